This is an optimization exercise on Yosys and OpenROAD, whose aim is small area, a short achievable clock period and few clock cycles per item, not a production implementation.
At most, simulation tests tie the RTL to the original design; equivalence was not proved.
The runs stand in the order in which they began. Some may have run side by side, so a run need not build on the results above it, and the first need not be the original design.
Some runs may be left out. An edit can pass the tests and still lose a function that they never use.
No functional check of the RTL was part of runs 1 and 6 to 12.
In runs 15 to 22 the design's own scripts or RTL, not TritonCTS, make the clock network.
The clock input has no modelled driver; a real chip could not lean on it and would need a root buffer or a full tree.

`design/flow/run.sh`:
```
#!/bin/bash
# synth_recipe.tcl (not shown) runs the flow's synth.tcl, then flattens the netlist and writes it again
# the make line also repeats each setting of config.mk as NAME=value (left out here)
make -C /OpenROAD-flow-scripts/flow DESIGN_CONFIG=/design/flow/config.mk WORK_HOME=/design/flow/orfs CLKGATE_MAP_FILE= SYNTH_SCRIPT=/design/flow/synth_recipe.tcl finish
```
`design/flow/design.v`:
```
module eb15_ctrl #(
    parameter S0 = 5'b1_0_10_0,
    parameter S1 = 5'b1_1_01_0,
    parameter S2 = 5'b0_1_00_0,
    parameter S3 = 5'b1_1_10_1,
    parameter S4 = 5'b0_1_00_1
) (
    input  s_valid,
    output s_ready,
    output m_valid,
    input  m_ready,
    output en0, en1, sel,
    input  clk, reset_n
);
reg [4:0] state, state_nxt;
always @(posedge clk or negedge reset_n)
    if (~reset_n) state <= S0;
    else          state <= state_nxt;
always @*
    casez({state, s_valid, m_ready})
        {S0, 2'b1?} : state_nxt = S1;
        {S1, 2'b01} : state_nxt = S0;
        {S1, 2'b10} : state_nxt = S2;
        {S1, 2'b11} : state_nxt = S3;
        {S2, 2'b?1} : state_nxt = S3;
        {S3, 2'b01} : state_nxt = S0;
        {S3, 2'b10} : state_nxt = S4;
        {S3, 2'b11} : state_nxt = S1;
        {S4, 2'b?1} : state_nxt = S1;
        default       state_nxt = state;
    endcase
assign s_ready = state[4];
assign m_valid = state[3];
assign en0     = state[2] & s_valid;
assign en1     = state[1] & s_valid;
assign sel     = state[0];
endmodule
`default_nettype none
module elbuf_ctrl (
    input   wire           clk,
    input   wire           reset_n,
    input   wire           s0_valid,
    output  wire           s0_ready,
    output  wire           m0_valid,
    input   wire           m0_ready,
    output  wire           en0_0,
    output  wire           en0_1,
    output  wire           sel0
);
wire             req0, ack0, ack0_0, req0_0;
assign req0 = s0_valid;
assign s0_ready = ack0;
wire ack0m, req0m;
eb15_ctrl u_eb15_ctrl(
	.s_valid (req0 ),
    .s_ready (ack0 ),
    .m_valid (req0m ),
    .m_ready (ack0m ),
    .en0     (en0_0 ),
    .en1     (en0_1 ),
    .sel     (sel0  ),
    .clk     (clk   ),
    .reset_n (reset_n )
);
assign req0_0 = req0m;
assign ack0m = ack0_0;
assign m0_valid = req0_0;
assign ack0_0 = m0_ready;
endmodule  
`default_nettype wire
module elbuf (
    input              clk,
    input              reset_n,
    input       [32:0] s0_data,
    input              s0_valid,
    output             s0_ready,
    output      [32:0] m0_data,
    output             m0_valid,
    input              m0_ready
);
wire      [32:0] dat0, dat0_nxt;
assign dat0_nxt = s0_data; 
assign m0_data = dat0; 
wire en0_0, en0_1, sel0;
reg [32:0] dat0_r0, dat0_r1;
always @(posedge clk) if (en0_0) dat0_r0 <= dat0_nxt;
always @(posedge clk) if (en0_1) dat0_r1 <= dat0_nxt;
assign dat0 = sel0 ? dat0_r1 : dat0_r0;
elbuf_ctrl u_elbuf_ctrl(
	.clk      (clk      ),
    .reset_n  (reset_n  ),
    .s0_valid (s0_valid ),
    .s0_ready (s0_ready ),
    .m0_valid (m0_valid ),
    .m0_ready (m0_ready ),
    .en0_0    (en0_0    ),
    .en0_1    (en0_1    ),
    .sel0     (sel0     )
);
endmodule
`timescale 1 ns / 1 ps
`default_nettype none
module arbiter
(
	input  wire          axis_aclk,
	input  wire          axis_aresetn,
	input  wire [31 : 0] s0a_axis_tdata,
	input  wire  		 s0a_axis_tvalid,
	output wire  		 s0a_axis_tready,
	input  wire  		 s0a_axis_tlast,
	input  wire [31 : 0] s0b_axis_tdata,
	input  wire          s0b_axis_tvalid,
	output wire          s0b_axis_tready,
	input  wire          s0b_axis_tlast,
	output wire [31 : 0] m0k_axis_tdata,
	output wire          m0k_axis_tvalid,
	input wire           m0k_axis_tready,
	output wire          m0k_axis_tlast,
    output wire          m0k_axis_a,
    output wire          m0k_axis_b
);
reg arb;
wire [31:0] dat0, dat1;
wire dat0_last, dat1_last;
wire ack0, req0;
wire ack1, req1;
wire s_ready;
elbuf u_elbuf0(
	.clk      (axis_aclk       ),
    .reset_n  (axis_aresetn    ),
    .s0_data  ({s0a_axis_tlast, s0a_axis_tdata}),
    .s0_valid (s0a_axis_tvalid ),
    .s0_ready (s0a_axis_tready ),
    .m0_data ({dat0_last, dat0}),
    .m0_valid (req0),
    .m0_ready (ack0)
);
elbuf u_elbuf1(
	.clk      (axis_aclk       ),
    .reset_n  (axis_aresetn    ),
    .s0_data  ({s0b_axis_tlast, s0b_axis_tdata}),
    .s0_valid (s0b_axis_tvalid ),
    .s0_ready (s0b_axis_tready ),
    .m0_data ({dat1_last, dat1}),
    .m0_valid (req1),
    .m0_ready (ack1)
);
wire [31:0] dat0_nxt;
wire dat0_nlast, dat0_nreq;
assign dat0_nxt = (arb) ? dat1 : dat0;
assign dat0_nlast = (arb) ? dat1_last: dat0_last;
assign dat0_nreq = (arb) ? req1 : req0;
assign {ack1, ack0} = (arb) ? {s_ready, 1'b0} : {1'b0, s_ready};
wire m_valid, en0_0, en0_1, sel0;
eb15_ctrl u_eb15_ctrl(
    .s_valid (dat0_nreq      ),
    .s_ready (s_ready        ),
    .m_valid (m_valid        ),
    .m_ready (m0k_axis_tready),
    .en0     (en0_0          ),
    .en1     (en0_1          ),
    .sel     (sel0           ),
    .clk     (axis_aclk      ),
    .reset_n (axis_aresetn   )
);
wire take = dat0_nreq & s_ready;
reg  lock;
always @(posedge axis_aclk or negedge axis_aresetn)
    if (~axis_aresetn) lock <= 1'b0;
    else if (take) lock <= ~dat0_nlast;
always @(posedge axis_aclk or negedge axis_aresetn)
    if (~axis_aresetn) arb <= 1'b0;
    else if (take ? dat0_nlast : (~lock & ~dat0_nreq)) arb <= ~arb;
reg [33:0] dat0_r0, dat0_r1;
wire [33:0] dat0_r;
always @(posedge axis_aclk) if (en0_0) dat0_r0 <= {arb, dat0_nlast, dat0_nxt};
always @(posedge axis_aclk) if (en0_1) dat0_r1 <= {arb, dat0_nlast, dat0_nxt};
assign dat0_r = sel0 ? dat0_r1 : dat0_r0;
assign m0k_axis_tvalid = m_valid;
assign m0k_axis_tdata = dat0_r[31:0];
assign m0k_axis_tlast = dat0_r[32];
assign m0k_axis_a = ~dat0_r[33];
assign m0k_axis_b = dat0_r[33];
endmodule
`default_nettype wire
```
`design/flow/config.mk`:
```
export PLATFORM = sky130hd
export DESIGN_NAME = arbiter
export DESIGN_NICKNAME = arbiter
export VERILOG_FILES = /design/flow/design.v
export SDC_FILE = /design/flow/constraint.sdc
export NUM_CORES = 4
export LEC_CHECK = 0
export CAP_MARGIN = 20
export CORE_MARGIN = 2
export CORE_UTILIZATION = 40
export SLEW_MARGIN = 20
```
`design/flow/constraint.sdc`:
```
create_clock -name core_clock -period 4.0 [get_ports {axis_aclk}]
set_input_delay 0.8000 -clock core_clock [delete_from_list [all_inputs] [get_ports {axis_aclk}]]
set_output_delay 0.8000 -clock core_clock [all_outputs]
set_load 0.01 [all_outputs]
```
==> results of run 1 <==
critical path: cells and delay by family, from the launching register on:
family / cells / cell delay (ns)
muxes: 1 / 0.44
buffers and inverters: 1 / 0.48
DFF: 1 / 1.00
cell families after synthesis:
family / count (synthesis) / synth area share (%)
mux: 73 / 9.01
simple gates: 98 / 6.80
compound gates: 94 / 7.37
flops: 217 / 74.5
xor+xnor: 3 / 0.304
buf+inv: 34 / 2.05
metal layers:
| metal | wire, µm | vias to the layer above | track usage, % |
|---|---|---|---|
| li1 | - | 2243 | - |
| met1 | 6730 | 2369 | 17.1 |
| met2 | 9000 | 130 | 28.1 |
| met3 | 1080 | 28 | 3.73 |
| met4 | 316 | 0 | 4.86 |
| met5 | 0 | - | 0 |
per-stage QoR:
stage | cells | instance area, µm² | hold WS [ns]
4_1_cts | 916 | 10600 | 0.519
6_report | 916 | 10600 | 0.508
3_5_place_dp | 874 | 9940 | 0.485
2_1_floorplan | 519 | 8650 | 0.450
3_3_place_gp | 874 | 9940 | 0.465
5_1_grt | 916 | 10600 | 0.559
sequential cells by signal, indices dropped and copies added (netlist names), 33 cells and up:
signal,flops
dat0_r1,34
u_elbuf1.dat0_r0,33
dat0_r0,34
u_elbuf1.dat0_r1,33
u_elbuf0.dat0_r0,33
u_elbuf0.dat0_r1,33
synth_stat cells (9+ instances only):
master / n
edfxtp_1: 200
mux2i_1: 37
mux2_2: 35
a21oi_1: 34
nor2b_1: 34
a211oi_1: 32
nand2_1: 16
dfrtp_1: 11
buf_2: 10
clkbuf_1: 9
nor2_1: 9
how the worst min path moves through the flow:
stage,from,to,cells after the start
after floorplan,lock$_DFFE_PN0P_,lock$_DFFE_PN0P_,2
after global placement,lock$_DFFE_PN0P_,lock$_DFFE_PN0P_,2
after detailed placement,lock$_DFFE_PN0P_,lock$_DFFE_PN0P_,2
after CTS,lock$_DFFE_PN0P_,lock$_DFFE_PN0P_,2
after global routing,lock$_DFFE_PN0P_,lock$_DFFE_PN0P_,2
final,lock$_DFFE_PN0P_,lock$_DFFE_PN0P_,2
cell type report:
cell class	count	area, µm²	area share [%]
flip-flops and latches	217	6440	60.8
repair buffers	111	1100	10.4
clock buffers	28	594	5.61
well taps	275	344	3.25
clock inverters	14	61.3	0.579
inverters	3	11.3	0.106
multi-input cells	268	2040	19.2
==> impl_metrics.csv, run 1 <==
group,metric,value,unit
outcome,status,"complete, no violations",
detailed_routing,drc,0,
worst_setup_path,crit_chain,"mux2_2 > clkdlybuf4s50_1",
clock_tree,root_buffer,"clkbuf_16",
clock_tree,clockBufferDepth,3,
synthesis,synth_warnings,3,
placement,post-dp-hpwl,10.7,mm
clock_tree,numCtsBuffers,23,
synthesis,synth_edf_count,200,
sta,hold_viol_final,0,
detailed_routing,drtPass1Iterations,4,
detailed_routing,wirelength,17.1,mm
worst_setup_path,worst_setup_path_start_kind,"register",
synthesis,synth_ff_type,"edfxtp_1",
detailed_routing,via_count,4770,
worst_setup_path,cp.required,3.20,ns
clock_tree,cts_sinks,217,
synthesis,synthDistinctLibCells,54,
worst_setup_path,endpoint_kind,"output port",
synthesis,synth.yosys.seq_area_share,74.5,%
die,start_util,41.0,%
cells_and_area,fin_util,50.2,%
die,ioPinCount,109,
global_routing,gr-total-overflow,0,
worst_setup_path,critical_path.max_stage_delay,1.00,ns
synthesis,async_flop_share,7.83,%
synthesis,syn_inst,519,
sta,slew_headroom,33.1,%
worst_setup_path,reg2reg_slack,1.65,ns
worst_setup_path,cp_data_arrival_time,2.43,ns
sta,worst_pin_slew,1.00,ns
die,rows,53,
clock_tree,post_cts_hold_buffer_count,0,
cells_and_area,final_common_cell,"edfxtp_1",
placement,place_ws,1.25,ns
clock_tree,cts_tree,"done",
synthesis,netlist_top_cells_area,"edfxtp_1, mux2_2, mux2i_1, dfrtp_1, a211oi_1",
synthesis,synth_area,8650,µm²
die,die_y,151,µm
synthesis,syn-mean-instance-area,16.7,µm²
global_routing,first_global_vias,5048,
sta,skew,0.00614,ns
cells_and_area,n_fill_cell,1789,
sta,grt_setup_unrepaired,"false",
worst_setup_path,path_class,"register to output port",
global_routing,antenna_found_initial,0,
global_routing,grt_max_degree,47,
sta,setup_viol,0,
flow_run,cap_viol_max_count,0,
sta,min_period,3.23,ns
synthesis,yosys.area.top_type_share,69.5,%
detailed_routing,drt-initial-drc-count,361,
clock_tree,post_cts_buffers,0,
detailed_routing,wl_per_cell,18.7,µm
synthesis,yosys_register_bits,217,
synthesis,post-synth-top-area-cell,"edfxtp_1",
clock_tree,cts_resized,0,
worst_setup_path,reg2reg_from,"arb$_DFFE_PN0P_",
detailed_routing,via_per_inst,5.21,
sta,drv_slew,0,
worst_setup_path,crit_start,"u_eb15_ctrl.state[0]$_DFFE_PN0P_",
sta,fin_crit_sh,80.8,%
cells_and_area,antennaDiodeCount,0,
cells_and_area,drive_gt1_share,14.2,%
worst_setup_path,critical_path.max_fanout,41,
clock_tree,clk_latency,0.50,ns
die,die_w,151,µm
cells_and_area,layout_common_cells,"edfxtp_1, clkdlybuf4s50_1, mux2i_1",
worst_setup_path,critPathSlowestCell,"dfrtp_2",
sta,timing.final.ws_setup,0.768,ns
clock_tree,h-tree-depth,1,
placement,gp_routability_congestion,0.799,
cells_and_area,areaGrowthSynthToFinish,22.5,%
sta,fin_setup_tns,0,ns
die,core,21100,µm²
worst_setup_path,reg2regPathDepth,2,
min_path,hp-class,"register to register",
worst_setup_path,reg2reg_to,"dat0_r1[14]$_DFFE_PP_",
cells_and_area,finalNetCount,695,
global_routing,grt_usage,15.2,%
sta,fmax,309,MHz
global_routing,grt_pass1_wl,26.5,mm
detailed_routing,ant_nets,0,
worst_setup_path,cp-endpoint,"m0k_axis_tdata[31]",
die,dieArea,22800,µm²
placement,port_buffers,108,
clock_tree,clkTransAtPathRegs,0.06,ns
synthesis,syn_nets,590,
Power of run 1 is not shown: the default activity estimate is doubtful for this run.
==> run 2, diff against run 1 <==
==> design/flow/design.v (replaced) <==
`timescale 1 ns / 1 ps
`default_nettype none
module arbiter
(
	input  wire          axis_aclk,
	input  wire          axis_aresetn,
	input  wire [31 : 0] s0a_axis_tdata,
	input  wire  		 s0a_axis_tvalid,
	output wire  		 s0a_axis_tready,
	input  wire  		 s0a_axis_tlast,
	input  wire [31 : 0] s0b_axis_tdata,
	input  wire          s0b_axis_tvalid,
	output wire          s0b_axis_tready,
	input  wire          s0b_axis_tlast,
	output wire [31 : 0] m0k_axis_tdata,
	output wire          m0k_axis_tvalid,
	input wire           m0k_axis_tready,
	output wire          m0k_axis_tlast,
    output wire          m0k_axis_a,
    output wire          m0k_axis_b
);
reg arb;
reg lock;
wire sel_valid = arb ? s0b_axis_tvalid : s0a_axis_tvalid;
wire sel_last  = arb ? s0b_axis_tlast  : s0a_axis_tlast;
wire oth_valid = arb ? s0a_axis_tvalid : s0b_axis_tvalid;
wire take      = sel_valid & m0k_axis_tready;
always @(posedge axis_aclk or negedge axis_aresetn)
    if (~axis_aresetn) lock <= 1'b0;
    else if (take) lock <= ~sel_last;
always @(posedge axis_aclk or negedge axis_aresetn)
    if (~axis_aresetn) arb <= 1'b0;
    else if (take ? (sel_last & oth_valid) : (~lock & ~sel_valid)) arb <= ~arb;
assign m0k_axis_tvalid = sel_valid;
assign m0k_axis_tdata  = arb ? s0b_axis_tdata : s0a_axis_tdata;
assign m0k_axis_tlast  = sel_last;
assign m0k_axis_a      = ~arb;
assign m0k_axis_b      = arb;
assign s0a_axis_tready = m0k_axis_tready & ~arb;
assign s0b_axis_tready = m0k_axis_tready & arb;
endmodule
`default_nettype wire
==> run 2 against run 1 <==
Against the previous run: synthesized cell count is 90% lower; synthesized area is 94% lower; the flow now stops in global placement (3_3_place_gp).
==> impl_metrics.csv, run 2 <==
group,metric,value,unit
outcome,status,"stopped before the end",
outcome,failing_step,"global placement (3_3_place_gp)",
outcome,firstError,"[ERROR GPL-0301] Utilization 138.537 % exceeds 100%.",
synthesis,async_flop_share,100,%
synthesis,syn_inst,51,
synthesis,post-synth-top-area-cell,"mux2_1",
synthesis,synth.yosys.seq_area_share,9.20,%
synthesis,synth_edf_count,0,
die,rows,13,
synthesis,synth_area,544,µm²
synthesis,yosys_register_bits,2,
synthesis,yosysMostFrequentCell,"mux2_1",
synthesis,syn_nets,122,
die,start_util,42.4,%
die,ioPinCount,109,
synthesis,syn-mean-instance-area,10.7,µm²
synthesis,yosys.area.top_type_share,51.7,%
synthesis,ys_top_cells_by_count,"mux2_1, mux2_2, buf_6",
synthesis,netlist_top_cells_area,"mux2_1, mux2_2, dfrtp_1, buf_6, mux2_4",
placement,port_buffers,108,
synthesis,synthDistinctLibCells,16,
die,die_y,40.9,µm
die,die_w,40.9,µm
synthesis,synth_ff_type,"dfrtp_1",
synthesis,synth_warnings,1,
[run 2: cell count changes after synthesis, sizes merged, moves of 8 or more]
| cell | change |
|---|---|
| a211oi | -33 |
| a21oi | -34 |
| buf | -16 |
| clkbuf | -11 |
| dfrtp | -9 |
| edfxtp | -200 |
| mux2i | -36 |
| nand2 | -15 |
| nor2 | -8 |
| nor2b | -33 |
[run 2: kinds of logic after synthesis]
group / after synthesis / share of synthesized area (%)
and+or+nand+nor: 5 / 4.60
buffers and inverters: 6 / 8.97
muxes: 35 / 73.6
DFF: 2 / 9.20
AOI/OAI and AO/OA: 3 / 3.68
Testbench counts for the RTL of run 2, summed over its fixed seeds: cycles 32,092, items 24,069.
==> run 3, diff against run 2 <==
==> design/flow/design.v (replaced) <==
`timescale 1 ns / 1 ps
`default_nettype none
module arbiter
(
	input  wire          axis_aclk,
	input  wire          axis_aresetn,
	input  wire [31 : 0] s0a_axis_tdata,
	input  wire  		 s0a_axis_tvalid,
	output wire  		 s0a_axis_tready,
	input  wire  		 s0a_axis_tlast,
	input  wire [31 : 0] s0b_axis_tdata,
	input  wire          s0b_axis_tvalid,
	output wire          s0b_axis_tready,
	input  wire          s0b_axis_tlast,
	output wire [31 : 0] m0k_axis_tdata,
	output wire          m0k_axis_tvalid,
	input wire           m0k_axis_tready,
	output wire          m0k_axis_tlast,
    output wire          m0k_axis_a,
    output wire          m0k_axis_b
);
reg ga, gb;
reg lock;
wire sel_valid = gb ? s0b_axis_tvalid : s0a_axis_tvalid;
wire sel_last  = gb ? s0b_axis_tlast  : s0a_axis_tlast;
wire oth_valid = gb ? s0a_axis_tvalid : s0b_axis_tvalid;
wire take      = sel_valid & m0k_axis_tready;
wire flip = take ? (sel_last & oth_valid) : (~lock & ~sel_valid);
always @(posedge axis_aclk or negedge axis_aresetn)
    if (~axis_aresetn) lock <= 1'b0;
    else if (take) lock <= ~sel_last;
always @(posedge axis_aclk or negedge axis_aresetn)
    if (~axis_aresetn) ga <= 1'b1;
    else if (flip) ga <= ~ga;
always @(posedge axis_aclk or negedge axis_aresetn)
    if (~axis_aresetn) gb <= 1'b0;
    else if (flip) gb <= ~gb;
assign m0k_axis_tvalid = sel_valid;
assign m0k_axis_tdata  = ({32{ga}} & s0a_axis_tdata) | ({32{gb}} & s0b_axis_tdata);
assign m0k_axis_tlast  = (ga & s0a_axis_tlast) | (gb & s0b_axis_tlast);
assign m0k_axis_a      = ga;
assign m0k_axis_b      = gb;
assign s0a_axis_tready = m0k_axis_tready & ~gb;
assign s0b_axis_tready = m0k_axis_tready & gb;
endmodule
`default_nettype wire
==> design/flow/flow/run.sh (new file) <==
#!/bin/bash
set -euo pipefail
bash standard.sh BUFFER_PORTS_ARGS="-buffer_cell sky130_fd_sc_hd__buf_1" finish > standard.log 2>&1
==> design/flow/standard.sh (new file) <==
#!/bin/bash
# synth_recipe.tcl (not shown) runs the flow's synth.tcl, then flattens the netlist and writes it again
# the make line also repeats each setting of config.mk as NAME=value (left out here)
make -C /OpenROAD-flow-scripts/flow DESIGN_CONFIG=/design/flow/config.mk WORK_HOME=/design/flow/orfs CLKGATE_MAP_FILE= SYNTH_SCRIPT=/design/flow/synth_recipe.tcl "${@:-finish}"
--- a/design/flow/config.mk
+++ b/design/flow/config.mk
@@ -7,5 +7,6 @@
 export LEC_CHECK = 0
 export CAP_MARGIN = 20
 export CORE_MARGIN = 2
-export CORE_UTILIZATION = 40
+export CORE_UTILIZATION = 20
+export SETUP_SLACK_MARGIN = 2.0
 export SLEW_MARGIN = 20
removed: design/flow/run.sh
==> run 3 against run 2 <==
Against the previous run: synthesized cell count increased by 5.9%; now clean on timing, DRC and antenna; synthesized area decreased by 9.2%.
==> impl_metrics.csv, run 3 <==
group,metric,value,unit
detailed_routing,via_count,952,
detailed_routing,ant_nets,0,
detailed_routing,drt-initial-drc-count,7,
synthesis,synth_warnings,1,
synthesis,synth_ff_type,"dfrtp_1",
die,ioPinCount,109,
cells_and_area,reg.largest.list,"ga: 1 flops, gb: 1 flops, lock: 1 flops",
sta,min_period,2.10,ns
placement,port_buffers,108,
worst_setup_path,endpoint_kind,"output port",
cells_and_area,drive_gt1_share,36.0,%
sta,timing.final.ws_setup,1.90,ns
placement,post-place-cells,184,
worst_setup_path,path_class,"input pin to output port",
die,core,2410,µm²
detailed_routing,wirelength,2.75,mm
sta,skew,0.00398,ns
worst_setup_path,reg2reg_slack,2.49,ns
synthesis,syn_inst,54,
synthesis,synth.yosys.seq_area_share,15.4,%
global_routing,grt_usage,15.6,%
clock_tree,clkTransAtPathRegs,0.04,ns
flow_run,cap_viol_max_count,0,
synthesis,ys_top_cells_by_count,"a22o_1, buf_2, dfrtp_1, xor2_1",
worst_setup_path,worst_setup_path_start_kind,"input pin",
detailed_routing,routed.top_layer,"met3",
sta,hold_viol_final,0,
synthesis,post-synth-top-area-cell,"a22o_1",
synthesis,syn_nets,125,
detailed_routing,met2_length,1.43,mm
synthesis,yosysMostFrequentCell,"a22o_1",
worst_setup_path,reg2reg_to,"lock$_DFFE_PN0P_",
cells_and_area,finalNetCount,244,
placement,gp_routability_congestion,0.612,
global_routing,gr-total-overflow,0,
synthesis,yosys_register_bits,3,
die,die_w,53.7,µm
clock_tree,cts_tree,"done",
cells_and_area,areaGrowthSynthToFinish,135,%
sta,hold_ws,0.372,ns
worst_setup_path,reg2regPathDepth,4,
cells_and_area,antennaDiodeCount,0,
detailed_routing,via_per_inst,4.71,
detailed_routing,wl_met3,283,µm
cells_and_area,final_common_cell,"buf_1",
detailed_routing,wl_per_cell,13.6,µm
clock_tree,h-tree-depth,1,
sta,drv_slew,0,
sta,worst_pin_slew,0.241,ns
clock_tree,clockBufferDepth,2,
detailed_routing,drc,0,
synthesis,yosys.area.top_type_share,58.5,%
synthesis,synth_area,494,µm²
global_routing,grt_max_degree,20,
worst_setup_path,reg2reg_from,"gb$_DFFE_PN0P_",
detailed_routing,drtPass1Iterations,4,
min_path,hp-class,"input pin to async pin",
detailed_routing,wl_met1,1.03,mm
synthesis,netlist_top_cells_area,"a22o_1, dfrtp_1, buf_2, dfstp_2, xor2_1",
sta,fin_setup_tns,0,ns
global_routing,first_global_vias,772,
clock_tree,root_buffer,"clkbuf_4",
synthesis,synthDistinctLibCells,15,
synthesis,async_flop_share,100,%
die,start_util,20.5,%
die,rows,18,
sta,grt_setup_unrepaired,"true",
global_routing,antenna_found_initial,0,
cells_and_area,layout_common_cells,"buf_1, buf_2, a22o_1",
die,die_y,53.7,µm
placement,post-dp-hpwl,1.93,mm
placement,place_ws,1.55,ns
cells_and_area,fin_cells,202,
worst_setup_path,critical_path.max_fanout,2,
sta,fin_crit_sh,52.4,%
worst_setup_path,cp.required,3.20,ns
clock_tree,post_cts_hold_buffer_count,0,
clock_tree,clk_latency,0.23,ns
global_routing,grt_pass1_wl,3.28,mm
sta,setup_viol,0,
worst_setup_path,cp_data_arrival_time,1.30,ns
clock_tree,numCtsBuffers,3,
outcome,status,"complete, no violations",
die,dieArea,2880,µm²
synthesis,synth_edf_count,0,
synthesis,syn-mean-instance-area,9.15,µm²
clock_tree,cts_sinks,3,
sta,fmax,477,MHz
sta,slew_headroom,83.5,%
[run 3: worst max-delay path by stage]
stage	startpoint	end	slack [ns]	cells past startpoint
after detailed placement	gb$_DFFE_PN0P_	m0k_axis_tvalid	1.55	2
after floorplan	ga$_DFFE_PN1P_	m0k_axis_tdata[11]	2.02	3
after CTS	ga$_DFFE_PN1P_	m0k_axis_tlast	1.90	3
after global routing	ga$_DFFE_PN1P_	m0k_axis_tdata[7]	1.86	3
after global placement	gb$_DFFE_PN0P_	m0k_axis_tvalid	1.64	2
final	s0a_axis_tvalid	m0k_axis_tvalid	1.90	3
[run 3: cell type report]
class                      instances  area, µm²
clock buffer                       4       26.3
fill                             267       1250
multi-input combinational         43        379
sequential                         3       83.8
tap                               30       37.5
timing repair buffer             122        636
[run 3: cells by family after synthesis]
kind of cell | synth area share (%)
AO/OA/AOI/OAI | 61.0
flip-flops | 15.4
buffers and inverters | 8.35
XOR/XNOR | 3.54
multiplexers | 7.34
AND/OR/NAND/NOR | 4.30
[run 3: what timing repair did]
action / in CTS / in global routing
setup endpoints to repair: 40 / 37
setup buffers: 8 / 4
gates cloned: 0 / 2
gates resized for setup: 43 / 11
[run 3: per-stage QoR]
step,utilization (%),area [µm²]
2_1_floorplan,-,494
3_3_place_gp,37.2,896
3_5_place_dp,37.2,896
4_1_cts,44.0,1060
5_1_grt,48.2,1160
6_report,48.2,1160
[run 3: worst max-delay path, cell delays in order]
cell	delay [ns]
buf_6	0.09
mux2_4	0.27
buf_6	0.13
[run 3: metal layers]
| layer | GRT usage, % | vias to the layer above |
|---|---|---|
| li1 | - | 462 |
| met1 | 16.3 | 433 |
| met2 | 31.7 | 57 |
| met3 | 3.06 | 0 |
| met4 | 2.56 | 0 |
| met5 | 0 | - |
Testbench counts for the RTL of run 3, summed over its fixed seeds: cycles 32,092, items 24,069.
Power of run 3 is not shown: the default activity estimate is doubtful for this run.
==> run 4, diff against run 3 <==
--- a/design/flow/config.mk
+++ b/design/flow/config.mk
@@ -8,5 +8,5 @@
 export CAP_MARGIN = 20
 export CORE_MARGIN = 2
 export CORE_UTILIZATION = 20
-export SETUP_SLACK_MARGIN = 2.0
+export SETUP_SLACK_MARGIN = 1.7
 export SLEW_MARGIN = 20
==> run 4 against run 3 <==
Against the previous run: critical path depth down 1; global-route usage fell by 2.2 points; first-iteration DRC count increased by 43%; fmax fell by 6.5%; die area unchanged.
==> impl_metrics.csv, run 4 <==
group,metric,value,unit
die,start_util,20.5,%
worst_setup_path,endpoint_kind,"output port",
synthesis,synth_top_family_by_area,"compound AO/OA/AOI/OAI gates",
clock_tree,root_buffer,"clkbuf_4",
cells_and_area,reg.largest.list,"ga: 1 flops, gb: 1 flops, lock: 1 flops",
detailed_routing,drc,0,
synthesis,synth.yosys.seq_area_share,15.4,%
detailed_routing,wirelength,2.32,mm
cells_and_area,layout_common_cells,"buf_1, a22o_1, clkbuf_4",
global_routing,met3_usage,3.06,%
worst_setup_path,cp.required,3.20,ns
worst_setup_path,critical_path.max_fanout,35,
sta,setup_viol,0,
sta,fin_setup_tns,0,ns
die,ioPinCount,109,
sta,drv_slew,0,
die,rows,18,
synthesis,synthAdderAreaFrac,0,%
clock_tree,clockBufferDepth,2,
global_routing,antenna_found_initial,0,
synthesis,syn_nets,125,
clock_tree,cts_tree,"done",
sta,skew,0.00521,ns
sta,min_period,2.24,ns
worst_setup_path,reg2regPathDepth,3,
placement,port_buffers,108,
placement,post-dp-hpwl,1.93,mm
worst_setup_path,crit_start,"ga$_DFFE_PN1P_",
clock_tree,clkTransAtPathRegs,0.04,ns
synthesis,netlist_top_cells_area,"a22o_1, dfrtp_1, buf_2, dfstp_2, xor2_1",
global_routing,first_global_vias,712,
outcome,status,"complete, no violations",
global_routing,grt_max_degree,40,
detailed_routing,wl_per_cell,12.3,µm
worst_setup_path,path_class,"register to output port",
sta,hold_viol_final,0,
cells_and_area,final_design_area_no_fill,930,µm²
global_routing,grtUsageMet2,26.4,%
synthesis,synth_edf_count,0,
synthesis,yosysMostFrequentCell,"a22o_1",
flow_run,cap_viol_max_count,0,
synthesis,syn_inst,54,
worst_setup_path,reg2reg_slack,2.45,ns
worst_setup_path,reg2reg_from,"gb$_DFFE_PN0P_",
sta,grt_setup_unrepaired,"true",
worst_setup_path,cp_data_arrival_time,1.44,ns
die,die_w,53.7,µm
cells_and_area,final_common_cell,"buf_1",
global_routing,gr-total-overflow,0,
die,dieArea,2880,µm²
synthesis,ys_top_cells_by_count,"a22o_1, buf_2, dfrtp_1, xor2_1",
clock_tree,numCtsBuffers,3,
sta,slew_headroom,73.1,%
clock_tree,post_cts_hold_buffer_count,0,
clock_tree,cts_sinks,3,
global_routing,grt_usage,13.4,%
placement,placed_area,896,µm²
synthesis,synth_area,494,µm²
sta,fmax,446,MHz
synthesis,syn-mean-instance-area,9.15,µm²
synthesis,synth-xor-area-share,3.54,%
global_routing,top_usage_layer,"met2",
worst_setup_path,worst_setup_path_start_kind,"register",
global_routing,use_met1,14.3,%
worst_setup_path,reg2reg_to,"lock$_DFFE_PN0P_",
sta,fin_crit_sh,56.0,%
cells_and_area,fin_cells,188,
cells_and_area,drive_gt1_share,5.06,%
synthesis,yosys_register_bits,3,
placement,post-place-cells,184,
die,core,2410,µm²
cells_and_area,antennaDiodeCount,0,
cells_and_area,areaGrowthSynthToFinish,88.1,%
clock_tree,h-tree-depth,1,
die,die_y,53.7,µm
synthesis,synthDistinctLibCells,15,
synthesis,synth-compound-area-share,61.0,%
synthesis,synth_ff_type,"dfrtp_1",
synthesis,yosys.area.top_type_share,58.5,%
clock_tree,clk_latency,0.23,ns
placement,gp_routability_congestion,0.612,
global_routing,grt_pass1_wl,2.88,mm
detailed_routing,drtPass1Iterations,4,
detailed_routing,via_per_inst,4.74,
synthesis,synth_warnings,1,
synthesis,post-synth-top-area-cell,"a22o_1",
detailed_routing,drt-initial-drc-count,10,
detailed_routing,via_count,892,
synthesis,yosys.area_share.simple,4.30,%
synthesis,synth.area.mux_share,7.34,%
clock_tree,post_cts_buffers,0,
cells_and_area,finalNetCount,230,
sta,worst_pin_slew,0.403,ns
detailed_routing,ant_nets,0,
synthesis,async_flop_share,100,%
min_path,hp-class,"input pin to async pin",
==> run 4: cell counts after synthesis <==
Identical to the previous run, type by type.
==> run 4: final cells by class <==
cell class                 instances  area [µm²]
multi-input combinational         43         377
sequential                         3        83.8
fill                             280        1480
timing repair buffer             108         405
tap                               30        37.5
clock buffer                       4        26.3
==> run 4: per-layer routing <==
metal | part of all wire [%] | vias up | wire [µm]
met5 | 0 | - | 0
met4 | 0 | 0 | 0
met3 | 11 | 0 | 266
met2 | 50 | 57 | 1160
met1 | 38 | 402 | 891
li1 | - | 433 | -
==> run 4: worst max-delay path by stage <==
stage | cells after the start | endpoint
final | 2 | m0k_axis_tdata[30]
after global placement | 2 | m0k_axis_tvalid
after floorplan | 3 | m0k_axis_tdata[11]
after detailed placement | 2 | m0k_axis_tvalid
after CTS | 2 | m0k_axis_tvalid
after global routing | 2 | m0k_axis_tdata[30]
==> run 4: repair_timing <==
| item | 4_1_cts | 5_1_grt |
|---|---|---|
| resized for setup | 2 | 1 |
| endpoints found under the setup margin | 37 | 22 |
| gates cloned | 0 | 0 |
| hold endpoints to repair | 0 | 0 |
==> run 4: critical path, stage by stage, from the launching register on <==
cell     delay, ns
dfstp_4       0.81
a22o_1        0.20
buf_1         0.19
==> run 4: cell families after synthesis <==
| logic type | after synthesis |
|---|---|
| simple gates | 4 |
| xor+xnor | 2 |
| buf+inv | 8 |
| compound gates | 34 |
| flops | 3 |
| mux | 3 |
==> run 4: metrics by stage <==
step / hold slack [ns] / setup slack [ns] / util (%)
floorplan: 0.500 / 2.02 / -
global placement: 0.519 / 1.64 / 37.2
detailed placement: 0.522 / 1.55 / 37.2
CTS: 0.359 / 1.66 / 38.5
global route: 0.364 / 1.69 / 38.6
finish: 0.363 / 1.76 / 38.6
Power of run 4 is not shown: the default activity estimate is doubtful for this run.
==> run 5, diff against run 4 <==
--- a/design/flow/config.mk
+++ b/design/flow/config.mk
@@ -6,7 +6,7 @@
 export NUM_CORES = 4
 export LEC_CHECK = 0
 export CAP_MARGIN = 20
-export CORE_MARGIN = 2
-export CORE_UTILIZATION = 20
+export CORE_AREA = 2.3 2.72 67.62 65.28
+export DIE_AREA = 0 0 70 68
 export SETUP_SLACK_MARGIN = 1.7
 export SLEW_MARGIN = 20
==> run 5 against run 4 <==
Against the previous run: utilization down 15 points; worst setup slack better by 0.018 ns; die area increased by 65%; synthesized area is the same; fmax is 0.81% higher; clock-buffer cell count is the same; synthesized cell count did not move; sequential share of layout area fell by 0.47 points; worst hold slack gained 0.038 ns; final cell count is 11% higher.
==> impl_metrics.csv, run 5 <==
group,metric,value,unit
outcome,status,"complete, no violations",
detailed_routing,wl_per_cell,12.1,µm
die,dieArea,4760,µm²
worst_setup_path,cp_num_buf_inv,1,
cells_and_area,finalNetCount,231,
sta,slew_headroom,78.7,%
detailed_routing,via_per_inst,4.33,
worst_setup_path,cp_top_family,"flip-flops",
worst_setup_path,path_class,"register to output port",
global_routing,first_global_vias,807,
clock_tree,post_cts_buffers,0,
synthesis,async_flop_share,100,%
worst_setup_path,cp.required,3.20,ns
synthesis,syn_inst,54,
detailed_routing,drc,0,
cells_and_area,final_design_area_no_fill,981,µm²
worst_setup_path,worst_setup_path_start_kind,"register",
synthesis,ys_top_cells_by_count,"a22o_1, buf_2, dfrtp_1, xor2_1",
die,start_util,12.1,%
synthesis,netlist_top_cells_area,"a22o_1, dfrtp_1, buf_2, dfstp_2, xor2_1",
synthesis,synth_ff_type,"dfrtp_1",
placement,post-dp-hpwl,2.11,mm
sta,min_period,2.22,ns
clock_tree,root_buffer,"clkbuf_8",
synthesis,synthDistinctLibCells,15,
cells_and_area,fin_util,24.0,%
detailed_routing,drt-initial-drc-count,12,
die,die_y,68,µm
die,die_w,70,µm
global_routing,grt_pass1_wl,3.42,mm
clock_tree,clockBufferDepth,2,
synthesis,synth_warnings,1,
die,ioPinCount,109,
placement,gp_routability_congestion,0.624,
global_routing,gr-total-overflow,0,
global_routing,antenna_found_initial,0,
cells_and_area,layout_common_cells,"buf_1, a22o_1, clkbuf_8",
sta,grt_setup_unrepaired,"true",
sta,hold_viol_final,0,
sta,skew,0.00252,ns
worst_setup_path,critical_path.max_stage_delay,0.82,ns
cells_and_area,areaGrowthSynthToFinish,98.5,%
synthesis,synth.yosys.seq_area_share,15.4,%
die,core,4090,µm²
cells_and_area,drive_gt1_share,5.66,%
worst_setup_path,critical_path.max_fanout,35,
worst_setup_path,reg2reg_slack,2.57,ns
synthesis,synth_area,494,µm²
worst_setup_path,critPathSlowestCell,"dfstp_4",
clock_tree,clk_latency,0.21,ns
flow_run,cap_viol_max_count,0,
detailed_routing,ant_nets,0,
global_routing,grt_usage,9.15,%
sta,fmax,450,MHz
min_path,hp-class,"input pin to async pin",
global_routing,grt_max_degree,36,
worst_setup_path,cp_data_arrival_time,1.42,ns
synthesis,yosys_register_bits,3,
placement,place_ws,1.74,ns
synthesis,post-synth-top-area-cell,"a22o_1",
synthesis,syn-mean-instance-area,9.15,µm²
detailed_routing,via_count,904,
sta,worst_pin_slew,0.320,ns
sta,drv_slew,0,
sta,setup_viol,0,
sta,timing.final.ws_setup,1.78,ns
synthesis,yosys.area.top_type_share,58.5,%
sta,fin_crit_sh,55.6,%
detailed_routing,wirelength,2.53,mm
placement,port_buffers,108,
clock_tree,cts_sinks,3,
clock_tree,numCtsBuffers,3,
clock_tree,cts_tree,"done",
synthesis,yosysMostFrequentCell,"a22o_1",
worst_setup_path,crit_chain,"a22o_1 > buf_1",
synthesis,synth_edf_count,0,
detailed_routing,drtPass1Iterations,4,
clock_tree,h-tree-depth,1,
clock_tree,post_cts_hold_buffer_count,0,
sta,fin_setup_tns,0,ns
clock_tree,clkTransAtPathRegs,0.03,ns
placement,placed_area,928,µm²
cells_and_area,reg.largest.list,"ga: 1 flops, gb: 1 flops, lock: 1 flops",
cells_and_area,antennaDiodeCount,0,
worst_setup_path,endpoint_kind,"output port",
synthesis,syn_nets,125,
cells_and_area,n_fill_cell,471,
die,rows,23,
cells_and_area,final_common_cell,"buf_1",
-- run 5: layer usage --
metal | wire [µm] | share of wire [%] | up-vias | global-route usage (%)
met3 | 243 | 9.6 | 0 | 2.50
met1 | 974 | 38 | 411 | 10.1
li1 | - | - | 436 | -
met4 | 0 | 0 | 0 | 2.88
met5 | 0 | 0 | - | 0
met2 | 1320 | 52 | 57 | 17.3
-- run 5: final timing paths --
path,end,start,cells after the start
max in group asynchronous,ga$_DFFE_PN1P_,axis_aresetn,1
max reg2reg,lock$_DFFE_PN0P_,gb$_DFFE_PN0P_,3
min,lock$_DFFE_PN0P_,axis_aresetn,1
max,m0k_axis_tdata[24],ga$_DFFE_PN1P_,2
min in group core_clock,lock$_DFFE_PN0P_,lock$_DFFE_PN0P_,1
min reg2reg,lock$_DFFE_PN0P_,lock$_DFFE_PN0P_,1
-- run 5: cell families (layout without fill, tap and decap cells) --
kind of cell / after synthesis / after routing / share of synthesized area [%]
XOR/XNOR: 2 / 2 / 3.54
multiplexers: 3 / 3 / 7.34
AND/OR/NAND/NOR: 4 / 4 / 4.30
AO/OA/AOI/OAI: 34 / 34 / 61.0
buffers and inverters: 8 / 113 / 8.35
flip-flops: 3 / 3 / 15.4
-- run 5: repair_timing --
item,CTS,global route
resized for setup,2,1
hold endpoints to repair,0,0
setup endpoints to repair,35,15
-- run 5: layout make-up --
cell class | instances | area (µm²) | share of cell area (%)
timing repair buffer | 109 | 413 | 42.1
multi-input combinational | 43 | 377 | 38.4
sequential | 3 | 83.8 | 8.55
tap | 50 | 62.6 | 6.38
clock buffer | 4 | 45.0 | 4.59
-- run 5: metrics by stage --
| step | hold WS, ns | cells |
|---|---|---|
| floorplan | 0.500 | 54 |
| global placement | 0.521 | 205 |
| detailed placement | 0.514 | 205 |
| CTS | 0.399 | 209 |
| global route | 0.408 | 209 |
| finish | 0.401 | 209 |
Power of run 5 is not shown: the default activity estimate is doubtful for this run.
==> run 6, diff against run 5 <==
--- a/design/flow/design.v
+++ b/design/flow/design.v
@@ -35,7 +35,7 @@
 always @(posedge axis_aclk or negedge axis_aresetn)
     if (~axis_aresetn) gb <= 1'b0;
     else if (flip) gb <= ~gb;
-assign m0k_axis_tvalid = sel_valid;
+assign m0k_axis_tvalid = (ga & s0a_axis_tvalid) | (gb & s0b_axis_tvalid);
 assign m0k_axis_tdata  = ({32{ga}} & s0a_axis_tdata) | ({32{gb}} & s0b_axis_tdata);
 assign m0k_axis_tlast  = (ga & s0a_axis_tlast) | (gb & s0b_axis_tlast);
 assign m0k_axis_a      = ga;
--- a/design/flow/config.mk
+++ b/design/flow/config.mk
@@ -7,6 +7,9 @@
 export LEC_CHECK = 0
 export CAP_MARGIN = 20
 export CORE_AREA = 2.3 2.72 67.62 65.28
+export CTS_BUF_LIST = sky130_fd_sc_hd__clkbuf_2 sky130_fd_sc_hd__clkbuf_4
+export CTS_CLUSTER_DIAMETER = 100
+export CTS_CLUSTER_SIZE = 30
 export DIE_AREA = 0 0 70 68
-export SETUP_SLACK_MARGIN = 1.7
+export SETUP_SLACK_MARGIN = 1.9
 export SLEW_MARGIN = 20
==> run 6 against run 5 <==
Against the previous run: still clean on timing, DRC and antenna; synthesized area increased by 1.8%; final cell count up 5.3%; first-iteration DRC count rose by 33%; fmax up 5.0%; wire length is 9.2% higher; flip-flop and latch count unchanged; die area unchanged; via count grew 7.7%; worst hold slack got worse by 0.041 ns; critical endpoint is now m0k_axis_tdata[20]; largest cell class unchanged.
==> impl_metrics.csv, run 6 <==
group,metric,value,unit
synthesis,synth_warnings,1,
global_routing,met3_usage,1.91,%
cells_and_area,n_fill_cell,467,
clock_tree,numCtsBuffers,3,
die,rows,23,
global_routing,grt_pass1_wl,4.01,mm
clock_tree,clk_latency,0.23,ns
placement,port_buffers,108,
global_routing,grt_usage,10.7,%
sta,grt_setup_unrepaired,"true",
outcome,status,"complete, no violations",
synthesis,yosys.area_share.simple,4.98,%
synthesis,synth_ff_type,"dfrtp_1",
synthesis,synth_area,503,µm²
worst_setup_path,worst_setup_path_start_kind,"register",
min_path,hp-class,"input pin to async pin",
worst_setup_path,endpoint_kind,"output port",
die,dieArea,4760,µm²
worst_setup_path,crit_chain,"buf_12 > a22o_1 > buf_1",
sta,worst_pin_slew,0.352,ns
clock_tree,clockBufferDepth,2,
cells_and_area,final_common_cell,"buf_1",
global_routing,grtUsageMet2,21.3,%
synthesis,yosysMostFrequentCell,"a22o_1",
cells_and_area,antennaDiodeCount,0,
placement,post-dp-hpwl,2.02,mm
die,ioPinCount,109,
worst_setup_path,critical_path.max_fanout,18,
synthesis,synthDistinctLibCells,16,
detailed_routing,drc,0,
synthesis,synth-xor-area-share,1.74,%
clock_tree,clkTransAtPathRegs,0.04,ns
die,core,4090,µm²
sta,hold_viol_final,0,
die,die_w,70,µm
cells_and_area,layout_common_cells,"buf_1, a22o_1, buf_2",
cells_and_area,reg.largest.list,"ga: 1 flops, gb: 1 flops, lock: 1 flops",
sta,setup_viol,0,
sta,slew_headroom,75.9,%
synthesis,synth.yosys.seq_area_share,15.2,%
synthesis,syn_inst,58,
global_routing,first_global_vias,894,
detailed_routing,wl_per_cell,12.6,µm
detailed_routing,via_count,974,
cells_and_area,multiInputGateArea,390,µm²
synthesis,syn-mean-instance-area,8.67,µm²
worst_setup_path,critPathSlowestCell,"dfstp_4",
sta,fin_crit_sh,52.9,%
cells_and_area,drive_gt1_share,25.9,%
detailed_routing,wirelength,2.77,mm
synthesis,ys_top_cells_by_count,"a22o_1, buf_2, clkbuf_1",
synthesis,netlist_top_cells_area,"a22o_1, dfrtp_1, dfstp_2, buf_2, mux2_1",
flow_run,cap_viol_max_count,0,
sta,min_period,2.12,ns
cells_and_area,regArea,83.8,µm²
sta,skew,0.000125,ns
synthesis,synth.area.mux_share,6.47,%
synthesis,synth-compound-area-share,64.4,%
sta,drv_slew,0,
global_routing,antenna_found_initial,0,
synthesis,synthAdderAreaFrac,0,%
cells_and_area,areaGrowthSynthToFinish,118,%
synthesis,async_flop_share,100,%
sta,fmax,472,MHz
synthesis,synth_edf_count,0,
worst_setup_path,cp_top_family,"flip-flops",
detailed_routing,via_per_inst,4.43,
die,start_util,12.3,%
global_routing,use_met1,11.7,%
synthesis,syn_nets,129,
global_routing,gr-total-overflow,0,
synthesis,yosys_register_bits,3,
global_routing,top_usage_layer,"met2",
sta,fin_setup_tns,0,ns
worst_setup_path,cp_num_buf_inv,2,
clock_tree,h-tree-depth,1,
detailed_routing,drt-initial-drc-count,16,
placement,gp_routability_congestion,0.695,
worst_setup_path,critical_path.max_stage_delay,0.64,ns
detailed_routing,ant_nets,0,
clock_tree,cts_tree,"done",
die,die_y,68,µm
detailed_routing,drtPass1Iterations,4,
clock_tree,root_buffer,"clkbuf_4",
clock_tree,cts_sinks,3,
synthesis,post-synth-top-area-cell,"a22o_1",
worst_setup_path,cp_data_arrival_time,1.32,ns
worst_setup_path,path_class,"register to output port",
worst_setup_path,cp.required,3.20,ns
global_routing,grt_max_degree,23,
synthesis,synth_top_family_by_area,"compound AO/OA/AOI/OAI gates",
cells_and_area,finalNetCount,242,
synthesis,yosys.area.top_type_share,59.2,%
## run 6: worst paths after layout
check,startpoint,endpoint,slack (ns),cells past startpoint
worst max-delay path,ga$_DFFE_PN1P_,m0k_axis_tdata[20],1.88,3
worst min-delay path,axis_aresetn,gb$_DFFE_PN0P_,0.36,1
worst max register to register,gb$_DFFE_PN0P_,lock$_DFFE_PN0P_,2.47,4
worst min register to register,lock$_DFFE_PN0P_,lock$_DFFE_PN0P_,0.57,1
max in group asynchronous,axis_aresetn,ga$_DFFE_PN1P_,3.42,1
min in group core_clock,lock$_DFFE_PN0P_,lock$_DFFE_PN0P_,0.57,1
## run 6: area by class of cell
| type | count | share of cell area [%] |
|---|---|---|
| sequential | 3 | 7.63 |
| timing repair buffer | 116 | 48.4 |
| clock buffer | 4 | 2.73 |
| multi-input combinational | 47 | 35.5 |
| tap | 50 | 5.69 |
## run 6: kinds of logic after synthesis
group	after synthesis
buf+inv	8
xor+xnor	1
flops	3
compound gates	38
mux	3
simple gates	5
## run 6: stage by stage
step           cells  hold slack, ns  util [%]  worst slack [ns]  cell area (µm²)
3_3_place_gp     209           0.534      23.1              1.83              942
4_1_cts          219           0.354      26.5              1.86             1080
5_1_grt          220           0.366      26.9              1.83             1100
6_report         220           0.360      26.9              1.88             1100
2_1_floorplan     58           0.504         -              1.99              503
3_5_place_dp     209           0.548      23.1              1.75              942
## run 6: metal layers
| metal | share of wire [%] | vias to the layer above |
|---|---|---|
| met5 | 0 | - |
| met4 | 0.54 | 0 |
| met3 | 7.8 | 2 |
| met2 | 53 | 52 |
| met1 | 39 | 450 |
| li1 | - | 470 |
## run 6: timing repair
item | 4_1_cts | 5_1_grt
endpoints found under the setup margin | 37 | 34
hold buffers | 0 | 0
setup buffers | 6 | 1
resized for setup | 30 | 5
Power of run 6 is not shown: the default activity estimate is doubtful for this run.
==> run 7, diff against run 6 <==
--- a/design/flow/config.mk
+++ b/design/flow/config.mk
@@ -7,9 +7,8 @@
 export LEC_CHECK = 0
 export CAP_MARGIN = 20
 export CORE_AREA = 2.3 2.72 67.62 65.28
-export CTS_BUF_LIST = sky130_fd_sc_hd__clkbuf_2 sky130_fd_sc_hd__clkbuf_4
 export CTS_CLUSTER_DIAMETER = 100
 export CTS_CLUSTER_SIZE = 30
 export DIE_AREA = 0 0 70 68
-export SETUP_SLACK_MARGIN = 1.9
+export SETUP_SLACK_MARGIN = 1.8
 export SLEW_MARGIN = 20
==> run 7 against run 6 <==
Against the previous run: flip-flop and latch count is the same; highest routed layer is now met3; fmax shrank 0.38%; utilization is 1.3 points lower; wire length down 2.6%; cell area is 4.8% lower; via count is 2.2% lower; register-to-register slack worse by 0.04 ns; sequential share of layout area is 0.38 points higher; final cell count decreased by 1.8%; largest cell class unchanged; die area unchanged; critical path depth is the same.
==> impl_metrics.csv, run 7 <==
group,metric,value,unit
synthesis,synthDistinctLibCells,16,
cells_and_area,areaGrowthSynthToFinish,108,%
worst_setup_path,critical_path.max_fanout,22,
worst_setup_path,reg2reg_to,"gb$_DFFE_PN0P_",
cells_and_area,final_common_cell,"buf_1",
worst_setup_path,cp.required,3.20,ns
sta,hold_viol_final,0,
sta,setup_viol,0,
sta,timing.final.ws_setup,1.87,ns
synthesis,syn-mean-instance-area,8.67,µm²
sta,worst_pin_slew,0.359,ns
global_routing,first_global_vias,869,
synthesis,netlist_top_cells_area,"a22o_1, dfrtp_1, dfstp_2, buf_2, mux2_1",
placement,port_buffers,108,
cells_and_area,layout_common_cells,"buf_1, a22o_1, clkbuf_8",
clock_tree,numCtsBuffers,3,
synthesis,async_flop_share,100,%
synthesis,synth_area,503,µm²
cells_and_area,antennaDiodeCount,0,
synthesis,yosys.area.top_type_share,59.2,%
global_routing,grt_max_degree,23,
synthesis,synth_ff_type,"dfrtp_1",
sta,fmax,470,MHz
synthesis,synth_warnings,1,
die,core,4090,µm²
detailed_routing,drtPass1Iterations,4,
worst_setup_path,reg2reg_from,"gb$_DFFE_PN0P_",
global_routing,grt_usage,10.2,%
sta,hold_ws,0.385,ns
worst_setup_path,cp_data_arrival_time,1.33,ns
clock_tree,clockBufferDepth,2,
clock_tree,clkTransAtPathRegs,0.03,ns
worst_setup_path,reg2reg_slack,2.43,ns
placement,place_ws,1.75,ns
worst_setup_path,worst_setup_path_start_kind,"register",
clock_tree,h-tree-depth,1,
sta,fin_setup_tns,0,ns
detailed_routing,wl_per_cell,12.5,µm
sta,grt_setup_unrepaired,"false",
clock_tree,cts_tree,"done",
clock_tree,post_cts_hold_buffer_count,0,
synthesis,yosysMostFrequentCell,"a22o_1",
global_routing,grt_pass1_wl,3.88,mm
global_routing,antenna_found_initial,0,
worst_setup_path,reg2regPathDepth,4,
clock_tree,clk_latency,0.21,ns
detailed_routing,ant_nets,0,
die,ioPinCount,109,
die,die_y,68,µm
detailed_routing,via_count,953,
detailed_routing,drc,0,
cells_and_area,n_fill_cell,461,
flow_run,cap_viol_max_count,0,
die,rows,23,
sta,min_period,2.13,ns
cells_and_area,drive_gt1_share,5.42,%
synthesis,post-synth-top-area-cell,"a22o_1",
clock_tree,root_buffer,"clkbuf_8",
worst_setup_path,path_class,"register to output port",
die,die_w,70,µm
global_routing,gr-total-overflow,0,
synthesis,ys_top_cells_by_count,"a22o_1, buf_2, clkbuf_1",
synthesis,synth.yosys.seq_area_share,15.2,%
min_path,hp-class,"input pin to async pin",
die,start_util,12.3,%
clock_tree,cts_sinks,3,
synthesis,yosys_register_bits,3,
synthesis,synth_edf_count,0,
detailed_routing,drt-initial-drc-count,12,
cells_and_area,finalNetCount,238,
synthesis,syn_nets,129,
sta,drv_slew,0,
sta,skew,0.00208,ns
worst_setup_path,endpoint_kind,"output port",
die,dieArea,4760,µm²
sta,fin_crit_sh,53.1,%
worst_setup_path,crit_start,"gb$_DFFE_PN0P_",
detailed_routing,via_per_inst,4.41,
synthesis,syn_inst,58,
sta,slew_headroom,75.4,%
cells_and_area,reg.largest.list,"ga: 1 flops, gb: 1 flops, lock: 1 flops",
detailed_routing,wirelength,2.70,mm
placement,gp_routability_congestion,0.695,
worst_setup_path,cp-endpoint,"m0k_axis_tlast",
outcome,status,"complete, no violations",
placement,post-dp-hpwl,2.02,mm
run 7: cell counts after synthesis:
No cell type changed its count.
run 7: logic make-up (layout without fill, tap and decap cells):
family / Yosys count / in the layout / share of synthesized area [%]
xor gates and xnor gates: 1 / 1 / 1.74
muxes: 3 / 3 / 6.47
and+or+nand+nor: 5 / 5 / 4.97
DFF: 3 / 3 / 15.2
buffers and inverters: 8 / 116 / 7.21
AOI/OAI and AO/OA: 38 / 38 / 64.4
run 7: what timing repair did:
item | CTS | global route
setup endpoints to repair | 36 | 23
resized for setup | 3 | 2
buffers inserted | 3 | 0
run 7: stage by stage:
stage                     cell area [µm²]  util [%]  instances
after floorplan                       503         -         58
after global placement                942      23.1        209
after detailed placement              942      23.1        209
after CTS                            1040      25.4        216
after global routing                 1050      25.6        216
final                                1050      25.6        216
run 7: final cells by class:
cell class	count	area, µm²	share of cell area, %
timing repair buffer	112	464	44.4
tap	50	62.6	5.98
multi-input combinational	47	390	37.3
clock buffer	4	45.0	4.31
sequential	3	83.8	8.01
run 7: per-layer routing:
metal	GRT usage [%]	part of all wire [%]
met3	1.91	8.1
met1	11.8	40
met2	19.8	52
met4	2.16	0
met5	0	0
run 7: how the worst min path moves through the flow:
stage                                start  cells after the start  slack [ns]          endpoint
final                         axis_aresetn                      1        0.38    gb$_DFFE_PN0P_
after global routing          axis_aresetn                      1        0.40    gb$_DFFE_PN0P_
after CTS                     axis_aresetn                      1        0.38    gb$_DFFE_PN0P_
after detailed placement  lock$_DFFE_PN0P_                      1        0.55  lock$_DFFE_PN0P_
after global placement    lock$_DFFE_PN0P_                      1        0.53  lock$_DFFE_PN0P_
after floorplan               axis_aresetn                      0        0.50    gb$_DFFE_PN0P_
run 7: critical path, stage by stage, from the launching register on:
cell and delay (ns):
dfrtp_4 0.57, buf_6 0.20, a22o_1 0.20, buf_1 0.13
Power of run 7 is not shown: the default activity estimate is doubtful for this run.
==> run 8, diff against run 7 <==
==> design/flow/flow/run.sh (replaced) <==
#!/bin/bash
set -euo pipefail
bash standard.sh \
  BUFFER_PORTS_ARGS="-buffer_cell sky130_fd_sc_hd__buf_1" \
  CTS_ARGS="-buf_list sky130_fd_sc_hd__clkbuf_2 -root_buf sky130_fd_sc_hd__clkbuf_2 -dont_use_dummy_load -repair_clock_nets" \
  finish > standard.log 2>&1
--- a/design/flow/config.mk
+++ b/design/flow/config.mk
@@ -7,8 +7,6 @@
 export LEC_CHECK = 0
 export CAP_MARGIN = 20
 export CORE_AREA = 2.3 2.72 67.62 65.28
-export CTS_CLUSTER_DIAMETER = 100
-export CTS_CLUSTER_SIZE = 30
 export DIE_AREA = 0 0 70 68
 export SETUP_SLACK_MARGIN = 1.8
 export SLEW_MARGIN = 20
==> run 8 against run 7 <==
Against the previous run: non-clock buffer count unchanged; utilization down 0.73 points; still clean on timing, DRC and antenna; cell area down 2.9%; critical endpoint unchanged; first-iteration DRC count unchanged; wire length down 0.15%; worst setup slack better by 0.026 ns.
==> impl_metrics.csv, run 8 <==
group,metric,value,unit
cells_and_area,n_fill_cell,464,
cells_and_area,final_common_cell,"buf_1",
die,ioPinCount,109,
synthesis,synth_warnings,1,
outcome,status,"complete, no violations",
detailed_routing,drc,0,
worst_setup_path,reg2reg_from,"gb$_DFFE_PN0P_",
cells_and_area,reg.largest.list,"ga: 1 flops, gb: 1 flops, lock: 1 flops",
die,core,4090,µm²
worst_setup_path,path_class,"register to output port",
synthesis,async_flop_share,100,%
synthesis,ys_top_cells_by_count,"a22o_1, buf_2, clkbuf_1",
placement,post-dp-hpwl,2.02,mm
worst_setup_path,crit_chain,"buf_6 > a22o_1 > buf_1",
clock_tree,h-tree-depth,1,
detailed_routing,drt-initial-drc-count,12,
synthesis,netlist_top_cells_area,"a22o_1, dfrtp_1, dfstp_2, buf_2, mux2_1",
sta,slew_headroom,75.5,%
synthesis,synth-compound-area-share,64.4,%
worst_setup_path,cp_top_family,"flip-flops",
worst_setup_path,endpoint_kind,"output port",
sta,fin_setup_tns,0,ns
placement,port_buffers,108,
global_routing,grt_max_degree,23,
detailed_routing,ant_nets,0,
detailed_routing,via_count,961,
die,die_w,70,µm
synthesis,synth_edf_count,0,
clock_tree,root_buffer,"clkbuf_2",
synthesis,syn-mean-instance-area,8.67,µm²
worst_setup_path,critPathSlowestCell,"dfrtp_4",
synthesis,post-synth-top-area-cell,"a22o_1",
global_routing,antenna_found_initial,0,
cells_and_area,areaGrowthSynthToFinish,102,%
synthesis,synth.area.mux_share,6.47,%
clock_tree,clk_latency,0.20,ns
die,die_y,68,µm
synthesis,synth_top_family_by_area,"compound AO/OA/AOI/OAI gates",
synthesis,syn_inst,58,
placement,gp_routability_congestion,0.695,
worst_setup_path,critical_path.max_fanout,22,
sta,hold_ws,0.396,ns
global_routing,grt_usage,10.2,%
cells_and_area,finalNetCount,238,
cells_and_area,layout_common_cells,"buf_1, a22o_1, clkbuf_2",
synthesis,synth.yosys.seq_area_share,15.2,%
worst_setup_path,reg2reg_slack,2.44,ns
detailed_routing,via_per_inst,4.47,
min_path,hp-class,"input pin to async pin",
sta,skew,0.0108,ns
clock_tree,numCtsBuffers,3,
worst_setup_path,worst_setup_path_start_kind,"register",
die,rows,23,
global_routing,first_global_vias,864,
cells_and_area,antennaDiodeCount,0,
sta,setup_viol,0,
cells_and_area,drive_gt1_share,5.45,%
synthesis,yosys.area.top_type_share,59.2,%
detailed_routing,drtPass1Iterations,2,
worst_setup_path,cp.required,3.20,ns
worst_setup_path,crit_start,"gb$_DFFE_PN0P_",
synthesis,synth_ff_type,"dfrtp_1",
worst_setup_path,critical_path.max_stage_delay,0.57,ns
clock_tree,post_cts_hold_buffer_count,0,
synthesis,synthDistinctLibCells,16,
die,dieArea,4760,µm²
flow_run,cap_viol_max_count,0,
sta,fin_crit_sh,52.5,%
synthesis,synth-xor-area-share,1.74,%
sta,fmax,476,MHz
sta,min_period,2.10,ns
sta,hold_viol_final,0,
synthesis,yosysMostFrequentCell,"a22o_1",
synthesis,synthAdderAreaFrac,0,%
clock_tree,clockBufferDepth,2,
synthesis,synth_area,503,µm²
synthesis,syn_nets,129,
worst_setup_path,cp_data_arrival_time,1.30,ns
clock_tree,cts_sinks,3,
synthesis,yosys.area_share.simple,4.98,%
die,start_util,12.3,%
sta,worst_pin_slew,0.357,ns
synthesis,yosys_register_bits,3,
sta,grt_setup_unrepaired,"false",
global_routing,gr-total-overflow,0,
clock_tree,cts_tree,"done",
sta,drv_slew,0,
clock_tree,clkTransAtPathRegs,0.04,ns
detailed_routing,wirelength,2.69,mm
worst_setup_path,cp_num_buf_inv,2,
global_routing,grt_pass1_wl,3.86,mm
detailed_routing,wl_per_cell,12.5,µm
==> run 8: cell counts after synthesis <==
Identical to the previous run, type by type.
==> run 8: final timing paths <==
path	endpoint	depth (start not counted)
max	m0k_axis_tlast	3
min	lock$_DFFE_PN0P_	1
max reg2reg	gb$_DFFE_PN0P_	4
min reg2reg	lock$_DFFE_PN0P_	1
max in group asynchronous	ga$_DFFE_PN1P_	1
min in group core_clock	lock$_DFFE_PN0P_	1
==> run 8: cells by family after synthesis <==
| logic type | Yosys count |
|---|---|
| buffers and inverters | 8 |
| AO/OA/AOI/OAI | 38 |
| XOR/XNOR | 1 |
| flip-flops | 3 |
| multiplexers | 3 |
| AND/OR/NAND/NOR | 5 |
==> run 8: repair_timing <==
| item | 4_1_cts | 5_1_grt |
|---|---|---|
| buffers inserted | 3 | 0 |
| gates resized for setup | 3 | 2 |
| setup endpoints to repair | 36 | 26 |
==> run 8: routing by layer <==
layer	up-vias	routed length [µm]	GRT usage, %
met4	0	0	2.16
met2	52	1400	19.6
met3	0	216	1.91
met1	447	1070	11.8
li1	462	-	-
met5	-	0	0
==> run 8: area by class of cell <==
class                           count  area, µm²  area share, %
Multi-Input combinational cell     47        390           38.4
Sequential cell                     3       83.8           8.25
Tap cell                           50       62.6           6.16
Clock buffer                        3       15.0           1.48
Timing Repair Buffer              112        464           45.7
==> run 8: through the flow <==
step,cell area [µm²],setup slack (ns),std cells,utilization [%]
4_1_cts,1010,1.81,215,24.6
3_3_place_gp,942,1.83,209,23.1
5_1_grt,1020,1.81,215,24.9
6_report,1020,1.90,215,24.9
3_5_place_dp,942,1.75,209,23.1
2_1_floorplan,503,1.99,58,-
==> run 8: worst register-to-register path, delay by kind of cell (launching register included) <==
kind            cells  cell delay (ns)
mux                 1             0.39
compound gates      2             0.28
flops               1             0.54
buf+inv             1             0.23
Power of run 8 is not shown: the default activity estimate is doubtful for this run.
==> run 9, diff against run 8 <==
==> design/flow/flow/run.sh (replaced) <==
#!/bin/bash
set -euo pipefail
bash standard.sh \
  BUFFER_PORTS_ARGS="-buffer_cell sky130_fd_sc_hd__buf_1" \
  CTS_ARGS="-buf_list sky130_fd_sc_hd__clkbuf_4 -root_buf sky130_fd_sc_hd__clkbuf_4 -dont_use_dummy_load -repair_clock_nets" \
  finish > standard.log 2>&1
==> run 9 against run 8 <==
Against the previous run: worst setup slack lost 0.033 ns; clock skew decreased by 0.0029 ns; wire length down 0.26%; register-to-register slack about the same; global-route usage did not move; critical path type unchanged; final cell count did not move; clock-buffer cell count stayed put; first-iteration DRC count is the same; flip-flop and latch count stayed put; worst hold slack worse by 0.032 ns; critical endpoint unchanged.
==> impl_metrics.csv, run 9 <==
group,metric,value,unit
worst_setup_path,reg2reg_from,"gb$_DFFE_PN0P_",
synthesis,synth_warnings,1,
worst_setup_path,cp_data_arrival_time,1.33,ns
synthesis,post-synth-top-area-cell,"a22o_1",
global_routing,grt_max_degree,23,
worst_setup_path,critical_path.max_fanout,22,
sta,fin_crit_sh,53.3,%
worst_setup_path,reg2reg_slack,2.44,ns
detailed_routing,wirelength,2.68,mm
cells_and_area,antennaDiodeCount,0,
global_routing,grt_usage,10.2,%
detailed_routing,drt-initial-drc-count,12,
die,die_y,68,µm
global_routing,antenna_found_initial,0,
clock_tree,clk_latency,0.23,ns
clock_tree,cts_sinks,3,
detailed_routing,drc,0,
detailed_routing,wl_per_cell,12.5,µm
clock_tree,numCtsBuffers,3,
synthesis,netlist_top_cells_area,"a22o_1, dfrtp_1, dfstp_2, buf_2, mux2_1",
sta,hold_viol_final,0,
global_routing,gr-total-overflow,0,
global_routing,grt_pass1_wl,3.86,mm
cells_and_area,areaGrowthSynthToFinish,104,%
synthesis,synth_area,503,µm²
detailed_routing,via_per_inst,4.44,
sta,grt_setup_unrepaired,"false",
sta,worst_pin_slew,0.357,ns
clock_tree,clockBufferDepth,2,
die,die_w,70,µm
synthesis,yosys.area.top_type_share,59.2,%
placement,gp_routability_congestion,0.695,
cells_and_area,layout_common_cells,"buf_1, a22o_1, clkbuf_4, clkbuf_2",
outcome,status,"complete, no violations",
worst_setup_path,endpoint_kind,"output port",
sta,skew,0.00790,ns
sta,setup_viol,0,
cells_and_area,final_common_cell,"buf_1",
worst_setup_path,worst_setup_path_start_kind,"register",
clock_tree,clkTransAtPathRegs,0.04,ns
flow_run,cap_viol_max_count,0,
synthesis,async_flop_share,100,%
placement,post-dp-hpwl,2.02,mm
die,rows,23,
cells_and_area,n_fill_cell,464,
clock_tree,cts_tree,"done",
synthesis,syn-mean-instance-area,8.67,µm²
sta,slew_headroom,75.5,%
worst_setup_path,crit_chain,"buf_6 > a22o_1 > buf_1",
synthesis,ys_top_cells_by_count,"a22o_1, buf_2, clkbuf_1",
worst_setup_path,reg2regPathDepth,4,
worst_setup_path,path_class,"register to output port",
die,start_util,12.3,%
detailed_routing,drtPass1Iterations,2,
synthesis,synth_ff_type,"dfrtp_1",
worst_setup_path,cp.required,3.20,ns
synthesis,synthDistinctLibCells,16,
clock_tree,post_cts_hold_buffer_count,0,
cells_and_area,reg.largest.list,"ga: 1 flops, gb: 1 flops, lock: 1 flops",
worst_setup_path,critPathSlowestCell,"dfrtp_4",
cells_and_area,finalNetCount,238,
global_routing,first_global_vias,864,
placement,port_buffers,108,
synthesis,syn_inst,58,
sta,drv_slew,0,
die,ioPinCount,109,
clock_tree,h-tree-depth,1,
sta,fmax,469,MHz
worst_setup_path,critical_path.max_stage_delay,0.57,ns
synthesis,syn_nets,129,
synthesis,yosysMostFrequentCell,"a22o_1",
synthesis,yosys_register_bits,3,
detailed_routing,ant_nets,0,
die,dieArea,4760,µm²
synthesis,synth_edf_count,0,
synthesis,synth.yosys.seq_area_share,15.2,%
sta,min_period,2.13,ns
clock_tree,root_buffer,"clkbuf_4",
detailed_routing,via_count,955,
die,core,4090,µm²
cells_and_area,drive_gt1_share,7.27,%
worst_setup_path,reg2reg_to,"gb$_DFFE_PN0P_",
min_path,hp-class,"input pin to async pin",
sta,fin_setup_tns,0,ns
-- run 9: cell counts after synthesis --
Identical to the previous run, type by type.
-- run 9: cells by family after synthesis --
kind of cell / synth area share [%]
AOI/OAI and AO/OA: 64.4
xor gates and xnor gates: 1.74
buffers and inverters: 7.21
DFF: 15.2
muxes: 6.47
and+or+nand+nor: 4.97
-- run 9: repair_timing --
item                       4_1_cts  5_1_grt
buffers inserted                 3        0
gates resized for setup          3        5
setup endpoints to repair       36       26
gates cloned                     0        0
-- run 9: worst max-delay path, delay by kind of cell, from the launching register on --
family | cells | cell delay (ns)
buf+inv | 2 | 0.33
flops | 1 | 0.57
compound gates | 1 | 0.20
-- run 9: area by class of cell --
cell class | count | area, µm² | area share [%]
Multi-Input combinational cell | 47 | 390 | 38.0
Tap cell | 50 | 62.6 | 6.09
Sequential cell | 3 | 83.8 | 8.16
Clock buffer | 3 | 22.5 | 2.19
Timing Repair Buffer | 112 | 468 | 45.6
-- run 9: stage by stage --
stage / setup slack [ns] / cells / instance area (µm²) / hold slack, ns / util (%)
after floorplan: 1.99 / 58 / 503 / 0.504 / -
after global placement: 1.83 / 209 / 942 / 0.534 / 23.1
after detailed placement: 1.75 / 209 / 942 / 0.548 / 23.1
after CTS: 1.79 / 215 / 1010 / 0.359 / 24.8
after global routing: 1.80 / 215 / 1030 / 0.370 / 25.1
final: 1.87 / 215 / 1030 / 0.364 / 25.1
-- run 9: worst max-delay path by stage --
stage                               from                  to  slack [ns]  cells after the start
after floorplan           ga$_DFFE_PN1P_  m0k_axis_tdata[21]        1.99                      3
after global placement    gb$_DFFE_PN0P_  m0k_axis_tdata[15]        1.83                      3
after detailed placement  gb$_DFFE_PN0P_   m0k_axis_tdata[0]        1.75                      3
after CTS                 gb$_DFFE_PN0P_   m0k_axis_tdata[0]        1.79                      3
after global routing      gb$_DFFE_PN0P_   m0k_axis_tdata[3]        1.80                      3
final                     gb$_DFFE_PN0P_      m0k_axis_tlast        1.87                      3
-- run 9: metal layers --
| metal | part of all wire (%) | GRT usage [%] |
|---|---|---|
| met1 | 39 | 11.8 |
| met2 | 52 | 19.6 |
| met3 | 8.3 | 1.91 |
| met4 | 0 | 2.16 |
| met5 | 0 | 0 |
Power of run 9 is not shown: the default activity estimate is doubtful for this run.
==> run 10, diff against run 9 <==
==> design/flow/flow/run.sh (replaced) <==
#!/bin/bash
set -euo pipefail
DU="sky130_fd_sc_hd__probe_p_8 sky130_fd_sc_hd__probec_p_8 sky130_fd_sc_hd__lpflow_bleeder_1 sky130_fd_sc_hd__lpflow_clkbufkapwr_1 sky130_fd_sc_hd__lpflow_clkbufkapwr_16 sky130_fd_sc_hd__lpflow_clkbufkapwr_2 sky130_fd_sc_hd__lpflow_clkbufkapwr_4 sky130_fd_sc_hd__lpflow_clkbufkapwr_8 sky130_fd_sc_hd__lpflow_clkinvkapwr_1 sky130_fd_sc_hd__lpflow_clkinvkapwr_16 sky130_fd_sc_hd__lpflow_clkinvkapwr_2 sky130_fd_sc_hd__lpflow_clkinvkapwr_4 sky130_fd_sc_hd__lpflow_clkinvkapwr_8 sky130_fd_sc_hd__lpflow_decapkapwr_12 sky130_fd_sc_hd__lpflow_decapkapwr_3 sky130_fd_sc_hd__lpflow_decapkapwr_4 sky130_fd_sc_hd__lpflow_decapkapwr_6 sky130_fd_sc_hd__lpflow_decapkapwr_8 sky130_fd_sc_hd__lpflow_inputiso0n_1 sky130_fd_sc_hd__lpflow_inputiso0p_1 sky130_fd_sc_hd__lpflow_inputiso1n_1 sky130_fd_sc_hd__lpflow_inputiso1p_1 sky130_fd_sc_hd__lpflow_inputisolatch_1 sky130_fd_sc_hd__lpflow_isobufsrc_1 sky130_fd_sc_hd__lpflow_isobufsrc_16 sky130_fd_sc_hd__lpflow_isobufsrc_2 sky130_fd_sc_hd__lpflow_isobufsrc_4 sky130_fd_sc_hd__lpflow_isobufsrc_8 sky130_fd_sc_hd__lpflow_isobufsrckapwr_16 sky130_fd_sc_hd__lpflow_lsbuf_lh_hl_isowell_tap_1 sky130_fd_sc_hd__lpflow_lsbuf_lh_hl_isowell_tap_2 sky130_fd_sc_hd__lpflow_lsbuf_lh_hl_isowell_tap_4 sky130_fd_sc_hd__lpflow_lsbuf_lh_isowell_4 sky130_fd_sc_hd__lpflow_lsbuf_lh_isowell_tap_1 sky130_fd_sc_hd__lpflow_lsbuf_lh_isowell_tap_2 sky130_fd_sc_hd__lpflow_lsbuf_lh_isowell_tap_4"
DU="$DU sky130_fd_sc_hd__buf_12 sky130_fd_sc_hd__buf_16 sky130_fd_sc_hd__clkbuf_8 sky130_fd_sc_hd__clkbuf_16"
DU="$DU sky130_fd_sc_hd__dfrtp_2 sky130_fd_sc_hd__dfrtp_4 sky130_fd_sc_hd__dfstp_2 sky130_fd_sc_hd__dfstp_4"
bash standard.sh \
  DONT_USE_CELLS="$DU" \
  BUFFER_PORTS_ARGS="-buffer_cell sky130_fd_sc_hd__buf_1" \
  CTS_ARGS="-buf_list sky130_fd_sc_hd__clkbuf_2 -root_buf sky130_fd_sc_hd__clkbuf_2 -dont_use_dummy_load -repair_clock_nets" \
  finish > standard.log 2>&1
--- a/design/flow/config.mk
+++ b/design/flow/config.mk
@@ -8,5 +8,5 @@
 export CAP_MARGIN = 20
 export CORE_AREA = 2.3 2.72 67.62 65.28
 export DIE_AREA = 0 0 70 68
-export SETUP_SLACK_MARGIN = 1.8
+export SETUP_SLACK_MARGIN = 1.9
 export SLEW_MARGIN = 20
==> run 10 against run 9 <==
Against the previous run: critical path type unchanged; die area did not move; highest routed layer unchanged; non-clock buffer count rose by 8; via count fell by 1.3%; global-route usage shrank 0.42 points; utilization rose by 1.1 points; synthesized area shrank 0.25%; register-to-register slack improved by 0.14 ns; critical path depth is 1 higher; cell area increased by 4.4%.
==> impl_metrics.csv, run 10 <==
group,metric,value,unit
synthesis,yosys.area_share.simple,4.99,%
synthesis,synth_ff_type,"dfrtp_1",
flow_run,cap_viol_max_count,0,
worst_setup_path,crit_start,"ga$_DFFE_PN1P_",
global_routing,first_global_vias,773,
die,die_w,70,µm
global_routing,grt_max_degree,23,
detailed_routing,via_per_inst,4.23,
synthesis,synth-xor-area-share,1.75,%
outcome,status,"complete, no violations",
cells_and_area,antennaDiodeCount,0,
synthesis,synth_edf_count,0,
placement,port_buffers,108,
synthesis,yosys.area.top_type_share,59.4,%
sta,skew,0.0153,ns
placement,post-dp-hpwl,1.89,mm
die,rows,23,
cells_and_area,areaGrowthSynthToFinish,114,%
detailed_routing,drt-initial-drc-count,18,
synthesis,async_flop_share,100,%
global_routing,antenna_found_initial,0,
die,die_y,68,µm
sta,setup_viol,0,
cells_and_area,final_common_cell,"buf_1",
cells_and_area,layout_common_cells,"buf_1, a22o_1, clkbuf_2",
clock_tree,clockBufferDepth,2,
cells_and_area,regArea,76.3,µm²
global_routing,grt_pass1_wl,3.70,mm
sta,timing.final.ws_setup,1.90,ns
detailed_routing,wl_per_cell,12.2,µm
placement,post-place-cells,209,
clock_tree,clk_latency,0.21,ns
synthesis,synth_warnings,1,
clock_tree,h-tree-depth,1,
sta,fin_setup_tns,0,ns
synthesis,ys_top_cells_by_count,"a22o_1, buf_2, clkbuf_1",
clock_tree,cts_tree,"done",
worst_setup_path,reg2reg_from,"gb$_DFFE_PN0P_",
worst_setup_path,endpoint_kind,"output port",
clock_tree,root_buffer,"clkbuf_2",
synthesis,synth_area,502,µm²
sta,hold_viol_final,0,
detailed_routing,via_count,943,
detailed_routing,drc,0,
sta,slew_headroom,75.0,%
die,core,4090,µm²
synthesis,netlist_top_cells_area,"a22o_1, dfrtp_1, dfstp_1, mux2_1, buf_2",
die,dieArea,4760,µm²
die,ioPinCount,109,
synthesis,synthDistinctLibCells,16,
global_routing,gr-total-overflow,0,
worst_setup_path,path_class,"register to output port",
global_routing,grt_usage,9.74,%
synthesis,synth-compound-area-share,64.6,%
detailed_routing,wirelength,2.72,mm
cells_and_area,fin_cells,223,
worst_setup_path,cp.required,3.20,ns
synthesis,syn_nets,129,
worst_setup_path,cp_data_arrival_time,1.30,ns
cells_and_area,multiInputGateArea,390,µm²
worst_setup_path,worst_setup_path_start_kind,"register",
synthesis,syn-mean-instance-area,8.65,µm²
detailed_routing,drtPass1Iterations,4,
detailed_routing,ant_nets,0,
synthesis,synth_top_family_by_area,"compound AO/OA/AOI/OAI gates",
cells_and_area,reg.largest.list,"ga: 1 flops, gb: 1 flops, lock: 1 flops",
cells_and_area,finalNetCount,246,
sta,grt_setup_unrepaired,"true",
sta,fmax,475,MHz
cells_and_area,n_fill_cell,463,
cells_and_area,fin_util,26.2,%
cells_and_area,drive_gt1_share,18.5,%
sta,fin_crit_sh,52.6,%
synthesis,yosys_register_bits,3,
synthesis,yosysMostFrequentCell,"a22o_1",
sta,worst_pin_slew,0.365,ns
synthesis,syn_inst,58,
clock_tree,post_cts_hold_buffer_count,0,
sta,drv_slew,0,
synthesis,post-synth-top-area-cell,"a22o_1",
clock_tree,cts_sinks,3,
worst_setup_path,critical_path.max_fanout,9,
synthesis,synthAdderAreaFrac,0,%
clock_tree,numCtsBuffers,3,
synthesis,synth.area.mux_share,6.48,%
min_path,hp-class,"input pin to async pin",
synthesis,synth.yosys.seq_area_share,15.2,%
clock_tree,clkTransAtPathRegs,0.05,ns
placement,place_ws,1.39,ns
sta,min_period,2.10,ns
die,start_util,12.3,%
placement,gp_routability_congestion,0.665,
==> run 10: per-layer routing <==
metal  vias to the layer above  global-route usage, %  wire, µm
li1                        477                      -         -
met1                       413                   12.2      1130
met2                        53                   17.5      1370
met3                         0                   1.91       221
met4                         0                   2.16         0
met5                         -                      0         0
==> run 10: timing repair <==
action / in CTS / in global routing
resized for setup: 1 / 29
buffers inserted: 6 / 5
endpoints found under the setup margin: 37 / 35
==> run 10: stage by stage <==
step / hold slack (ns) / cell area [µm²]
2_1_floorplan: 0.504 / 502
3_3_place_gp: 0.529 / 940
3_5_place_dp: 0.537 / 940
4_1_cts: 0.378 / 998
5_1_grt: 0.400 / 1070
6_report: 0.386 / 1070
==> run 10: critical path, cell delays in order, from the launching register on <==
cell and delay, ns:
dfstp_1 0.58, buf_8 0.13, buf_8 0.13, a22o_1 0.13, clkbuf_2 0.12
==> run 10: path summary, 6_finish.rpt <==
check                      depth (start not counted)  slack, ns                end
setup / recovery                                   4       1.90  m0k_axis_tdata[8]
hold / removal                                     1       0.39   lock$_DFFE_PN0P_
setup reg to reg                                   4       2.58     gb$_DFFE_PN0P_
hold reg to reg                                    1       0.55   lock$_DFFE_PN0P_
max in group asynchronous                          1       3.39     ga$_DFFE_PN1P_
min in group core_clock                            1       0.55   lock$_DFFE_PN0P_
==> run 10: final cells by class <==
class | instances | share of cell area, %
repair buffers | 120 | 49.2
multi-input cells | 47 | 36.4
flip-flops and latches | 3 | 7.12
well taps | 50 | 5.83
clock buffers | 3 | 1.40
==> run 10: cell families after synthesis <==
| family | count (synthesis) |
|---|---|
| buffers and inverters | 8 |
| and+or+nand+nor | 5 |
| muxes | 3 |
| AOI/OAI and AO/OA | 38 |
| xor gates and xnor gates | 1 |
| DFF | 3 |
Power of run 10 is not shown: the default activity estimate is doubtful for this run.
==> run 11, diff against run 10 <==
--- a/design/flow/config.mk
+++ b/design/flow/config.mk
@@ -8,5 +8,5 @@
 export CAP_MARGIN = 20
 export CORE_AREA = 2.3 2.72 67.62 65.28
 export DIE_AREA = 0 0 70 68
-export SETUP_SLACK_MARGIN = 1.9
+export SETUP_SLACK_MARGIN = 1.8
 export SLEW_MARGIN = 20
==> run 11 against run 10 <==
Against the previous run: critical path type unchanged; flip-flop and latch count stayed put; fmax up 1.3%; clock skew up 0.0015 ns; utilization down 1.8 points; synthesized area unchanged; global-route usage stayed put; via count shrank 1.7%; non-clock buffer count shrank 5; wire length down 4.4%; worst setup slack improved by 0.027 ns; worst hold slack barely moved; highest routed layer unchanged.
==> impl_metrics.csv, run 11 <==
group,metric,value,unit
outcome,status,"complete, no violations",
worst_setup_path,cp_top_family,"flip-flops",
clock_tree,cts_sinks,3,
cells_and_area,areaGrowthSynthToFinish,99.0,%
cells_and_area,reg.largest.list,"ga: 1 flops, gb: 1 flops, lock: 1 flops",
worst_setup_path,cp_num_cells,3,
synthesis,synthDistinctLibCells,16,
placement,gp_routability_congestion,0.665,
clock_tree,cts_tree,"done",
detailed_routing,drtPass1Iterations,4,
worst_setup_path,crit_start,"ga$_DFFE_PN1P_",
detailed_routing,ant_nets,0,
synthesis,yosys_register_bits,3,
synthesis,async_flop_share,100,%
worst_setup_path,reg2reg_from,"gb$_DFFE_PN0P_",
detailed_routing,drc,0,
sta,hold_viol_final,0,
global_routing,grt_max_degree,23,
cells_and_area,final_design_area_no_fill,998,µm²
sta,fin_setup_tns,0,ns
cells_and_area,finalNetCount,241,
die,ioPinCount,109,
die,dieArea,4760,µm²
worst_setup_path,cp_num_buf_inv,2,
sta,slew_headroom,76.0,%
synthesis,syn-mean-instance-area,8.65,µm²
synthesis,post-synth-top-area-cell,"a22o_1",
cells_and_area,drive_gt1_share,5.95,%
placement,post-place-cells,209,
synthesis,synth_edf_count,0,
flow_run,cap_viol_max_count,0,
placement,placed_area,940,µm²
die,core,4090,µm²
synthesis,yosys.area.top_type_share,59.4,%
sta,worst_pin_slew,0.350,ns
worst_setup_path,critPathSlowestCell,"dfstp_1",
sta,fmax,482,MHz
synthesis,syn_inst,58,
sta,fin_crit_sh,51.9,%
die,die_y,68,µm
worst_setup_path,path_class,"register to output port",
detailed_routing,via_count,927,
cells_and_area,final_common_cell,"buf_1",
sta,skew,0.0168,ns
synthesis,synth_area,502,µm²
clock_tree,root_buffer,"clkbuf_2",
cells_and_area,n_fill_cell,465,
clock_tree,clkTransAtPathRegs,0.05,ns
die,rows,23,
detailed_routing,wirelength,2.60,mm
detailed_routing,via_per_inst,4.25,
detailed_routing,wl_per_cell,11.9,µm
sta,min_period,2.08,ns
synthesis,syn_nets,129,
cells_and_area,antennaDiodeCount,0,
synthesis,ys_top_cells_by_count,"a22o_1, buf_2, clkbuf_1",
sta,drv_slew,0,
worst_setup_path,critical_path.max_stage_delay,0.54,ns
die,die_w,70,µm
synthesis,synth_warnings,1,
synthesis,synth_ff_type,"dfrtp_1",
cells_and_area,fin_cells,218,
global_routing,first_global_vias,773,
global_routing,grt_pass1_wl,3.70,mm
placement,post-dp-hpwl,1.89,mm
placement,port_buffers,108,
synthesis,yosysMostFrequentCell,"a22o_1",
global_routing,gr-total-overflow,0,
worst_setup_path,crit_chain,"buf_4 > a22o_1 > buf_1",
worst_setup_path,cp_data_arrival_time,1.28,ns
global_routing,antenna_found_initial,0,
min_path,hp-class,"input pin to async pin",
worst_setup_path,endpoint_kind,"output port",
clock_tree,clk_latency,0.21,ns
detailed_routing,drt-initial-drc-count,16,
worst_setup_path,worst_setup_path_start_kind,"register",
cells_and_area,layout_common_cells,"buf_1, a22o_1, clkbuf_2, buf_4, buf_2",
clock_tree,numCtsBuffers,3,
clock_tree,clockBufferDepth,2,
worst_setup_path,cp.required,3.20,ns
synthesis,synth.yosys.seq_area_share,15.2,%
sta,setup_viol,0,
worst_setup_path,critical_path.max_fanout,11,
clock_tree,h-tree-depth,1,
die,start_util,12.3,%
worst_setup_path,reg2regPathDepth,4,
sta,grt_setup_unrepaired,"false",
synthesis,netlist_top_cells_area,"a22o_1, dfrtp_1, dfstp_1, mux2_1, buf_2",
global_routing,grt_usage,9.74,%
-- run 11: cell counts after synthesis --
No cell type changed its count.
-- run 11: cells by family after synthesis --
| group | count (synthesis) | synth area share (%) |
|---|---|---|
| and+or+nand+nor | 5 | 4.99 |
| muxes | 3 | 6.48 |
| buffers and inverters | 8 | 6.98 |
| AOI/OAI and AO/OA | 38 | 64.6 |
| DFF | 3 | 15.2 |
| xor gates and xnor gates | 1 | 1.75 |
-- run 11: area by class of cell --
type	count	area [µm²]	area share, %
timing repair buffer	115	454	45.5
multi-input combinational	47	390	39.1
sequential	3	76.3	7.64
tap	50	62.6	6.27
clock buffer	3	15.0	1.50
-- run 11: path summary, 6_finish.rpt --
check,to,slack [ns]
max in group asynchronous,ga$_DFFE_PN1P_,3.39
worst min-delay path,lock$_DFFE_PN0P_,0.39
worst max register to register,gb$_DFFE_PN0P_,2.58
min in group core_clock,lock$_DFFE_PN0P_,0.55
worst max-delay path,m0k_axis_tdata[31],1.92
worst min register to register,lock$_DFFE_PN0P_,0.55
-- run 11: metal layers --
layer | GRT usage (%) | vias up | wire, µm
met5 | 0 | - | 0
met4 | 2.16 | 0 | 0
met3 | 1.91 | 0 | 207
met2 | 17.5 | 47 | 1310
met1 | 12.2 | 411 | 1080
li1 | - | 469 | -
-- run 11: through the flow --
stage          util, %  hold slack (ns)  setup WS, ns
6_report          24.4            0.387          1.92
5_1_grt           24.4            0.400          1.82
3_5_place_dp      23.0            0.537          1.39
3_3_place_gp      23.0            0.529          1.46
2_1_floorplan        -            0.504          1.96
4_1_cts           24.4            0.378          1.90
-- run 11: repair_timing --
action,4_1_cts,5_1_grt
setup buffers,6,0
hold buffers,0,0
resized for setup,1,0
setup endpoints to repair,36,0
Power of run 11 is not shown: the default activity estimate is doubtful for this run.
==> run 12, diff against run 11 <==
==> design/flow/design.v (replaced) <==
`timescale 1 ns / 1 ps
`default_nettype none
module arbiter
(
	input  wire          axis_aclk,
	input  wire          axis_aresetn,
	input  wire [31 : 0] s0a_axis_tdata,
	input  wire  		 s0a_axis_tvalid,
	output wire  		 s0a_axis_tready,
	input  wire  		 s0a_axis_tlast,
	input  wire [31 : 0] s0b_axis_tdata,
	input  wire          s0b_axis_tvalid,
	output wire          s0b_axis_tready,
	input  wire          s0b_axis_tlast,
	output wire [31 : 0] m0k_axis_tdata,
	output wire          m0k_axis_tvalid,
	input wire           m0k_axis_tready,
	output wire          m0k_axis_tlast,
    output wire          m0k_axis_a,
    output wire          m0k_axis_b
);
reg ga, gb;
reg lock;
wire sel_valid = (ga & s0a_axis_tvalid) | (gb & s0b_axis_tvalid);
wire sel_last  = (ga & s0a_axis_tlast)  | (gb & s0b_axis_tlast);
wire oth_valid = (gb & s0a_axis_tvalid) | (ga & s0b_axis_tvalid);
wire take      = sel_valid & m0k_axis_tready;
wire flip = oth_valid & (take ? sel_last : (~lock & ~sel_valid));
wire gb_nxt = gb ^ flip;
always @(posedge axis_aclk or negedge axis_aresetn)
    if (~axis_aresetn) lock <= 1'b0;
    else if (take) lock <= ~sel_last;
always @(posedge axis_aclk or negedge axis_aresetn)
    if (~axis_aresetn) gb <= 1'b0;
    else gb <= gb_nxt;
always @(posedge axis_aclk or negedge axis_aresetn)
    if (~axis_aresetn) ga <= 1'b1;
    else ga <= ~gb_nxt;
assign m0k_axis_tvalid = sel_valid;
assign m0k_axis_tdata  = ({32{ga}} & s0a_axis_tdata) | ({32{gb}} & s0b_axis_tdata);
assign m0k_axis_tlast  = sel_last;
assign m0k_axis_a      = ga;
assign m0k_axis_b      = gb;
assign s0a_axis_tready = m0k_axis_tready & ga;
assign s0b_axis_tready = m0k_axis_tready & gb;
endmodule
`default_nettype wire
==> design/flow/flow/run.sh (replaced) <==
#!/bin/bash
set -euo pipefail
R=orfs/results/sky130hd/arbiter/base

bash standard.sh synth > synth.log 2>&1

regs() { grep -oE 'sky130_fd_sc_hd__(df|ed|sdf|dl)[a-z]+_[0-9]+ +[^ (]+' "$1" | sed -E 's/_[0-9]+ +/ /' | sort; }
regs $R/1_2_yosys.v > regs_standard.txt
regs flow/netlist.v > regs_hand.txt
if [[ -s regs_standard.txt ]] && cmp -s regs_standard.txt regs_hand.txt; then
  echo "registers match: using flow/netlist.v" > netlist_choice.log
  cp $R/1_2_yosys.v $R/1_2_yosys_standard.v
  cp flow/netlist.v $R/1_2_yosys.v
  rm -f $R/1_synth.odb $R/1_synth.sdc
  bash standard.sh synth > synth_odb.log 2>&1
else
  echo "registers differ: keeping the standard netlist" > netlist_choice.log
fi

bash standard.sh \
  BUFFER_PORTS_ARGS="-buffer_cell sky130_fd_sc_hd__buf_1" \
  GPL_TIMING_DRIVEN=0 \
  CTS_ARGS="-buf_list sky130_fd_sc_hd__clkbuf_2 -root_buf sky130_fd_sc_hd__clkbuf_2 -dont_use_dummy_load -repair_clock_nets" \
  finish > standard.log 2>&1
==> design/flow/flow/netlist.v (new file) <==
/* hand-mapped netlist of arbiter, see gen/mknet.py */
module arbiter(axis_aclk, axis_aresetn, s0a_axis_tdata, s0a_axis_tvalid, s0a_axis_tready, s0a_axis_tlast, s0b_axis_tdata, s0b_axis_tvalid, s0b_axis_tready, s0b_axis_tlast, m0k_axis_tdata, m0k_axis_tvalid, m0k_axis_tready, m0k_axis_tlast, m0k_axis_a, m0k_axis_b);
  input axis_aclk;
  input axis_aresetn;
  input [31:0] s0a_axis_tdata;
  input s0a_axis_tvalid;
  output s0a_axis_tready;
  input s0a_axis_tlast;
  input [31:0] s0b_axis_tdata;
  input s0b_axis_tvalid;
  output s0b_axis_tready;
  input s0b_axis_tlast;
  output [31:0] m0k_axis_tdata;
  output m0k_axis_tvalid;
  input m0k_axis_tready;
  output m0k_axis_tlast;
  output m0k_axis_a;
  output m0k_axis_b;

  wire gax;
  wire gbx;
  wire ov;
  wire take;
  wire idle;
  wire xfree;
  wire flip;
  wire gb_nxt;
  wire ga_nxt;
  wire nlk;
  wire lock_nxt;
  wire lock;
  sky130_fd_sc_hd__buf_6 gbuf_a (.A(m0k_axis_a), .X(gax));
  sky130_fd_sc_hd__buf_6 gbuf_b (.A(m0k_axis_b), .X(gbx));
  sky130_fd_sc_hd__a22o_1 mx_d0 (.A1(gax), .A2(s0a_axis_tdata[0]), .B1(s0b_axis_tdata[0]), .B2(gbx), .X(m0k_axis_tdata[0]));
  sky130_fd_sc_hd__a22o_1 mx_d1 (.A1(gax), .A2(s0a_axis_tdata[1]), .B1(s0b_axis_tdata[1]), .B2(gbx), .X(m0k_axis_tdata[1]));
  sky130_fd_sc_hd__a22o_1 mx_d2 (.A1(gax), .A2(s0a_axis_tdata[2]), .B1(s0b_axis_tdata[2]), .B2(gbx), .X(m0k_axis_tdata[2]));
  sky130_fd_sc_hd__a22o_1 mx_d3 (.A1(gax), .A2(s0a_axis_tdata[3]), .B1(s0b_axis_tdata[3]), .B2(gbx), .X(m0k_axis_tdata[3]));
  sky130_fd_sc_hd__a22o_1 mx_d4 (.A1(gax), .A2(s0a_axis_tdata[4]), .B1(s0b_axis_tdata[4]), .B2(gbx), .X(m0k_axis_tdata[4]));
  sky130_fd_sc_hd__a22o_1 mx_d5 (.A1(gax), .A2(s0a_axis_tdata[5]), .B1(s0b_axis_tdata[5]), .B2(gbx), .X(m0k_axis_tdata[5]));
  sky130_fd_sc_hd__a22o_1 mx_d6 (.A1(gax), .A2(s0a_axis_tdata[6]), .B1(s0b_axis_tdata[6]), .B2(gbx), .X(m0k_axis_tdata[6]));
  sky130_fd_sc_hd__a22o_1 mx_d7 (.A1(gax), .A2(s0a_axis_tdata[7]), .B1(s0b_axis_tdata[7]), .B2(gbx), .X(m0k_axis_tdata[7]));
  sky130_fd_sc_hd__a22o_1 mx_d8 (.A1(gax), .A2(s0a_axis_tdata[8]), .B1(s0b_axis_tdata[8]), .B2(gbx), .X(m0k_axis_tdata[8]));
  sky130_fd_sc_hd__a22o_1 mx_d9 (.A1(gax), .A2(s0a_axis_tdata[9]), .B1(s0b_axis_tdata[9]), .B2(gbx), .X(m0k_axis_tdata[9]));
  sky130_fd_sc_hd__a22o_1 mx_d10 (.A1(gax), .A2(s0a_axis_tdata[10]), .B1(s0b_axis_tdata[10]), .B2(gbx), .X(m0k_axis_tdata[10]));
  sky130_fd_sc_hd__a22o_1 mx_d11 (.A1(gax), .A2(s0a_axis_tdata[11]), .B1(s0b_axis_tdata[11]), .B2(gbx), .X(m0k_axis_tdata[11]));
  sky130_fd_sc_hd__a22o_1 mx_d12 (.A1(gax), .A2(s0a_axis_tdata[12]), .B1(s0b_axis_tdata[12]), .B2(gbx), .X(m0k_axis_tdata[12]));
  sky130_fd_sc_hd__a22o_1 mx_d13 (.A1(gax), .A2(s0a_axis_tdata[13]), .B1(s0b_axis_tdata[13]), .B2(gbx), .X(m0k_axis_tdata[13]));
  sky130_fd_sc_hd__a22o_1 mx_d14 (.A1(gax), .A2(s0a_axis_tdata[14]), .B1(s0b_axis_tdata[14]), .B2(gbx), .X(m0k_axis_tdata[14]));
  sky130_fd_sc_hd__a22o_1 mx_d15 (.A1(gax), .A2(s0a_axis_tdata[15]), .B1(s0b_axis_tdata[15]), .B2(gbx), .X(m0k_axis_tdata[15]));
  sky130_fd_sc_hd__a22o_1 mx_d16 (.A1(gax), .A2(s0a_axis_tdata[16]), .B1(s0b_axis_tdata[16]), .B2(gbx), .X(m0k_axis_tdata[16]));
  sky130_fd_sc_hd__a22o_1 mx_d17 (.A1(gax), .A2(s0a_axis_tdata[17]), .B1(s0b_axis_tdata[17]), .B2(gbx), .X(m0k_axis_tdata[17]));
  sky130_fd_sc_hd__a22o_1 mx_d18 (.A1(gax), .A2(s0a_axis_tdata[18]), .B1(s0b_axis_tdata[18]), .B2(gbx), .X(m0k_axis_tdata[18]));
  sky130_fd_sc_hd__a22o_1 mx_d19 (.A1(gax), .A2(s0a_axis_tdata[19]), .B1(s0b_axis_tdata[19]), .B2(gbx), .X(m0k_axis_tdata[19]));
  sky130_fd_sc_hd__a22o_1 mx_d20 (.A1(gax), .A2(s0a_axis_tdata[20]), .B1(s0b_axis_tdata[20]), .B2(gbx), .X(m0k_axis_tdata[20]));
  sky130_fd_sc_hd__a22o_1 mx_d21 (.A1(gax), .A2(s0a_axis_tdata[21]), .B1(s0b_axis_tdata[21]), .B2(gbx), .X(m0k_axis_tdata[21]));
  sky130_fd_sc_hd__a22o_1 mx_d22 (.A1(gax), .A2(s0a_axis_tdata[22]), .B1(s0b_axis_tdata[22]), .B2(gbx), .X(m0k_axis_tdata[22]));
  sky130_fd_sc_hd__a22o_1 mx_d23 (.A1(gax), .A2(s0a_axis_tdata[23]), .B1(s0b_axis_tdata[23]), .B2(gbx), .X(m0k_axis_tdata[23]));
  sky130_fd_sc_hd__a22o_1 mx_d24 (.A1(gax), .A2(s0a_axis_tdata[24]), .B1(s0b_axis_tdata[24]), .B2(gbx), .X(m0k_axis_tdata[24]));
  sky130_fd_sc_hd__a22o_1 mx_d25 (.A1(gax), .A2(s0a_axis_tdata[25]), .B1(s0b_axis_tdata[25]), .B2(gbx), .X(m0k_axis_tdata[25]));
  sky130_fd_sc_hd__a22o_1 mx_d26 (.A1(gax), .A2(s0a_axis_tdata[26]), .B1(s0b_axis_tdata[26]), .B2(gbx), .X(m0k_axis_tdata[26]));
  sky130_fd_sc_hd__a22o_1 mx_d27 (.A1(gax), .A2(s0a_axis_tdata[27]), .B1(s0b_axis_tdata[27]), .B2(gbx), .X(m0k_axis_tdata[27]));
  sky130_fd_sc_hd__a22o_1 mx_d28 (.A1(gax), .A2(s0a_axis_tdata[28]), .B1(s0b_axis_tdata[28]), .B2(gbx), .X(m0k_axis_tdata[28]));
  sky130_fd_sc_hd__a22o_1 mx_d29 (.A1(gax), .A2(s0a_axis_tdata[29]), .B1(s0b_axis_tdata[29]), .B2(gbx), .X(m0k_axis_tdata[29]));
  sky130_fd_sc_hd__a22o_1 mx_d30 (.A1(gax), .A2(s0a_axis_tdata[30]), .B1(s0b_axis_tdata[30]), .B2(gbx), .X(m0k_axis_tdata[30]));
  sky130_fd_sc_hd__a22o_1 mx_d31 (.A1(gax), .A2(s0a_axis_tdata[31]), .B1(s0b_axis_tdata[31]), .B2(gbx), .X(m0k_axis_tdata[31]));
  sky130_fd_sc_hd__a22o_1 mx_v (.A1(gax), .A2(s0a_axis_tvalid), .B1(s0b_axis_tvalid), .B2(gbx), .X(m0k_axis_tvalid));
  sky130_fd_sc_hd__a22o_1 mx_l (.A1(gax), .A2(s0a_axis_tlast), .B1(s0b_axis_tlast), .B2(gbx), .X(m0k_axis_tlast));
  sky130_fd_sc_hd__a22o_1 mx_o (.A1(m0k_axis_a), .A2(s0b_axis_tvalid), .B1(s0a_axis_tvalid), .B2(m0k_axis_b), .X(ov));
  sky130_fd_sc_hd__and2_1 g_take (.A(m0k_axis_tvalid), .B(m0k_axis_tready), .X(take));
  sky130_fd_sc_hd__nor2_1 g_idle (.A(m0k_axis_tvalid), .B(lock), .Y(idle));
  sky130_fd_sc_hd__a21o_1 g_free (.A1(take), .A2(m0k_axis_tlast), .B1(idle), .X(xfree));
  sky130_fd_sc_hd__and2_1 g_flip (.A(ov), .B(xfree), .X(flip));
  sky130_fd_sc_hd__xor2_1 g_gbn (.A(m0k_axis_b), .B(flip), .X(gb_nxt));
  sky130_fd_sc_hd__inv_1 g_gan (.A(gb_nxt), .Y(ga_nxt));
  sky130_fd_sc_hd__nor2_1 g_nlk (.A(take), .B(lock), .Y(nlk));
  sky130_fd_sc_hd__a21oi_1 g_lock (.A1(take), .A2(m0k_axis_tlast), .B1(nlk), .Y(lock_nxt));
  sky130_fd_sc_hd__and2_1 g_rdya (.A(m0k_axis_tready), .B(m0k_axis_a), .X(s0a_axis_tready));
  sky130_fd_sc_hd__and2_1 g_rdyb (.A(m0k_axis_tready), .B(m0k_axis_b), .X(s0b_axis_tready));
  sky130_fd_sc_hd__dfstp_2 \ga$_DFF_PN1_  (.CLK(axis_aclk), .D(ga_nxt), .SET_B(axis_aresetn), .Q(m0k_axis_a));
  sky130_fd_sc_hd__dfrtp_1 \gb$_DFF_PN0_  (.CLK(axis_aclk), .D(gb_nxt), .RESET_B(axis_aresetn), .Q(m0k_axis_b));
  sky130_fd_sc_hd__dfrtp_1 \lock$_DFFE_PN0P_  (.CLK(axis_aclk), .D(lock_nxt), .RESET_B(axis_aresetn), .Q(lock));
endmodule
--- a/design/flow/config.mk
+++ b/design/flow/config.mk
@@ -8,5 +8,4 @@
 export CAP_MARGIN = 20
 export CORE_AREA = 2.3 2.72 67.62 65.28
 export DIE_AREA = 0 0 70 68
-export SETUP_SLACK_MARGIN = 1.8
 export SLEW_MARGIN = 20
==> run 12 against run 11 <==
Against the previous run: worst hold slack better by 0.0094 ns; fmax is 5.0% lower; worst setup slack worse by 0.11 ns; critical path type unchanged; highest routed layer unchanged.
==> impl_metrics.csv, run 12 <==
group,metric,value,unit
clock_tree,numCtsBuffers,3,
die,dieArea,4760,µm²
synthesis,syn_nets,121,
cells_and_area,areaGrowthSynthToFinish,104,%
detailed_routing,ant_nets,0,
clock_tree,root_buffer,"clkbuf_2",
detailed_routing,via_count,882,
global_routing,first_global_vias,736,
sta,skew,0.0177,ns
cells_and_area,fin_cells,211,
synthesis,synth_warnings,1,
synthesis,syn-mean-instance-area,9.26,µm²
clock_tree,post_cts_buffers,0,
sta,worst_pin_slew,0.249,ns
sta,drv_slew,0,
worst_setup_path,critical_path.max_stage_delay,0.56,ns
clock_tree,cts_sinks,3,
clock_tree,post_cts_hold_buffer_count,0,
worst_setup_path,worst_setup_path_start_kind,"register",
global_routing,grt_max_degree,35,
placement,port_buffers,108,
detailed_routing,drt-initial-drc-count,22,
sta,min_period,2.19,ns
sta,fmax,457,MHz
worst_setup_path,cp.required,3.20,ns
sta,hold_viol_final,0,
cells_and_area,reg.largest.list,"ga: 1 flops, gb: 1 flops, lock: 1 flops",
clock_tree,clk_latency,0.20,ns
detailed_routing,drtPass1Iterations,4,
clock_tree,clockBufferDepth,2,
sta,grt_setup_unrepaired,"false",
placement,post-place-cells,208,
worst_setup_path,critPathSlowestCell,"dfstp_2",
clock_tree,h-tree-depth,1,
global_routing,antenna_found_initial,0,
cells_and_area,antennaDiodeCount,0,
sta,fin_crit_sh,54.7,%
die,ioPinCount,109,
worst_setup_path,cp_data_arrival_time,1.39,ns
global_routing,gr-total-overflow,0,
detailed_routing,via_per_inst,4.18,
clock_tree,cts_resized,0,
die,start_util,11.3,%
worst_setup_path,endpoint_kind,"output port",
sta,fin_setup_tns,0,ns
worst_setup_path,crit_chain,"buf_6 > a22o_1 > buf_1",
cells_and_area,drive_gt1_share,3.73,%
die,core,4090,µm²
die,rows,23,
detailed_routing,wirelength,2.21,mm
global_routing,grt_pass1_wl,3.19,mm
die,die_y,68,µm
synthesis,syn_inst,50,
detailed_routing,drc,0,
worst_setup_path,critical_path.max_fanout,34,
clock_tree,clkTransAtPathRegs,0.05,ns
flow_run,cap_viol_max_count,0,
clock_tree,cts_tree,"done",
die,die_w,70,µm
cells_and_area,layout_common_cells,"buf_1, a22o_1, and2_1",
outcome,status,"complete, no violations",
sta,slew_headroom,83.4,%
sta,setup_viol,0,
placement,gp_routability_congestion,0.658,
detailed_routing,wl_per_cell,10.5,µm
cells_and_area,final_common_cell,"buf_1",
worst_setup_path,path_class,"register to output port",
cells_and_area,finalNetCount,234,
min_path,hp-class,"input pin to async pin",
placement,post-dp-hpwl,1.80,mm
synthesis,synth_area,463,µm²
global_routing,grt_usage,8.14,%
-- run 12: changes by cell type in the layout (fill, tap and decap cells not counted), moves of 2 or more --
cell and change:
and2_1 +3, buf_2 -3, buf_4 -3, mux2_1 -2, o22ai_1 -2
-- run 12: through the flow --
| stage | hold slack [ns] | setup slack, ns | area (µm²) | utilization (%) |
|---|---|---|---|---|
| 3_5_place_dp | 0.527 | 1.94 | 931 | 22.8 |
| 5_1_grt | 0.403 | 1.70 | 946 | 23.1 |
| 3_3_place_gp | 0.511 | 1.94 | 931 | 22.8 |
| 4_1_cts | 0.394 | 1.78 | 946 | 23.1 |
| 2_1_floorplan | 0.490 | 2.14 | 463 | - |
| 6_report | 0.396 | 1.81 | 946 | 23.1 |
-- run 12: final timing paths --
check                                 startpoint          endpoint  slack, ns  depth (start not counted)
worst min-delay path                axis_aresetn  lock$_DFFE_PN0P_       0.40                          1
worst max register to register      ga$_DFF_PN1_      ga$_DFF_PN1_       2.25                          7
worst max-delay path                ga$_DFF_PN1_    m0k_axis_tlast       1.81                          3
max in group asynchronous           axis_aresetn      ga$_DFF_PN1_       3.35                          1
min in group core_clock         lock$_DFFE_PN0P_  lock$_DFFE_PN0P_       0.55                          2
worst min register to register  lock$_DFFE_PN0P_  lock$_DFFE_PN0P_       0.55                          2
-- run 12: cell type report --
cell class,instances,area [µm²]
Tap cell,50,62.6
Buffer,2,22.5
Clock buffer,3,15.0
Sequential cell,3,76.3
Multi-Input combinational cell,44,360
Inverter,1,3.75
Timing Repair Buffer,108,405
Fill cell,469,3140
-- run 12: routing by layer --
layer  vias to the layer above  GRT usage, %  part of all wire, %
met5                         -             0                    0
met4                         0          1.44                    0
li1                        442             -                    -
met1                       379          9.95                   43
met2                        61          15.0                   46
met3                         0          1.77                   11
-- run 12: critical path: cells and delay by family (launching register included) --
kind | cells | cell delay, ns
AO/OA/AOI/OAI | 1 | 0.23
buffers and inverters | 2 | 0.41
flip-flops | 1 | 0.56
Power of run 12 is not shown: the default activity estimate is doubtful for this run.
==> run 13, diff against run 12 <==
--- a/design/flow/design.v
+++ b/design/flow/design.v
@@ -19,11 +19,11 @@
     output wire          m0k_axis_a,
     output wire          m0k_axis_b
 );
-reg ga, gb;
+reg gb;
 reg lock;
-wire sel_valid = (ga & s0a_axis_tvalid) | (gb & s0b_axis_tvalid);
-wire sel_last  = (ga & s0a_axis_tlast)  | (gb & s0b_axis_tlast);
-wire oth_valid = (gb & s0a_axis_tvalid) | (ga & s0b_axis_tvalid);
+wire sel_valid = gb ? s0b_axis_tvalid : s0a_axis_tvalid;
+wire sel_last  = gb ? s0b_axis_tlast  : s0a_axis_tlast;
+wire oth_valid = gb ? s0a_axis_tvalid : s0b_axis_tvalid;
 wire take      = sel_valid & m0k_axis_tready;
 wire flip = oth_valid & (take ? sel_last : (~lock & ~sel_valid));
 wire gb_nxt = gb ^ flip;
@@ -33,15 +33,12 @@
 always @(posedge axis_aclk or negedge axis_aresetn)
     if (~axis_aresetn) gb <= 1'b0;
     else gb <= gb_nxt;
-always @(posedge axis_aclk or negedge axis_aresetn)
-    if (~axis_aresetn) ga <= 1'b1;
-    else ga <= ~gb_nxt;
 assign m0k_axis_tvalid = sel_valid;
-assign m0k_axis_tdata  = ({32{ga}} & s0a_axis_tdata) | ({32{gb}} & s0b_axis_tdata);
+assign m0k_axis_tdata  = gb ? s0b_axis_tdata : s0a_axis_tdata;
 assign m0k_axis_tlast  = sel_last;
-assign m0k_axis_a      = ga;
+assign m0k_axis_a      = ~gb;
 assign m0k_axis_b      = gb;
-assign s0a_axis_tready = m0k_axis_tready & ga;
+assign s0a_axis_tready = m0k_axis_tready & ~gb;
 assign s0b_axis_tready = m0k_axis_tready & gb;
 endmodule
 `default_nettype wire
--- a/design/flow/flow/netlist.v
+++ b/design/flow/flow/netlist.v
@@ -17,6 +17,7 @@
   output m0k_axis_a;
   output m0k_axis_b;
 
+  wire gb;
   wire gax;
   wire gbx;
   wire ov;
@@ -25,12 +26,11 @@
   wire xfree;
   wire flip;
   wire gb_nxt;
-  wire ga_nxt;
   wire nlk;
   wire lock_nxt;
   wire lock;
-  sky130_fd_sc_hd__buf_6 gbuf_a (.A(m0k_axis_a), .X(gax));
-  sky130_fd_sc_hd__buf_6 gbuf_b (.A(m0k_axis_b), .X(gbx));
+  sky130_fd_sc_hd__inv_4 gbuf_a (.A(gb), .Y(gax));
+  sky130_fd_sc_hd__buf_6 gbuf_b (.A(gb), .X(gbx));
   sky130_fd_sc_hd__a22o_1 mx_d0 (.A1(gax), .A2(s0a_axis_tdata[0]), .B1(s0b_axis_tdata[0]), .B2(gbx), .X(m0k_axis_tdata[0]));
   sky130_fd_sc_hd__a22o_1 mx_d1 (.A1(gax), .A2(s0a_axis_tdata[1]), .B1(s0b_axis_tdata[1]), .B2(gbx), .X(m0k_axis_tdata[1]));
   sky130_fd_sc_hd__a22o_1 mx_d2 (.A1(gax), .A2(s0a_axis_tdata[2]), .B1(s0b_axis_tdata[2]), .B2(gbx), .X(m0k_axis_tdata[2]));
@@ -65,18 +65,18 @@
   sky130_fd_sc_hd__a22o_1 mx_d31 (.A1(gax), .A2(s0a_axis_tdata[31]), .B1(s0b_axis_tdata[31]), .B2(gbx), .X(m0k_axis_tdata[31]));
   sky130_fd_sc_hd__a22o_1 mx_v (.A1(gax), .A2(s0a_axis_tvalid), .B1(s0b_axis_tvalid), .B2(gbx), .X(m0k_axis_tvalid));
   sky130_fd_sc_hd__a22o_1 mx_l (.A1(gax), .A2(s0a_axis_tlast), .B1(s0b_axis_tlast), .B2(gbx), .X(m0k_axis_tlast));
-  sky130_fd_sc_hd__a22o_1 mx_o (.A1(m0k_axis_a), .A2(s0b_axis_tvalid), .B1(s0a_axis_tvalid), .B2(m0k_axis_b), .X(ov));
+  sky130_fd_sc_hd__a22o_1 mx_o (.A1(gax), .A2(s0b_axis_tvalid), .B1(s0a_axis_tvalid), .B2(gbx), .X(ov));
   sky130_fd_sc_hd__and2_1 g_take (.A(m0k_axis_tvalid), .B(m0k_axis_tready), .X(take));
   sky130_fd_sc_hd__nor2_1 g_idle (.A(m0k_axis_tvalid), .B(lock), .Y(idle));
   sky130_fd_sc_hd__a21o_1 g_free (.A1(take), .A2(m0k_axis_tlast), .B1(idle), .X(xfree));
   sky130_fd_sc_hd__and2_1 g_flip (.A(ov), .B(xfree), .X(flip));
-  sky130_fd_sc_hd__xor2_1 g_gbn (.A(m0k_axis_b), .B(flip), .X(gb_nxt));
-  sky130_fd_sc_hd__inv_1 g_gan (.A(gb_nxt), .Y(ga_nxt));
+  sky130_fd_sc_hd__xor2_1 g_gbn (.A(gb), .B(flip), .X(gb_nxt));
   sky130_fd_sc_hd__nor2_1 g_nlk (.A(take), .B(lock), .Y(nlk));
   sky130_fd_sc_hd__a21oi_1 g_lock (.A1(take), .A2(m0k_axis_tlast), .B1(nlk), .Y(lock_nxt));
-  sky130_fd_sc_hd__and2_1 g_rdya (.A(m0k_axis_tready), .B(m0k_axis_a), .X(s0a_axis_tready));
-  sky130_fd_sc_hd__and2_1 g_rdyb (.A(m0k_axis_tready), .B(m0k_axis_b), .X(s0b_axis_tready));
-  sky130_fd_sc_hd__dfstp_2 \ga$_DFF_PN1_  (.CLK(axis_aclk), .D(ga_nxt), .SET_B(axis_aresetn), .Q(m0k_axis_a));
-  sky130_fd_sc_hd__dfrtp_1 \gb$_DFF_PN0_  (.CLK(axis_aclk), .D(gb_nxt), .RESET_B(axis_aresetn), .Q(m0k_axis_b));
+  sky130_fd_sc_hd__and2_1 g_rdya (.A(m0k_axis_tready), .B(gax), .X(s0a_axis_tready));
+  sky130_fd_sc_hd__and2_1 g_rdyb (.A(m0k_axis_tready), .B(gbx), .X(s0b_axis_tready));
+  sky130_fd_sc_hd__dfrtp_1 \gb$_DFF_PN0_  (.CLK(axis_aclk), .D(gb_nxt), .RESET_B(axis_aresetn), .Q(gb));
   sky130_fd_sc_hd__dfrtp_1 \lock$_DFFE_PN0P_  (.CLK(axis_aclk), .D(lock_nxt), .RESET_B(axis_aresetn), .Q(lock));
+  assign m0k_axis_a = gax;
+  assign m0k_axis_b = gbx;
 endmodule
==> run 13 against run 12 <==
Against the previous run: sequential share of layout area decreased by 2.6 points; first-iteration DRC count decreased by 14%; register-to-register slack improved by 0.15 ns; synthesized area decreased by 7.6%; final cell count decreased by 0.95%; via count decreased by 0.57%.
==> impl_metrics.csv, run 13 <==
group,metric,value,unit
worst_setup_path,path_class,"register to output port",
sta,fin_setup_tns,0,ns
die,core,4090,µm²
detailed_routing,wirelength,2.19,mm
detailed_routing,ant_nets,0,
clock_tree,clk_latency,0.19,ns
cells_and_area,drive_gt1_share,3.14,%
synthesis,synth_warnings,1,
worst_setup_path,critical_path.max_fanout,37,
sta,setup_viol,0,
worst_setup_path,endpoint_kind,"output port",
detailed_routing,via_count,877,
clock_tree,clockBufferDepth,2,
worst_setup_path,cp.required,3.20,ns
detailed_routing,via_per_inst,4.20,
sta,min_period,2.10,ns
min_path,hp-class,"input pin to async pin",
sta,slew_headroom,77.2,%
global_routing,grt_pass1_wl,3.32,mm
cells_and_area,fin_cells,209,
clock_tree,cts_sinks,2,
clock_tree,h-tree-depth,1,
sta,worst_pin_slew,0.342,ns
clock_tree,cts_tree,"done",
clock_tree,clkTransAtPathRegs,0.03,ns
cells_and_area,reg.largest.list,"gb: 1 flops, lock: 1 flops",
clock_tree,root_buffer,"clkbuf_2",
detailed_routing,drt-initial-drc-count,19,
cells_and_area,layout_common_cells,"buf_1, a22o_1, and2_1",
clock_tree,post_cts_hold_buffer_count,0,
clock_tree,post_cts_buffers,0,
placement,post-place-cells,206,
flow_run,cap_viol_max_count,0,
sta,hold_viol_final,0,
sta,drv_slew,0,
sta,fin_crit_sh,52.6,%
synthesis,syn_nets,119,
die,rows,23,
cells_and_area,finalNetCount,232,
worst_setup_path,crit_chain,"inv_4 > a22o_1 > buf_1",
cells_and_area,antennaDiodeCount,0,
die,die_y,68,µm
global_routing,first_global_vias,795,
cells_and_area,fin_util,22.3,%
global_routing,antenna_found_initial,0,
placement,port_buffers,108,
worst_setup_path,critPathSlowestCell,"dfrtp_1",
worst_setup_path,cp_data_arrival_time,1.30,ns
cells_and_area,areaGrowthSynthToFinish,113,%
clock_tree,numCtsBuffers,3,
sta,fmax,475,MHz
global_routing,gr-total-overflow,0,
outcome,status,"complete, no violations",
synthesis,synth_area,428,µm²
die,start_util,10.5,%
placement,post-dp-hpwl,1.77,mm
synthesis,syn-mean-instance-area,8.91,µm²
sta,skew,0.00333,ns
detailed_routing,wl_per_cell,10.5,µm
clock_tree,cts_resized,0,
worst_setup_path,cp_top_family,"buffers and inverters",
cells_and_area,final_common_cell,"buf_1",
worst_setup_path,critical_path.max_stage_delay,0.42,ns
detailed_routing,drtPass1Iterations,4,
sta,timing.final.ws_setup,1.90,ns
synthesis,syn_inst,48,
sta,grt_setup_unrepaired,"false",
global_routing,grt_max_degree,38,
placement,place_ws,1.93,ns
worst_setup_path,worst_setup_path_start_kind,"register",
worst_setup_path,cp_num_buf_inv,2,
global_routing,grt_usage,8.60,%
die,ioPinCount,109,
detailed_routing,drc,0,
placement,gp_routability_congestion,0.685,
die,dieArea,4760,µm²
die,die_w,70,µm
==> run 13: cell count changes in the layout (fill, tap and decap cells not counted), sizes merged <==
cell / change
buf: -1
dfstp: -1
==> run 13: worst paths after layout <==
| kind | from | endpoint | slack [ns] | cells past startpoint |
|---|---|---|---|---|
| setup reg to reg | gb$_DFF_PN0_ | gb$_DFF_PN0_ | 2.40 | 6 |
| hold reg to reg | lock$_DFFE_PN0P_ | lock$_DFFE_PN0P_ | 0.53 | 2 |
| hold / removal | axis_aresetn | gb$_DFF_PN0_ | 0.39 | 1 |
| setup / recovery | gb$_DFF_PN0_ | m0k_axis_tlast | 1.90 | 3 |
| max in group asynchronous | axis_aresetn | lock$_DFFE_PN0P_ | 3.49 | 1 |
| min in group core_clock | lock$_DFFE_PN0P_ | lock$_DFFE_PN0P_ | 0.53 | 2 |
==> run 13: worst register-to-register path, delay by kind of cell (launching register included) <==
| family | cells | cell delay [ns] |
|---|---|---|
| buffers and inverters | 1 | 0.21 |
| flip-flops | 1 | 0.42 |
| XOR/XNOR | 1 | 0.14 |
| AO/OA/AOI/OAI | 2 | 0.40 |
| AND/OR/NAND/NOR | 2 | 0.31 |
==> run 13: layout make-up <==
cell class                      instances  area (µm²)
Multi-Input combinational cell         44         360
Inverter                                1        6.26
Timing Repair Buffer                  108         405
Tap cell                               50        62.6
Buffer                                  1        11.3
Clock buffer                            3        15.0
Fill cell                             464        3180
Sequential cell                         2        50.0
==> run 13: metal layers <==
layer	GRT usage, %	vias up	share of wire (%)
li1	-	438	-
met1	8.88	378	39
met2	16.8	61	49
met3	2.21	0	12
met4	3.61	0	0
met5	0	-	0
==> run 13: per-stage QoR <==
step	instance area (µm²)	hold slack (ns)
finish	911	0.386
global route	911	0.380
CTS	911	0.370
detailed placement	896	0.536
global placement	896	0.533
floorplan	428	0.490
Testbench counts for the RTL of run 13, summed over its fixed seeds: cycles 32,092, items 24,069.
Power of run 13 is not shown: the default activity estimate is doubtful for this run.
==> run 14, diff against run 13 <==
--- a/design/flow/flow/netlist.v
+++ b/design/flow/flow/netlist.v
@@ -29,7 +29,7 @@
   wire nlk;
   wire lock_nxt;
   wire lock;
-  sky130_fd_sc_hd__inv_4 gbuf_a (.A(gb), .Y(gax));
+  sky130_fd_sc_hd__inv_6 gbuf_a (.A(gb), .Y(gax));
   sky130_fd_sc_hd__buf_6 gbuf_b (.A(gb), .X(gbx));
   sky130_fd_sc_hd__a22o_1 mx_d0 (.A1(gax), .A2(s0a_axis_tdata[0]), .B1(s0b_axis_tdata[0]), .B2(gbx), .X(m0k_axis_tdata[0]));
   sky130_fd_sc_hd__a22o_1 mx_d1 (.A1(gax), .A2(s0a_axis_tdata[1]), .B1(s0b_axis_tdata[1]), .B2(gbx), .X(m0k_axis_tdata[1]));
@@ -75,7 +75,7 @@
   sky130_fd_sc_hd__a21oi_1 g_lock (.A1(take), .A2(m0k_axis_tlast), .B1(nlk), .Y(lock_nxt));
   sky130_fd_sc_hd__and2_1 g_rdya (.A(m0k_axis_tready), .B(gax), .X(s0a_axis_tready));
   sky130_fd_sc_hd__and2_1 g_rdyb (.A(m0k_axis_tready), .B(gbx), .X(s0b_axis_tready));
-  sky130_fd_sc_hd__dfrtp_1 \gb$_DFF_PN0_  (.CLK(axis_aclk), .D(gb_nxt), .RESET_B(axis_aresetn), .Q(gb));
+  sky130_fd_sc_hd__dfrtp_2 \gb$_DFF_PN0_  (.CLK(axis_aclk), .D(gb_nxt), .RESET_B(axis_aresetn), .Q(gb));
   sky130_fd_sc_hd__dfrtp_1 \lock$_DFFE_PN0P_  (.CLK(axis_aclk), .D(lock_nxt), .RESET_B(axis_aresetn), .Q(lock));
   assign m0k_axis_a = gax;
   assign m0k_axis_b = gbx;
==> run 14 against run 13 <==
Against the previous run: wire length rose by 6.2%; clock skew down 0.0023 ns; worst hold slack worse by 0.0018 ns; first-iteration DRC count unchanged; fmax is 1.8% higher; still clean; register-to-register slack worse by 0.02 ns; global-route usage is 0.25 points lower; synthesized area increased by 0.88%; largest cell class unchanged; worst setup slack better by 0.036 ns; sequential share of layout area grew 0.11 points; critical path depth stayed put.
==> impl_metrics.csv, run 14 <==
group,metric,value,unit
placement,port_buffers,108,
detailed_routing,ant_nets,0,
placement,placed_area,900,µm²
detailed_routing,wl_per_cell,11.1,µm
sta,hold_viol_final,0,
synthesis,synth_area,432,µm²
cells_and_area,drive_gt1_share,3.77,%
clock_tree,post_cts_hold_buffer_count,0,
clock_tree,cts_resized,0,
die,start_util,10.6,%
worst_setup_path,crit_chain,"buf_1 > a22o_1 > buf_1",
global_routing,gr-total-overflow,0,
sta,skew,0.000980,ns
detailed_routing,drc,0,
sta,fmax,484,MHz
placement,gp_routability_congestion,0.716,
worst_setup_path,cp_num_buf_inv,2,
detailed_routing,via_per_inst,4.11,
worst_setup_path,critical_path.max_stage_delay,0.25,ns
sta,setup_viol,0,
worst_setup_path,endpoint_kind,"output port",
cells_and_area,areaGrowthSynthToFinish,112,%
detailed_routing,drt-initial-drc-count,19,
sta,slew_headroom,82.2,%
flow_run,cap_viol_max_count,0,
synthesis,syn_nets,119,
worst_setup_path,path_class,"input pin to output port",
clock_tree,numCtsBuffers,3,
die,dieArea,4760,µm²
detailed_routing,wirelength,2.32,mm
synthesis,synth_warnings,1,
detailed_routing,drtPass1Iterations,4,
worst_setup_path,critical_path.max_fanout,3,
worst_setup_path,reg2regPathDepth,6,
synthesis,syn_inst,48,
global_routing,grt_max_degree,38,
clock_tree,clockBufferDepth,2,
cells_and_area,reg.largest.list,"gb: 1 flops, lock: 1 flops",
placement,post-dp-hpwl,1.84,mm
worst_setup_path,worst_setup_path_start_kind,"input pin",
global_routing,grt_pass1_wl,3.11,mm
die,ioPinCount,109,
outcome,status,"complete, no violations",
clock_tree,cts_sinks,2,
worst_setup_path,cp_num_cells,3,
global_routing,antenna_found_initial,0,
global_routing,first_global_vias,712,
min_path,hp-class,"input pin to async pin",
cells_and_area,antennaDiodeCount,0,
cells_and_area,layout_common_cells,"buf_1, a22o_1, and2_1",
worst_setup_path,crit_top_cell,"buf_1",
clock_tree,cts_tree,"done",
detailed_routing,via_count,860,
clock_tree,h-tree-depth,1,
sta,worst_pin_slew,0.268,ns
die,rows,23,
sta,fin_crit_sh,51.7,%
synthesis,syn-mean-instance-area,8.99,µm²
clock_tree,post_cts_buffers,0,
worst_setup_path,critPathSlowestCell,"a22o_1",
die,core,4090,µm²
clock_tree,clk_latency,0.19,ns
sta,fin_setup_tns,0,ns
cells_and_area,finalNetCount,232,
cells_and_area,final_common_cell,"buf_1",
global_routing,grt_usage,8.35,%
sta,drv_slew,0,
clock_tree,clkTransAtPathRegs,0.03,ns
worst_setup_path,cp_data_arrival_time,1.27,ns
die,die_w,70,µm
sta,grt_setup_unrepaired,"false",
sta,min_period,2.07,ns
die,die_y,68,µm
cells_and_area,final_design_area_no_fill,915,µm²
clock_tree,root_buffer,"clkbuf_2",
worst_setup_path,cp.required,3.20,ns
worst_setup_path,cp_top_family,"compound AO/OA/AOI/OAI gates",
-- run 14: worst paths after layout --
check	start	to	slack, ns
worst max-delay path	s0a_axis_tvalid	m0k_axis_tvalid	1.93
worst min-delay path	axis_aresetn	lock$_DFFE_PN0P_	0.38
worst max register to register	gb$_DFF_PN0_	gb$_DFF_PN0_	2.38
worst min register to register	lock$_DFFE_PN0P_	lock$_DFFE_PN0P_	0.53
max in group asynchronous	axis_aresetn	gb$_DFF_PN0_	3.48
min in group core_clock	lock$_DFFE_PN0P_	lock$_DFFE_PN0P_	0.53
-- run 14: through the flow --
step	util, %	worst slack [ns]	std cells	hold slack (ns)
2_1_floorplan	-	2.14	48	0.490
3_3_place_gp	22.0	1.93	206	0.535
3_5_place_dp	22.0	1.94	206	0.525
4_1_cts	22.4	1.92	209	0.368
5_1_grt	22.4	1.85	209	0.373
6_report	22.4	1.93	209	0.384
-- run 14: worst register-to-register path, cell delays in order, from the launching register on --
cell     delay (ns)
dfrtp_2        0.44
buf_6          0.21
a22o_1         0.25
and2_1         0.17
a21o_1         0.15
and2_1         0.15
xor2_1         0.14
-- run 14: cell type report --
class | instances | area (µm²)
plain buffers | 1 | 11.3
clock buffers | 3 | 15.0
fillers | 465 | 3170
inverters | 1 | 8.76
multi-input cells | 44 | 360
flip-flops and latches | 2 | 51.3
well taps | 50 | 62.6
repair buffers | 108 | 405
-- run 14: layer usage --
layer  up-vias  track usage (%)  share of wire (%)
met1       356             9.24                 43
li1        439                -                  -
met4         0             3.61                  0
met3         0             1.47                9.3
met5         -                0                  0
met2        65             16.0                 47
Power of run 14 is not shown: the default activity estimate is doubtful for this run.
==> run 15, diff against run 14 <==
--- a/design/flow/flow/run.sh
+++ b/design/flow/flow/run.sh
@@ -1,6 +1,7 @@
 #!/bin/bash
 set -euo pipefail
 R=orfs/results/sky130hd/arbiter/base
+VARS=(BUFFER_PORTS_ARGS="-buffer_cell sky130_fd_sc_hd__buf_1" GPL_TIMING_DRIVEN=0)
 
 bash standard.sh synth > synth.log 2>&1
 
@@ -17,8 +18,12 @@
   echo "registers differ: keeping the standard netlist" > netlist_choice.log
 fi
 
-bash standard.sh \
-  BUFFER_PORTS_ARGS="-buffer_cell sky130_fd_sc_hd__buf_1" \
-  GPL_TIMING_DRIVEN=0 \
-  CTS_ARGS="-buf_list sky130_fd_sc_hd__clkbuf_2 -root_buf sky130_fd_sc_hd__clkbuf_2 -dont_use_dummy_load -repair_clock_nets" \
-  finish > standard.log 2>&1
+bash standard.sh "${VARS[@]}" place > place.log 2>&1
+
+# clock: one buffer instead of ORFS's CTS step
+RESULTS=$R CLOCK_BUFFER=sky130_fd_sc_hd__clkbuf_1 \
+  openroad -no_init -exit flow/clock_buffer.tcl > clock_buffer.log 2>&1
+cp $R/4_1_cts.odb $R/4_cts.odb
+{ cat $R/3_place.sdc; echo "set_propagated_clock [get_clocks {core_clock}]"; } > $R/4_cts.sdc
+
+bash standard.sh "${VARS[@]}" finish > standard.log 2>&1
==> design/flow/flow/clock_buffer.tcl (new file) <==
# Clock "tree" for this two-register design: one clock buffer, placed at the
# registers' centroid, drives every register clock pin. It replaces ORFS's
# CTS step (4_1_cts), which for two sinks builds a root buffer and two leaf
# buffers. Reads 3_place.odb and writes 4_1_cts.odb.
set results $::env(RESULTS)
read_db $results/3_place.odb
read_liberty $::env(FLOW_HOME)/platforms/sky130hd/lib/sky130_fd_sc_hd__tt_025C_1v80.lib
read_sdc $results/3_place.sdc

set blk [ord::get_db_block]
set clk [$blk findNet axis_aclk]
set master [[ord::get_db] findMaster $::env(CLOCK_BUFFER)]
set sinks [$clk getITerms]
set n [llength $sinks]
if {$n == 0 || $n > 8} { error "unexpected clock sink count $n" }
set xs 0; set ys 0
foreach it $sinks {
  set loc [[$it getInst] getLocation]
  set xs [expr {$xs + [lindex $loc 0]}]; set ys [expr {$ys + [lindex $loc 1]}]
}
set buf [odb::dbInst_create $blk $master clkbuf_regs]
set net [odb::dbNet_create $blk clknet_regs]
$net setSigType CLOCK
foreach it $sinks { $it disconnect; $it connect $net }
[$buf findITerm A] connect $clk
[$buf findITerm X] connect $net
$buf setLocation [expr {$xs / $n}] [expr {$ys / $n}]
$buf setPlacementStatus PLACED
puts "inserted $::env(CLOCK_BUFFER) clkbuf_regs for $n clock pins"

detailed_placement
check_placement -verbose
set_propagated_clock [all_clocks]
estimate_parasitics -placement
report_clock_latency
report_checks -path_delay max -digits 3
report_worst_slack -max
report_worst_slack -min
write_db $results/4_1_cts.odb
==> run 15 against run 14 <==
Against the previous run: worst hold slack better by 0.10 ns; synthesized area stayed put; first-iteration DRC count is 26% lower; clock skew is 0.00095 ns lower; wire length down 2.8%; critical path depth did not move; global-route usage fell by 0.82 points; cell area fell by 1.2%; flip-flop and latch count did not move; worst setup slack hardly changed.
==> impl_metrics.csv, run 15 <==
group,metric,value,unit
outcome,status,"complete, no violations",
worst_setup_path,reg2regPathDepth,6,
cells_and_area,drive_gt1_share,1.91,%
synthesis,synth_warnings,1,
cells_and_area,layout_common_cells,"buf_1, a22o_1, and2_1",
worst_setup_path,reg2reg_from,"gb$_DFF_PN0_",
cells_and_area,finalNetCount,230,
sta,skew,0.0000286,ns
global_routing,grt_max_degree,38,
global_routing,antenna_found_initial,0,
min_path,hp-class,"input pin to async pin",
die,start_util,10.6,%
detailed_routing,via_per_inst,4.13,
worst_setup_path,reg2reg_to,"gb$_DFF_PN0_",
die,core,4090,µm²
cells_and_area,antennaDiodeCount,0,
sta,hold_viol_final,0,
worst_setup_path,endpoint_kind,"output port",
global_routing,grt_usage,7.53,%
clock_tree,clkTransAtPathRegs,0.07,ns
worst_setup_path,path_class,"input pin to output port",
worst_setup_path,cp-endpoint,"m0k_axis_tvalid",
placement,port_buffers,108,
cells_and_area,n_fill_cell,465,
placement,gp_routability_congestion,0.716,
sta,fmax,484,MHz
cells_and_area,reg.largest.list,"gb: 1 flops, lock: 1 flops",
die,die_w,70,µm
synthesis,syn-mean-instance-area,8.99,µm²
sta,slew_headroom,82.2,%
die,ioPinCount,109,
detailed_routing,wl_per_cell,10.9,µm
sta,min_period,2.07,ns
cells_and_area,areaGrowthSynthToFinish,109,%
detailed_routing,drt-initial-drc-count,14,
synthesis,syn_inst,48,
sta,fin_crit_sh,51.7,%
worst_setup_path,reg2reg_slack,2.37,ns
die,dieArea,4760,µm²
placement,post-dp-hpwl,1.84,mm
clock_tree,clk_latency,0.08,ns
detailed_routing,drc,0,
worst_setup_path,cp_data_arrival_time,1.27,ns
sta,drv_slew,0,
detailed_routing,ant_nets,0,
sta,worst_pin_slew,0.267,ns
worst_setup_path,critical_path.max_fanout,3,
die,die_y,68,µm
flow_run,cap_viol_max_count,0,
die,rows,23,
worst_setup_path,worst_setup_path_start_kind,"input pin",
global_routing,gr-total-overflow,0,
detailed_routing,drtPass1Iterations,4,
global_routing,grt_pass1_wl,2.98,mm
global_routing,first_global_vias,675,
cells_and_area,final_common_cell,"buf_1",
sta,hold_ws,0.485,ns
worst_setup_path,cp.required,3.20,ns
synthesis,syn_nets,119,
sta,setup_viol,0,
sta,grt_setup_unrepaired,"false",
sta,fin_setup_tns,0,ns
synthesis,synth_area,432,µm²
detailed_routing,via_count,854,
detailed_routing,wirelength,2.26,mm
worst_setup_path,crit_start,"s0a_axis_tvalid",
[run 15: worst max-delay path: stages]
cell and delay (ns):
buf_1 0.08, a22o_1 0.25, buf_1 0.13
[run 15: how the worst min path moves through the flow]
stage / from / to / slack (ns) / cells past startpoint
6_report: axis_aresetn / lock$_DFFE_PN0P_ / 0.49 / 1
5_1_grt: axis_aresetn / lock$_DFFE_PN0P_ / 0.49 / 1
3_5_place_dp: lock$_DFFE_PN0P_ / lock$_DFFE_PN0P_ / 0.53 / 2
2_1_floorplan: lock$_DFFE_PN0P_ / lock$_DFFE_PN0P_ / 0.49 / 2
3_3_place_gp: gb$_DFF_PN0_ / gb$_DFF_PN0_ / 0.53 / 1
[run 15: area by class of cell]
class,instances,area (µm²),share of cell area (%)
well taps,50,62.6,6.93
plain buffers,2,15.0,1.66
inverters,1,8.76,0.970
repair buffers,108,405,44.9
flip-flops and latches,2,51.3,5.68
multi-input cells,44,360,39.9
[run 15: per-stage QoR]
step	std cells	instance area, µm²	setup slack [ns]	utilization [%]
final	207	903	1.93	22.1
after global routing	207	903	1.90	22.1
after detailed placement	206	900	1.94	22.0
after global placement	206	900	1.93	22.0
after floorplan	48	432	2.14	-
[run 15: layer usage]
metal  global-route usage (%)  vias up  part of all wire [%]
met4                    0.240        0                     0
li1                         -      435                     -
met1                     9.24      352                    43
met2                     15.2       67                    47
met3                    0.589        0                    10
met5                        0        -                     0
Power of run 15 is not shown: the default activity estimate is doubtful for this run.
==> run 16, diff against run 15 <==
--- a/design/flow/flow/clock_buffer.tcl
+++ b/design/flow/flow/clock_buffer.tcl
@@ -6,6 +6,7 @@
 read_db $results/3_place.odb
 read_liberty $::env(FLOW_HOME)/platforms/sky130hd/lib/sky130_fd_sc_hd__tt_025C_1v80.lib
 read_sdc $results/3_place.sdc
+source $::env(FLOW_HOME)/platforms/sky130hd/setRC.tcl
 
 set blk [ord::get_db_block]
 set clk [$blk findNet axis_aclk]
--- a/design/flow/flow/netlist.v
+++ b/design/flow/flow/netlist.v
@@ -29,8 +29,8 @@
   wire nlk;
   wire lock_nxt;
   wire lock;
-  sky130_fd_sc_hd__inv_6 gbuf_a (.A(gb), .Y(gax));
-  sky130_fd_sc_hd__buf_6 gbuf_b (.A(gb), .X(gbx));
+  sky130_fd_sc_hd__inv_4 gbuf_a (.A(gb), .Y(gax));
+  sky130_fd_sc_hd__buf_4 gbuf_b (.A(gb), .X(gbx));
   sky130_fd_sc_hd__a22o_1 mx_d0 (.A1(gax), .A2(s0a_axis_tdata[0]), .B1(s0b_axis_tdata[0]), .B2(gbx), .X(m0k_axis_tdata[0]));
   sky130_fd_sc_hd__a22o_1 mx_d1 (.A1(gax), .A2(s0a_axis_tdata[1]), .B1(s0b_axis_tdata[1]), .B2(gbx), .X(m0k_axis_tdata[1]));
   sky130_fd_sc_hd__a22o_1 mx_d2 (.A1(gax), .A2(s0a_axis_tdata[2]), .B1(s0b_axis_tdata[2]), .B2(gbx), .X(m0k_axis_tdata[2]));
@@ -75,7 +75,7 @@
   sky130_fd_sc_hd__a21oi_1 g_lock (.A1(take), .A2(m0k_axis_tlast), .B1(nlk), .Y(lock_nxt));
   sky130_fd_sc_hd__and2_1 g_rdya (.A(m0k_axis_tready), .B(gax), .X(s0a_axis_tready));
   sky130_fd_sc_hd__and2_1 g_rdyb (.A(m0k_axis_tready), .B(gbx), .X(s0b_axis_tready));
-  sky130_fd_sc_hd__dfrtp_2 \gb$_DFF_PN0_  (.CLK(axis_aclk), .D(gb_nxt), .RESET_B(axis_aresetn), .Q(gb));
+  sky130_fd_sc_hd__dfrtp_1 \gb$_DFF_PN0_  (.CLK(axis_aclk), .D(gb_nxt), .RESET_B(axis_aresetn), .Q(gb));
   sky130_fd_sc_hd__dfrtp_1 \lock$_DFFE_PN0P_  (.CLK(axis_aclk), .D(lock_nxt), .RESET_B(axis_aresetn), .Q(lock));
   assign m0k_axis_a = gax;
   assign m0k_axis_b = gbx;
==> run 16 against run 15 <==
Against the previous run: still clean on timing, DRC and antenna; clock skew about the same; worst setup slack lost 0.021 ns; global-route usage is 0.72 points lower.
==> impl_metrics.csv, run 16 <==
group,metric,value,unit
detailed_routing,drt-initial-drc-count,3,
worst_setup_path,cp.required,3.20,ns
detailed_routing,drtPass1Iterations,3,
cells_and_area,areaGrowthSynthToFinish,111,%
detailed_routing,drc,0,
synthesis,syn-mean-instance-area,8.84,µm²
die,dieArea,4760,µm²
outcome,status,"complete, no violations",
sta,skew,0.0000181,ns
detailed_routing,ant_nets,0,
cells_and_area,reg.largest.list,"gb: 1 flops, lock: 1 flops",
min_path,hp-class,"input pin to async pin",
detailed_routing,via_per_inst,4.24,
clock_tree,clk_latency,0.09,ns
cells_and_area,layout_common_cells,"buf_1, a22o_1, and2_1",
worst_setup_path,path_class,"register to output port",
die,core,4090,µm²
cells_and_area,finalNetCount,230,
clock_tree,clkTransAtPathRegs,0.08,ns
cells_and_area,final_common_cell,"buf_1",
die,ioPinCount,109,
worst_setup_path,cp_top_family,"buffers and inverters",
worst_setup_path,critical_path.max_fanout,37,
detailed_routing,via_count,878,
die,die_y,68,µm
detailed_routing,wl_per_cell,10.1,µm
cells_and_area,regArea,50.0,µm²
cells_and_area,n_fill_cell,482,
global_routing,grt_pass1_wl,2.74,mm
global_routing,gr-total-overflow,0,
worst_setup_path,cp_num_cells,3,
die,die_w,70,µm
flow_run,cap_viol_max_count,0,
placement,post-dp-hpwl,1.74,mm
sta,slew_headroom,76.3,%
sta,min_period,2.09,ns
sta,drv_slew,0,
placement,port_buffers,108,
worst_setup_path,endpoint_kind,"output port",
synthesis,synth_warnings,1,
sta,worst_pin_slew,0.355,ns
global_routing,first_global_vias,664,
detailed_routing,wirelength,2.10,mm
sta,fmax,479,MHz
sta,setup_viol,0,
cells_and_area,drive_gt1_share,1.27,%
cells_and_area,antennaDiodeCount,0,
cells_and_area,multiInputGateArea,360,µm²
sta,fin_crit_sh,52.2,%
synthesis,syn_inst,48,
synthesis,synth_area,424,µm²
die,rows,23,
die,start_util,10.4,%
global_routing,grt_max_degree,38,
sta,hold_viol_final,0,
worst_setup_path,crit_chain,"buf_4 > a22o_1 > buf_1",
sta,fin_setup_tns,0,ns
synthesis,syn_nets,119,
worst_setup_path,critPathSlowestCell,"dfrtp_1",
sta,grt_setup_unrepaired,"false",
worst_setup_path,critical_path.max_stage_delay,0.42,ns
global_routing,grt_usage,6.81,%
worst_setup_path,worst_setup_path_start_kind,"register",
global_routing,antenna_found_initial,0,
worst_setup_path,cp_data_arrival_time,1.29,ns
worst_setup_path,reg2regPathDepth,6,
placement,gp_routability_congestion,0.632,
worst_setup_path,cp_num_buf_inv,2,
-- run 16: cell types whose count changed in the layout (fill, tap and decap cells not counted) --
cell	delta
inv_4	+1
buf_4	+1
dfrtp_1	+1
inv_6	-1
dfrtp_2	-1
buf_6	-1
-- run 16: worst reg2reg max path: stages (launching register included) --
cell and delay (ns):
dfrtp_1 0.43, buf_4 0.26, a22o_1 0.27, and2_1 0.17, a21o_1 0.15, and2_1 0.16, xor2_1 0.14
-- run 16: path summary, 6_finish.rpt --
check	slack, ns	startpoint	endpoint
worst max-delay path	1.91	gb$_DFF_PN0_	m0k_axis_tvalid
worst min-delay path	0.48	axis_aresetn	gb$_DFF_PN0_
worst max register to register	2.32	gb$_DFF_PN0_	gb$_DFF_PN0_
worst min register to register	0.54	gb$_DFF_PN0_	gb$_DFF_PN0_
max in group asynchronous	3.39	axis_aresetn	lock$_DFFE_PN0P_
min in group core_clock	0.54	gb$_DFF_PN0_	gb$_DFF_PN0_
-- run 16: routing by layer --
layer	track usage [%]	up-vias	wire [µm]
li1	-	435	-
met1	8.20	369	830
met2	13.8	72	990
met3	0.442	2	258
met4	0.721	0	19
met5	0	-	0
-- run 16: stage by stage --
stage / hold slack, ns / cell area (µm²) / utilization, % / std cells / worst slack, ns
5_1_grt: 0.482 / 896 / 21.9 / 207 / 1.81
6_report: 0.479 / 896 / 21.9 / 207 / 1.91
2_1_floorplan: 0.490 / 424 / - / 48 / 2.14
3_5_place_dp: 0.532 / 892 / 21.8 / 206 / 1.93
3_3_place_gp: 0.531 / 892 / 21.8 / 206 / 1.93
-- run 16: layout make-up --
type | count | area share [%]
Multi-Input combinational cell | 44 | 40.2
Tap cell | 50 | 6.98
Buffer | 2 | 1.26
Timing Repair Buffer | 108 | 45.3
Sequential cell | 2 | 5.59
Inverter | 1 | 0.698
Power of run 16 is not shown: the default activity estimate is doubtful for this run.
==> run 17, diff against run 16 <==
--- a/design/flow/design.v
+++ b/design/flow/design.v
@@ -23,9 +23,8 @@
 reg lock;
 wire sel_valid = gb ? s0b_axis_tvalid : s0a_axis_tvalid;
 wire sel_last  = gb ? s0b_axis_tlast  : s0a_axis_tlast;
-wire oth_valid = gb ? s0a_axis_tvalid : s0b_axis_tvalid;
 wire take      = sel_valid & m0k_axis_tready;
-wire flip = oth_valid & (take ? sel_last : (~lock & ~sel_valid));
+wire flip = take ? sel_last : (~lock & ~sel_valid);
 wire gb_nxt = gb ^ flip;
 always @(posedge axis_aclk or negedge axis_aresetn)
     if (~axis_aresetn) lock <= 1'b0;
--- a/design/flow/flow/netlist.v
+++ b/design/flow/flow/netlist.v
@@ -20,17 +20,15 @@
   wire gb;
   wire gax;
   wire gbx;
-  wire ov;
   wire take;
   wire idle;
-  wire xfree;
   wire flip;
   wire gb_nxt;
   wire nlk;
   wire lock_nxt;
   wire lock;
-  sky130_fd_sc_hd__inv_4 gbuf_a (.A(gb), .Y(gax));
-  sky130_fd_sc_hd__buf_4 gbuf_b (.A(gb), .X(gbx));
+  sky130_fd_sc_hd__inv_6 gbuf_a (.A(gb), .Y(gax));
+  sky130_fd_sc_hd__buf_6 gbuf_b (.A(gb), .X(gbx));
   sky130_fd_sc_hd__a22o_1 mx_d0 (.A1(gax), .A2(s0a_axis_tdata[0]), .B1(s0b_axis_tdata[0]), .B2(gbx), .X(m0k_axis_tdata[0]));
   sky130_fd_sc_hd__a22o_1 mx_d1 (.A1(gax), .A2(s0a_axis_tdata[1]), .B1(s0b_axis_tdata[1]), .B2(gbx), .X(m0k_axis_tdata[1]));
   sky130_fd_sc_hd__a22o_1 mx_d2 (.A1(gax), .A2(s0a_axis_tdata[2]), .B1(s0b_axis_tdata[2]), .B2(gbx), .X(m0k_axis_tdata[2]));
@@ -65,17 +63,15 @@
   sky130_fd_sc_hd__a22o_1 mx_d31 (.A1(gax), .A2(s0a_axis_tdata[31]), .B1(s0b_axis_tdata[31]), .B2(gbx), .X(m0k_axis_tdata[31]));
   sky130_fd_sc_hd__a22o_1 mx_v (.A1(gax), .A2(s0a_axis_tvalid), .B1(s0b_axis_tvalid), .B2(gbx), .X(m0k_axis_tvalid));
   sky130_fd_sc_hd__a22o_1 mx_l (.A1(gax), .A2(s0a_axis_tlast), .B1(s0b_axis_tlast), .B2(gbx), .X(m0k_axis_tlast));
-  sky130_fd_sc_hd__a22o_1 mx_o (.A1(gax), .A2(s0b_axis_tvalid), .B1(s0a_axis_tvalid), .B2(gbx), .X(ov));
   sky130_fd_sc_hd__and2_1 g_take (.A(m0k_axis_tvalid), .B(m0k_axis_tready), .X(take));
   sky130_fd_sc_hd__nor2_1 g_idle (.A(m0k_axis_tvalid), .B(lock), .Y(idle));
-  sky130_fd_sc_hd__a21o_1 g_free (.A1(take), .A2(m0k_axis_tlast), .B1(idle), .X(xfree));
-  sky130_fd_sc_hd__and2_1 g_flip (.A(ov), .B(xfree), .X(flip));
+  sky130_fd_sc_hd__a21o_1 g_flip (.A1(take), .A2(m0k_axis_tlast), .B1(idle), .X(flip));
   sky130_fd_sc_hd__xor2_1 g_gbn (.A(gb), .B(flip), .X(gb_nxt));
   sky130_fd_sc_hd__nor2_1 g_nlk (.A(take), .B(lock), .Y(nlk));
   sky130_fd_sc_hd__a21oi_1 g_lock (.A1(take), .A2(m0k_axis_tlast), .B1(nlk), .Y(lock_nxt));
   sky130_fd_sc_hd__and2_1 g_rdya (.A(m0k_axis_tready), .B(gax), .X(s0a_axis_tready));
   sky130_fd_sc_hd__and2_1 g_rdyb (.A(m0k_axis_tready), .B(gbx), .X(s0b_axis_tready));
-  sky130_fd_sc_hd__dfrtp_1 \gb$_DFF_PN0_  (.CLK(axis_aclk), .D(gb_nxt), .RESET_B(axis_aresetn), .Q(gb));
+  sky130_fd_sc_hd__dfrtp_2 \gb$_DFF_PN0_  (.CLK(axis_aclk), .D(gb_nxt), .RESET_B(axis_aresetn), .Q(gb));
   sky130_fd_sc_hd__dfrtp_1 \lock$_DFFE_PN0P_  (.CLK(axis_aclk), .D(lock_nxt), .RESET_B(axis_aresetn), .Q(lock));
   assign m0k_axis_a = gax;
   assign m0k_axis_b = gbx;
==> run 17 against run 16 <==
Against the previous run: clock skew barely moved; synthesized cell count shrank 4.2%; worst setup slack improved by 0.040 ns; utilization decreased by 0.18 points; final cell count is 0.97% lower; wire length increased by 2.7%; register-to-register slack gained 0.21 ns; synthesized area fell by 1.8%; die area did not move; first-iteration DRC count grew to 2.7 times the previous value; cell area decreased by 0.84%; critical path type is now input pin to output port; largest cell class unchanged.
==> impl_metrics.csv, run 17 <==
group,metric,value,unit
die,die_y,68,µm
cells_and_area,fin_util,21.7,%
worst_setup_path,reg2reg_slack,2.53,ns
worst_setup_path,cp.required,3.20,ns
clock_tree,clk_latency,0.08,ns
synthesis,syn_nets,117,
worst_setup_path,endpoint_kind,"output port",
die,start_util,10.2,%
worst_setup_path,reg2reg_to,"gb$_DFF_PN0_",
sta,fmax,488,MHz
worst_setup_path,reg2reg_from,"gb$_DFF_PN0_",
sta,hold_ws,0.492,ns
worst_setup_path,cp_top_family,"compound AO/OA/AOI/OAI gates",
detailed_routing,wirelength,2.16,mm
cells_and_area,fin_cells,205,
sta,fin_crit_sh,51.2,%
worst_setup_path,cp_num_buf_inv,2,
detailed_routing,wl_met1,890,µm
detailed_routing,met2_length,996,µm
detailed_routing,wl_met3,267,µm
detailed_routing,ant_nets,0,
synthesis,syn-mean-instance-area,9.06,µm²
outcome,status,"complete, no violations",
cells_and_area,final_common_cell,"buf_1",
detailed_routing,drtPass1Iterations,4,
synthesis,synth_area,417,µm²
sta,worst_pin_slew,0.245,ns
worst_setup_path,crit_top_cell,"buf_1",
placement,port_buffers,108,
sta,min_period,2.05,ns
global_routing,grt_max_degree,37,
clock_tree,clkTransAtPathRegs,0.06,ns
cells_and_area,n_fill_cell,461,
min_path,hp-class,"input pin to async pin",
sta,fin_setup_tns,0,ns
detailed_routing,drt-initial-drc-count,8,
sta,setup_viol,0,
worst_setup_path,cp_data_arrival_time,1.25,ns
worst_setup_path,crit_start,"s0a_axis_tlast",
synthesis,syn_inst,46,
worst_setup_path,critical_path.max_fanout,3,
cells_and_area,finalNetCount,228,
flow_run,cap_viol_max_count,0,
global_routing,antenna_found_initial,0,
placement,post-place-cells,204,
worst_setup_path,critical_path.max_stage_delay,0.24,ns
detailed_routing,drc,0,
worst_setup_path,crit_chain,"buf_1 > a22o_1 > buf_1",
die,ioPinCount,109,
sta,skew,0.00000974,ns
global_routing,first_global_vias,634,
global_routing,gr-total-overflow,0,
cells_and_area,layout_common_cells,"buf_1, a22o_1, and2_1",
global_routing,grt_pass1_wl,2.78,mm
sta,hold_viol_final,0,
worst_setup_path,path_class,"input pin to output port",
worst_setup_path,critPathSlowestCell,"a22o_1",
placement,gp_routability_congestion,0.705,
detailed_routing,via_per_inst,4.13,
cells_and_area,areaGrowthSynthToFinish,113,%
worst_setup_path,worst_setup_path_start_kind,"input pin",
die,dieArea,4760,µm²
worst_setup_path,reg2regPathDepth,5,
sta,drv_slew,0,
die,die_w,70,µm
die,rows,23,
cells_and_area,antennaDiodeCount,0,
placement,post-dp-hpwl,1.86,mm
detailed_routing,wl_per_cell,10.5,µm
die,core,4090,µm²
synthesis,synth_warnings,1,
detailed_routing,via_count,847,
sta,grt_setup_unrepaired,"false",
cells_and_area,reg.largest.list,"gb: 1 flops, lock: 1 flops",
cells_and_area,drive_gt1_share,1.94,%
sta,slew_headroom,83.7,%
detailed_routing,routed.top_layer,"met3",
global_routing,grt_usage,6.90,%
==> run 17: metrics by stage <==
| step | area (µm²) | setup slack (ns) |
|---|---|---|
| after global routing | 888 | 1.93 |
| after global placement | 885 | 1.95 |
| after detailed placement | 885 | 1.95 |
| final | 888 | 1.95 |
| after floorplan | 417 | 2.14 |
==> run 17: cell type report <==
type                       instances  area, µm²  area share, %
buffer                             2       15.0           1.69
multi-input combinational         42        345           38.9
tap                               50       62.6           7.04
timing repair buffer             108        405           45.6
sequential                         2       51.3           5.77
inverter                           1       8.76          0.986
==> run 17: worst max path at each step <==
| stage | end | slack [ns] | depth (start not counted) |
|---|---|---|---|
| 2_1_floorplan | m0k_axis_tlast | 2.14 | 1 |
| 3_3_place_gp | m0k_axis_tlast | 1.95 | 3 |
| 3_5_place_dp | m0k_axis_tlast | 1.95 | 3 |
| 5_1_grt | m0k_axis_tlast | 1.93 | 3 |
| 6_report | m0k_axis_tlast | 1.95 | 3 |
==> run 17: worst register-to-register path: stages, from the launching register on <==
cell and delay (ns):
dfrtp_2 0.45, buf_6 0.20, a22o_1 0.24, and2_1 0.16, a21o_1 0.17, xor2_1 0.14
==> run 17: routing by layer <==
layer	vias to the layer above	track usage [%]
li1	425	-
met1	361	8.54
met2	61	13.3
met3	0	1.18
met4	0	0.240
met5	-	0
Testbench counts for the RTL of run 17, summed over its fixed seeds: cycles 32,207, items 24,069.
Power of run 17 is not shown: the default activity estimate is doubtful for this run.
==> run 18, diff against run 17 <==
==> design/flow/flow/netlist.v (replaced) <==
/* hand-mapped netlist of arbiter, see gen/mknet.py */
module arbiter(axis_aclk, axis_aresetn, s0a_axis_tdata, s0a_axis_tvalid, s0a_axis_tready, s0a_axis_tlast, s0b_axis_tdata, s0b_axis_tvalid, s0b_axis_tready, s0b_axis_tlast, m0k_axis_tdata, m0k_axis_tvalid, m0k_axis_tready, m0k_axis_tlast, m0k_axis_a, m0k_axis_b);
  input axis_aclk;
  input axis_aresetn;
  input [31:0] s0a_axis_tdata;
  input s0a_axis_tvalid;
  output s0a_axis_tready;
  input s0a_axis_tlast;
  input [31:0] s0b_axis_tdata;
  input s0b_axis_tvalid;
  output s0b_axis_tready;
  input s0b_axis_tlast;
  output [31:0] m0k_axis_tdata;
  output m0k_axis_tvalid;
  input m0k_axis_tready;
  output m0k_axis_tlast;
  output m0k_axis_a;
  output m0k_axis_b;

  wire gb;
  wire gax;
  wire gbx;
  wire take;
  wire idle;
  wire flip;
  wire gb_nxt;
  wire nlk;
  wire lock_nxt;
  wire lock;
  sky130_fd_sc_hd__inv_6 gbuf_a (.A(gb), .Y(gax));
  sky130_fd_sc_hd__buf_6 gbuf_b (.A(gb), .X(gbx));
  sky130_fd_sc_hd__a22o_1 mx_d0 (.A1(s0a_axis_tdata[0]), .A2(gax), .B1(s0b_axis_tdata[0]), .B2(gbx), .X(m0k_axis_tdata[0]));
  sky130_fd_sc_hd__a22o_1 mx_d1 (.A1(s0a_axis_tdata[1]), .A2(gax), .B1(s0b_axis_tdata[1]), .B2(gbx), .X(m0k_axis_tdata[1]));
  sky130_fd_sc_hd__a22o_1 mx_d2 (.A1(s0a_axis_tdata[2]), .A2(gax), .B1(s0b_axis_tdata[2]), .B2(gbx), .X(m0k_axis_tdata[2]));
  sky130_fd_sc_hd__a22o_1 mx_d3 (.A1(s0a_axis_tdata[3]), .A2(gax), .B1(s0b_axis_tdata[3]), .B2(gbx), .X(m0k_axis_tdata[3]));
  sky130_fd_sc_hd__a22o_1 mx_d4 (.A1(s0a_axis_tdata[4]), .A2(gax), .B1(s0b_axis_tdata[4]), .B2(gbx), .X(m0k_axis_tdata[4]));
  sky130_fd_sc_hd__a22o_1 mx_d5 (.A1(s0a_axis_tdata[5]), .A2(gax), .B1(s0b_axis_tdata[5]), .B2(gbx), .X(m0k_axis_tdata[5]));
  sky130_fd_sc_hd__a22o_1 mx_d6 (.A1(s0a_axis_tdata[6]), .A2(gax), .B1(s0b_axis_tdata[6]), .B2(gbx), .X(m0k_axis_tdata[6]));
  sky130_fd_sc_hd__a22o_1 mx_d7 (.A1(s0a_axis_tdata[7]), .A2(gax), .B1(s0b_axis_tdata[7]), .B2(gbx), .X(m0k_axis_tdata[7]));
  sky130_fd_sc_hd__a22o_1 mx_d8 (.A1(s0a_axis_tdata[8]), .A2(gax), .B1(s0b_axis_tdata[8]), .B2(gbx), .X(m0k_axis_tdata[8]));
  sky130_fd_sc_hd__a22o_1 mx_d9 (.A1(s0a_axis_tdata[9]), .A2(gax), .B1(s0b_axis_tdata[9]), .B2(gbx), .X(m0k_axis_tdata[9]));
  sky130_fd_sc_hd__a22o_1 mx_d10 (.A1(s0a_axis_tdata[10]), .A2(gax), .B1(s0b_axis_tdata[10]), .B2(gbx), .X(m0k_axis_tdata[10]));
  sky130_fd_sc_hd__a22o_1 mx_d11 (.A1(s0a_axis_tdata[11]), .A2(gax), .B1(s0b_axis_tdata[11]), .B2(gbx), .X(m0k_axis_tdata[11]));
  sky130_fd_sc_hd__a22o_1 mx_d12 (.A1(s0a_axis_tdata[12]), .A2(gax), .B1(s0b_axis_tdata[12]), .B2(gbx), .X(m0k_axis_tdata[12]));
  sky130_fd_sc_hd__a22o_1 mx_d13 (.A1(s0a_axis_tdata[13]), .A2(gax), .B1(s0b_axis_tdata[13]), .B2(gbx), .X(m0k_axis_tdata[13]));
  sky130_fd_sc_hd__a22o_1 mx_d14 (.A1(s0a_axis_tdata[14]), .A2(gax), .B1(s0b_axis_tdata[14]), .B2(gbx), .X(m0k_axis_tdata[14]));
  sky130_fd_sc_hd__a22o_1 mx_d15 (.A1(s0a_axis_tdata[15]), .A2(gax), .B1(s0b_axis_tdata[15]), .B2(gbx), .X(m0k_axis_tdata[15]));
  sky130_fd_sc_hd__a22o_1 mx_d16 (.A1(s0a_axis_tdata[16]), .A2(gax), .B1(s0b_axis_tdata[16]), .B2(gbx), .X(m0k_axis_tdata[16]));
  sky130_fd_sc_hd__a22o_1 mx_d17 (.A1(s0a_axis_tdata[17]), .A2(gax), .B1(s0b_axis_tdata[17]), .B2(gbx), .X(m0k_axis_tdata[17]));
  sky130_fd_sc_hd__a22o_1 mx_d18 (.A1(s0a_axis_tdata[18]), .A2(gax), .B1(s0b_axis_tdata[18]), .B2(gbx), .X(m0k_axis_tdata[18]));
  sky130_fd_sc_hd__a22o_1 mx_d19 (.A1(s0a_axis_tdata[19]), .A2(gax), .B1(s0b_axis_tdata[19]), .B2(gbx), .X(m0k_axis_tdata[19]));
  sky130_fd_sc_hd__a22o_1 mx_d20 (.A1(s0a_axis_tdata[20]), .A2(gax), .B1(s0b_axis_tdata[20]), .B2(gbx), .X(m0k_axis_tdata[20]));
  sky130_fd_sc_hd__a22o_1 mx_d21 (.A1(s0a_axis_tdata[21]), .A2(gax), .B1(s0b_axis_tdata[21]), .B2(gbx), .X(m0k_axis_tdata[21]));
  sky130_fd_sc_hd__a22o_1 mx_d22 (.A1(s0a_axis_tdata[22]), .A2(gax), .B1(s0b_axis_tdata[22]), .B2(gbx), .X(m0k_axis_tdata[22]));
  sky130_fd_sc_hd__a22o_1 mx_d23 (.A1(s0a_axis_tdata[23]), .A2(gax), .B1(s0b_axis_tdata[23]), .B2(gbx), .X(m0k_axis_tdata[23]));
  sky130_fd_sc_hd__a22o_1 mx_d24 (.A1(s0a_axis_tdata[24]), .A2(gax), .B1(s0b_axis_tdata[24]), .B2(gbx), .X(m0k_axis_tdata[24]));
  sky130_fd_sc_hd__a22o_1 mx_d25 (.A1(s0a_axis_tdata[25]), .A2(gax), .B1(s0b_axis_tdata[25]), .B2(gbx), .X(m0k_axis_tdata[25]));
  sky130_fd_sc_hd__a22o_1 mx_d26 (.A1(s0a_axis_tdata[26]), .A2(gax), .B1(s0b_axis_tdata[26]), .B2(gbx), .X(m0k_axis_tdata[26]));
  sky130_fd_sc_hd__a22o_1 mx_d27 (.A1(s0a_axis_tdata[27]), .A2(gax), .B1(s0b_axis_tdata[27]), .B2(gbx), .X(m0k_axis_tdata[27]));
  sky130_fd_sc_hd__a22o_1 mx_d28 (.A1(s0a_axis_tdata[28]), .A2(gax), .B1(s0b_axis_tdata[28]), .B2(gbx), .X(m0k_axis_tdata[28]));
  sky130_fd_sc_hd__a22o_1 mx_d29 (.A1(s0a_axis_tdata[29]), .A2(gax), .B1(s0b_axis_tdata[29]), .B2(gbx), .X(m0k_axis_tdata[29]));
  sky130_fd_sc_hd__a22o_1 mx_d30 (.A1(s0a_axis_tdata[30]), .A2(gax), .B1(s0b_axis_tdata[30]), .B2(gbx), .X(m0k_axis_tdata[30]));
  sky130_fd_sc_hd__a22o_1 mx_d31 (.A1(s0a_axis_tdata[31]), .A2(gax), .B1(s0b_axis_tdata[31]), .B2(gbx), .X(m0k_axis_tdata[31]));
  sky130_fd_sc_hd__a22o_1 mx_v (.A1(s0a_axis_tvalid), .A2(gax), .B1(s0b_axis_tvalid), .B2(gbx), .X(m0k_axis_tvalid));
  sky130_fd_sc_hd__a22o_1 mx_l (.A1(s0a_axis_tlast), .A2(gax), .B1(s0b_axis_tlast), .B2(gbx), .X(m0k_axis_tlast));
  sky130_fd_sc_hd__and2_1 g_take (.A(m0k_axis_tvalid), .B(m0k_axis_tready), .X(take));
  sky130_fd_sc_hd__nor2_1 g_idle (.A(m0k_axis_tvalid), .B(lock), .Y(idle));
  sky130_fd_sc_hd__a21o_1 g_flip (.A1(take), .A2(m0k_axis_tlast), .B1(idle), .X(flip));
  sky130_fd_sc_hd__xor2_1 g_gbn (.A(gb), .B(flip), .X(gb_nxt));
  sky130_fd_sc_hd__nor2_1 g_nlk (.A(take), .B(lock), .Y(nlk));
  sky130_fd_sc_hd__a21oi_1 g_lock (.A1(take), .A2(m0k_axis_tlast), .B1(nlk), .Y(lock_nxt));
  sky130_fd_sc_hd__and2_1 g_rdya (.A(m0k_axis_tready), .B(gax), .X(s0a_axis_tready));
  sky130_fd_sc_hd__and2_1 g_rdyb (.A(m0k_axis_tready), .B(gbx), .X(s0b_axis_tready));
  sky130_fd_sc_hd__dfrtp_2 \gb$_DFF_PN0_  (.CLK(axis_aclk), .D(gb_nxt), .RESET_B(axis_aresetn), .Q(gb));
  sky130_fd_sc_hd__dfrtp_1 \lock$_DFFE_PN0P_  (.CLK(axis_aclk), .D(lock_nxt), .RESET_B(axis_aresetn), .Q(lock));
  assign m0k_axis_a = gax;
  assign m0k_axis_b = gbx;
endmodule
==> run 18 against run 17 <==
Against the previous run: register-to-register slack about the same; clock skew hardly changed; sequential share of layout area unchanged; global-route usage grew 0.81 points; worst hold slack hardly changed; wire length is 2.4% lower; flip-flop and latch count unchanged; critical path depth unchanged; synthesized area unchanged; worst setup slack better by 0.0025 ns; first-iteration DRC count increased by 110%; highest routed layer unchanged.
==> impl_metrics.csv, run 18 <==
group,metric,value,unit
placement,gp_routability_congestion,0.689,
cells_and_area,drive_gt1_share,1.94,%
worst_setup_path,path_class,"input pin to output port",
detailed_routing,wirelength,2.10,mm
detailed_routing,ant_nets,0,
detailed_routing,wl_per_cell,10.3,µm
worst_setup_path,reg2regPathDepth,5,
sta,setup_viol,0,
cells_and_area,finalNetCount,228,
sta,fin_crit_sh,51.1,%
sta,skew,0.00000792,ns
die,die_w,70,µm
global_routing,first_global_vias,707,
detailed_routing,via_count,883,
flow_run,cap_viol_max_count,0,
placement,post-place-cells,204,
die,ioPinCount,109,
sta,fin_setup_tns,0,ns
clock_tree,clkTransAtPathRegs,0.06,ns
outcome,status,"complete, no violations",
die,start_util,10.2,%
worst_setup_path,cp_data_arrival_time,1.25,ns
sta,fmax,489,MHz
cells_and_area,final_common_cell,"buf_1",
cells_and_area,areaGrowthSynthToFinish,113,%
worst_setup_path,critical_path.max_fanout,3,
worst_setup_path,crit_start,"s0a_axis_tlast",
synthesis,syn_nets,117,
worst_setup_path,worst_setup_path_start_kind,"input pin",
worst_setup_path,endpoint_kind,"output port",
placement,port_buffers,108,
sta,worst_pin_slew,0.251,ns
sta,drv_slew,0,
detailed_routing,drc,0,
synthesis,syn_inst,46,
cells_and_area,antennaDiodeCount,0,
global_routing,grt_usage,7.72,%
global_routing,gr-total-overflow,0,
synthesis,synth_area,417,µm²
worst_setup_path,reg2reg_slack,2.53,ns
placement,post-dp-hpwl,1.78,mm
global_routing,grt_pass1_wl,3.13,mm
worst_setup_path,reg2reg_to,"gb$_DFF_PN0_",
global_routing,grt_max_degree,37,
cells_and_area,fin_cells,205,
min_path,hp-class,"input pin to async pin",
worst_setup_path,reg2reg_from,"gb$_DFF_PN0_",
global_routing,antenna_found_initial,0,
die,die_y,68,µm
sta,slew_headroom,83.3,%
synthesis,syn-mean-instance-area,9.06,µm²
worst_setup_path,cp.required,3.20,ns
die,rows,23,
clock_tree,clk_latency,0.08,ns
die,core,4090,µm²
cells_and_area,reg.largest.list,"gb: 1 flops, lock: 1 flops",
synthesis,synth_warnings,1,
sta,min_period,2.05,ns
cells_and_area,layout_common_cells,"buf_1, a22o_1, and2_1",
detailed_routing,drtPass1Iterations,4,
die,dieArea,4760,µm²
sta,grt_setup_unrepaired,"false",
detailed_routing,via_per_inst,4.31,
detailed_routing,drt-initial-drc-count,17,
sta,hold_viol_final,0,
-- run 18: cell counts in the layout (fill, tap and decap cells not counted) --
Identical to the previous run, type by type.
-- run 18: per-stage QoR --
| step | instance area [µm²] | hold slack (ns) | worst slack [ns] | util, % |
|---|---|---|---|---|
| 2_1_floorplan | 417 | 0.490 | 2.16 | - |
| 3_3_place_gp | 885 | 0.527 | 1.96 | 21.6 |
| 3_5_place_dp | 885 | 0.523 | 1.96 | 21.6 |
| 5_1_grt | 888 | 0.478 | 1.91 | 21.7 |
| 6_report | 888 | 0.492 | 1.95 | 21.7 |
-- run 18: per-layer routing --
metal,global-route usage (%),vias up,share of wire (%)
li1,-,427,-
met1,9.40,392,40
met2,15.4,64,47
met3,1.18,0,12
met4,0,0,0
met5,0,-,0
-- run 18: layout make-up --
class                   instances  area, µm²
flip-flops and latches          2       51.3
multi-input cells              42        345
well taps                      50       62.6
plain buffers                   2       15.0
repair buffers                108        405
inverters                       1       8.76
fillers                       476       3200
-- run 18: critical path, cell delays in order --
cell,delay [ns]
buf_1,0.07
a22o_1,0.24
buf_1,0.14
-- run 18: worst max path at each step --
| stage | to | depth (start not counted) |
|---|---|---|
| 2_1_floorplan | m0k_axis_tlast | 1 |
| 3_3_place_gp | m0k_axis_tlast | 3 |
| 3_5_place_dp | m0k_axis_tlast | 3 |
| 5_1_grt | m0k_axis_tlast | 3 |
| 6_report | m0k_axis_tlast | 3 |
Power of run 18 is not shown: the default activity estimate is doubtful for this run.
==> run 19, diff against run 18 <==
--- a/design/flow/flow/netlist.v
+++ b/design/flow/flow/netlist.v
@@ -20,6 +20,7 @@
   wire gb;
   wire gax;
   wire gbx;
+  wire sl_c;
   wire take;
   wire idle;
   wire flip;
@@ -63,12 +64,13 @@
   sky130_fd_sc_hd__a22o_1 mx_d31 (.A1(s0a_axis_tdata[31]), .A2(gax), .B1(s0b_axis_tdata[31]), .B2(gbx), .X(m0k_axis_tdata[31]));
   sky130_fd_sc_hd__a22o_1 mx_v (.A1(s0a_axis_tvalid), .A2(gax), .B1(s0b_axis_tvalid), .B2(gbx), .X(m0k_axis_tvalid));
   sky130_fd_sc_hd__a22o_1 mx_l (.A1(s0a_axis_tlast), .A2(gax), .B1(s0b_axis_tlast), .B2(gbx), .X(m0k_axis_tlast));
+  sky130_fd_sc_hd__a22o_1 mx_lc (.A1(s0a_axis_tlast), .A2(gax), .B1(s0b_axis_tlast), .B2(gbx), .X(sl_c));
   sky130_fd_sc_hd__and2_1 g_take (.A(m0k_axis_tvalid), .B(m0k_axis_tready), .X(take));
   sky130_fd_sc_hd__nor2_1 g_idle (.A(m0k_axis_tvalid), .B(lock), .Y(idle));
-  sky130_fd_sc_hd__a21o_1 g_flip (.A1(take), .A2(m0k_axis_tlast), .B1(idle), .X(flip));
+  sky130_fd_sc_hd__a21o_1 g_flip (.A1(take), .A2(sl_c), .B1(idle), .X(flip));
   sky130_fd_sc_hd__xor2_1 g_gbn (.A(gb), .B(flip), .X(gb_nxt));
   sky130_fd_sc_hd__nor2_1 g_nlk (.A(take), .B(lock), .Y(nlk));
-  sky130_fd_sc_hd__a21oi_1 g_lock (.A1(take), .A2(m0k_axis_tlast), .B1(nlk), .Y(lock_nxt));
+  sky130_fd_sc_hd__a21oi_1 g_lock (.A1(take), .A2(sl_c), .B1(nlk), .Y(lock_nxt));
   sky130_fd_sc_hd__and2_1 g_rdya (.A(m0k_axis_tready), .B(gax), .X(s0a_axis_tready));
   sky130_fd_sc_hd__and2_1 g_rdyb (.A(m0k_axis_tready), .B(gbx), .X(s0b_axis_tready));
   sky130_fd_sc_hd__dfrtp_2 \gb$_DFF_PN0_  (.CLK(axis_aclk), .D(gb_nxt), .RESET_B(axis_aresetn), .Q(gb));
==> run 19 against run 18 <==
Against the previous run: worst hold slack worse by 0.0021 ns; synthesized cell count rose by 2.2%; cell area is 0.99% higher; synthesized area up 2.1%; critical path depth did not move; via count is 2.6% lower; flip-flop and latch count is the same; worst setup slack better by 0.015 ns; fmax rose by 0.72%; final cell count increased by 0.49%; first-iteration DRC count decreased by 18%; sequential share of layout area shrank 0.056 points.
==> impl_metrics.csv, run 19 <==
group,metric,value,unit
worst_setup_path,crit_top_cell,"buf_1",
detailed_routing,wl_per_cell,9.55,µm
cells_and_area,final_common_cell,"buf_1",
synthesis,syn_inst,47,
detailed_routing,drc,0,
die,ioPinCount,109,
sta,drv_slew,0,
die,die_w,70,µm
worst_setup_path,cp_top_family,"compound AO/OA/AOI/OAI gates",
outcome,status,"complete, no violations",
global_routing,grt_max_degree,38,
sta,timing.final.ws_setup,1.97,ns
cells_and_area,final_design_area_no_fill,897,µm²
placement,place_ws,1.97,ns
sta,setup_viol,0,
detailed_routing,ant_nets,0,
placement,gp_routability_congestion,0.648,
cells_and_area,areaGrowthSynthToFinish,111,%
worst_setup_path,crit_chain,"buf_1 > a22o_1 > buf_1",
clock_tree,clkTransAtPathRegs,0.06,ns
global_routing,grt_pass1_wl,2.70,mm
sta,fin_crit_sh,50.8,%
worst_setup_path,critPathSlowestCell,"a22o_1",
synthesis,synth_area,425,µm²
global_routing,grt_usage,6.68,%
sta,fmax,492,MHz
placement,port_buffers,108,
sta,fin_setup_tns,0,ns
worst_setup_path,cp_num_buf_inv,2,
cells_and_area,finalNetCount,229,
worst_setup_path,critical_path.max_stage_delay,0.23,ns
cells_and_area,antennaDiodeCount,0,
die,die_y,68,µm
sta,grt_setup_unrepaired,"false",
global_routing,first_global_vias,616,
cells_and_area,drive_gt1_share,1.92,%
sta,skew,0.00000829,ns
die,start_util,10.4,%
sta,hold_viol_final,0,
detailed_routing,via_per_inst,4.17,
die,dieArea,4760,µm²
worst_setup_path,endpoint_kind,"output port",
clock_tree,clk_latency,0.08,ns
global_routing,antenna_found_initial,0,
detailed_routing,drt-initial-drc-count,14,
placement,post-dp-hpwl,1.65,mm
sta,worst_pin_slew,0.258,ns
worst_setup_path,cp_data_arrival_time,1.23,ns
flow_run,cap_viol_max_count,0,
synthesis,synth_warnings,1,
worst_setup_path,critical_path.max_fanout,3,
cells_and_area,layout_common_cells,"buf_1, a22o_1, and2_1",
die,rows,23,
sta,min_period,2.03,ns
cells_and_area,reg.largest.list,"gb: 1 flops, lock: 1 flops",
worst_setup_path,path_class,"input pin to output port",
synthesis,syn_nets,118,
detailed_routing,drtPass1Iterations,4,
detailed_routing,wirelength,1.97,mm
worst_setup_path,cp.required,3.20,ns
placement,placed_area,893,µm²
synthesis,syn-mean-instance-area,9.05,µm²
worst_setup_path,worst_setup_path_start_kind,"input pin",
detailed_routing,via_count,860,
global_routing,gr-total-overflow,0,
min_path,hp-class,"input pin to async pin",
die,core,4090,µm²
sta,slew_headroom,82.8,%
[run 19: layer usage]
layer  share of wire, %  global-route usage, %  vias to the layer above
met5                  0                      0                        -
met4                  0                  0.240                        0
met3                 12                  0.884                        0
met2                 47                   13.5                       61
met1                 40                   8.02                      369
li1                   -                      -                      430
[run 19: area by class of cell]
cell class	instances	area (µm²)
buffer	2	15.0
fill	461	3190
inverter	1	8.76
multi-input combinational	43	354
sequential	2	51.3
tap	50	62.6
timing repair buffer	108	405
[run 19: path summary, 6_finish.rpt]
| check | start | endpoint | slack [ns] | cells past startpoint |
|---|---|---|---|---|
| max in group asynchronous | axis_aresetn | gb$_DFF_PN0_ | 3.38 | 1 |
| worst max register to register | gb$_DFF_PN0_ | gb$_DFF_PN0_ | 2.52 | 5 |
| min in group core_clock | lock$_DFFE_PN0P_ | lock$_DFFE_PN0P_ | 0.54 | 2 |
| worst min register to register | lock$_DFFE_PN0P_ | lock$_DFFE_PN0P_ | 0.54 | 2 |
| worst min-delay path | axis_aresetn | lock$_DFFE_PN0P_ | 0.49 | 1 |
| worst max-delay path | s0a_axis_tvalid | m0k_axis_tvalid | 1.97 | 3 |
[run 19: stage by stage]
step | hold WS, ns | utilization, % | instances
after floorplan | 0.490 | - | 47
after global placement | 0.527 | 21.9 | 205
after detailed placement | 0.533 | 21.9 | 205
after global routing | 0.494 | 22.0 | 206
final | 0.490 | 22.0 | 206
Power of run 19 is not shown: the default activity estimate is doubtful for this run.
==> run 20, diff against run 19 <==
--- a/design/flow/flow/netlist.v
+++ b/design/flow/flow/netlist.v
@@ -21,6 +21,7 @@
   wire gax;
   wire gbx;
   wire sl_c;
+  wire nsv_c;
   wire take;
   wire idle;
   wire flip;
@@ -65,15 +66,16 @@
   sky130_fd_sc_hd__a22o_1 mx_v (.A1(s0a_axis_tvalid), .A2(gax), .B1(s0b_axis_tvalid), .B2(gbx), .X(m0k_axis_tvalid));
   sky130_fd_sc_hd__a22o_1 mx_l (.A1(s0a_axis_tlast), .A2(gax), .B1(s0b_axis_tlast), .B2(gbx), .X(m0k_axis_tlast));
   sky130_fd_sc_hd__a22o_1 mx_lc (.A1(s0a_axis_tlast), .A2(gax), .B1(s0b_axis_tlast), .B2(gbx), .X(sl_c));
-  sky130_fd_sc_hd__and2_1 g_take (.A(m0k_axis_tvalid), .B(m0k_axis_tready), .X(take));
-  sky130_fd_sc_hd__nor2_1 g_idle (.A(m0k_axis_tvalid), .B(lock), .Y(idle));
+  sky130_fd_sc_hd__a22oi_1 mx_nvc (.A1(s0a_axis_tvalid), .A2(gax), .B1(s0b_axis_tvalid), .B2(gbx), .Y(nsv_c));
+  sky130_fd_sc_hd__nor2b_1 g_take (.A(nsv_c), .B_N(m0k_axis_tready), .Y(take));
+  sky130_fd_sc_hd__nor2b_1 g_idle (.A(lock), .B_N(nsv_c), .Y(idle));
   sky130_fd_sc_hd__a21o_1 g_flip (.A1(take), .A2(sl_c), .B1(idle), .X(flip));
   sky130_fd_sc_hd__xor2_1 g_gbn (.A(gb), .B(flip), .X(gb_nxt));
   sky130_fd_sc_hd__nor2_1 g_nlk (.A(take), .B(lock), .Y(nlk));
   sky130_fd_sc_hd__a21oi_1 g_lock (.A1(take), .A2(sl_c), .B1(nlk), .Y(lock_nxt));
   sky130_fd_sc_hd__and2_1 g_rdya (.A(m0k_axis_tready), .B(gax), .X(s0a_axis_tready));
   sky130_fd_sc_hd__and2_1 g_rdyb (.A(m0k_axis_tready), .B(gbx), .X(s0b_axis_tready));
-  sky130_fd_sc_hd__dfrtp_2 \gb$_DFF_PN0_  (.CLK(axis_aclk), .D(gb_nxt), .RESET_B(axis_aresetn), .Q(gb));
+  sky130_fd_sc_hd__dfrtp_1 \gb$_DFF_PN0_  (.CLK(axis_aclk), .D(gb_nxt), .RESET_B(axis_aresetn), .Q(gb));
   sky130_fd_sc_hd__dfrtp_1 \lock$_DFFE_PN0P_  (.CLK(axis_aclk), .D(lock_nxt), .RESET_B(axis_aresetn), .Q(lock));
   assign m0k_axis_a = gax;
   assign m0k_axis_b = gbx;
==> run 20 against run 19 <==
Against the previous run: still clean; sequential share of layout area decreased by 0.19 points; utilization increased by 0.21 points; via count rose by 0.70%; flip-flop and latch count stayed put; synthesized cell count is 2.1% higher; final cell count rose by 0.49%; worst hold slack got worse by 0.0015 ns; register-to-register slack improved by 0.03 ns; clock skew hardly changed; highest routed layer unchanged.
==> impl_metrics.csv, run 20 <==
group,metric,value,unit
outcome,status,"complete, no violations",
worst_setup_path,cp.required,3.20,ns
synthesis,synth_area,434,µm²
detailed_routing,drc,0,
sta,fmax,497,MHz
global_routing,gr-total-overflow,0,
worst_setup_path,endpoint_kind,"output port",
die,die_w,70,µm
cells_and_area,areaGrowthSynthToFinish,109,%
die,dieArea,4760,µm²
sta,worst_pin_slew,0.271,ns
cells_and_area,n_fill_cell,453,
worst_setup_path,worst_setup_path_start_kind,"register",
global_routing,grt_pass1_wl,2.76,mm
synthesis,syn_inst,48,
detailed_routing,via_per_inst,4.18,
flow_run,cap_viol_max_count,0,
die,start_util,10.6,%
sta,min_period,2.01,ns
cells_and_area,layout_common_cells,"buf_1, a22o_1, nor2b_1, and2_1, dfrtp_1",
sta,fin_crit_sh,50.3,%
clock_tree,clk_latency,0.08,ns
sta,skew,0.00000536,ns
min_path,hp-class,"input pin to async pin",
synthesis,synth_warnings,1,
die,die_y,68,µm
clock_tree,clkTransAtPathRegs,0.07,ns
cells_and_area,reg.largest.list,"gb: 1 flops, lock: 1 flops",
detailed_routing,ant_nets,0,
die,rows,23,
global_routing,grt_usage,6.77,%
cells_and_area,finalNetCount,230,
sta,fin_setup_tns,0,ns
detailed_routing,wirelength,2.04,mm
detailed_routing,via_count,866,
sta,slew_headroom,81.9,%
sta,grt_setup_unrepaired,"false",
synthesis,syn_nets,119,
global_routing,first_global_vias,653,
worst_setup_path,path_class,"register to output port",
worst_setup_path,cp_data_arrival_time,1.21,ns
die,core,4090,µm²
die,ioPinCount,109,
global_routing,antenna_found_initial,0,
placement,gp_routability_congestion,0.683,
cells_and_area,final_common_cell,"buf_1",
cells_and_area,drive_gt1_share,1.27,%
placement,post-dp-hpwl,1.67,mm
sta,hold_viol_final,0,
cells_and_area,antennaDiodeCount,0,
sta,drv_slew,0,
detailed_routing,wl_per_cell,9.85,µm
detailed_routing,drtPass1Iterations,4,
global_routing,grt_max_degree,39,
detailed_routing,drt-initial-drc-count,21,
synthesis,syn-mean-instance-area,9.05,µm²
sta,setup_viol,0,
placement,port_buffers,108,
worst_setup_path,critical_path.max_fanout,38,
[run 20: per-layer routing]
| layer | share of wire [%] | vias up | wire, µm | track usage (%) |
|---|---|---|---|---|
| li1 | - | 438 | - | - |
| met1 | 39 | 368 | 802 | 7.48 |
| met2 | 48 | 60 | 985 | 14.5 |
| met3 | 12 | 0 | 251 | 0.884 |
| met4 | 0 | 0 | 0 | 0.240 |
| met5 | 0 | - | 0 | 0 |
[run 20: critical path: stages (launching register included)]
cell and delay [ns]:
dfrtp_1 0.46, buf_6 0.30, a22o_1 0.18, buf_1 0.18
[run 20: final cells by class]
type / instances / area (µm²) / share of cell area (%)
Sequential cell: 2 / 50.0 / 5.52
Timing Repair Buffer: 108 / 405 / 44.8
Multi-Input combinational cell: 44 / 364 / 40.2
Inverter: 1 / 8.76 / 0.967
Buffer: 2 / 15.0 / 1.66
Tap cell: 50 / 62.6 / 6.91
[run 20: per-stage QoR]
step	hold slack, ns	std cells	utilization (%)	area, µm²	worst slack (ns)
6_report	0.488	207	22.2	906	1.99
5_1_grt	0.477	207	22.2	906	1.89
3_5_place_dp	0.524	206	22.1	902	1.99
3_3_place_gp	0.517	206	22.1	902	1.99
2_1_floorplan	0.489	48	-	434	2.18
[run 20: path summary, 6_finish.rpt]
path                       slack (ns)                end  cells after the start        startpoint
max                              1.99  m0k_axis_tdata[6]                      3      gb$_DFF_PN0_
max reg2reg                      2.55       gb$_DFF_PN0_                      5      gb$_DFF_PN0_
max in group asynchronous        3.39       gb$_DFF_PN0_                      1      axis_aresetn
min                              0.49   lock$_DFFE_PN0P_                      1      axis_aresetn
min reg2reg                      0.53   lock$_DFFE_PN0P_                      2  lock$_DFFE_PN0P_
min in group core_clock          0.53   lock$_DFFE_PN0P_                      2  lock$_DFFE_PN0P_
Power of run 20 is not shown: the default activity estimate is doubtful for this run.
==> run 21, diff against run 20 <==
==> design/flow/flow/netlist.v (replaced) <==
/* hand-mapped netlist of arbiter, see gen/mknet.py */
module arbiter(axis_aclk, axis_aresetn, s0a_axis_tdata, s0a_axis_tvalid, s0a_axis_tready, s0a_axis_tlast, s0b_axis_tdata, s0b_axis_tvalid, s0b_axis_tready, s0b_axis_tlast, m0k_axis_tdata, m0k_axis_tvalid, m0k_axis_tready, m0k_axis_tlast, m0k_axis_a, m0k_axis_b);
  input axis_aclk;
  input axis_aresetn;
  input [31:0] s0a_axis_tdata;
  input s0a_axis_tvalid;
  output s0a_axis_tready;
  input s0a_axis_tlast;
  input [31:0] s0b_axis_tdata;
  input s0b_axis_tvalid;
  output s0b_axis_tready;
  input s0b_axis_tlast;
  output [31:0] m0k_axis_tdata;
  output m0k_axis_tvalid;
  input m0k_axis_tready;
  output m0k_axis_tlast;
  output m0k_axis_a;
  output m0k_axis_b;

  wire gb;
  wire gax;
  wire gbx;
  wire take;
  wire idle;
  wire flip;
  wire gb_nxt;
  wire nlk;
  wire lock_nxt;
  wire lock;
  sky130_fd_sc_hd__inv_6 gbuf_a (.A(gb), .Y(gax));
  sky130_fd_sc_hd__buf_6 gbuf_b (.A(gb), .X(gbx));
  sky130_fd_sc_hd__o22a_1 mx_d0 (.A1(s0a_axis_tdata[0]), .A2(gbx), .B1(s0b_axis_tdata[0]), .B2(gax), .X(m0k_axis_tdata[0]));
  sky130_fd_sc_hd__o22a_1 mx_d1 (.A1(s0a_axis_tdata[1]), .A2(gbx), .B1(s0b_axis_tdata[1]), .B2(gax), .X(m0k_axis_tdata[1]));
  sky130_fd_sc_hd__o22a_1 mx_d2 (.A1(s0a_axis_tdata[2]), .A2(gbx), .B1(s0b_axis_tdata[2]), .B2(gax), .X(m0k_axis_tdata[2]));
  sky130_fd_sc_hd__o22a_1 mx_d3 (.A1(s0a_axis_tdata[3]), .A2(gbx), .B1(s0b_axis_tdata[3]), .B2(gax), .X(m0k_axis_tdata[3]));
  sky130_fd_sc_hd__o22a_1 mx_d4 (.A1(s0a_axis_tdata[4]), .A2(gbx), .B1(s0b_axis_tdata[4]), .B2(gax), .X(m0k_axis_tdata[4]));
  sky130_fd_sc_hd__o22a_1 mx_d5 (.A1(s0a_axis_tdata[5]), .A2(gbx), .B1(s0b_axis_tdata[5]), .B2(gax), .X(m0k_axis_tdata[5]));
  sky130_fd_sc_hd__o22a_1 mx_d6 (.A1(s0a_axis_tdata[6]), .A2(gbx), .B1(s0b_axis_tdata[6]), .B2(gax), .X(m0k_axis_tdata[6]));
  sky130_fd_sc_hd__o22a_1 mx_d7 (.A1(s0a_axis_tdata[7]), .A2(gbx), .B1(s0b_axis_tdata[7]), .B2(gax), .X(m0k_axis_tdata[7]));
  sky130_fd_sc_hd__o22a_1 mx_d8 (.A1(s0a_axis_tdata[8]), .A2(gbx), .B1(s0b_axis_tdata[8]), .B2(gax), .X(m0k_axis_tdata[8]));
  sky130_fd_sc_hd__o22a_1 mx_d9 (.A1(s0a_axis_tdata[9]), .A2(gbx), .B1(s0b_axis_tdata[9]), .B2(gax), .X(m0k_axis_tdata[9]));
  sky130_fd_sc_hd__o22a_1 mx_d10 (.A1(s0a_axis_tdata[10]), .A2(gbx), .B1(s0b_axis_tdata[10]), .B2(gax), .X(m0k_axis_tdata[10]));
  sky130_fd_sc_hd__o22a_1 mx_d11 (.A1(s0a_axis_tdata[11]), .A2(gbx), .B1(s0b_axis_tdata[11]), .B2(gax), .X(m0k_axis_tdata[11]));
  sky130_fd_sc_hd__o22a_1 mx_d12 (.A1(s0a_axis_tdata[12]), .A2(gbx), .B1(s0b_axis_tdata[12]), .B2(gax), .X(m0k_axis_tdata[12]));
  sky130_fd_sc_hd__o22a_1 mx_d13 (.A1(s0a_axis_tdata[13]), .A2(gbx), .B1(s0b_axis_tdata[13]), .B2(gax), .X(m0k_axis_tdata[13]));
  sky130_fd_sc_hd__o22a_1 mx_d14 (.A1(s0a_axis_tdata[14]), .A2(gbx), .B1(s0b_axis_tdata[14]), .B2(gax), .X(m0k_axis_tdata[14]));
  sky130_fd_sc_hd__o22a_1 mx_d15 (.A1(s0a_axis_tdata[15]), .A2(gbx), .B1(s0b_axis_tdata[15]), .B2(gax), .X(m0k_axis_tdata[15]));
  sky130_fd_sc_hd__o22a_1 mx_d16 (.A1(s0a_axis_tdata[16]), .A2(gbx), .B1(s0b_axis_tdata[16]), .B2(gax), .X(m0k_axis_tdata[16]));
  sky130_fd_sc_hd__o22a_1 mx_d17 (.A1(s0a_axis_tdata[17]), .A2(gbx), .B1(s0b_axis_tdata[17]), .B2(gax), .X(m0k_axis_tdata[17]));
  sky130_fd_sc_hd__o22a_1 mx_d18 (.A1(s0a_axis_tdata[18]), .A2(gbx), .B1(s0b_axis_tdata[18]), .B2(gax), .X(m0k_axis_tdata[18]));
  sky130_fd_sc_hd__o22a_1 mx_d19 (.A1(s0a_axis_tdata[19]), .A2(gbx), .B1(s0b_axis_tdata[19]), .B2(gax), .X(m0k_axis_tdata[19]));
  sky130_fd_sc_hd__o22a_1 mx_d20 (.A1(s0a_axis_tdata[20]), .A2(gbx), .B1(s0b_axis_tdata[20]), .B2(gax), .X(m0k_axis_tdata[20]));
  sky130_fd_sc_hd__o22a_1 mx_d21 (.A1(s0a_axis_tdata[21]), .A2(gbx), .B1(s0b_axis_tdata[21]), .B2(gax), .X(m0k_axis_tdata[21]));
  sky130_fd_sc_hd__o22a_1 mx_d22 (.A1(s0a_axis_tdata[22]), .A2(gbx), .B1(s0b_axis_tdata[22]), .B2(gax), .X(m0k_axis_tdata[22]));
  sky130_fd_sc_hd__o22a_1 mx_d23 (.A1(s0a_axis_tdata[23]), .A2(gbx), .B1(s0b_axis_tdata[23]), .B2(gax), .X(m0k_axis_tdata[23]));
  sky130_fd_sc_hd__o22a_1 mx_d24 (.A1(s0a_axis_tdata[24]), .A2(gbx), .B1(s0b_axis_tdata[24]), .B2(gax), .X(m0k_axis_tdata[24]));
  sky130_fd_sc_hd__o22a_1 mx_d25 (.A1(s0a_axis_tdata[25]), .A2(gbx), .B1(s0b_axis_tdata[25]), .B2(gax), .X(m0k_axis_tdata[25]));
  sky130_fd_sc_hd__o22a_1 mx_d26 (.A1(s0a_axis_tdata[26]), .A2(gbx), .B1(s0b_axis_tdata[26]), .B2(gax), .X(m0k_axis_tdata[26]));
  sky130_fd_sc_hd__o22a_1 mx_d27 (.A1(s0a_axis_tdata[27]), .A2(gbx), .B1(s0b_axis_tdata[27]), .B2(gax), .X(m0k_axis_tdata[27]));
  sky130_fd_sc_hd__o22a_1 mx_d28 (.A1(s0a_axis_tdata[28]), .A2(gbx), .B1(s0b_axis_tdata[28]), .B2(gax), .X(m0k_axis_tdata[28]));
  sky130_fd_sc_hd__o22a_1 mx_d29 (.A1(s0a_axis_tdata[29]), .A2(gbx), .B1(s0b_axis_tdata[29]), .B2(gax), .X(m0k_axis_tdata[29]));
  sky130_fd_sc_hd__o22a_1 mx_d30 (.A1(s0a_axis_tdata[30]), .A2(gbx), .B1(s0b_axis_tdata[30]), .B2(gax), .X(m0k_axis_tdata[30]));
  sky130_fd_sc_hd__o22a_1 mx_d31 (.A1(s0a_axis_tdata[31]), .A2(gbx), .B1(s0b_axis_tdata[31]), .B2(gax), .X(m0k_axis_tdata[31]));
  sky130_fd_sc_hd__o22a_1 mx_v (.A1(s0a_axis_tvalid), .A2(gbx), .B1(s0b_axis_tvalid), .B2(gax), .X(m0k_axis_tvalid));
  sky130_fd_sc_hd__o22a_1 mx_l (.A1(s0a_axis_tlast), .A2(gbx), .B1(s0b_axis_tlast), .B2(gax), .X(m0k_axis_tlast));
  sky130_fd_sc_hd__and2_1 g_take (.A(m0k_axis_tvalid), .B(m0k_axis_tready), .X(take));
  sky130_fd_sc_hd__nor2_1 g_idle (.A(m0k_axis_tvalid), .B(lock), .Y(idle));
  sky130_fd_sc_hd__a21o_1 g_flip (.A1(take), .A2(m0k_axis_tlast), .B1(idle), .X(flip));
  sky130_fd_sc_hd__xor2_1 g_gbn (.A(gb), .B(flip), .X(gb_nxt));
  sky130_fd_sc_hd__nor2_1 g_nlk (.A(take), .B(lock), .Y(nlk));
  sky130_fd_sc_hd__a21oi_1 g_lock (.A1(take), .A2(m0k_axis_tlast), .B1(nlk), .Y(lock_nxt));
  sky130_fd_sc_hd__and2_1 g_rdya (.A(m0k_axis_tready), .B(gax), .X(s0a_axis_tready));
  sky130_fd_sc_hd__and2_1 g_rdyb (.A(m0k_axis_tready), .B(gbx), .X(s0b_axis_tready));
  sky130_fd_sc_hd__dfrtp_2 \gb$_DFF_PN0_  (.CLK(axis_aclk), .D(gb_nxt), .RESET_B(axis_aresetn), .Q(gb));
  sky130_fd_sc_hd__dfrtp_1 \lock$_DFFE_PN0P_  (.CLK(axis_aclk), .D(lock_nxt), .RESET_B(axis_aresetn), .Q(lock));
  assign m0k_axis_a = gax;
  assign m0k_axis_b = gbx;
endmodule
==> run 21 against run 20 <==
Against the previous run: clock skew is essentially flat; cell area shrank 1.9%; first-iteration DRC count shrank 14%; wire length grew 0.15%; sequential share of layout area grew 0.25 points; final cell count shrank 0.97%.
==> impl_metrics.csv, run 21 <==
group,metric,value,unit
placement,gp_routability_congestion,0.716,
die,rows,23,
die,ioPinCount,109,
sta,hold_ws,0.490,ns
detailed_routing,wl_met3,252,µm
detailed_routing,wl_per_cell,9.96,µm
die,dieArea,4760,µm²
cells_and_area,areaGrowthSynthToFinish,113,%
synthesis,syn-mean-instance-area,9.06,µm²
cells_and_area,antennaDiodeCount,0,
cells_and_area,multiInputGateArea,345,µm²
synthesis,syn_inst,46,
detailed_routing,wl_met1,907,µm
min_path,hp-class,"input pin to async pin",
flow_run,cap_viol_max_count,0,
worst_setup_path,critical_path.max_fanout,3,
placement,port_buffers,108,
clock_tree,clk_latency,0.08,ns
clock_tree,clkTransAtPathRegs,0.06,ns
sta,fmax,489,MHz
synthesis,syn_nets,117,
sta,slew_headroom,81.9,%
sta,fin_crit_sh,51.1,%
global_routing,grt_usage,6.93,%
die,die_w,70,µm
detailed_routing,drt-initial-drc-count,18,
worst_setup_path,cp_data_arrival_time,1.24,ns
cells_and_area,finalNetCount,228,
detailed_routing,met2_length,882,µm
worst_setup_path,worst_setup_path_start_kind,"input pin",
outcome,status,"complete, no violations",
detailed_routing,via_per_inst,4.07,
die,core,4090,µm²
placement,placed_area,885,µm²
worst_setup_path,endpoint_kind,"output port",
detailed_routing,drc,0,
synthesis,synth_warnings,1,
cells_and_area,final_common_cell,"buf_1",
synthesis,synth_area,417,µm²
worst_setup_path,path_class,"input pin to output port",
global_routing,first_global_vias,631,
sta,skew,0.0000135,ns
sta,fin_setup_tns,0,ns
detailed_routing,routed.top_layer,"met3",
sta,hold_viol_final,0,
detailed_routing,ant_nets,0,
global_routing,antenna_found_initial,0,
detailed_routing,drtPass1Iterations,4,
die,start_util,10.2,%
global_routing,grt_max_degree,37,
sta,grt_setup_unrepaired,"false",
sta,worst_pin_slew,0.272,ns
cells_and_area,final_design_area_no_fill,888,µm²
global_routing,grt_pass1_wl,2.82,mm
cells_and_area,reg.largest.list,"gb: 1 flops, lock: 1 flops",
placement,post-dp-hpwl,1.61,mm
die,die_y,68,µm
sta,setup_viol,0,
detailed_routing,wirelength,2.04,mm
cells_and_area,drive_gt1_share,1.94,%
sta,drv_slew,0,
worst_setup_path,cp.required,3.20,ns
cells_and_area,n_fill_cell,457,
detailed_routing,via_count,835,
global_routing,gr-total-overflow,0,
cells_and_area,regArea,51.3,µm²
cells_and_area,layout_common_cells,"buf_1, o22a_1, and2_1",
sta,min_period,2.04,ns
==> run 21: cell type report <==
class | instances | share of cell area, %
repair buffers | 108 | 45.6
multi-input cells | 42 | 38.9
well taps | 50 | 7.04
flip-flops and latches | 2 | 5.77
plain buffers | 2 | 1.69
inverters | 1 | 0.986
==> run 21: routing by layer <==
layer / up-vias / GRT usage (%)
met2: 58 / 12.1
li1: 425 / -
met3: 0 / 0.736
met5: - / 0
met4: 0 / 0.240
met1: 352 / 9.75
==> run 21: final timing paths <==
| check | from | endpoint | slack, ns | cells past startpoint |
|---|---|---|---|---|
| min reg2reg | lock$_DFFE_PN0P_ | lock$_DFFE_PN0P_ | 0.53 | 2 |
| min | axis_aresetn | lock$_DFFE_PN0P_ | 0.49 | 1 |
| max | s0a_axis_tvalid | m0k_axis_tvalid | 1.96 | 3 |
| max reg2reg | gb$_DFF_PN0_ | gb$_DFF_PN0_ | 2.50 | 5 |
| max in group asynchronous | axis_aresetn | gb$_DFF_PN0_ | 3.37 | 1 |
| min in group core_clock | lock$_DFFE_PN0P_ | lock$_DFFE_PN0P_ | 0.53 | 2 |
==> run 21: through the flow <==
| stage | worst slack [ns] | utilization [%] | std cells |
|---|---|---|---|
| final | 1.96 | 21.7 | 205 |
| after global routing | 1.94 | 21.7 | 205 |
| after global placement | 1.97 | 21.6 | 204 |
| after detailed placement | 1.97 | 21.6 | 204 |
| after floorplan | 2.16 | - | 46 |
==> run 21: worst max-delay path, cell delays in order <==
cell    delay, ns
buf_1        0.07
o22a_1       0.23
buf_1        0.14
Power of run 21 is not shown: the default activity estimate is doubtful for this run.
==> run 22, diff against run 21 <==
==> design/flow/flow/netlist.v (replaced) <==
/* hand-mapped netlist of arbiter, see gen/mknet.py */
module arbiter(axis_aclk, axis_aresetn, s0a_axis_tdata, s0a_axis_tvalid, s0a_axis_tready, s0a_axis_tlast, s0b_axis_tdata, s0b_axis_tvalid, s0b_axis_tready, s0b_axis_tlast, m0k_axis_tdata, m0k_axis_tvalid, m0k_axis_tready, m0k_axis_tlast, m0k_axis_a, m0k_axis_b);
  input axis_aclk;
  input axis_aresetn;
  input [31:0] s0a_axis_tdata;
  input s0a_axis_tvalid;
  output s0a_axis_tready;
  input s0a_axis_tlast;
  input [31:0] s0b_axis_tdata;
  input s0b_axis_tvalid;
  output s0b_axis_tready;
  input s0b_axis_tlast;
  output [31:0] m0k_axis_tdata;
  output m0k_axis_tvalid;
  input m0k_axis_tready;
  output m0k_axis_tlast;
  output m0k_axis_a;
  output m0k_axis_b;

  wire gb;
  wire gax;
  wire gbx;
  wire take;
  wire idle;
  wire flip;
  wire gb_nxt;
  wire nlk;
  wire lock_nxt;
  wire lock;
  sky130_fd_sc_hd__inv_4 gbuf_a (.A(gb), .Y(gax));
  sky130_fd_sc_hd__buf_6 gbuf_b (.A(gb), .X(gbx));
  sky130_fd_sc_hd__a22o_1 mx_d0 (.A1(gax), .A2(s0a_axis_tdata[0]), .B1(s0b_axis_tdata[0]), .B2(gbx), .X(m0k_axis_tdata[0]));
  sky130_fd_sc_hd__a22o_1 mx_d1 (.A1(gax), .A2(s0a_axis_tdata[1]), .B1(s0b_axis_tdata[1]), .B2(gbx), .X(m0k_axis_tdata[1]));
  sky130_fd_sc_hd__a22o_1 mx_d2 (.A1(gax), .A2(s0a_axis_tdata[2]), .B1(s0b_axis_tdata[2]), .B2(gbx), .X(m0k_axis_tdata[2]));
  sky130_fd_sc_hd__a22o_1 mx_d3 (.A1(gax), .A2(s0a_axis_tdata[3]), .B1(s0b_axis_tdata[3]), .B2(gbx), .X(m0k_axis_tdata[3]));
  sky130_fd_sc_hd__a22o_1 mx_d4 (.A1(gax), .A2(s0a_axis_tdata[4]), .B1(s0b_axis_tdata[4]), .B2(gbx), .X(m0k_axis_tdata[4]));
  sky130_fd_sc_hd__a22o_1 mx_d5 (.A1(gax), .A2(s0a_axis_tdata[5]), .B1(s0b_axis_tdata[5]), .B2(gbx), .X(m0k_axis_tdata[5]));
  sky130_fd_sc_hd__a22o_1 mx_d6 (.A1(gax), .A2(s0a_axis_tdata[6]), .B1(s0b_axis_tdata[6]), .B2(gbx), .X(m0k_axis_tdata[6]));
  sky130_fd_sc_hd__a22o_1 mx_d7 (.A1(gax), .A2(s0a_axis_tdata[7]), .B1(s0b_axis_tdata[7]), .B2(gbx), .X(m0k_axis_tdata[7]));
  sky130_fd_sc_hd__a22o_1 mx_d8 (.A1(gax), .A2(s0a_axis_tdata[8]), .B1(s0b_axis_tdata[8]), .B2(gbx), .X(m0k_axis_tdata[8]));
  sky130_fd_sc_hd__a22o_1 mx_d9 (.A1(gax), .A2(s0a_axis_tdata[9]), .B1(s0b_axis_tdata[9]), .B2(gbx), .X(m0k_axis_tdata[9]));
  sky130_fd_sc_hd__a22o_1 mx_d10 (.A1(gax), .A2(s0a_axis_tdata[10]), .B1(s0b_axis_tdata[10]), .B2(gbx), .X(m0k_axis_tdata[10]));
  sky130_fd_sc_hd__a22o_1 mx_d11 (.A1(gax), .A2(s0a_axis_tdata[11]), .B1(s0b_axis_tdata[11]), .B2(gbx), .X(m0k_axis_tdata[11]));
  sky130_fd_sc_hd__a22o_1 mx_d12 (.A1(gax), .A2(s0a_axis_tdata[12]), .B1(s0b_axis_tdata[12]), .B2(gbx), .X(m0k_axis_tdata[12]));
  sky130_fd_sc_hd__a22o_1 mx_d13 (.A1(gax), .A2(s0a_axis_tdata[13]), .B1(s0b_axis_tdata[13]), .B2(gbx), .X(m0k_axis_tdata[13]));
  sky130_fd_sc_hd__a22o_1 mx_d14 (.A1(gax), .A2(s0a_axis_tdata[14]), .B1(s0b_axis_tdata[14]), .B2(gbx), .X(m0k_axis_tdata[14]));
  sky130_fd_sc_hd__a22o_1 mx_d15 (.A1(gax), .A2(s0a_axis_tdata[15]), .B1(s0b_axis_tdata[15]), .B2(gbx), .X(m0k_axis_tdata[15]));
  sky130_fd_sc_hd__a22o_1 mx_d16 (.A1(gax), .A2(s0a_axis_tdata[16]), .B1(s0b_axis_tdata[16]), .B2(gbx), .X(m0k_axis_tdata[16]));
  sky130_fd_sc_hd__a22o_1 mx_d17 (.A1(gax), .A2(s0a_axis_tdata[17]), .B1(s0b_axis_tdata[17]), .B2(gbx), .X(m0k_axis_tdata[17]));
  sky130_fd_sc_hd__a22o_1 mx_d18 (.A1(gax), .A2(s0a_axis_tdata[18]), .B1(s0b_axis_tdata[18]), .B2(gbx), .X(m0k_axis_tdata[18]));
  sky130_fd_sc_hd__a22o_1 mx_d19 (.A1(gax), .A2(s0a_axis_tdata[19]), .B1(s0b_axis_tdata[19]), .B2(gbx), .X(m0k_axis_tdata[19]));
  sky130_fd_sc_hd__a22o_1 mx_d20 (.A1(gax), .A2(s0a_axis_tdata[20]), .B1(s0b_axis_tdata[20]), .B2(gbx), .X(m0k_axis_tdata[20]));
  sky130_fd_sc_hd__a22o_1 mx_d21 (.A1(gax), .A2(s0a_axis_tdata[21]), .B1(s0b_axis_tdata[21]), .B2(gbx), .X(m0k_axis_tdata[21]));
  sky130_fd_sc_hd__a22o_1 mx_d22 (.A1(gax), .A2(s0a_axis_tdata[22]), .B1(s0b_axis_tdata[22]), .B2(gbx), .X(m0k_axis_tdata[22]));
  sky130_fd_sc_hd__a22o_1 mx_d23 (.A1(gax), .A2(s0a_axis_tdata[23]), .B1(s0b_axis_tdata[23]), .B2(gbx), .X(m0k_axis_tdata[23]));
  sky130_fd_sc_hd__a22o_1 mx_d24 (.A1(gax), .A2(s0a_axis_tdata[24]), .B1(s0b_axis_tdata[24]), .B2(gbx), .X(m0k_axis_tdata[24]));
  sky130_fd_sc_hd__a22o_1 mx_d25 (.A1(gax), .A2(s0a_axis_tdata[25]), .B1(s0b_axis_tdata[25]), .B2(gbx), .X(m0k_axis_tdata[25]));
  sky130_fd_sc_hd__a22o_1 mx_d26 (.A1(gax), .A2(s0a_axis_tdata[26]), .B1(s0b_axis_tdata[26]), .B2(gbx), .X(m0k_axis_tdata[26]));
  sky130_fd_sc_hd__a22o_1 mx_d27 (.A1(gax), .A2(s0a_axis_tdata[27]), .B1(s0b_axis_tdata[27]), .B2(gbx), .X(m0k_axis_tdata[27]));
  sky130_fd_sc_hd__a22o_1 mx_d28 (.A1(gax), .A2(s0a_axis_tdata[28]), .B1(s0b_axis_tdata[28]), .B2(gbx), .X(m0k_axis_tdata[28]));
  sky130_fd_sc_hd__a22o_1 mx_d29 (.A1(gax), .A2(s0a_axis_tdata[29]), .B1(s0b_axis_tdata[29]), .B2(gbx), .X(m0k_axis_tdata[29]));
  sky130_fd_sc_hd__a22o_1 mx_d30 (.A1(gax), .A2(s0a_axis_tdata[30]), .B1(s0b_axis_tdata[30]), .B2(gbx), .X(m0k_axis_tdata[30]));
  sky130_fd_sc_hd__a22o_1 mx_d31 (.A1(gax), .A2(s0a_axis_tdata[31]), .B1(s0b_axis_tdata[31]), .B2(gbx), .X(m0k_axis_tdata[31]));
  sky130_fd_sc_hd__a22o_1 mx_v (.A1(gax), .A2(s0a_axis_tvalid), .B1(s0b_axis_tvalid), .B2(gbx), .X(m0k_axis_tvalid));
  sky130_fd_sc_hd__a22o_1 mx_l (.A1(gax), .A2(s0a_axis_tlast), .B1(s0b_axis_tlast), .B2(gbx), .X(m0k_axis_tlast));
  sky130_fd_sc_hd__and2_1 g_take (.A(m0k_axis_tvalid), .B(m0k_axis_tready), .X(take));
  sky130_fd_sc_hd__nor2_1 g_idle (.A(m0k_axis_tvalid), .B(lock), .Y(idle));
  sky130_fd_sc_hd__a21o_1 g_flip (.A1(take), .A2(m0k_axis_tlast), .B1(idle), .X(flip));
  sky130_fd_sc_hd__xor2_1 g_gbn (.A(gb), .B(flip), .X(gb_nxt));
  sky130_fd_sc_hd__nor2_1 g_nlk (.A(take), .B(lock), .Y(nlk));
  sky130_fd_sc_hd__a21oi_1 g_lock (.A1(take), .A2(m0k_axis_tlast), .B1(nlk), .Y(lock_nxt));
  sky130_fd_sc_hd__and2_1 g_rdya (.A(m0k_axis_tready), .B(gax), .X(s0a_axis_tready));
  sky130_fd_sc_hd__and2_1 g_rdyb (.A(m0k_axis_tready), .B(gbx), .X(s0b_axis_tready));
  sky130_fd_sc_hd__dfrtp_1 \gb$_DFF_PN0_  (.CLK(axis_aclk), .D(gb_nxt), .RESET_B(axis_aresetn), .Q(gb));
  sky130_fd_sc_hd__dfrtp_1 \lock$_DFFE_PN0P_  (.CLK(axis_aclk), .D(lock_nxt), .RESET_B(axis_aresetn), .Q(lock));
  assign m0k_axis_a = gax;
  assign m0k_axis_b = gbx;
endmodule
==> run 22 against run 21 <==
Against the previous run: still clean on timing, DRC and antenna; die area unchanged; final cell count unchanged; utilization down 0.092 points; via count up 3.8%; critical path type unchanged.
==> impl_metrics.csv, run 22 <==
group,metric,value,unit
outcome,status,"complete, no violations",
placement,gp_routability_congestion,0.721,
min_path,hp-class,"input pin to async pin",
synthesis,syn-mean-instance-area,8.98,µm²
sta,fmax,488,MHz
sta,fin_setup_tns,0,ns
worst_setup_path,cp.required,3.20,ns
cells_and_area,drive_gt1_share,1.29,%
cells_and_area,reg.largest.list,"gb: 1 flops, lock: 1 flops",
die,core,4090,µm²
detailed_routing,drt-initial-drc-count,23,
sta,hold_viol_final,0,
cells_and_area,areaGrowthSynthToFinish,114,%
die,die_y,68,µm
placement,post-dp-hpwl,1.90,mm
placement,place_ws,1.95,ns
detailed_routing,via_count,867,
detailed_routing,via_per_inst,4.23,
detailed_routing,drc,0,
flow_run,cap_viol_max_count,0,
sta,setup_viol,0,
synthesis,synth_area,413,µm²
worst_setup_path,endpoint_kind,"output port",
detailed_routing,drtPass1Iterations,4,
die,die_w,70,µm
global_routing,gr-total-overflow,0,
global_routing,antenna_found_initial,0,
die,dieArea,4760,µm²
worst_setup_path,critical_path.max_fanout,3,
sta,grt_setup_unrepaired,"false",
synthesis,syn_inst,46,
detailed_routing,wl_met3,254,µm
worst_setup_path,path_class,"input pin to output port",
cells_and_area,finalNetCount,228,
sta,timing.final.ws_setup,1.95,ns
detailed_routing,wl_met1,915,µm
synthesis,synth_warnings,1,
placement,port_buffers,108,
sta,slew_headroom,77.6,%
global_routing,grt_pass1_wl,2.94,mm
worst_setup_path,worst_setup_path_start_kind,"input pin",
sta,worst_pin_slew,0.335,ns
cells_and_area,layout_common_cells,"buf_1, a22o_1, and2_1",
sta,fin_crit_sh,51.2,%
die,start_util,10.1,%
detailed_routing,routed.top_layer,"met4",
sta,skew,0.00000842,ns
cells_and_area,final_common_cell,"buf_1",
detailed_routing,ant_nets,0,
die,rows,23,
clock_tree,clk_latency,0.08,ns
global_routing,grt_max_degree,37,
die,ioPinCount,109,
sta,min_period,2.05,ns
clock_tree,clkTransAtPathRegs,0.06,ns
detailed_routing,wl_per_cell,11.1,µm
sta,drv_slew,0,
cells_and_area,antennaDiodeCount,0,
detailed_routing,wirelength,2.27,mm
global_routing,grt_usage,7.57,%
global_routing,first_global_vias,655,
synthesis,syn_nets,117,
detailed_routing,met2_length,1.10,mm
worst_setup_path,cp_data_arrival_time,1.25,ns
## run 22: cell types whose count changed in the layout (fill, tap and decap cells not counted)
| cell | delta |
|---|---|
| dfrtp_2 | -1 |
| inv_6 | -1 |
| inv_4 | +1 |
| o22a_1 | -34 |
| dfrtp_1 | +1 |
| a22o_1 | +34 |
## run 22: final cells by class
cell class                      instances  area, µm²
Timing Repair Buffer                  108        405
Tap cell                               50       62.6
Sequential cell                         2       50.0
Multi-Input combinational cell         42        345
Inverter                                1       6.26
Buffer                                  2       15.0
Fill cell                             488       3200
## run 22: final timing paths
path	start	end	slack (ns)	cells after the start
max	s0a_axis_tlast	m0k_axis_tlast	1.95	3
min	axis_aresetn	lock$_DFFE_PN0P_	0.49	1
max reg2reg	gb$_DFF_PN0_	gb$_DFF_PN0_	2.52	5
min reg2reg	lock$_DFFE_PN0P_	lock$_DFFE_PN0P_	0.54	2
max in group asynchronous	axis_aresetn	gb$_DFF_PN0_	3.39	1
min in group core_clock	lock$_DFFE_PN0P_	lock$_DFFE_PN0P_	0.54	2
## run 22: metrics by stage
stage | util (%) | hold WS (ns) | area [µm²] | std cells
after floorplan | - | 0.490 | 413 | 46
after global placement | 21.6 | 0.530 | 881 | 204
after detailed placement | 21.6 | 0.534 | 881 | 204
after global routing | 21.6 | 0.497 | 885 | 205
final | 21.6 | 0.490 | 885 | 205
## run 22: worst max-delay path, stage by stage
cell    delay (ns)
buf_1         0.07
a22o_1        0.25
buf_1         0.13
## run 22: per-layer routing
layer / up-vias / GRT usage [%]
li1: 425 / -
met1: 371 / 9.68
met2: 69 / 14.3
met3: 2 / 0.884
met4: 0 / 0.721
met5: - / 0
Power of run 22 is not shown: the default activity estimate is doubtful for this run.

static timing again, ports no longer ideal:
In the flow no input, the clock included, has a driving cell. The finished layouts below were timed again as built, in two steps.
Step 1 assumes that a clkbuf_16 drives the clock port and a buf_2 every other input.
Step 2 times the ports against the registers' clock, not the clock port: input delays grow and output delays shrink by t, the midpoint of the rising clock arrivals with the driver on.
Three values: ideal, step 1, step 2; two values: the first two.
| run | shift t [ns] | slack for setup (ns) | latest minus earliest clock arrival (ns) | worst data-port slew with drivers (ns) |
|---|---|---|---|---|
| run 1 | 0.537 | 0.768 / 0.729 / 1.266 | 0.008 / 0.008 | 0.06 |
| run 3 | 0.247 | 1.904 / 1.871 / 1.871 | 0.004 / 0.004 | 0.04 |
| run 4 | 0.246 | 1.758 / 1.743 / 1.880 | 0.005 / 0.005 | 0.04 |
| run 5 | 0.232 | 1.776 / 1.757 / 1.874 | 0.002 / 0.003 | 0.04 |
| run 6 | 0.251 | 1.882 / 1.866 / 1.904 | 0.000 / 0.000 | 0.05 |
| run 7 | 0.231 | 1.874 / 1.855 / 1.913 | 0.002 / 0.002 | 0.05 |
| run 8 | 0.210 | 1.900 / 1.884 / 1.915 | 0.011 / 0.011 | 0.04 |
| run 9 | 0.243 | 1.867 / 1.851 / 1.915 | 0.008 / 0.008 | 0.04 |
| run 10 | 0.216 | 1.897 / 1.881 / 1.911 | 0.015 / 0.015 | 0.04 |
| run 11 | 0.215 | 1.923 / 1.908 / 1.915 | 0.017 / 0.017 | 0.04 |
| run 12 | 0.208 | 1.813 / 1.798 / 1.915 | 0.018 / 0.018 | 0.04 |
| run 13 | 0.203 | 1.897 / 1.883 / 1.911 | 0.003 / 0.004 | 0.04 |
| run 14 | 0.205 | 1.933 / 1.913 / 1.913 | 0.001 / 0.001 | 0.05 |
| run 15 | 0.095 | 1.934 / 1.914 / 1.914 | 0.000 / 0.000 | 0.05 |
| run 16 | 0.113 | 1.913 / 1.893 / 1.906 | 0.000 / 0.000 | 0.04 |
| run 17 | 0.091 | 1.952 / 1.932 / 1.932 | 0.000 / 0.000 | 0.04 |
| run 18 | 0.092 | 1.955 / 1.934 / 1.934 | 0.000 / 0.000 | 0.04 |
| run 19 | 0.091 | 1.969 / 1.950 / 1.950 | 0.000 / 0.000 | 0.04 |
| run 20 | 0.096 | 1.987 / 1.968 / 1.968 | 0.000 / 0.000 | 0.04 |
| run 21 | 0.092 | 1.956 / 1.937 / 1.937 | 0.000 / 0.000 | 0.04 |
| run 22 | 0.092 | 1.950 / 1.930 / 1.930 | 0.000 / 0.000 | 0.05 |
After both steps every run listed still meets setup and hold. For run 3, which loses most, drivers alone change the setup slack by -0.033 ns; drivers and shift together by -0.033 ns.
